Source: an optimization exercise on an open RTL-to-GDS flow (aim: small area). Production flows keep margins and buffers that such runs may drop.
In this exercise RTL edits were held to simulation tests only and were not proved equivalent to the original.
Runs are listed by start time; runs that overlapped did not see each other's results, and the first one shown may already differ from the original design.
Some runs may be left out. An edit can pass the tests and still lose a function that they never use.
Power and IR drop assume default switching activity.

==> design.v <==
module DivFrec (
	input clk,
	input sys_rst,
	output reg [15:0] cnt);
always @(posedge clk) begin
	if (sys_rst) cnt <= 16'hfff8;
	else cnt <= cnt + 16'd1;
end
endmodule
module Nokia5110 (
	input clk,
	input sys_rst,	 
	input [2:0] stat,
	input [2:0] h,
	input [2:0] e,
	input [2:0] d,
	input calor,
	input frio,
	input cerca,
	input luz,
	input jugar,
	input alimentar,
	input test,
	input reset,
	output reg rst,
	output reg ce,
	output reg dc,
	output reg din,
	output dclk
	);
wire [15:0] cnt;
DivFrec divfrec (.clk(clk), .sys_rst(sys_rst), .cnt(cnt));
assign dclk = cnt[2];
wire tick = (cnt[2:0] == 3'd0);
wire [12:0] t = cnt[15:3];
wire init = (cnt == 16'hfff8);		 
wire pre  = (cnt == 16'hfff0);		 
reg first;			 
reg [2:0] l_stat, l_h, l_e, l_d;
reg [1:0] l_tempe;
reg l_cerca, l_luz, l_jugar, l_alim, l_test, l_reset;
wire win = first ? (t <= 13'd4070) : (t <= 13'd4063);
reg s_bit;
always @* begin
	case (t[4:0])
		5'd9, 5'd14, 5'd15, 5'd16, 5'd25: s_bit = 1'b1;
		default: s_bit = 1'b0;
	endcase
end
wire din1 = (t[12:5] == 8'd0) & s_bit;
reg [7:0] fbyte;
always @* begin
	fbyte = 8'h00;
	case (t[11:3])
		9'd0: fbyte = 8'h0c;
		9'd1: fbyte = 8'h40;
		9'd2: fbyte = 8'h80;
		9'd23: case(l_stat) 3'd0: fbyte = 8'h7e; 3'd1: fbyte = 8'h12; 3'd2: fbyte = 8'h3c; 3'd3: fbyte = 8'h7e; 3'd4: fbyte = 8'h7e; 3'd5: fbyte = 8'h7e; default: fbyte = 8'h7e; endcase
		9'd24: case(l_stat) 3'd0: fbyte = 8'h12; 3'd1: fbyte = 8'h12; 3'd2: fbyte = 8'h42; 3'd3: fbyte = 8'h42; 3'd4: fbyte = 8'h10; 3'd5: fbyte = 8'h52; default: fbyte = 8'h0c; endcase
		9'd25: case(l_stat) 3'd0: fbyte = 8'h12; 3'd1: fbyte = 8'h7e; 3'd2: fbyte = 8'h42; 3'd3: fbyte = 8'h42; 3'd4: fbyte = 8'h10; 3'd5: fbyte = 8'h52; default: fbyte = 8'h18; endcase
		9'd26: case(l_stat) 3'd0: fbyte = 8'h02; 3'd1: fbyte = 8'h00; 3'd2: fbyte = 8'h24; 3'd3: fbyte = 8'h7e; 3'd4: fbyte = 8'h7e; 3'd5: fbyte = 8'h42; default: fbyte = 8'h0c; endcase
		9'd27: case(l_stat) 3'd0: fbyte = 8'h00; 3'd1: fbyte = 8'h7e; 3'd2: fbyte = 8'h00; 3'd3: fbyte = 8'h00; 3'd4: fbyte = 8'h00; 3'd5: fbyte = 8'h00; default: fbyte = 8'h7e; endcase
		9'd28: case(l_stat) 3'd0: fbyte = 8'h38; 3'd1: fbyte = 8'h48; 3'd2: fbyte = 8'h30; 3'd3: fbyte = 8'h38; 3'd4: fbyte = 8'h30; 3'd5: fbyte = 8'h78; default: fbyte = 8'h00; endcase
		9'd29: case(l_stat) 3'd0: fbyte = 8'h54; 3'd1: fbyte = 8'h48; 3'd2: fbyte = 8'h48; 3'd3: fbyte = 8'h54; 3'd4: fbyte = 8'h48; 3'd5: fbyte = 8'h08; default: fbyte = 8'h78; endcase
		9'd30: case(l_stat) 3'd0: fbyte = 8'h54; 3'd1: fbyte = 8'h70; 3'd2: fbyte = 8'h48; 3'd3: fbyte = 8'h54; 3'd4: fbyte = 8'h48; 3'd5: fbyte = 8'h08; default: fbyte = 8'h40; endcase
		9'd31: case(l_stat) 3'd0: fbyte = 8'h18; 3'd1: fbyte = 8'h00; 3'd2: fbyte = 8'h78; 3'd3: fbyte = 8'h18; 3'd4: fbyte = 8'h78; 3'd5: fbyte = 8'h70; default: fbyte = 8'h78; endcase
		9'd32: case(l_stat) 3'd0: fbyte = 8'h00; 3'd1: fbyte = 8'h78; 3'd2: fbyte = 8'h40; 3'd3: fbyte = 8'h00; 3'd4: fbyte = 8'h40; 3'd5: fbyte = 8'h00; default: fbyte = 8'h00; endcase
		9'd33: case(l_stat) 3'd0: fbyte = 8'h7e; 3'd1: fbyte = 8'h40; 3'd2: fbyte = 8'h00; 3'd3: fbyte = 8'h5c; 3'd4: fbyte = 8'h00; 3'd5: fbyte = 8'h78; default: fbyte = 8'h38; endcase
		9'd34: case(l_stat) 3'd0: fbyte = 8'h00; 3'd1: fbyte = 8'h78; 3'd2: fbyte = 8'h78; 3'd3: fbyte = 8'h54; 3'd4: fbyte = 8'h78; 3'd5: fbyte = 8'h14; default: fbyte = 8'h54; endcase
		9'd35: case(l_stat) 3'd0: fbyte = 8'h7a; 3'd1: fbyte = 8'h00; 3'd2: fbyte = 8'h08; 3'd3: fbyte = 8'h74; 3'd4: fbyte = 8'h08; 3'd5: fbyte = 8'h04; default: fbyte = 8'h54; endcase
		9'd36: case(l_stat) 3'd0: fbyte = 8'h00; 3'd1: fbyte = 8'h78; 3'd2: fbyte = 8'h08; 3'd3: fbyte = 8'h00; 3'd4: fbyte = 8'h70; 3'd5: fbyte = 8'h00; default: fbyte = 8'h18; endcase
		9'd37: case(l_stat) 3'd0: fbyte = 8'h64; 3'd1: fbyte = 8'h08; 3'd2: fbyte = 8'h70; 3'd3: fbyte = 8'h30; 3'd4: fbyte = 8'h08; 3'd5: fbyte = 8'h38; default: fbyte = 8'h00; endcase
		9'd38: case(l_stat) 3'd0: fbyte = 8'h54; 3'd1: fbyte = 8'h00; 3'd2: fbyte = 8'h00; 3'd3: fbyte = 8'h48; 3'd4: fbyte = 8'h70; 3'd5: fbyte = 8'h54; default: fbyte = 8'h78; endcase
		9'd39: case(l_stat) 3'd0: fbyte = 8'h4c; 3'd1: fbyte = 8'h78; 3'd2: fbyte = 8'h5c; 3'd3: fbyte = 8'h48; 3'd4: fbyte = 8'h00; 3'd5: fbyte = 8'h54; default: fbyte = 8'h08; endcase
		9'd40: case(l_stat) 3'd0: fbyte = 8'h44; 3'd1: fbyte = 8'h08; 3'd2: fbyte = 8'h54; 3'd3: fbyte = 8'h00; 3'd4: fbyte = 8'h7e; 3'd5: fbyte = 8'h18; default: fbyte = 8'h00; endcase
		9'd41: case(l_stat) 3'd0: fbyte = 8'h00; 3'd1: fbyte = 8'h00; 3'd2: fbyte = 8'h74; 3'd3: fbyte = 8'h30; 3'd4: fbyte = 8'h48; 3'd5: fbyte = 8'h00; default: fbyte = 8'h7e; endcase
		9'd42: case(l_stat) 3'd0: fbyte = 8'h00; 3'd1: fbyte = 8'h7a; 3'd2: fbyte = 8'h00; 3'd3: fbyte = 8'h48; 3'd4: fbyte = 8'h48; 3'd5: fbyte = 8'h78; default: fbyte = 8'h48; endcase
		9'd43: case(l_stat) 3'd0: fbyte = 8'h00; 3'd1: fbyte = 8'h00; 3'd2: fbyte = 8'h30; 3'd3: fbyte = 8'h48; 3'd4: fbyte = 8'h70; 3'd5: fbyte = 8'h08; default: fbyte = 8'h00; endcase
		9'd44: case(l_stat) 3'd0: fbyte = 8'h00; 3'd1: fbyte = 8'h70; 3'd2: fbyte = 8'h48; 3'd3: fbyte = 8'h78; 3'd4: fbyte = 8'h00; 3'd5: fbyte = 8'h00; default: fbyte = 8'h30; endcase
		9'd45: case(l_stat) 3'd0: fbyte = 8'h00; 3'd1: fbyte = 8'h48; 3'd2: fbyte = 8'h48; 3'd3: fbyte = 8'h40; 3'd4: fbyte = 8'h78; 3'd5: fbyte = 8'h78; default: fbyte = 8'h48; endcase
		9'd46: case(l_stat) 3'd0: fbyte = 8'h00; 3'd1: fbyte = 8'h48; 3'd2: fbyte = 8'h78; 3'd3: fbyte = 8'h00; 3'd4: fbyte = 8'h08; 3'd5: fbyte = 8'h08; default: fbyte = 8'h48; endcase
		9'd47: case(l_stat) 3'd0: fbyte = 8'h00; 3'd1: fbyte = 8'h7e; 3'd2: fbyte = 8'h40; 3'd3: fbyte = 8'h78; 3'd4: fbyte = 8'h00; 3'd5: fbyte = 8'h70; default: fbyte = 8'h30; endcase
		9'd48: case(l_stat) 3'd0: fbyte = 8'h00; 3'd1: fbyte = 8'h00; 3'd2: fbyte = 8'h00; 3'd3: fbyte = 8'h08; 3'd4: fbyte = 8'h7a; 3'd5: fbyte = 8'h08; default: fbyte = 8'h00; endcase
		9'd49: case(l_stat) 3'd0: fbyte = 8'h00; 3'd1: fbyte = 8'h30; 3'd2: fbyte = 8'h70; 3'd3: fbyte = 8'h08; 3'd4: fbyte = 8'h00; 3'd5: fbyte = 8'h70; default: fbyte = 8'h00; endcase
		9'd50: case(l_stat) 3'd0: fbyte = 8'h00; 3'd1: fbyte = 8'h48; 3'd2: fbyte = 8'h48; 3'd3: fbyte = 8'h70; 3'd4: fbyte = 8'h38; 3'd5: fbyte = 8'h00; default: fbyte = 8'h00; endcase
		9'd51: case(l_stat) 3'd0: fbyte = 8'h00; 3'd1: fbyte = 8'h48; 3'd2: fbyte = 8'h48; 3'd3: fbyte = 8'h00; 3'd4: fbyte = 8'h54; 3'd5: fbyte = 8'h30; default: fbyte = 8'h00; endcase
		9'd52: case(l_stat) 3'd0: fbyte = 8'h00; 3'd1: fbyte = 8'h30; 3'd2: fbyte = 8'h7e; 3'd3: fbyte = 8'h5c; 3'd4: fbyte = 8'h54; 3'd5: fbyte = 8'h48; default: fbyte = 8'h00; endcase
		9'd53: case(l_stat) 3'd0: fbyte = 8'h00; 3'd1: fbyte = 8'h00; 3'd2: fbyte = 8'h00; 3'd3: fbyte = 8'h54; 3'd4: fbyte = 8'h18; 3'd5: fbyte = 8'h48; default: fbyte = 8'h00; endcase
		9'd54: case(l_stat) 3'd0: fbyte = 8'h00; 3'd1: fbyte = 8'h00; 3'd2: fbyte = 8'h30; 3'd3: fbyte = 8'h74; 3'd4: fbyte = 8'h00; 3'd5: fbyte = 8'h30; default: fbyte = 8'h00; endcase
		9'd55: case(l_stat) 3'd0: fbyte = 8'h00; 3'd1: fbyte = 8'h00; 3'd2: fbyte = 8'h48; 3'd3: fbyte = 8'h00; 3'd4: fbyte = 8'h78; 3'd5: fbyte = 8'h00; default: fbyte = 8'h00; endcase
		9'd56: case(l_stat) 3'd0: fbyte = 8'h00; 3'd1: fbyte = 8'h00; 3'd2: fbyte = 8'h48; 3'd3: fbyte = 8'h30; 3'd4: fbyte = 8'h08; 3'd5: fbyte = 8'h00; default: fbyte = 8'h00; endcase
		9'd57: case(l_stat) 3'd0: fbyte = 8'h00; 3'd1: fbyte = 8'h00; 3'd2: fbyte = 8'h30; 3'd3: fbyte = 8'h48; 3'd4: fbyte = 8'h08; 3'd5: fbyte = 8'h00; default: fbyte = 8'h00; endcase
		9'd58: case(l_stat) 3'd0: fbyte = 8'h00; 3'd1: fbyte = 8'h00; 3'd2: fbyte = 8'h00; 3'd3: fbyte = 8'h48; 3'd4: fbyte = 8'h70; 3'd5: fbyte = 8'h00; default: fbyte = 8'h00; endcase
		9'd59: case(l_stat) 3'd0: fbyte = 8'h00; 3'd1: fbyte = 8'h00; 3'd2: fbyte = 8'h00; 3'd3: fbyte = 8'h30; 3'd4: fbyte = 8'h00; 3'd5: fbyte = 8'h00; default: fbyte = 8'h00; endcase
		9'd60: case(l_stat) 3'd0: fbyte = 8'h00; 3'd1: fbyte = 8'h00; 3'd2: fbyte = 8'h00; 3'd3: fbyte = 8'h00; 3'd4: fbyte = 8'h7e; 3'd5: fbyte = 8'h00; default: fbyte = 8'h00; endcase
		9'd61: case(l_stat) 3'd0: fbyte = 8'h00; 3'd1: fbyte = 8'h00; 3'd2: fbyte = 8'h00; 3'd3: fbyte = 8'h00; 3'd4: fbyte = 8'h48; 3'd5: fbyte = 8'h00; default: fbyte = 8'h00; endcase
		9'd63: case(l_stat) 3'd0: fbyte = 8'h00; 3'd1: fbyte = 8'h00; 3'd2: fbyte = 8'h00; 3'd3: fbyte = 8'h00; 3'd4: fbyte = 8'h30; 3'd5: fbyte = 8'h00; default: fbyte = 8'h00; endcase
		9'd64: case(l_stat) 3'd0: fbyte = 8'h00; 3'd1: fbyte = 8'h00; 3'd2: fbyte = 8'h00; 3'd3: fbyte = 8'h00; 3'd4: fbyte = 8'h48; 3'd5: fbyte = 8'h00; default: fbyte = 8'h00; endcase
		9'd65: case(l_stat) 3'd0: fbyte = 8'h00; 3'd1: fbyte = 8'h00; 3'd2: fbyte = 8'h00; 3'd3: fbyte = 8'h00; 3'd4: fbyte = 8'h48; 3'd5: fbyte = 8'h00; default: fbyte = 8'h00; endcase
		9'd66: case(l_stat) 3'd0: fbyte = 8'h00; 3'd1: fbyte = 8'h00; 3'd2: fbyte = 8'h00; 3'd3: fbyte = 8'h00; 3'd4: fbyte = 8'h30; 3'd5: fbyte = 8'h00; default: fbyte = 8'h00; endcase
		9'd100: fbyte = 8'h7e;
		9'd101: fbyte = 8'h10;
		9'd102: fbyte = 8'h10;
		9'd103: fbyte = 8'h7e;
		9'd105: fbyte = 8'h24;
		9'd107: case(l_h) 3'd0: fbyte = 8'h3c; 3'd1: fbyte = 8'h00; 3'd2: fbyte = 8'h72; 3'd3: fbyte = 8'h42; 3'd4: fbyte = 8'h1e; default: fbyte = 8'h4e; endcase
		9'd108: case(l_h) 3'd0: fbyte = 8'h42; 3'd1: fbyte = 8'h42; 3'd2: fbyte = 8'h52; 3'd3: fbyte = 8'h52; 3'd4: fbyte = 8'h10; default: fbyte = 8'h4a; endcase
		9'd109: case(l_h) 3'd0: fbyte = 8'h42; 3'd1: fbyte = 8'h7e; 3'd2: fbyte = 8'h52; 3'd3: fbyte = 8'h52; 3'd4: fbyte = 8'h10; default: fbyte = 8'h4a; endcase
		9'd110: case(l_h) 3'd0: fbyte = 8'h3c; 3'd1: fbyte = 8'h40; 3'd2: fbyte = 8'h5e; 3'd3: fbyte = 8'h7e; 3'd4: fbyte = 8'h7e; default: fbyte = 8'h7a; endcase
		9'd119: fbyte = 8'hf8;
		9'd120: fbyte = 8'hfc;
		9'd121: fbyte = 8'hfe;
		9'd122: fbyte = 8'hfe;
		9'd123: fbyte = 8'hfe;
		9'd124: fbyte = 8'hfe;
		9'd125: fbyte = 8'hfc;
		9'd126: fbyte = 8'hf8;
		9'd127: fbyte = 8'he0;
		9'd128: fbyte = 8'he0;
		9'd129: fbyte = 8'he0;
		9'd130: fbyte = 8'hf8;
		9'd131: fbyte = 8'hfc;
		9'd132: fbyte = 8'hfe;
		9'd133: fbyte = 8'hfe;
		9'd134: fbyte = 8'hfe;
		9'd135: fbyte = 8'hfe;
		9'd136: fbyte = 8'hfe;
		9'd137: fbyte = 8'hfc;
		9'd138: fbyte = 8'hf8;
		9'd140: case(l_stat) 3'd0: fbyte = 8'h00; 3'd1: fbyte = 8'h00; 3'd2: fbyte = 8'h7f; 3'd3: fbyte = 8'he8; 3'd4: fbyte = 8'h00; 3'd5: fbyte = 8'h00; default: fbyte = 8'h00; endcase
		9'd141: case(l_stat) 3'd0: fbyte = 8'h00; 3'd1: fbyte = 8'h00; 3'd2: fbyte = 8'h41; 3'd3: fbyte = 8'hb8; 3'd4: fbyte = 8'h00; 3'd5: fbyte = 8'h00; default: fbyte = 8'h00; endcase
		9'd142: case(l_stat) 3'd0: fbyte = 8'h00; 3'd1: fbyte = 8'h00; 3'd2: fbyte = 8'h5d; 3'd3: fbyte = 8'h00; 3'd4: fbyte = 8'h00; 3'd5: fbyte = 8'h00; default: fbyte = 8'h00; endcase
		9'd143: case(l_stat) 3'd0: fbyte = 8'h00; 3'd1: fbyte = 8'h00; 3'd2: fbyte = 8'h5d; 3'd3: fbyte = 8'h3a; 3'd4: fbyte = 8'h00; 3'd5: fbyte = 8'h00; default: fbyte = 8'h00; endcase
		9'd144: case(l_stat) 3'd0: fbyte = 8'h00; 3'd1: fbyte = 8'h00; 3'd2: fbyte = 8'h41; 3'd3: fbyte = 8'h2e; 3'd4: fbyte = 8'h00; 3'd5: fbyte = 8'h00; default: fbyte = 8'h00; endcase
		9'd145: case(l_stat) 3'd0: fbyte = 8'h00; 3'd1: fbyte = 8'h00; 3'd2: fbyte = 8'h41; 3'd3: fbyte = 8'h00; 3'd4: fbyte = 8'h00; 3'd5: fbyte = 8'h00; default: fbyte = 8'h00; endcase
		9'd146: case(l_stat) 3'd0: fbyte = 8'h00; 3'd1: fbyte = 8'h00; 3'd2: fbyte = 8'h41; 3'd3: fbyte = 8'h1d; 3'd4: fbyte = 8'h00; 3'd5: fbyte = 8'h00; default: fbyte = 8'h00; endcase
		9'd147: case(l_stat) 3'd0: fbyte = 8'h00; 3'd1: fbyte = 8'h00; 3'd2: fbyte = 8'h41; 3'd3: fbyte = 8'h17; 3'd4: fbyte = 8'h00; 3'd5: fbyte = 8'h00; default: fbyte = 8'h00; endcase
		9'd148: case(l_stat) 3'd0: fbyte = 8'h00; 3'd1: fbyte = 8'h00; 3'd2: fbyte = 8'h41; 3'd3: fbyte = 8'h00; 3'd4: fbyte = 8'h00; 3'd5: fbyte = 8'h00; default: fbyte = 8'h00; endcase
		9'd149: case(l_stat) 3'd0: fbyte = 8'h00; 3'd1: fbyte = 8'h00; 3'd2: fbyte = 8'h41; 3'd3: fbyte = 8'h00; 3'd4: fbyte = 8'h00; 3'd5: fbyte = 8'h00; default: fbyte = 8'h00; endcase
		9'd150: case(l_stat) 3'd0: fbyte = 8'h00; 3'd1: fbyte = 8'h00; 3'd2: fbyte = 8'h41; 3'd3: fbyte = 8'h00; 3'd4: fbyte = 8'h00; 3'd5: fbyte = 8'h00; default: fbyte = 8'h00; endcase
		9'd151: case(l_stat) 3'd0: fbyte = 8'h00; 3'd1: fbyte = 8'h00; 3'd2: fbyte = 8'h7f; 3'd3: fbyte = 8'h00; 3'd4: fbyte = 8'h00; 3'd5: fbyte = 8'h00; default: fbyte = 8'h00; endcase
		9'd152: case(l_stat) 3'd0: fbyte = 8'h00; 3'd1: fbyte = 8'h00; 3'd2: fbyte = 8'h1c; 3'd3: fbyte = 8'h00; 3'd4: fbyte = 8'h00; 3'd5: fbyte = 8'h00; default: fbyte = 8'h00; endcase
		9'd184: fbyte = 8'h7e;
		9'd185: fbyte = 8'h52;
		9'd186: fbyte = 8'h52;
		9'd187: fbyte = 8'h42;
		9'd189: fbyte = 8'h24;
		9'd191: case(l_e) 3'd0: fbyte = 8'h3c; 3'd1: fbyte = 8'h00; 3'd2: fbyte = 8'h72; 3'd3: fbyte = 8'h42; 3'd4: fbyte = 8'h1e; default: fbyte = 8'h4e; endcase
		9'd192: case(l_e) 3'd0: fbyte = 8'h42; 3'd1: fbyte = 8'h42; 3'd2: fbyte = 8'h52; 3'd3: fbyte = 8'h52; 3'd4: fbyte = 8'h10; default: fbyte = 8'h4a; endcase
		9'd193: case(l_e) 3'd0: fbyte = 8'h42; 3'd1: fbyte = 8'h7e; 3'd2: fbyte = 8'h52; 3'd3: fbyte = 8'h52; 3'd4: fbyte = 8'h10; default: fbyte = 8'h4a; endcase
		9'd194: case(l_e) 3'd0: fbyte = 8'h3c; 3'd1: fbyte = 8'h40; 3'd2: fbyte = 8'h5e; 3'd3: fbyte = 8'h7e; 3'd4: fbyte = 8'h7e; default: fbyte = 8'h7a; endcase
		9'd199: fbyte = 8'hc0;
		9'd200: fbyte = 8'h30;
		9'd201: fbyte = 8'h0c;
		9'd202: fbyte = 8'h06;
		9'd203: case(l_stat) 3'd0: fbyte = 8'h87; 3'd1: fbyte = 8'h87; 3'd2: fbyte = 8'h87; 3'd3: fbyte = 8'h07; 3'd4: fbyte = 8'h87; 3'd5: fbyte = 8'h87; default: fbyte = 8'h07; endcase
		9'd204: case(l_stat) 3'd0: fbyte = 8'h47; 3'd1: fbyte = 8'h47; 3'd2: fbyte = 8'h47; 3'd3: fbyte = 8'h87; 3'd4: fbyte = 8'h47; 3'd5: fbyte = 8'h47; default: fbyte = 8'h07; endcase
		9'd205: case(l_stat) 3'd0: fbyte = 8'h27; 3'd1: fbyte = 8'h27; 3'd2: fbyte = 8'h27; 3'd3: fbyte = 8'h87; 3'd4: fbyte = 8'h27; 3'd5: fbyte = 8'h27; default: fbyte = 8'h47; endcase
		9'd206: case(l_stat) 3'd0: fbyte = 8'he7; 3'd1: fbyte = 8'he7; 3'd2: fbyte = 8'he7; 3'd3: fbyte = 8'h87; 3'd4: fbyte = 8'he7; 3'd5: fbyte = 8'he7; default: fbyte = 8'h87; endcase
		9'd207: case(l_stat) 3'd0: fbyte = 8'h27; 3'd1: fbyte = 8'h27; 3'd2: fbyte = 8'h27; 3'd3: fbyte = 8'h87; 3'd4: fbyte = 8'h27; 3'd5: fbyte = 8'h27; default: fbyte = 8'h07; endcase
		9'd208: case(l_stat) 3'd0: fbyte = 8'he7; 3'd1: fbyte = 8'he7; 3'd2: fbyte = 8'he7; 3'd3: fbyte = 8'h87; 3'd4: fbyte = 8'he7; 3'd5: fbyte = 8'he7; default: fbyte = 8'h87; endcase
		9'd209: case(l_stat) 3'd0: fbyte = 8'hc7; 3'd1: fbyte = 8'hc7; 3'd2: fbyte = 8'hc7; 3'd3: fbyte = 8'h87; 3'd4: fbyte = 8'hc7; 3'd5: fbyte = 8'hc7; default: fbyte = 8'h47; endcase
		9'd210: case(l_stat) 3'd0: fbyte = 8'h07; 3'd1: fbyte = 8'h07; 3'd2: fbyte = 8'h07; 3'd3: fbyte = 8'h87; 3'd4: fbyte = 8'h07; 3'd5: fbyte = 8'h07; default: fbyte = 8'h07; endcase
		9'd211: fbyte = 8'h07;
		9'd212: fbyte = 8'h07;
		9'd213: fbyte = 8'h07;
		9'd214: fbyte = 8'h07;
		9'd215: case(l_stat) 3'd0: fbyte = 8'h87; 3'd1: fbyte = 8'h87; 3'd2: fbyte = 8'h87; 3'd3: fbyte = 8'h87; 3'd4: fbyte = 8'h87; 3'd5: fbyte = 8'h87; default: fbyte = 8'h47; endcase
		9'd216: case(l_stat) 3'd0: fbyte = 8'h47; 3'd1: fbyte = 8'h47; 3'd2: fbyte = 8'h47; 3'd3: fbyte = 8'h87; 3'd4: fbyte = 8'h47; 3'd5: fbyte = 8'h47; default: fbyte = 8'h87; endcase
		9'd217: case(l_stat) 3'd0: fbyte = 8'h27; 3'd1: fbyte = 8'h27; 3'd2: fbyte = 8'h27; 3'd3: fbyte = 8'h87; 3'd4: fbyte = 8'h27; 3'd5: fbyte = 8'h27; default: fbyte = 8'h07; endcase
		9'd218: case(l_stat) 3'd0: fbyte = 8'he7; 3'd1: fbyte = 8'he7; 3'd2: fbyte = 8'he7; 3'd3: fbyte = 8'h87; 3'd4: fbyte = 8'he7; 3'd5: fbyte = 8'he7; default: fbyte = 8'h87; endcase
		9'd219: case(l_stat) 3'd0: fbyte = 8'h27; 3'd1: fbyte = 8'h27; 3'd2: fbyte = 8'h27; 3'd3: fbyte = 8'h87; 3'd4: fbyte = 8'h27; 3'd5: fbyte = 8'h27; default: fbyte = 8'h47; endcase
		9'd220: case(l_stat) 3'd0: fbyte = 8'he7; 3'd1: fbyte = 8'he7; 3'd2: fbyte = 8'he7; 3'd3: fbyte = 8'h87; 3'd4: fbyte = 8'he7; 3'd5: fbyte = 8'he7; default: fbyte = 8'h07; endcase
		9'd221: case(l_stat) 3'd0: fbyte = 8'hc7; 3'd1: fbyte = 8'hc7; 3'd2: fbyte = 8'hc7; 3'd3: fbyte = 8'h87; 3'd4: fbyte = 8'hc7; 3'd5: fbyte = 8'hc7; default: fbyte = 8'h07; endcase
		9'd222: fbyte = 8'h07;
		9'd223: fbyte = 8'h06;
		9'd224: fbyte = 8'h0c;
		9'd225: fbyte = 8'h30;
		9'd226: fbyte = 8'hc0;
		9'd237: fbyte = l_test ? 8'h00 : 8'h20;
		9'd238: fbyte = l_test ? 8'h00 : 8'h14;
		9'd239: fbyte = l_test ? 8'h00 : 8'h0c;
		9'd240: fbyte = l_test ? 8'h00 : 8'h1c;
		9'd268: fbyte = 8'h7e;
		9'd269: fbyte = 8'h42;
		9'd270: fbyte = 8'h42;
		9'd271: fbyte = 8'h3c;
		9'd273: fbyte = 8'h24;
		9'd275: case(l_d) 3'd0: fbyte = 8'h3c; 3'd1: fbyte = 8'h00; 3'd2: fbyte = 8'h72; 3'd3: fbyte = 8'h42; 3'd4: fbyte = 8'h1e; default: fbyte = 8'h4e; endcase
		9'd276: case(l_d) 3'd0: fbyte = 8'h42; 3'd1: fbyte = 8'h42; 3'd2: fbyte = 8'h52; 3'd3: fbyte = 8'h52; 3'd4: fbyte = 8'h10; default: fbyte = 8'h4a; endcase
		9'd277: case(l_d) 3'd0: fbyte = 8'h42; 3'd1: fbyte = 8'h7e; 3'd2: fbyte = 8'h52; 3'd3: fbyte = 8'h52; 3'd4: fbyte = 8'h10; default: fbyte = 8'h4a; endcase
		9'd278: case(l_d) 3'd0: fbyte = 8'h3c; 3'd1: fbyte = 8'h40; 3'd2: fbyte = 8'h5e; 3'd3: fbyte = 8'h7e; 3'd4: fbyte = 8'h7e; default: fbyte = 8'h7a; endcase
		9'd283: fbyte = 8'h0f;
		9'd284: case(l_stat) 3'd0: fbyte = 8'h30; 3'd1: fbyte = 8'h30; 3'd2: fbyte = 8'h30; 3'd3: fbyte = 8'h30; 3'd4: fbyte = 8'h30; 3'd5: fbyte = 8'h31; default: fbyte = 8'h30; endcase
		9'd285: case(l_stat) 3'd0: fbyte = 8'h40; 3'd1: fbyte = 8'h40; 3'd2: fbyte = 8'h40; 3'd3: fbyte = 8'h40; 3'd4: fbyte = 8'h40; 3'd5: fbyte = 8'h42; default: fbyte = 8'h40; endcase
		9'd286: case(l_stat) 3'd0: fbyte = 8'h80; 3'd1: fbyte = 8'h80; 3'd2: fbyte = 8'h80; 3'd3: fbyte = 8'h80; 3'd4: fbyte = 8'h80; 3'd5: fbyte = 8'h84; default: fbyte = 8'h80; endcase
		9'd287: case(l_stat) 3'd0: fbyte = 8'h81; 3'd1: fbyte = 8'h81; 3'd2: fbyte = 8'h81; 3'd3: fbyte = 8'h80; 3'd4: fbyte = 8'h81; 3'd5: fbyte = 8'hf9; default: fbyte = 8'h80; endcase
		9'd288: case(l_stat) 3'd0: fbyte = 8'h02; 3'd1: fbyte = 8'h03; 3'd2: fbyte = 8'h02; 3'd3: fbyte = 8'h00; 3'd4: fbyte = 8'h02; 3'd5: fbyte = 8'h7a; default: fbyte = 8'h00; endcase
		9'd289: case(l_stat) 3'd0: fbyte = 8'h04; 3'd1: fbyte = 8'h07; 3'd2: fbyte = 8'h04; 3'd3: fbyte = 8'h00; 3'd4: fbyte = 8'h04; 3'd5: fbyte = 8'h7c; default: fbyte = 8'h04; endcase
		9'd290: case(l_stat) 3'd0: fbyte = 8'h07; 3'd1: fbyte = 8'h07; 3'd2: fbyte = 8'h07; 3'd3: fbyte = 8'h00; 3'd4: fbyte = 8'h07; 3'd5: fbyte = 8'h7f; default: fbyte = 8'h02; endcase
		9'd291: case(l_stat) 3'd0: fbyte = 8'h07; 3'd1: fbyte = 8'h04; 3'd2: fbyte = 8'h07; 3'd3: fbyte = 8'h00; 3'd4: fbyte = 8'h07; 3'd5: fbyte = 8'h7f; default: fbyte = 8'h01; endcase
		9'd292: case(l_stat) 3'd0: fbyte = 8'h07; 3'd1: fbyte = 8'h04; 3'd2: fbyte = 8'h07; 3'd3: fbyte = 8'h00; 3'd4: fbyte = 8'h07; 3'd5: fbyte = 8'h7f; default: fbyte = 8'h02; endcase
		9'd293: case(l_stat) 3'd0: fbyte = 8'h13; 3'd1: fbyte = 8'h43; 3'd2: fbyte = 8'h43; 3'd3: fbyte = 8'h00; 3'd4: fbyte = 8'h13; 3'd5: fbyte = 8'h7b; default: fbyte = 8'h04; endcase
		9'd294: case(l_stat) 3'd0: fbyte = 8'h20; 3'd1: fbyte = 8'h60; 3'd2: fbyte = 8'h60; 3'd3: fbyte = 8'h10; 3'd4: fbyte = 8'h20; 3'd5: fbyte = 8'h78; default: fbyte = 8'h00; endcase
		9'd295: case(l_stat) 3'd0: fbyte = 8'h20; 3'd1: fbyte = 8'h50; 3'd2: fbyte = 8'h50; 3'd3: fbyte = 8'h10; 3'd4: fbyte = 8'h20; 3'd5: fbyte = 8'h78; default: fbyte = 8'h50; endcase
		9'd296: case(l_stat) 3'd0: fbyte = 8'h20; 3'd1: fbyte = 8'h50; 3'd2: fbyte = 8'h50; 3'd3: fbyte = 8'h10; 3'd4: fbyte = 8'h20; 3'd5: fbyte = 8'h78; default: fbyte = 8'h20; endcase
		9'd297: case(l_stat) 3'd0: fbyte = 8'h20; 3'd1: fbyte = 8'h50; 3'd2: fbyte = 8'h50; 3'd3: fbyte = 8'h10; 3'd4: fbyte = 8'he0; 3'd5: fbyte = 8'h78; default: fbyte = 8'h50; endcase
		9'd298: case(l_stat) 3'd0: fbyte = 8'h20; 3'd1: fbyte = 8'h50; 3'd2: fbyte = 8'h50; 3'd3: fbyte = 8'h10; 3'd4: fbyte = 8'he0; 3'd5: fbyte = 8'h78; default: fbyte = 8'h00; endcase
		9'd299: case(l_stat) 3'd0: fbyte = 8'h21; 3'd1: fbyte = 8'h61; 3'd2: fbyte = 8'h61; 3'd3: fbyte = 8'h10; 3'd4: fbyte = 8'he1; 3'd5: fbyte = 8'h79; default: fbyte = 8'h04; endcase
		9'd300: case(l_stat) 3'd0: fbyte = 8'h12; 3'd1: fbyte = 8'h43; 3'd2: fbyte = 8'h42; 3'd3: fbyte = 8'h00; 3'd4: fbyte = 8'h32; 3'd5: fbyte = 8'h7a; default: fbyte = 8'h02; endcase
		9'd301: case(l_stat) 3'd0: fbyte = 8'h04; 3'd1: fbyte = 8'h07; 3'd2: fbyte = 8'h04; 3'd3: fbyte = 8'h00; 3'd4: fbyte = 8'h04; 3'd5: fbyte = 8'h7c; default: fbyte = 8'h01; endcase
		9'd302: case(l_stat) 3'd0: fbyte = 8'h07; 3'd1: fbyte = 8'h07; 3'd2: fbyte = 8'h07; 3'd3: fbyte = 8'h00; 3'd4: fbyte = 8'h07; 3'd5: fbyte = 8'h7f; default: fbyte = 8'h02; endcase
		9'd303: case(l_stat) 3'd0: fbyte = 8'h07; 3'd1: fbyte = 8'h04; 3'd2: fbyte = 8'h07; 3'd3: fbyte = 8'h00; 3'd4: fbyte = 8'h07; 3'd5: fbyte = 8'h7f; default: fbyte = 8'h04; endcase
		9'd304: case(l_stat) 3'd0: fbyte = 8'h07; 3'd1: fbyte = 8'h04; 3'd2: fbyte = 8'h07; 3'd3: fbyte = 8'h00; 3'd4: fbyte = 8'h07; 3'd5: fbyte = 8'h7f; default: fbyte = 8'h00; endcase
		9'd305: case(l_stat) 3'd0: fbyte = 8'h03; 3'd1: fbyte = 8'h03; 3'd2: fbyte = 8'h03; 3'd3: fbyte = 8'h00; 3'd4: fbyte = 8'h03; 3'd5: fbyte = 8'h7b; default: fbyte = 8'h00; endcase
		9'd306: case(l_stat) 3'd0: fbyte = 8'h80; 3'd1: fbyte = 8'h80; 3'd2: fbyte = 8'h80; 3'd3: fbyte = 8'h80; 3'd4: fbyte = 8'h80; 3'd5: fbyte = 8'hf8; default: fbyte = 8'h80; endcase
		9'd307: case(l_stat) 3'd0: fbyte = 8'h80; 3'd1: fbyte = 8'h80; 3'd2: fbyte = 8'h80; 3'd3: fbyte = 8'h80; 3'd4: fbyte = 8'h80; 3'd5: fbyte = 8'h84; default: fbyte = 8'h80; endcase
		9'd308: case(l_stat) 3'd0: fbyte = 8'h40; 3'd1: fbyte = 8'h40; 3'd2: fbyte = 8'h40; 3'd3: fbyte = 8'h40; 3'd4: fbyte = 8'h40; 3'd5: fbyte = 8'h42; default: fbyte = 8'h40; endcase
		9'd309: case(l_stat) 3'd0: fbyte = 8'h30; 3'd1: fbyte = 8'h30; 3'd2: fbyte = 8'h30; 3'd3: fbyte = 8'h30; 3'd4: fbyte = 8'h30; 3'd5: fbyte = 8'h31; default: fbyte = 8'h30; endcase
		9'd310: fbyte = 8'h0f;
		9'd320: fbyte = l_reset ? 8'h00 : 8'h72;
		9'd321: fbyte = l_reset ? 8'h00 : 8'h32;
		9'd322: fbyte = l_reset ? 8'h00 : 8'h52;
		9'd323: fbyte = l_reset ? 8'h00 : 8'h4a;
		9'd324: fbyte = l_reset ? 8'h00 : 8'h4c;
		9'd325: fbyte = l_reset ? 8'h00 : 8'h4e;
		9'd351: fbyte = l_cerca ? 8'h18 : 8'h00;
		9'd352: fbyte = l_cerca ? 8'h18 : 8'h00;
		9'd353: fbyte = l_cerca ? 8'h7e : 8'h00;
		9'd354: fbyte = l_cerca ? 8'h7e : 8'h00;
		9'd355: fbyte = l_cerca ? 8'h18 : 8'h00;
		9'd356: fbyte = l_cerca ? 8'h18 : 8'h00;
		9'd358: fbyte = (l_tempe==2'd2) ? 8'h70 : (l_tempe==2'd1) ? 8'h44 : 8'h00;
		9'd359: fbyte = (l_tempe==2'd2) ? 8'h74 : (l_tempe==2'd1) ? 8'h6e : 8'h00;
		9'd360: fbyte = (l_tempe==2'd2) ? 8'h72 : (l_tempe==2'd1) ? 8'h44 : 8'h00;
		9'd361: fbyte = (l_tempe==2'd2) ? 8'h00 : (l_tempe==2'd1) ? 8'h10 : 8'h00;
		9'd362: fbyte = (l_tempe==2'd2) ? 8'h24 : (l_tempe==2'd1) ? 8'h38 : 8'h00;
		9'd363: fbyte = (l_tempe==2'd2) ? 8'h12 : (l_tempe==2'd1) ? 8'h10 : 8'h00;
		9'd372: fbyte = 8'h19;
		9'd373: fbyte = 8'h25;
		9'd374: fbyte = 8'h23;
		9'd375: case(l_stat) 3'd0: fbyte = 8'h39; 3'd1: fbyte = 8'h39; 3'd2: fbyte = 8'h39; 3'd3: fbyte = 8'h79; 3'd4: fbyte = 8'h39; 3'd5: fbyte = 8'h39; default: fbyte = 8'h79; endcase
		9'd376: case(l_stat) 3'd0: fbyte = 8'h41; 3'd1: fbyte = 8'h41; 3'd2: fbyte = 8'h41; 3'd3: fbyte = 8'h81; 3'd4: fbyte = 8'h41; 3'd5: fbyte = 8'h41; default: fbyte = 8'h81; endcase
		9'd377: case(l_stat) 3'd0: fbyte = 8'h41; 3'd1: fbyte = 8'h41; 3'd2: fbyte = 8'h41; 3'd3: fbyte = 8'h81; 3'd4: fbyte = 8'h41; 3'd5: fbyte = 8'h41; default: fbyte = 8'h81; endcase
		9'd378: case(l_stat) 3'd0: fbyte = 8'h21; 3'd1: fbyte = 8'h21; 3'd2: fbyte = 8'h21; 3'd3: fbyte = 8'h61; 3'd4: fbyte = 8'h21; 3'd5: fbyte = 8'h21; default: fbyte = 8'h61; endcase
		9'd379: fbyte = 8'h21;
		9'd380: fbyte = 8'h21;
		9'd381: fbyte = 8'h21;
		9'd382: fbyte = 8'h61;
		9'd383: fbyte = 8'h61;
		9'd384: fbyte = 8'h81;
		9'd385: fbyte = 8'h81;
		9'd386: fbyte = 8'h79;
		9'd387: fbyte = 8'h23;
		9'd388: fbyte = 8'h25;
		9'd389: fbyte = 8'h19;
		9'd397: fbyte = l_alim ? 8'h00 : 8'h30;
		9'd398: fbyte = l_alim ? 8'h00 : 8'h78;
		9'd399: fbyte = l_alim ? 8'h00 : 8'h78;
		9'd400: fbyte = l_alim ? 8'h00 : 8'h38;
		9'd401: fbyte = l_alim ? 8'h00 : 8'h06;
		9'd402: fbyte = l_alim ? 8'h00 : 8'h04;
		9'd404: fbyte = l_jugar ? 8'h00 : 8'h30;
		9'd405: fbyte = l_jugar ? 8'h00 : 8'h24;
		9'd406: fbyte = l_jugar ? 8'h00 : 8'h20;
		9'd407: fbyte = l_jugar ? 8'h00 : 8'h20;
		9'd408: fbyte = l_jugar ? 8'h00 : 8'h24;
		9'd409: fbyte = l_jugar ? 8'h00 : 8'h30;
		9'd442: fbyte = 8'h02;
		9'd443: fbyte = 8'h02;
		9'd444: fbyte = 8'h02;
		9'd445: fbyte = 8'h7e;
		9'd446: fbyte = 8'h02;
		9'd447: fbyte = 8'h32;
		9'd448: fbyte = 8'h4a;
		9'd449: fbyte = 8'h4a;
		9'd450: fbyte = 8'h7a;
		9'd451: fbyte = 8'h42;
		9'd452: fbyte = 8'h02;
		9'd453: fbyte = 8'h7a;
		9'd454: fbyte = 8'h0a;
		9'd455: fbyte = 8'h72;
		9'd456: fbyte = 8'h0a;
		9'd457: fbyte = 8'h72;
		9'd458: fbyte = 8'h02;
		9'd459: fbyte = 8'h32;
		9'd460: fbyte = 8'h4a;
		9'd461: fbyte = 8'h4a;
		9'd462: fbyte = 8'h7a;
		9'd463: fbyte = 8'h40;
		9'd464: fbyte = 8'h0c;
		9'd465: fbyte = 8'h52;
		9'd466: fbyte = 8'h52;
		9'd467: fbyte = 8'h3e;
		9'd469: fbyte = 8'h30;
		9'd470: fbyte = 8'h48;
		9'd471: fbyte = 8'h48;
		9'd472: fbyte = 8'h30;
		9'd474: fbyte = 8'h7e;
		9'd475: fbyte = 8'h48;
		9'd477: fbyte = 8'h30;
		9'd478: fbyte = 8'h48;
		9'd479: fbyte = 8'h48;
		9'd481: fbyte = 8'h7e;
		9'd482: fbyte = 8'h10;
		9'd483: fbyte = 8'h10;
		9'd484: fbyte = 8'h60;
		9'd486: fbyte = 8'h74;
		9'd507: fbyte = l_luz ? 8'h0d : 8'h00;
		default: fbyte = 8'h00;
	endcase
end
wire din2 = fbyte[~t[2:0]];
always @(posedge clk) begin
	if (sys_rst) begin
		first <= 1'b1;
		rst <= 1'b0; ce <= 1'b0; dc <= 1'b0; din <= 1'b0;
	end else begin
		if (cnt[15:14] == 2'b10) first <= 1'b0;
		if (tick && t == 13'd7) rst <= 1'b1;
		if (tick && !init) ce <= !win;
		if (tick && win) begin
			din <= first ? din1 : din2;
			dc <= !first && (t[11:3] >= 9'd3) && (t[11:3] != 9'd507);
		end
	end
end
always @(posedge clk) begin
	if (pre) l_tempe <= {calor, frio};
	if (init) begin
		l_stat <= stat; l_h <= h; l_e <= e; l_d <= d;
		l_cerca <= cerca; l_luz <= luz; l_jugar <= jugar;
		l_alim <= alimentar; l_test <= test; l_reset <= reset;
	end
end
endmodule
==> run.sh <==
#!/bin/bash
# synth_recipe.tcl (not shown) runs the flow's synth.tcl, then flattens the netlist and writes it again
# the make line also repeats each setting of config.mk as NAME=value (left out here)
make -C /OpenROAD-flow-scripts/flow DESIGN_CONFIG=/design/flow/config.mk WORK_HOME=/design/flow/orfs CLKGATE_MAP_FILE= SYNTH_SCRIPT=/design/flow/synth_recipe.tcl finish
==> config.mk <==
export PLATFORM = sky130hd
export DESIGN_NAME = Nokia5110
export DESIGN_NICKNAME = Nokia5110
export VERILOG_FILES = /design/flow/design.v
export SDC_FILE = /design/flow/constraint.sdc
export NUM_CORES = 4
export LEC_CHECK = 0
export CAP_MARGIN = 20
export CORE_MARGIN = 2
export CORE_UTILIZATION = 40
export SLEW_MARGIN = 20
==> constraint.sdc <==
create_clock -name core_clock -period 10.0 [get_ports {clk}]
set_input_delay 2.0000 -clock core_clock [delete_from_list [all_inputs] [get_ports {clk}]]
set_output_delay 2.0000 -clock core_clock [all_outputs]
set_load 0.01 [all_outputs]
==> results of run 1 <==
worst max-delay path, cell delays in order, from the launching register on:
cell and delay [ps]:
dfxtp_2 330, buf_4 560, and2_1 860, nand2_1 770
o22ai_1 780, nor3_1 130, nand3_1 230, nor4bb_1 160
a211oi_1 260, nand4_1 140, o32ai_1 310
final timing paths:
kind | slack [ps] | to | from
setup / recovery | 5360 | din | divfrec.cnt[6]
hold / removal | 490 | divfrec.cnt[0] | divfrec.cnt[0]
setup reg to reg | 5360 | din | divfrec.cnt[6]
hold reg to reg | 490 | divfrec.cnt[0] | divfrec.cnt[0]
per-stage QoR:
stage / instances / power (µW) / worst slack (ps) / hold WS (ps)
2_1_floorplan: 1209 / 321 / 6920 / 426
3_3_place_gp: 1420 / 404 / 5760 / 439
3_5_place_dp: 1420 / 400 / 5770 / 475
4_1_cts: 1428 / 577 / 5760 / 490
5_1_grt: 1429 / 602 / 5530 / 519
6_report: 1431 / 594 / 5360 / 491
where the power goes:
group          internal (µW)  switching, µW  leakage, µW
Sequential               191           19.9     0.000361
Combinational           53.7            154      0.00221
Clock                   94.3           81.2    0.0000747
Total                    339            255      0.00265
registers in the layout, summed over array words and instances (netlist names), 2 cells and up:
name,flops
l_h,3
l_d,3
l_e,3
l_tempe,2
l_stat,3
divfrec.cnt,16
cell families (layout without fill, tap and decap cells):
logic type / Yosys count / in the layout / synth area share [%]
compound gates: 388 / 388 / 33.1
xor+xnor: 21 / 21 / 2.27
fa+ha+maj: 12 / 12 / 1.80
buf+inv: 149 / 98 / 9.27
flops: 41 / 41 / 12.6
mux: 5 / 5 / 0.634
other cells: 0 / 3 / 0
simple gates: 593 / 593 / 40.3
cells in the final DEF (no fill, tap or decap), drive strengths merged, types with 13 or more instances in the layout:
cell type,count
a2111oi,15
a211oi,15
a21oi,66
a22oi,16
a31oi,14
and3,13
buf,46
clkdlybuf4s50,26
dfxtp,21
edfxtp,20
inv,19
nand2,119
nand2b,31
nand3,59
nand4,32
nor2,119
nor2b,19
nor3,70
nor4,29
o211ai,15
o21ai,75
o22ai,43
o31ai,14
o32ai,18
routing by layer:
metal  share of wire [%]  track usage, %  routed length (µm)
met5               0.068            1.36                  40
met4                  12            39.9                6790
met3                  18            32.2               10900
met2                  36            70.7               21500
met1                  34            61.3               19800
final cells by class:
class                           instances  area, µm²  share of cell area [%]
Clock buffer                            5        125                    1.46
Clock inverter                          3       23.8                   0.278
Inverter                               18       67.6                   0.789
Antenna cell                            3       7.51                  0.0877
Multi-Input combinational cell       1019       6370                    74.4
Timing Repair Buffer                   72        606                    7.07
Sequential cell                        41       1030                    12.0
Tap cell                              270        338                    3.94
==> reports/metrics.csv, run 1 <==
metric;value;unit
final setup fails;0;
Worst Path Required;10210;ps
drt wl/cell;41.3;µm
Worst slew margin;9.06;%
DR vias;12000;
post_cts resized;0;
Die Wd;146;µm
Slew Viols, Final;0;
dpl cell area;0.00840;mm²
Worst-Margin Slew;1350;ps
Post-CTS Setup Bufs;0;
syn_area_per_cell;6.69;µm²
Seq/Total Area, Yosys;12.6;%
crit share post-route;46.4;%
Final ANT Viol Nets;0;
Initial Utilization;40.3;%
GPL Wtd Cong;1.19;
TritonRoute pass-1 iters;13;
core area;0.0200;mm²
flops & latches, synth;41;
initial antenna violation count;7;
port buffer count;26;
Tmin final;4640;ps
CTS Buf Count;5;
Sink Count;41;
Clk pin slew, worst setup/hold paths;80;ps
# IOs;27;
Top FF cell, synth;dfxtp_1;
hold depth;1;
filler cell count in the final layout;2207;
EDFF count, synth;20;
Critical Path Start Type;flip-flop;
worst hold path class;reg -> reg;
LEAKAGE;0.00265;µW
RSZ-0062 raised after global routing;false;
area leader, netlist;edfxtp_1;
Final Hold Viols;0;
cell area after layout;0.00856;mm²
Synth cell types;94;
asr flop ratio synth;0;%
Setup Crit Path Kind;reg -> reg;
most numerous cell in the Yosys netlist;nor2_1;
CP Capture Type;flip-flop;
max-cap violations;0;
Reg2Reg Depth;10;
Clock Tree Buf Depth;2;
clock root buffer master;clkbuf_16;
DRC Markers;0;
Initial DRC Count;3145;
Crit path arrival time;4840;ps
num rows;52;
Max VDD drop;0.0981;mV
final HPWL from detailed placement;42600;µm
post-synth top area share;7.43;%
vias per cell;8.37;
# hold bufs at CTS;0;
worst-path maximum fanout;54;
P&R area growth vs syn;5.93;%
die height;146;µm
Synth Net Count;1241;
number of H-tree levels;2;
layout cells sized above 1;9.24;%
Cell Pwr Density;69.3;mW/mm²
Post-Syn Area;0.00809;mm²
Yosys warnings;2;
vias in the first global route;10900;
Layout Nets;1189;
gr ovfl total;0;
achievable frequency;0.216;GHz
global-route usage over all layers;53.1;%
outcome;timing/DRC/antenna clean;
Post-Route Utilization;42.7;%
DRT Wirelength;59100;µm
post-route setup TNS;0;ps
post-route clock skew;17.5;ps
main area contributors after synthesis;edfxtp_1, nor2_1, nand2_1, dfxtp_1, o21ai_0;
commonest cells in the netlist;nor2_1, nand2_1, o21ai_0;
pin count of the biggest net entering global routing;69;
Die ar.;0.0214;mm²
worst skew pair latency;310;ps
CTS tree;yes;
Cells after Synth;1209;
first-pass GRT wire length;81900;µm
==> run 2: changes to the inputs <==
==> design.v (replaced) <==
module Nokia5110 (
	input clk,
	input sys_rst,	 
	input [2:0] stat,
	input [2:0] h,
	input [2:0] e,
	input [2:0] d,
	input calor,
	input frio,
	input cerca,
	input luz,
	input jugar,
	input alimentar,
	input test,
	input reset,
	output reg rst,
	output reg ce,
	output reg dc,
	output reg din,
	output dclk
	);
reg [15:0] cnt;
always @(posedge clk) cnt <= sys_rst ? 16'hfff8 : cnt + 16'd1;
assign dclk = cnt[2];
wire tick = ~|cnt[2:0];
wire [12:0] t = cnt[15:3];
wire init = &cnt[15:3] & tick;				 
wire pre = &cnt[15:4] & ~cnt[3] & tick;		 
reg first;			 
reg [2:0] l_stat, l_h, l_e, l_d;
reg [1:0] l_tempe;
reg l_cerca, l_luz, l_jugar, l_alim, l_test, l_reset;
wire top7 = &t[11:5];
wire win = ~t[12] & ~top7;					 
wire win_ext = ~t[12] & top7 & ~t[4] & ~t[3] & ~&t[2:0];	 
reg s_bit;
always @* begin
	case (t[4:0])
		5'd9, 5'd14, 5'd15, 5'd16, 5'd25: s_bit = 1'b1;
		default: s_bit = 1'b0;
	endcase
end
wire din1 = ~|t[11:5] & s_bit;
wire din2;
NokiaRom rom (.k(t[11:0]), .stat(l_stat), .h(l_h), .e(l_e), .d(l_d), .tempe(l_tempe),
	.cerca(l_cerca), .luz(l_luz), .jugar(l_jugar), .alim(l_alim), .test(l_test), .reset(l_reset),
	.q(din2));
wire [8:0] b = t[11:3];
wire dc_n = ~first & (|b[8:2] | &b[1:0]) & (b != 9'd507);
always @(posedge clk) begin
	if (sys_rst) begin
		first <= 1'b1;
		rst <= 1'b0; ce <= 1'b0; dc <= 1'b0; din <= 1'b0;
	end else begin
		if (cnt[15] & ~cnt[14]) first <= 1'b0;
		if (cnt[5:0] == 6'b111000 && !cnt[15]) rst <= 1'b1;	 
		if (tick && !init) ce <= ~(win | (first & win_ext));
		if (tick && win) begin
			din <= first ? din1 : din2;
			dc <= dc_n;
		end
	end
end
always @(posedge clk) begin
	if (pre) l_tempe <= {calor, frio};
	if (init) begin
		l_stat <= stat; l_h <= h; l_e <= e; l_d <= d;
		l_cerca <= cerca; l_luz <= luz; l_jugar <= jugar;
		l_alim <= alimentar; l_test <= test; l_reset <= reset;
	end
end
endmodule
module NokiaRom (
	input [11:0] k,
	input [2:0] stat, h, e, d,
	input [1:0] tempe,
	input cerca, luz, jugar, alim, test, reset,
	output q
);
wire n_new_n100;
wire n_new_n101;
wire n_new_n102;
wire n_new_n103;
wire n_new_n104;
wire n_new_n105;
wire n_new_n106;
wire n_new_n107;
wire n_new_n108;
wire n_new_n109;
wire n_new_n110;
wire n_new_n111;
wire n_new_n112;
wire n_new_n113;
wire n_new_n114;
wire n_new_n115;
wire n_new_n116;
wire n_new_n117;
wire n_new_n118;
wire n_new_n119;
wire n_new_n120;
wire n_new_n121;
wire n_new_n122;
wire n_new_n123;
wire n_new_n124;
wire n_new_n125;
wire n_new_n126;
wire n_new_n127;
wire n_new_n128;
wire n_new_n129;
wire n_new_n130;
wire n_new_n131;
wire n_new_n132;
wire n_new_n133;
wire n_new_n134;
wire n_new_n135;
wire n_new_n136;
wire n_new_n137;
wire n_new_n138;
wire n_new_n139;
wire n_new_n140;
wire n_new_n141;
wire n_new_n142;
wire n_new_n143;
wire n_new_n144;
wire n_new_n145;
wire n_new_n146;
wire n_new_n147;
wire n_new_n148;
wire n_new_n149;
wire n_new_n150;
wire n_new_n151;
wire n_new_n152;
wire n_new_n153;
wire n_new_n154;
wire n_new_n155;
wire n_new_n156;
wire n_new_n157;
wire n_new_n158;
wire n_new_n159;
wire n_new_n160;
wire n_new_n161;
wire n_new_n162;
wire n_new_n163;
wire n_new_n164;
wire n_new_n165;
wire n_new_n166;
wire n_new_n167;
wire n_new_n168;
wire n_new_n169;
wire n_new_n170;
wire n_new_n171;
wire n_new_n172;
wire n_new_n173;
wire n_new_n174;
wire n_new_n175;
wire n_new_n176;
wire n_new_n177;
wire n_new_n178;
wire n_new_n179;
wire n_new_n180;
wire n_new_n181;
wire n_new_n182;
wire n_new_n183;
wire n_new_n184;
wire n_new_n185;
wire n_new_n186;
wire n_new_n187;
wire n_new_n188;
wire n_new_n189;
wire n_new_n190;
wire n_new_n191;
wire n_new_n192;
wire n_new_n193;
wire n_new_n194;
wire n_new_n195;
wire n_new_n196;
wire n_new_n197;
wire n_new_n198;
wire n_new_n199;
wire n_new_n200;
wire n_new_n201;
wire n_new_n202;
wire n_new_n203;
wire n_new_n204;
wire n_new_n205;
wire n_new_n206;
wire n_new_n207;
wire n_new_n208;
wire n_new_n209;
wire n_new_n210;
wire n_new_n211;
wire n_new_n212;
wire n_new_n213;
wire n_new_n214;
wire n_new_n215;
wire n_new_n216;
wire n_new_n217;
wire n_new_n218;
wire n_new_n219;
wire n_new_n220;
wire n_new_n221;
wire n_new_n222;
wire n_new_n223;
wire n_new_n224;
wire n_new_n225;
wire n_new_n226;
wire n_new_n227;
wire n_new_n228;
wire n_new_n229;
wire n_new_n230;
wire n_new_n231;
wire n_new_n232;
wire n_new_n233;
wire n_new_n234;
wire n_new_n235;
wire n_new_n236;
wire n_new_n237;
wire n_new_n238;
wire n_new_n239;
wire n_new_n240;
wire n_new_n241;
wire n_new_n242;
wire n_new_n243;
wire n_new_n244;
wire n_new_n245;
wire n_new_n246;
wire n_new_n247;
wire n_new_n248;
wire n_new_n249;
wire n_new_n250;
wire n_new_n251;
wire n_new_n252;
wire n_new_n253;
wire n_new_n254;
wire n_new_n255;
wire n_new_n256;
wire n_new_n257;
wire n_new_n258;
wire n_new_n259;
wire n_new_n260;
wire n_new_n261;
wire n_new_n262;
wire n_new_n263;
wire n_new_n264;
wire n_new_n265;
wire n_new_n266;
wire n_new_n267;
wire n_new_n268;
wire n_new_n269;
wire n_new_n270;
wire n_new_n271;
wire n_new_n272;
wire n_new_n273;
wire n_new_n274;
wire n_new_n275;
wire n_new_n276;
wire n_new_n277;
wire n_new_n278;
wire n_new_n279;
wire n_new_n280;
wire n_new_n281;
wire n_new_n282;
wire n_new_n283;
wire n_new_n284;
wire n_new_n285;
wire n_new_n286;
wire n_new_n287;
wire n_new_n288;
wire n_new_n289;
wire n_new_n290;
wire n_new_n291;
wire n_new_n292;
wire n_new_n293;
wire n_new_n294;
wire n_new_n295;
wire n_new_n296;
wire n_new_n297;
wire n_new_n298;
wire n_new_n299;
wire n_new_n300;
wire n_new_n301;
wire n_new_n302;
wire n_new_n303;
wire n_new_n304;
wire n_new_n305;
wire n_new_n306;
wire n_new_n307;
wire n_new_n308;
wire n_new_n309;
wire n_new_n310;
wire n_new_n311;
wire n_new_n312;
wire n_new_n313;
wire n_new_n314;
wire n_new_n315;
wire n_new_n316;
wire n_new_n317;
wire n_new_n318;
wire n_new_n319;
wire n_new_n320;
wire n_new_n321;
wire n_new_n322;
wire n_new_n323;
wire n_new_n324;
wire n_new_n325;
wire n_new_n326;
wire n_new_n327;
wire n_new_n328;
wire n_new_n329;
wire n_new_n330;
wire n_new_n331;
wire n_new_n332;
wire n_new_n333;
wire n_new_n334;
wire n_new_n335;
wire n_new_n336;
wire n_new_n337;
wire n_new_n338;
wire n_new_n339;
wire n_new_n34;
wire n_new_n340;
wire n_new_n341;
wire n_new_n342;
wire n_new_n343;
wire n_new_n344;
wire n_new_n345;
wire n_new_n346;
wire n_new_n347;
wire n_new_n348;
wire n_new_n349;
wire n_new_n35;
wire n_new_n350;
wire n_new_n351;
wire n_new_n352;
wire n_new_n353;
wire n_new_n354;
wire n_new_n355;
wire n_new_n356;
wire n_new_n357;
wire n_new_n358;
wire n_new_n359;
wire n_new_n36;
wire n_new_n360;
wire n_new_n361;
wire n_new_n362;
wire n_new_n363;
wire n_new_n364;
wire n_new_n365;
wire n_new_n366;
wire n_new_n367;
wire n_new_n368;
wire n_new_n369;
wire n_new_n37;
wire n_new_n370;
wire n_new_n371;
wire n_new_n372;
wire n_new_n373;
wire n_new_n374;
wire n_new_n375;
wire n_new_n376;
wire n_new_n377;
wire n_new_n378;
wire n_new_n379;
wire n_new_n38;
wire n_new_n380;
wire n_new_n381;
wire n_new_n382;
wire n_new_n383;
wire n_new_n384;
wire n_new_n385;
wire n_new_n386;
wire n_new_n387;
wire n_new_n388;
wire n_new_n389;
wire n_new_n39;
wire n_new_n390;
wire n_new_n391;
wire n_new_n392;
wire n_new_n393;
wire n_new_n394;
wire n_new_n395;
wire n_new_n396;
wire n_new_n397;
wire n_new_n398;
wire n_new_n399;
wire n_new_n40;
wire n_new_n400;
wire n_new_n401;
wire n_new_n402;
wire n_new_n403;
wire n_new_n404;
wire n_new_n405;
wire n_new_n406;
wire n_new_n407;
wire n_new_n408;
wire n_new_n409;
wire n_new_n41;
wire n_new_n410;
wire n_new_n411;
wire n_new_n412;
wire n_new_n413;
wire n_new_n414;
wire n_new_n415;
wire n_new_n416;
wire n_new_n417;
wire n_new_n418;
wire n_new_n419;
wire n_new_n42;
wire n_new_n420;
wire n_new_n421;
wire n_new_n422;
wire n_new_n423;
wire n_new_n424;
wire n_new_n425;
wire n_new_n426;
wire n_new_n427;
wire n_new_n428;
wire n_new_n429;
wire n_new_n43;
wire n_new_n430;
wire n_new_n431;
wire n_new_n432;
wire n_new_n433;
wire n_new_n434;
wire n_new_n435;
wire n_new_n436;
wire n_new_n437;
wire n_new_n438;
wire n_new_n439;
wire n_new_n44;
wire n_new_n440;
wire n_new_n441;
wire n_new_n442;
wire n_new_n443;
wire n_new_n444;
wire n_new_n445;
wire n_new_n446;
wire n_new_n447;
wire n_new_n448;
wire n_new_n449;
wire n_new_n45;
wire n_new_n450;
wire n_new_n451;
wire n_new_n452;
wire n_new_n453;
wire n_new_n454;
wire n_new_n455;
wire n_new_n456;
wire n_new_n457;
wire n_new_n458;
wire n_new_n459;
wire n_new_n46;
wire n_new_n460;
wire n_new_n461;
wire n_new_n462;
wire n_new_n463;
wire n_new_n464;
wire n_new_n465;
wire n_new_n466;
wire n_new_n467;
wire n_new_n468;
wire n_new_n469;
wire n_new_n47;
wire n_new_n470;
wire n_new_n471;
wire n_new_n472;
wire n_new_n473;
wire n_new_n474;
wire n_new_n475;
wire n_new_n476;
wire n_new_n477;
wire n_new_n478;
wire n_new_n479;
wire n_new_n48;
wire n_new_n480;
wire n_new_n481;
wire n_new_n482;
wire n_new_n483;
wire n_new_n484;
wire n_new_n485;
wire n_new_n486;
wire n_new_n487;
wire n_new_n488;
wire n_new_n489;
wire n_new_n49;
wire n_new_n490;
wire n_new_n491;
wire n_new_n492;
wire n_new_n493;
wire n_new_n494;
wire n_new_n495;
wire n_new_n496;
wire n_new_n497;
wire n_new_n498;
wire n_new_n499;
wire n_new_n50;
wire n_new_n500;
wire n_new_n501;
wire n_new_n502;
wire n_new_n503;
wire n_new_n504;
wire n_new_n505;
wire n_new_n506;
wire n_new_n507;
wire n_new_n508;
wire n_new_n509;
wire n_new_n51;
wire n_new_n510;
wire n_new_n511;
wire n_new_n512;
wire n_new_n513;
wire n_new_n514;
wire n_new_n515;
wire n_new_n516;
wire n_new_n517;
wire n_new_n518;
wire n_new_n519;
wire n_new_n52;
wire n_new_n520;
wire n_new_n521;
wire n_new_n522;
wire n_new_n523;
wire n_new_n524;
wire n_new_n525;
wire n_new_n526;
wire n_new_n527;
wire n_new_n528;
wire n_new_n529;
wire n_new_n53;
wire n_new_n530;
wire n_new_n531;
wire n_new_n532;
wire n_new_n533;
wire n_new_n534;
wire n_new_n535;
wire n_new_n536;
wire n_new_n537;
wire n_new_n538;
wire n_new_n539;
wire n_new_n54;
wire n_new_n540;
wire n_new_n541;
wire n_new_n542;
wire n_new_n543;
wire n_new_n544;
wire n_new_n545;
wire n_new_n546;
wire n_new_n547;
wire n_new_n548;
wire n_new_n549;
wire n_new_n55;
wire n_new_n550;
wire n_new_n551;
wire n_new_n552;
wire n_new_n553;
wire n_new_n554;
wire n_new_n555;
wire n_new_n556;
wire n_new_n557;
wire n_new_n558;
wire n_new_n559;
wire n_new_n56;
wire n_new_n560;
wire n_new_n561;
wire n_new_n562;
wire n_new_n563;
wire n_new_n564;
wire n_new_n565;
wire n_new_n566;
wire n_new_n567;
wire n_new_n568;
wire n_new_n569;
wire n_new_n57;
wire n_new_n570;
wire n_new_n571;
wire n_new_n572;
wire n_new_n573;
wire n_new_n574;
wire n_new_n575;
wire n_new_n576;
wire n_new_n577;
wire n_new_n578;
wire n_new_n579;
wire n_new_n58;
wire n_new_n580;
wire n_new_n581;
wire n_new_n582;
wire n_new_n583;
wire n_new_n584;
wire n_new_n585;
wire n_new_n586;
wire n_new_n587;
wire n_new_n588;
wire n_new_n589;
wire n_new_n59;
wire n_new_n590;
wire n_new_n591;
wire n_new_n592;
wire n_new_n593;
wire n_new_n594;
wire n_new_n595;
wire n_new_n596;
wire n_new_n597;
wire n_new_n598;
wire n_new_n599;
wire n_new_n60;
wire n_new_n600;
wire n_new_n601;
wire n_new_n602;
wire n_new_n603;
wire n_new_n604;
wire n_new_n605;
wire n_new_n606;
wire n_new_n607;
wire n_new_n608;
wire n_new_n609;
wire n_new_n61;
wire n_new_n610;
wire n_new_n611;
wire n_new_n612;
wire n_new_n613;
wire n_new_n614;
wire n_new_n615;
wire n_new_n616;
wire n_new_n617;
wire n_new_n618;
wire n_new_n619;
wire n_new_n62;
wire n_new_n620;
wire n_new_n621;
wire n_new_n622;
wire n_new_n623;
wire n_new_n624;
wire n_new_n625;
wire n_new_n626;
wire n_new_n627;
wire n_new_n628;
wire n_new_n629;
wire n_new_n63;
wire n_new_n630;
wire n_new_n631;
wire n_new_n632;
wire n_new_n633;
wire n_new_n634;
wire n_new_n635;
wire n_new_n636;
wire n_new_n637;
wire n_new_n638;
wire n_new_n639;
wire n_new_n64;
wire n_new_n640;
wire n_new_n641;
wire n_new_n642;
wire n_new_n643;
wire n_new_n644;
wire n_new_n645;
wire n_new_n646;
wire n_new_n647;
wire n_new_n648;
wire n_new_n649;
wire n_new_n65;
wire n_new_n650;
wire n_new_n651;
wire n_new_n652;
wire n_new_n653;
wire n_new_n654;
wire n_new_n655;
wire n_new_n656;
wire n_new_n657;
wire n_new_n658;
wire n_new_n659;
wire n_new_n66;
wire n_new_n660;
wire n_new_n661;
wire n_new_n662;
wire n_new_n663;
wire n_new_n664;
wire n_new_n665;
wire n_new_n666;
wire n_new_n667;
wire n_new_n668;
wire n_new_n669;
wire n_new_n67;
wire n_new_n670;
wire n_new_n671;
wire n_new_n672;
wire n_new_n673;
wire n_new_n674;
wire n_new_n675;
wire n_new_n676;
wire n_new_n677;
wire n_new_n678;
wire n_new_n679;
wire n_new_n68;
wire n_new_n680;
wire n_new_n681;
wire n_new_n682;
wire n_new_n683;
wire n_new_n684;
wire n_new_n685;
wire n_new_n686;
wire n_new_n687;
wire n_new_n688;
wire n_new_n689;
wire n_new_n69;
wire n_new_n690;
wire n_new_n691;
wire n_new_n692;
wire n_new_n693;
wire n_new_n694;
wire n_new_n695;
wire n_new_n696;
wire n_new_n697;
wire n_new_n698;
wire n_new_n699;
wire n_new_n70;
wire n_new_n700;
wire n_new_n701;
wire n_new_n702;
wire n_new_n703;
wire n_new_n704;
wire n_new_n705;
wire n_new_n706;
wire n_new_n707;
wire n_new_n708;
wire n_new_n709;
wire n_new_n71;
wire n_new_n710;
wire n_new_n711;
wire n_new_n712;
wire n_new_n713;
wire n_new_n714;
wire n_new_n715;
wire n_new_n716;
wire n_new_n717;
wire n_new_n718;
wire n_new_n719;
wire n_new_n72;
wire n_new_n720;
wire n_new_n721;
wire n_new_n722;
wire n_new_n723;
wire n_new_n724;
wire n_new_n725;
wire n_new_n726;
wire n_new_n727;
wire n_new_n728;
wire n_new_n729;
wire n_new_n73;
wire n_new_n730;
wire n_new_n731;
wire n_new_n732;
wire n_new_n733;
wire n_new_n734;
wire n_new_n735;
wire n_new_n736;
wire n_new_n737;
wire n_new_n738;
wire n_new_n739;
wire n_new_n74;
wire n_new_n740;
wire n_new_n741;
wire n_new_n742;
wire n_new_n743;
wire n_new_n744;
wire n_new_n745;
wire n_new_n746;
wire n_new_n747;
wire n_new_n748;
wire n_new_n749;
wire n_new_n75;
wire n_new_n750;
wire n_new_n751;
wire n_new_n752;
wire n_new_n753;
wire n_new_n754;
wire n_new_n755;
wire n_new_n756;
wire n_new_n757;
wire n_new_n758;
wire n_new_n759;
wire n_new_n76;
wire n_new_n760;
wire n_new_n761;
wire n_new_n762;
wire n_new_n763;
wire n_new_n764;
wire n_new_n765;
wire n_new_n766;
wire n_new_n767;
wire n_new_n768;
wire n_new_n769;
wire n_new_n77;
wire n_new_n770;
wire n_new_n771;
wire n_new_n772;
wire n_new_n773;
wire n_new_n774;
wire n_new_n775;
wire n_new_n776;
wire n_new_n777;
wire n_new_n778;
wire n_new_n779;
wire n_new_n78;
wire n_new_n780;
wire n_new_n781;
wire n_new_n782;
wire n_new_n783;
wire n_new_n784;
wire n_new_n785;
wire n_new_n786;
wire n_new_n787;
wire n_new_n788;
wire n_new_n789;
wire n_new_n79;
wire n_new_n790;
wire n_new_n791;
wire n_new_n792;
wire n_new_n793;
wire n_new_n794;
wire n_new_n795;
wire n_new_n796;
wire n_new_n797;
wire n_new_n798;
wire n_new_n799;
wire n_new_n80;
wire n_new_n800;
wire n_new_n801;
wire n_new_n802;
wire n_new_n803;
wire n_new_n804;
wire n_new_n805;
wire n_new_n806;
wire n_new_n807;
wire n_new_n808;
wire n_new_n809;
wire n_new_n81;
wire n_new_n810;
wire n_new_n811;
wire n_new_n812;
wire n_new_n813;
wire n_new_n814;
wire n_new_n815;
wire n_new_n816;
wire n_new_n817;
wire n_new_n818;
wire n_new_n819;
wire n_new_n82;
wire n_new_n820;
wire n_new_n821;
wire n_new_n822;
wire n_new_n823;
wire n_new_n824;
wire n_new_n825;
wire n_new_n826;
wire n_new_n827;
wire n_new_n828;
wire n_new_n829;
wire n_new_n83;
wire n_new_n830;
wire n_new_n831;
wire n_new_n832;
wire n_new_n833;
wire n_new_n834;
wire n_new_n835;
wire n_new_n836;
wire n_new_n837;
wire n_new_n838;
wire n_new_n839;
wire n_new_n84;
wire n_new_n840;
wire n_new_n841;
wire n_new_n842;
wire n_new_n843;
wire n_new_n844;
wire n_new_n845;
wire n_new_n846;
wire n_new_n847;
wire n_new_n848;
wire n_new_n849;
wire n_new_n85;
wire n_new_n850;
wire n_new_n851;
wire n_new_n852;
wire n_new_n853;
wire n_new_n854;
wire n_new_n855;
wire n_new_n856;
wire n_new_n857;
wire n_new_n858;
wire n_new_n859;
wire n_new_n86;
wire n_new_n860;
wire n_new_n861;
wire n_new_n862;
wire n_new_n863;
wire n_new_n864;
wire n_new_n865;
wire n_new_n866;
wire n_new_n867;
wire n_new_n868;
wire n_new_n869;
wire n_new_n87;
wire n_new_n870;
wire n_new_n871;
wire n_new_n872;
wire n_new_n873;
wire n_new_n874;
wire n_new_n875;
wire n_new_n876;
wire n_new_n877;
wire n_new_n878;
wire n_new_n879;
wire n_new_n88;
wire n_new_n880;
wire n_new_n881;
wire n_new_n882;
wire n_new_n883;
wire n_new_n884;
wire n_new_n885;
wire n_new_n886;
wire n_new_n887;
wire n_new_n888;
wire n_new_n889;
wire n_new_n89;
wire n_new_n890;
wire n_new_n891;
wire n_new_n892;
wire n_new_n893;
wire n_new_n894;
wire n_new_n895;
wire n_new_n896;
wire n_new_n897;
wire n_new_n898;
wire n_new_n899;
wire n_new_n90;
wire n_new_n900;
wire n_new_n901;
wire n_new_n902;
wire n_new_n903;
wire n_new_n904;
wire n_new_n905;
wire n_new_n906;
wire n_new_n907;
wire n_new_n908;
wire n_new_n909;
wire n_new_n91;
wire n_new_n910;
wire n_new_n911;
wire n_new_n912;
wire n_new_n913;
wire n_new_n914;
wire n_new_n915;
wire n_new_n916;
wire n_new_n917;
wire n_new_n918;
wire n_new_n919;
wire n_new_n92;
wire n_new_n920;
wire n_new_n921;
wire n_new_n922;
wire n_new_n923;
wire n_new_n924;
wire n_new_n925;
wire n_new_n926;
wire n_new_n927;
wire n_new_n928;
wire n_new_n929;
wire n_new_n93;
wire n_new_n930;
wire n_new_n931;
wire n_new_n932;
wire n_new_n933;
wire n_new_n934;
wire n_new_n935;
wire n_new_n936;
wire n_new_n937;
wire n_new_n938;
wire n_new_n939;
wire n_new_n94;
wire n_new_n940;
wire n_new_n941;
wire n_new_n942;
wire n_new_n943;
wire n_new_n944;
wire n_new_n945;
wire n_new_n946;
wire n_new_n947;
wire n_new_n948;
wire n_new_n949;
wire n_new_n95;
wire n_new_n950;
wire n_new_n951;
wire n_new_n952;
wire n_new_n953;
wire n_new_n954;
wire n_new_n955;
wire n_new_n956;
wire n_new_n957;
wire n_new_n958;
wire n_new_n959;
wire n_new_n96;
wire n_new_n960;
wire n_new_n961;
wire n_new_n962;
wire n_new_n963;
wire n_new_n964;
wire n_new_n97;
wire n_new_n98;
wire n_new_n99;
assign n_new_n34 = ~k[7] & ~k[8];
assign n_new_n35 = ~k[9] & k[10];
assign n_new_n36 = k[11] & n_new_n35;
assign n_new_n37 = n_new_n34 & n_new_n36;
assign n_new_n38 = ~k[5] & ~k[6];
assign n_new_n39 = ~k[3] & n_new_n38;
assign n_new_n40 = n_new_n37 & n_new_n39;
assign n_new_n41 = stat[0] & stat[2];
assign n_new_n42 = ~k[10] & k[11];
assign n_new_n43 = ~k[9] & n_new_n42;
assign n_new_n44 = k[8] & n_new_n43;
assign n_new_n45 = n_new_n41 & n_new_n44;
assign n_new_n46 = n_new_n39 & n_new_n45;
assign n_new_n47 = ~k[3] & ~k[4];
assign n_new_n48 = k[5] & k[6];
assign n_new_n49 = ~alim & n_new_n48;
assign n_new_n50 = ~n_new_n47 & n_new_n49;
assign n_new_n51 = n_new_n37 & n_new_n50;
assign n_new_n52 = ~n_new_n46 & ~n_new_n51;
assign n_new_n53 = ~n_new_n40 & n_new_n52;
assign n_new_n54 = k[4] & ~n_new_n53;
assign n_new_n55 = k[3] & k[4];
assign n_new_n56 = ~k[7] & k[8];
assign n_new_n57 = ~k[6] & n_new_n56;
assign n_new_n58 = ~k[10] & ~k[11];
assign n_new_n59 = k[5] & n_new_n58;
assign n_new_n60 = n_new_n57 & n_new_n59;
assign n_new_n61 = n_new_n55 & n_new_n60;
assign n_new_n62 = stat[0] & stat[1];
assign n_new_n63 = ~k[9] & n_new_n58;
assign n_new_n64 = k[7] & k[8];
assign n_new_n65 = n_new_n63 & n_new_n64;
assign n_new_n66 = n_new_n62 & n_new_n65;
assign n_new_n67 = n_new_n56 & n_new_n63;
assign n_new_n68 = ~stat[0] & stat[2];
assign n_new_n69 = k[4] & stat[0];
assign n_new_n70 = ~n_new_n68 & ~n_new_n69;
assign n_new_n71 = n_new_n67 & ~n_new_n70;
assign n_new_n72 = ~n_new_n66 & ~n_new_n71;
assign n_new_n73 = n_new_n61 & n_new_n72;
assign n_new_n74 = ~k[5] & k[6];
assign n_new_n75 = k[3] & ~k[4];
assign n_new_n76 = ~k[3] & k[4];
assign n_new_n77 = ~n_new_n75 & ~n_new_n76;
assign n_new_n78 = n_new_n74 & ~n_new_n77;
assign n_new_n79 = ~n_new_n72 & n_new_n78;
assign n_new_n80 = ~n_new_n73 & ~n_new_n79;
assign n_new_n81 = ~n_new_n54 & n_new_n80;
assign n_new_n82 = n_new_n48 & n_new_n64;
assign n_new_n83 = n_new_n36 & n_new_n82;
assign n_new_n84 = k[3] & k[5];
assign n_new_n85 = k[9] & k[10];
assign n_new_n86 = k[11] & n_new_n85;
assign n_new_n87 = ~n_new_n84 & n_new_n86;
assign n_new_n88 = n_new_n57 & n_new_n87;
assign n_new_n89 = ~n_new_n83 & ~n_new_n88;
assign n_new_n90 = n_new_n75 & ~n_new_n89;
assign n_new_n91 = ~k[11] & n_new_n35;
assign n_new_n92 = n_new_n64 & n_new_n91;
assign n_new_n93 = n_new_n47 & n_new_n74;
assign n_new_n94 = n_new_n92 & n_new_n93;
assign n_new_n95 = k[9] & n_new_n58;
assign n_new_n96 = n_new_n56 & n_new_n95;
assign n_new_n97 = k[5] & ~k[6];
assign n_new_n98 = n_new_n77 & n_new_n97;
assign n_new_n99 = n_new_n96 & n_new_n98;
assign n_new_n100 = k[7] & ~k[8];
assign n_new_n101 = n_new_n86 & n_new_n100;
assign n_new_n102 = ~k[3] & ~k[5];
assign n_new_n103 = k[4] & k[6];
assign n_new_n104 = n_new_n102 & n_new_n103;
assign n_new_n105 = n_new_n101 & n_new_n104;
assign n_new_n106 = ~n_new_n99 & ~n_new_n105;
assign n_new_n107 = ~n_new_n94 & n_new_n106;
assign n_new_n108 = ~n_new_n90 & n_new_n107;
assign n_new_n109 = ~stat[1] & n_new_n68;
assign n_new_n110 = n_new_n65 & n_new_n109;
assign n_new_n111 = n_new_n34 & n_new_n95;
assign n_new_n112 = n_new_n109 & n_new_n111;
assign n_new_n113 = ~n_new_n110 & ~n_new_n112;
assign n_new_n114 = ~n_new_n74 & ~n_new_n97;
assign n_new_n115 = ~k[4] & n_new_n114;
assign n_new_n116 = ~k[6] & k[7];
assign n_new_n117 = ~k[7] & n_new_n48;
assign n_new_n118 = ~n_new_n116 & ~n_new_n117;
assign n_new_n119 = n_new_n115 & n_new_n118;
assign n_new_n120 = ~n_new_n113 & n_new_n119;
assign n_new_n121 = k[4] & ~n_new_n38;
assign n_new_n122 = n_new_n101 & n_new_n121;
assign n_new_n123 = ~n_new_n120 & ~n_new_n122;
assign n_new_n124 = ~k[4] & ~k[5];
assign n_new_n125 = k[7] & ~n_new_n124;
assign n_new_n126 = n_new_n47 & n_new_n48;
assign n_new_n127 = n_new_n75 & n_new_n97;
assign n_new_n128 = ~n_new_n126 & ~n_new_n127;
assign n_new_n129 = ~k[4] & ~k[6];
assign n_new_n130 = ~n_new_n38 & ~n_new_n129;
assign n_new_n131 = ~n_new_n48 & n_new_n130;
assign n_new_n132 = n_new_n128 & ~n_new_n131;
assign n_new_n133 = ~n_new_n125 & n_new_n132;
assign n_new_n134 = n_new_n45 & n_new_n133;
assign n_new_n135 = ~stat[0] & ~n_new_n103;
assign n_new_n136 = n_new_n77 & n_new_n135;
assign n_new_n137 = ~n_new_n38 & ~n_new_n136;
assign n_new_n138 = ~n_new_n41 & ~n_new_n62;
assign n_new_n139 = stat[1] & ~stat[2];
assign n_new_n140 = ~stat[0] & ~n_new_n139;
assign n_new_n141 = n_new_n138 & ~n_new_n140;
assign n_new_n142 = n_new_n65 & n_new_n141;
assign n_new_n143 = ~n_new_n115 & n_new_n142;
assign n_new_n144 = ~n_new_n137 & n_new_n143;
assign n_new_n145 = ~n_new_n134 & ~n_new_n144;
assign n_new_n146 = n_new_n123 & n_new_n145;
assign n_new_n147 = n_new_n108 & n_new_n146;
assign n_new_n148 = n_new_n63 & n_new_n100;
assign n_new_n149 = n_new_n48 & n_new_n148;
assign n_new_n150 = ~k[4] & n_new_n149;
assign n_new_n151 = ~n_new_n67 & ~n_new_n150;
assign n_new_n152 = ~n_new_n84 & ~n_new_n102;
assign n_new_n153 = ~k[4] & ~n_new_n152;
assign n_new_n154 = ~n_new_n38 & n_new_n153;
assign n_new_n155 = n_new_n48 & n_new_n76;
assign n_new_n156 = ~n_new_n154 & ~n_new_n155;
assign n_new_n157 = ~stat[1] & ~stat[2];
assign n_new_n158 = ~stat[0] & ~n_new_n157;
assign n_new_n159 = stat[0] & ~stat[1];
assign n_new_n160 = ~n_new_n158 & ~n_new_n159;
assign n_new_n161 = stat[1] & ~n_new_n48;
assign n_new_n162 = ~n_new_n160 & ~n_new_n161;
assign n_new_n163 = ~n_new_n156 & n_new_n162;
assign n_new_n164 = ~n_new_n151 & n_new_n163;
assign n_new_n165 = n_new_n47 & ~n_new_n158;
assign n_new_n166 = n_new_n149 & n_new_n165;
assign n_new_n167 = k[4] & n_new_n84;
assign n_new_n168 = ~k[6] & n_new_n167;
assign n_new_n169 = ~n_new_n104 & ~n_new_n168;
assign n_new_n170 = k[9] & n_new_n42;
assign n_new_n171 = n_new_n56 & n_new_n170;
assign n_new_n172 = tempe[0] & ~tempe[1];
assign n_new_n173 = n_new_n171 & n_new_n172;
assign n_new_n174 = ~n_new_n169 & n_new_n173;
assign n_new_n175 = k[4] & n_new_n38;
assign n_new_n176 = k[3] & n_new_n175;
assign n_new_n177 = ~reset & n_new_n34;
assign n_new_n178 = n_new_n170 & n_new_n177;
assign n_new_n179 = n_new_n176 & n_new_n178;
assign n_new_n180 = ~k[0] & ~n_new_n179;
assign n_new_n181 = ~n_new_n174 & n_new_n180;
assign n_new_n182 = ~n_new_n166 & n_new_n181;
assign n_new_n183 = ~stat[0] & ~stat[2];
assign n_new_n184 = stat[1] & ~n_new_n183;
assign n_new_n185 = ~n_new_n157 & ~n_new_n184;
assign n_new_n186 = ~n_new_n77 & n_new_n149;
assign n_new_n187 = n_new_n185 & n_new_n186;
assign n_new_n188 = n_new_n55 & n_new_n74;
assign n_new_n189 = n_new_n35 & n_new_n103;
assign n_new_n190 = ~k[10] & n_new_n97;
assign n_new_n191 = n_new_n76 & n_new_n190;
assign n_new_n192 = ~n_new_n189 & ~n_new_n191;
assign n_new_n193 = ~n_new_n188 & n_new_n192;
assign n_new_n194 = ~k[6] & ~n_new_n64;
assign n_new_n195 = k[6] & ~n_new_n100;
assign n_new_n196 = n_new_n43 & ~n_new_n195;
assign n_new_n197 = ~n_new_n194 & n_new_n196;
assign n_new_n198 = k[11] & n_new_n64;
assign n_new_n199 = luz & n_new_n85;
assign n_new_n200 = n_new_n198 & n_new_n199;
assign n_new_n201 = ~n_new_n197 & ~n_new_n200;
assign n_new_n202 = ~n_new_n193 & ~n_new_n201;
assign n_new_n203 = ~n_new_n187 & ~n_new_n202;
assign n_new_n204 = n_new_n182 & n_new_n203;
assign n_new_n205 = ~n_new_n164 & n_new_n204;
assign n_new_n206 = n_new_n147 & n_new_n205;
assign n_new_n207 = n_new_n81 & n_new_n206;
assign n_new_n208 = ~stat[1] & n_new_n65;
assign n_new_n209 = k[3] & n_new_n124;
assign n_new_n210 = ~n_new_n208 & n_new_n209;
assign n_new_n211 = ~k[4] & n_new_n97;
assign n_new_n212 = ~k[3] & n_new_n211;
assign n_new_n213 = ~n_new_n210 & ~n_new_n212;
assign n_new_n214 = n_new_n38 & n_new_n47;
assign n_new_n215 = n_new_n213 & ~n_new_n214;
assign n_new_n216 = n_new_n65 & ~n_new_n215;
assign n_new_n217 = n_new_n43 & n_new_n56;
assign n_new_n218 = stat[2] & n_new_n217;
assign n_new_n219 = n_new_n67 & n_new_n188;
assign n_new_n220 = ~n_new_n218 & ~n_new_n219;
assign n_new_n221 = ~n_new_n216 & n_new_n220;
assign n_new_n222 = ~n_new_n138 & ~n_new_n221;
assign n_new_n223 = k[6] & n_new_n75;
assign n_new_n224 = ~k[8] & n_new_n91;
assign n_new_n225 = ~k[7] & n_new_n224;
assign n_new_n226 = ~n_new_n67 & ~n_new_n225;
assign n_new_n227 = ~n_new_n70 & n_new_n97;
assign n_new_n228 = ~k[4] & k[5];
assign n_new_n229 = ~k[6] & stat[0];
assign n_new_n230 = ~stat[2] & ~n_new_n229;
assign n_new_n231 = n_new_n228 & n_new_n230;
assign n_new_n232 = ~n_new_n227 & ~n_new_n231;
assign n_new_n233 = stat[1] & ~n_new_n232;
assign n_new_n234 = ~n_new_n226 & n_new_n233;
assign n_new_n235 = ~n_new_n223 & ~n_new_n234;
assign n_new_n236 = n_new_n74 & n_new_n148;
assign n_new_n237 = stat[1] & stat[2];
assign n_new_n238 = ~n_new_n157 & ~n_new_n237;
assign n_new_n239 = ~n_new_n183 & ~n_new_n238;
assign n_new_n240 = n_new_n236 & n_new_n239;
assign n_new_n241 = n_new_n75 & ~n_new_n110;
assign n_new_n242 = ~n_new_n240 & n_new_n241;
assign n_new_n243 = ~n_new_n235 & ~n_new_n242;
assign n_new_n244 = n_new_n65 & n_new_n127;
assign n_new_n245 = n_new_n76 & n_new_n236;
assign n_new_n246 = ~n_new_n244 & ~n_new_n245;
assign n_new_n247 = ~n_new_n167 & n_new_n246;
assign n_new_n248 = ~n_new_n55 & n_new_n183;
assign n_new_n249 = stat[0] & ~stat[2];
assign n_new_n250 = n_new_n67 & n_new_n249;
assign n_new_n251 = n_new_n148 & ~n_new_n159;
assign n_new_n252 = ~n_new_n250 & ~n_new_n251;
assign n_new_n253 = ~n_new_n248 & ~n_new_n252;
assign n_new_n254 = ~n_new_n247 & n_new_n253;
assign n_new_n255 = ~n_new_n243 & ~n_new_n254;
assign n_new_n256 = n_new_n62 & n_new_n225;
assign n_new_n257 = n_new_n223 & n_new_n256;
assign n_new_n258 = ~stat[2] & n_new_n159;
assign n_new_n259 = n_new_n67 & n_new_n258;
assign n_new_n260 = n_new_n36 & n_new_n100;
assign n_new_n261 = ~alim & n_new_n260;
assign n_new_n262 = ~n_new_n259 & ~n_new_n261;
assign n_new_n263 = n_new_n214 & ~n_new_n262;
assign n_new_n264 = n_new_n101 & n_new_n176;
assign n_new_n265 = n_new_n34 & n_new_n86;
assign n_new_n266 = n_new_n76 & n_new_n114;
assign n_new_n267 = n_new_n265 & n_new_n266;
assign n_new_n268 = ~n_new_n264 & ~n_new_n267;
assign n_new_n269 = ~n_new_n263 & n_new_n268;
assign n_new_n270 = ~n_new_n257 & n_new_n269;
assign n_new_n271 = n_new_n110 & n_new_n167;
assign n_new_n272 = ~n_new_n47 & n_new_n74;
assign n_new_n273 = ~n_new_n55 & ~n_new_n272;
assign n_new_n274 = ~n_new_n271 & ~n_new_n273;
assign n_new_n275 = n_new_n110 & ~n_new_n152;
assign n_new_n276 = ~n_new_n265 & ~n_new_n275;
assign n_new_n277 = ~n_new_n103 & ~n_new_n212;
assign n_new_n278 = ~n_new_n276 & n_new_n277;
assign n_new_n279 = ~n_new_n274 & n_new_n278;
assign n_new_n280 = n_new_n270 & ~n_new_n279;
assign n_new_n281 = n_new_n255 & n_new_n280;
assign n_new_n282 = ~n_new_n222 & n_new_n281;
assign n_new_n283 = n_new_n64 & n_new_n170;
assign n_new_n284 = ~n_new_n259 & ~n_new_n283;
assign n_new_n285 = n_new_n98 & ~n_new_n284;
assign n_new_n286 = n_new_n64 & n_new_n95;
assign n_new_n287 = ~k[6] & ~n_new_n167;
assign n_new_n288 = n_new_n286 & ~n_new_n287;
assign n_new_n289 = ~k[7] & ~n_new_n48;
assign n_new_n290 = ~n_new_n188 & n_new_n289;
assign n_new_n291 = n_new_n224 & n_new_n290;
assign n_new_n292 = ~n_new_n288 & ~n_new_n291;
assign n_new_n293 = ~n_new_n285 & n_new_n292;
assign n_new_n294 = n_new_n48 & n_new_n55;
assign n_new_n295 = ~k[5] & n_new_n129;
assign n_new_n296 = ~n_new_n294 & ~n_new_n295;
assign n_new_n297 = ~n_new_n293 & n_new_n296;
assign n_new_n298 = ~stat[0] & stat[1];
assign n_new_n299 = n_new_n76 & ~n_new_n298;
assign n_new_n300 = ~k[4] & ~n_new_n68;
assign n_new_n301 = ~n_new_n299 & ~n_new_n300;
assign n_new_n302 = n_new_n139 & n_new_n225;
assign n_new_n303 = k[5] & n_new_n302;
assign n_new_n304 = n_new_n301 & n_new_n303;
assign n_new_n305 = n_new_n41 & n_new_n197;
assign n_new_n306 = n_new_n294 & n_new_n305;
assign n_new_n307 = n_new_n158 & ~n_new_n237;
assign n_new_n308 = ~n_new_n258 & ~n_new_n307;
assign n_new_n309 = n_new_n38 & n_new_n67;
assign n_new_n310 = n_new_n75 & n_new_n309;
assign n_new_n311 = n_new_n308 & n_new_n310;
assign n_new_n312 = k[5] & ~n_new_n47;
assign n_new_n313 = n_new_n56 & ~n_new_n312;
assign n_new_n314 = ~n_new_n294 & ~n_new_n313;
assign n_new_n315 = cerca & ~n_new_n195;
assign n_new_n316 = n_new_n170 & n_new_n315;
assign n_new_n317 = ~n_new_n314 & n_new_n316;
assign n_new_n318 = ~k[8] & n_new_n43;
assign n_new_n319 = n_new_n77 & n_new_n117;
assign n_new_n320 = n_new_n318 & n_new_n319;
assign n_new_n321 = n_new_n37 & n_new_n127;
assign n_new_n322 = ~n_new_n320 & ~n_new_n321;
assign n_new_n323 = ~n_new_n317 & n_new_n322;
assign n_new_n324 = ~n_new_n311 & n_new_n323;
assign n_new_n325 = ~n_new_n306 & n_new_n324;
assign n_new_n326 = ~n_new_n304 & n_new_n325;
assign n_new_n327 = ~n_new_n297 & n_new_n326;
assign n_new_n328 = n_new_n148 & n_new_n168;
assign n_new_n329 = n_new_n67 & ~n_new_n192;
assign n_new_n330 = ~n_new_n328 & ~n_new_n329;
assign n_new_n331 = n_new_n236 & ~n_new_n301;
assign n_new_n332 = n_new_n330 & ~n_new_n331;
assign n_new_n333 = stat[2] & ~n_new_n332;
assign n_new_n334 = n_new_n48 & n_new_n67;
assign n_new_n335 = k[3] & n_new_n334;
assign n_new_n336 = stat[2] & n_new_n75;
assign n_new_n337 = ~stat[2] & n_new_n175;
assign n_new_n338 = ~n_new_n336 & ~n_new_n337;
assign n_new_n339 = ~n_new_n103 & ~n_new_n129;
assign n_new_n340 = ~n_new_n76 & n_new_n339;
assign n_new_n341 = n_new_n65 & ~n_new_n340;
assign n_new_n342 = ~n_new_n338 & n_new_n341;
assign n_new_n343 = ~n_new_n335 & ~n_new_n342;
assign n_new_n344 = ~n_new_n140 & ~n_new_n343;
assign n_new_n345 = ~n_new_n333 & ~n_new_n344;
assign n_new_n346 = k[5] & n_new_n208;
assign n_new_n347 = ~n_new_n345 & n_new_n346;
assign n_new_n348 = n_new_n327 & ~n_new_n347;
assign n_new_n349 = n_new_n282 & n_new_n348;
assign n_new_n350 = n_new_n207 & n_new_n349;
assign n_new_n351 = ~k[11] & n_new_n85;
assign n_new_n352 = n_new_n34 & n_new_n38;
assign n_new_n353 = n_new_n351 & n_new_n352;
assign n_new_n354 = k[6] & n_new_n96;
assign n_new_n355 = n_new_n116 & n_new_n318;
assign n_new_n356 = ~n_new_n354 & ~n_new_n355;
assign n_new_n357 = ~k[5] & ~n_new_n356;
assign n_new_n358 = n_new_n48 & n_new_n92;
assign n_new_n359 = ~n_new_n357 & ~n_new_n358;
assign n_new_n360 = ~n_new_n356 & n_new_n359;
assign n_new_n361 = ~n_new_n353 & ~n_new_n360;
assign n_new_n362 = ~n_new_n55 & ~n_new_n361;
assign n_new_n363 = n_new_n55 & ~n_new_n359;
assign n_new_n364 = ~n_new_n362 & ~n_new_n363;
assign n_new_n365 = ~h[1] & n_new_n58;
assign n_new_n366 = k[11] & ~d[1];
assign n_new_n367 = k[10] & ~e[1];
assign n_new_n368 = ~n_new_n366 & ~n_new_n367;
assign n_new_n369 = ~n_new_n365 & n_new_n368;
assign n_new_n370 = k[3] & n_new_n369;
assign n_new_n371 = ~h[0] & n_new_n58;
assign n_new_n372 = k[11] & ~d[0];
assign n_new_n373 = k[10] & ~e[0];
assign n_new_n374 = ~n_new_n372 & ~n_new_n373;
assign n_new_n375 = ~n_new_n371 & n_new_n374;
assign n_new_n376 = ~h[2] & n_new_n58;
assign n_new_n377 = k[11] & ~d[2];
assign n_new_n378 = k[10] & ~e[2];
assign n_new_n379 = ~n_new_n377 & ~n_new_n378;
assign n_new_n380 = ~n_new_n376 & n_new_n379;
assign n_new_n381 = n_new_n375 & n_new_n380;
assign n_new_n382 = ~n_new_n370 & n_new_n381;
assign n_new_n383 = ~n_new_n364 & n_new_n382;
assign n_new_n384 = n_new_n67 & n_new_n175;
assign n_new_n385 = n_new_n100 & n_new_n351;
assign n_new_n386 = n_new_n168 & ~n_new_n237;
assign n_new_n387 = k[4] & ~n_new_n62;
assign n_new_n388 = n_new_n102 & n_new_n184;
assign n_new_n389 = ~n_new_n387 & n_new_n388;
assign n_new_n390 = n_new_n115 & ~n_new_n237;
assign n_new_n391 = ~n_new_n389 & ~n_new_n390;
assign n_new_n392 = ~n_new_n386 & n_new_n391;
assign n_new_n393 = n_new_n385 & ~n_new_n392;
assign n_new_n394 = n_new_n47 & n_new_n393;
assign n_new_n395 = ~k[5] & ~k[7];
assign n_new_n396 = k[5] & k[7];
assign n_new_n397 = ~n_new_n395 & ~n_new_n396;
assign n_new_n398 = ~k[8] & n_new_n351;
assign n_new_n399 = k[6] & n_new_n398;
assign n_new_n400 = n_new_n397 & n_new_n399;
assign n_new_n401 = ~n_new_n47 & n_new_n400;
assign n_new_n402 = ~k[3] & n_new_n308;
assign n_new_n403 = k[3] & ~n_new_n160;
assign n_new_n404 = n_new_n384 & ~n_new_n403;
assign n_new_n405 = ~n_new_n402 & n_new_n404;
assign n_new_n406 = ~n_new_n401 & ~n_new_n405;
assign n_new_n407 = ~n_new_n394 & n_new_n406;
assign n_new_n408 = ~n_new_n184 & ~n_new_n407;
assign n_new_n409 = ~n_new_n307 & ~n_new_n408;
assign n_new_n410 = n_new_n384 & ~n_new_n409;
assign n_new_n411 = ~n_new_n383 & ~n_new_n410;
assign n_new_n412 = n_new_n350 & n_new_n411;
assign n_new_n413 = ~stat[1] & n_new_n217;
assign n_new_n414 = ~n_new_n128 & n_new_n413;
assign n_new_n415 = ~n_new_n149 & ~n_new_n185;
assign n_new_n416 = n_new_n67 & n_new_n93;
assign n_new_n417 = n_new_n65 & n_new_n176;
assign n_new_n418 = stat[2] & ~n_new_n417;
assign n_new_n419 = ~n_new_n416 & n_new_n418;
assign n_new_n420 = ~n_new_n415 & ~n_new_n419;
assign n_new_n421 = ~n_new_n414 & ~n_new_n420;
assign n_new_n422 = n_new_n141 & ~n_new_n416;
assign n_new_n423 = ~n_new_n421 & ~n_new_n422;
assign n_new_n424 = ~k[3] & ~stat[1];
assign n_new_n425 = k[3] & stat[1];
assign n_new_n426 = ~n_new_n424 & ~n_new_n425;
assign n_new_n427 = n_new_n74 & ~n_new_n426;
assign n_new_n428 = ~k[4] & n_new_n427;
assign n_new_n429 = ~n_new_n423 & ~n_new_n428;
assign n_new_n430 = ~stat[0] & n_new_n67;
assign n_new_n431 = ~n_new_n429 & n_new_n430;
assign n_new_n432 = ~stat[0] & n_new_n139;
assign n_new_n433 = n_new_n224 & n_new_n432;
assign n_new_n434 = ~n_new_n118 & n_new_n433;
assign n_new_n435 = k[5] & stat[1];
assign n_new_n436 = k[6] & ~n_new_n435;
assign n_new_n437 = n_new_n218 & n_new_n436;
assign n_new_n438 = ~n_new_n302 & ~n_new_n437;
assign n_new_n439 = n_new_n47 & ~n_new_n438;
assign n_new_n440 = ~n_new_n168 & ~n_new_n439;
assign n_new_n441 = n_new_n434 & ~n_new_n440;
assign n_new_n442 = ~n_new_n77 & n_new_n317;
assign n_new_n443 = ~n_new_n441 & ~n_new_n442;
assign n_new_n444 = n_new_n74 & n_new_n173;
assign n_new_n445 = ~n_new_n88 & ~n_new_n444;
assign n_new_n446 = ~n_new_n47 & ~n_new_n445;
assign n_new_n447 = ~tempe[0] & tempe[1];
assign n_new_n448 = n_new_n171 & n_new_n447;
assign n_new_n449 = n_new_n55 & n_new_n448;
assign n_new_n450 = ~n_new_n225 & ~n_new_n449;
assign n_new_n451 = ~n_new_n446 & n_new_n450;
assign n_new_n452 = n_new_n97 & ~n_new_n451;
assign n_new_n453 = n_new_n443 & ~n_new_n452;
assign n_new_n454 = n_new_n228 & n_new_n237;
assign n_new_n455 = ~n_new_n407 & n_new_n454;
assign n_new_n456 = n_new_n303 & n_new_n387;
assign n_new_n457 = ~n_new_n41 & ~n_new_n183;
assign n_new_n458 = ~k[3] & ~n_new_n457;
assign n_new_n459 = ~n_new_n183 & ~n_new_n424;
assign n_new_n460 = n_new_n129 & ~n_new_n459;
assign n_new_n461 = n_new_n67 & n_new_n460;
assign n_new_n462 = ~n_new_n458 & n_new_n461;
assign n_new_n463 = n_new_n426 & n_new_n462;
assign n_new_n464 = n_new_n109 & n_new_n417;
assign n_new_n465 = k[0] & ~n_new_n464;
assign n_new_n466 = ~n_new_n77 & n_new_n97;
assign n_new_n467 = n_new_n66 & n_new_n466;
assign n_new_n468 = ~n_new_n93 & ~n_new_n97;
assign n_new_n469 = ~n_new_n228 & ~n_new_n468;
assign n_new_n470 = n_new_n173 & n_new_n469;
assign n_new_n471 = ~n_new_n467 & ~n_new_n470;
assign n_new_n472 = n_new_n465 & n_new_n471;
assign n_new_n473 = ~n_new_n463 & n_new_n472;
assign n_new_n474 = ~n_new_n456 & n_new_n473;
assign n_new_n475 = ~n_new_n455 & n_new_n474;
assign n_new_n476 = n_new_n453 & n_new_n475;
assign n_new_n477 = ~n_new_n431 & n_new_n476;
assign n_new_n478 = n_new_n236 & n_new_n258;
assign n_new_n479 = n_new_n359 & ~n_new_n478;
assign n_new_n480 = n_new_n75 & ~n_new_n479;
assign n_new_n481 = n_new_n238 & n_new_n251;
assign n_new_n482 = ~n_new_n448 & ~n_new_n481;
assign n_new_n483 = n_new_n104 & ~n_new_n482;
assign n_new_n484 = ~n_new_n320 & ~n_new_n483;
assign n_new_n485 = ~n_new_n480 & n_new_n484;
assign n_new_n486 = n_new_n47 & n_new_n110;
assign n_new_n487 = n_new_n167 & n_new_n259;
assign n_new_n488 = ~n_new_n486 & ~n_new_n487;
assign n_new_n489 = n_new_n48 & ~n_new_n488;
assign n_new_n490 = n_new_n108 & ~n_new_n489;
assign n_new_n491 = k[11] & ~n_new_n176;
assign n_new_n492 = ~n_new_n103 & n_new_n289;
assign n_new_n493 = ~k[8] & n_new_n85;
assign n_new_n494 = ~n_new_n492 & n_new_n493;
assign n_new_n495 = ~n_new_n491 & n_new_n494;
assign n_new_n496 = n_new_n38 & n_new_n75;
assign n_new_n497 = n_new_n261 & n_new_n496;
assign n_new_n498 = ~n_new_n126 & ~n_new_n272;
assign n_new_n499 = n_new_n286 & ~n_new_n498;
assign n_new_n500 = ~n_new_n497 & ~n_new_n499;
assign n_new_n501 = ~n_new_n495 & n_new_n500;
assign n_new_n502 = n_new_n490 & n_new_n501;
assign n_new_n503 = n_new_n61 & ~n_new_n457;
assign n_new_n504 = n_new_n43 & ~n_new_n184;
assign n_new_n505 = k[8] & n_new_n129;
assign n_new_n506 = n_new_n397 & n_new_n505;
assign n_new_n507 = n_new_n504 & n_new_n506;
assign n_new_n508 = n_new_n47 & n_new_n507;
assign n_new_n509 = ~n_new_n503 & ~n_new_n508;
assign n_new_n510 = ~jugar & ~n_new_n114;
assign n_new_n511 = n_new_n260 & n_new_n510;
assign n_new_n512 = n_new_n153 & n_new_n511;
assign n_new_n513 = n_new_n56 & n_new_n114;
assign n_new_n514 = n_new_n504 & n_new_n513;
assign n_new_n515 = ~n_new_n47 & n_new_n514;
assign n_new_n516 = ~n_new_n512 & ~n_new_n515;
assign n_new_n517 = n_new_n509 & n_new_n516;
assign n_new_n518 = ~k[6] & ~n_new_n312;
assign n_new_n519 = ~n_new_n283 & ~n_new_n518;
assign n_new_n520 = ~n_new_n37 & n_new_n518;
assign n_new_n521 = ~n_new_n519 & ~n_new_n520;
assign n_new_n522 = n_new_n211 & n_new_n521;
assign n_new_n523 = ~n_new_n202 & ~n_new_n522;
assign n_new_n524 = n_new_n517 & n_new_n523;
assign n_new_n525 = n_new_n152 & n_new_n197;
assign n_new_n526 = ~n_new_n309 & ~n_new_n525;
assign n_new_n527 = k[4] & n_new_n41;
assign n_new_n528 = ~n_new_n526 & n_new_n527;
assign n_new_n529 = ~n_new_n186 & ~n_new_n310;
assign n_new_n530 = n_new_n160 & ~n_new_n529;
assign n_new_n531 = ~n_new_n528 & ~n_new_n530;
assign n_new_n532 = n_new_n524 & n_new_n531;
assign n_new_n533 = n_new_n502 & n_new_n532;
assign n_new_n534 = ~n_new_n97 & n_new_n339;
assign n_new_n535 = stat[2] & n_new_n425;
assign n_new_n536 = n_new_n217 & n_new_n535;
assign n_new_n537 = ~n_new_n134 & n_new_n536;
assign n_new_n538 = ~n_new_n534 & ~n_new_n537;
assign n_new_n539 = n_new_n76 & ~n_new_n261;
assign n_new_n540 = n_new_n292 & n_new_n340;
assign n_new_n541 = ~n_new_n539 & ~n_new_n540;
assign n_new_n542 = ~n_new_n538 & n_new_n541;
assign n_new_n543 = ~n_new_n298 & ~n_new_n330;
assign n_new_n544 = ~n_new_n457 & n_new_n543;
assign n_new_n545 = n_new_n65 & n_new_n238;
assign n_new_n546 = n_new_n212 & n_new_n545;
assign n_new_n547 = ~n_new_n41 & n_new_n546;
assign n_new_n548 = n_new_n62 & n_new_n224;
assign n_new_n549 = n_new_n176 & n_new_n548;
assign n_new_n550 = n_new_n56 & n_new_n351;
assign n_new_n551 = ~test & n_new_n48;
assign n_new_n552 = n_new_n550 & n_new_n551;
assign n_new_n553 = n_new_n76 & n_new_n552;
assign n_new_n554 = n_new_n184 & n_new_n384;
assign n_new_n555 = ~n_new_n553 & ~n_new_n554;
assign n_new_n556 = ~n_new_n549 & n_new_n555;
assign n_new_n557 = ~n_new_n547 & n_new_n556;
assign n_new_n558 = ~n_new_n544 & n_new_n557;
assign n_new_n559 = ~n_new_n542 & n_new_n558;
assign n_new_n560 = n_new_n533 & n_new_n559;
assign n_new_n561 = n_new_n485 & n_new_n560;
assign n_new_n562 = n_new_n477 & n_new_n561;
assign n_new_n563 = ~n_new_n412 & ~n_new_n562;
assign n_new_n564 = n_new_n236 & n_new_n237;
assign n_new_n565 = k[4] & n_new_n369;
assign n_new_n566 = ~n_new_n361 & n_new_n565;
assign n_new_n567 = ~n_new_n564 & ~n_new_n566;
assign n_new_n568 = ~k[3] & ~n_new_n567;
assign n_new_n569 = n_new_n55 & n_new_n240;
assign n_new_n570 = n_new_n75 & ~n_new_n380;
assign n_new_n571 = n_new_n375 & ~n_new_n570;
assign n_new_n572 = ~n_new_n76 & ~n_new_n375;
assign n_new_n573 = ~n_new_n369 & ~n_new_n572;
assign n_new_n574 = ~n_new_n571 & n_new_n573;
assign n_new_n575 = ~n_new_n361 & n_new_n574;
assign n_new_n576 = ~n_new_n569 & ~n_new_n575;
assign n_new_n577 = n_new_n363 & n_new_n380;
assign n_new_n578 = n_new_n363 & ~n_new_n375;
assign n_new_n579 = ~n_new_n577 & ~n_new_n578;
assign n_new_n580 = ~n_new_n369 & ~n_new_n579;
assign n_new_n581 = k[7] & n_new_n548;
assign n_new_n582 = n_new_n34 & n_new_n63;
assign n_new_n583 = ~n_new_n101 & ~n_new_n550;
assign n_new_n584 = ~n_new_n582 & n_new_n583;
assign n_new_n585 = ~k[4] & ~n_new_n584;
assign n_new_n586 = ~n_new_n581 & ~n_new_n585;
assign n_new_n587 = n_new_n39 & ~n_new_n586;
assign n_new_n588 = ~n_new_n258 & n_new_n328;
assign n_new_n589 = n_new_n55 & n_new_n552;
assign n_new_n590 = n_new_n178 & n_new_n211;
assign n_new_n591 = ~k[1] & ~n_new_n590;
assign n_new_n592 = ~n_new_n589 & n_new_n591;
assign n_new_n593 = ~n_new_n588 & n_new_n592;
assign n_new_n594 = ~k[7] & n_new_n399;
assign n_new_n595 = n_new_n209 & n_new_n594;
assign n_new_n596 = ~n_new_n93 & ~n_new_n168;
assign n_new_n597 = n_new_n433 & ~n_new_n596;
assign n_new_n598 = ~test & n_new_n64;
assign n_new_n599 = n_new_n351 & n_new_n598;
assign n_new_n600 = n_new_n214 & n_new_n599;
assign n_new_n601 = ~n_new_n597 & ~n_new_n600;
assign n_new_n602 = ~n_new_n595 & n_new_n601;
assign n_new_n603 = n_new_n593 & n_new_n602;
assign n_new_n604 = ~n_new_n587 & n_new_n603;
assign n_new_n605 = ~n_new_n580 & n_new_n604;
assign n_new_n606 = n_new_n576 & n_new_n605;
assign n_new_n607 = ~n_new_n568 & n_new_n606;
assign n_new_n608 = ~n_new_n563 & n_new_n607;
assign n_new_n609 = n_new_n380 & ~n_new_n572;
assign n_new_n610 = ~k[4] & ~n_new_n380;
assign n_new_n611 = ~n_new_n565 & ~n_new_n610;
assign n_new_n612 = ~n_new_n609 & n_new_n611;
assign n_new_n613 = ~n_new_n364 & ~n_new_n612;
assign n_new_n614 = n_new_n74 & n_new_n92;
assign n_new_n615 = ~n_new_n77 & n_new_n101;
assign n_new_n616 = ~n_new_n486 & ~n_new_n615;
assign n_new_n617 = n_new_n38 & ~n_new_n616;
assign n_new_n618 = ~n_new_n614 & ~n_new_n617;
assign n_new_n619 = n_new_n48 & ~n_new_n55;
assign n_new_n620 = k[10] & n_new_n38;
assign n_new_n621 = ~n_new_n619 & ~n_new_n620;
assign n_new_n622 = ~n_new_n43 & ~n_new_n86;
assign n_new_n623 = n_new_n34 & ~n_new_n622;
assign n_new_n624 = ~n_new_n621 & n_new_n623;
assign n_new_n625 = ~n_new_n569 & ~n_new_n624;
assign n_new_n626 = n_new_n618 & n_new_n625;
assign n_new_n627 = ~n_new_n613 & n_new_n626;
assign n_new_n628 = ~n_new_n62 & n_new_n217;
assign n_new_n629 = ~n_new_n243 & ~n_new_n628;
assign n_new_n630 = ~n_new_n132 & ~n_new_n140;
assign n_new_n631 = ~n_new_n629 & n_new_n630;
assign n_new_n632 = n_new_n147 & n_new_n345;
assign n_new_n633 = ~n_new_n631 & n_new_n632;
assign n_new_n634 = n_new_n212 & ~n_new_n633;
assign n_new_n635 = ~k[3] & n_new_n249;
assign n_new_n636 = ~n_new_n69 & ~n_new_n237;
assign n_new_n637 = ~n_new_n635 & n_new_n636;
assign n_new_n638 = n_new_n77 & ~n_new_n637;
assign n_new_n639 = ~n_new_n77 & n_new_n426;
assign n_new_n640 = n_new_n185 & n_new_n639;
assign n_new_n641 = ~n_new_n638 & ~n_new_n640;
assign n_new_n642 = ~k[3] & ~n_new_n69;
assign n_new_n643 = n_new_n67 & ~n_new_n642;
assign n_new_n644 = n_new_n427 & n_new_n643;
assign n_new_n645 = n_new_n641 & n_new_n644;
assign n_new_n646 = ~n_new_n238 & n_new_n645;
assign n_new_n647 = ~n_new_n37 & ~n_new_n581;
assign n_new_n648 = n_new_n176 & ~n_new_n647;
assign n_new_n649 = ~stat[1] & n_new_n183;
assign n_new_n650 = n_new_n309 & n_new_n649;
assign n_new_n651 = ~n_new_n174 & ~n_new_n650;
assign n_new_n652 = k[3] & ~n_new_n651;
assign n_new_n653 = ~n_new_n648 & ~n_new_n652;
assign n_new_n654 = ~n_new_n646 & n_new_n653;
assign n_new_n655 = n_new_n502 & n_new_n654;
assign n_new_n656 = ~n_new_n577 & n_new_n655;
assign n_new_n657 = n_new_n167 & n_new_n256;
assign n_new_n658 = n_new_n214 & n_new_n581;
assign n_new_n659 = n_new_n109 & n_new_n416;
assign n_new_n660 = ~k[0] & ~n_new_n659;
assign n_new_n661 = ~n_new_n658 & n_new_n660;
assign n_new_n662 = ~n_new_n657 & n_new_n661;
assign n_new_n663 = k[4] & n_new_n114;
assign n_new_n664 = ~n_new_n454 & ~n_new_n663;
assign n_new_n665 = ~n_new_n390 & n_new_n664;
assign n_new_n666 = ~k[3] & n_new_n628;
assign n_new_n667 = ~n_new_n665 & n_new_n666;
assign n_new_n668 = n_new_n76 & n_new_n258;
assign n_new_n669 = n_new_n331 & ~n_new_n668;
assign n_new_n670 = n_new_n225 & ~n_new_n468;
assign n_new_n671 = n_new_n74 & n_new_n77;
assign n_new_n672 = n_new_n448 & n_new_n671;
assign n_new_n673 = ~n_new_n670 & ~n_new_n672;
assign n_new_n674 = ~n_new_n669 & n_new_n673;
assign n_new_n675 = ~n_new_n667 & n_new_n674;
assign n_new_n676 = n_new_n188 & n_new_n197;
assign n_new_n677 = ~n_new_n114 & n_new_n265;
assign n_new_n678 = ~n_new_n83 & ~n_new_n677;
assign n_new_n679 = ~n_new_n192 & n_new_n198;
assign n_new_n680 = n_new_n678 & ~n_new_n679;
assign n_new_n681 = ~n_new_n676 & n_new_n680;
assign n_new_n682 = n_new_n128 & n_new_n228;
assign n_new_n683 = n_new_n305 & n_new_n682;
assign n_new_n684 = ~n_new_n130 & n_new_n178;
assign n_new_n685 = ~n_new_n212 & n_new_n684;
assign n_new_n686 = n_new_n328 & ~n_new_n432;
assign n_new_n687 = ~n_new_n685 & ~n_new_n686;
assign n_new_n688 = ~n_new_n683 & n_new_n687;
assign n_new_n689 = n_new_n681 & n_new_n688;
assign n_new_n690 = n_new_n675 & n_new_n689;
assign n_new_n691 = n_new_n662 & n_new_n690;
assign n_new_n692 = n_new_n443 & n_new_n691;
assign n_new_n693 = n_new_n656 & n_new_n692;
assign n_new_n694 = ~n_new_n634 & n_new_n693;
assign n_new_n695 = n_new_n627 & n_new_n694;
assign n_new_n696 = ~n_new_n128 & n_new_n197;
assign n_new_n697 = n_new_n41 & n_new_n696;
assign n_new_n698 = ~n_new_n38 & n_new_n283;
assign n_new_n699 = n_new_n37 & ~n_new_n130;
assign n_new_n700 = k[0] & ~n_new_n699;
assign n_new_n701 = ~n_new_n698 & n_new_n700;
assign n_new_n702 = ~n_new_n202 & n_new_n701;
assign n_new_n703 = ~n_new_n697 & n_new_n702;
assign n_new_n704 = n_new_n337 & ~n_new_n647;
assign n_new_n705 = n_new_n223 & n_new_n435;
assign n_new_n706 = ~n_new_n176 & ~n_new_n705;
assign n_new_n707 = n_new_n218 & ~n_new_n706;
assign n_new_n708 = ~n_new_n100 & ~n_new_n188;
assign n_new_n709 = n_new_n504 & ~n_new_n708;
assign n_new_n710 = ~n_new_n314 & n_new_n709;
assign n_new_n711 = ~n_new_n434 & ~n_new_n710;
assign n_new_n712 = ~n_new_n707 & n_new_n711;
assign n_new_n713 = ~n_new_n704 & n_new_n712;
assign n_new_n714 = n_new_n703 & n_new_n713;
assign n_new_n715 = ~n_new_n695 & ~n_new_n714;
assign n_new_n716 = n_new_n55 & n_new_n594;
assign n_new_n717 = n_new_n398 & n_new_n619;
assign n_new_n718 = ~n_new_n48 & n_new_n385;
assign n_new_n719 = k[1] & ~n_new_n718;
assign n_new_n720 = ~n_new_n717 & n_new_n719;
assign n_new_n721 = n_new_n507 & ~n_new_n635;
assign n_new_n722 = ~k[4] & ~n_new_n249;
assign n_new_n723 = n_new_n55 & n_new_n249;
assign n_new_n724 = ~n_new_n722 & ~n_new_n723;
assign n_new_n725 = n_new_n514 & n_new_n724;
assign n_new_n726 = ~n_new_n721 & ~n_new_n725;
assign n_new_n727 = n_new_n720 & n_new_n726;
assign n_new_n728 = ~n_new_n716 & n_new_n727;
assign n_new_n729 = ~n_new_n715 & n_new_n728;
assign n_new_n730 = ~n_new_n608 & ~n_new_n729;
assign n_new_n731 = k[2] & ~n_new_n730;
assign n_new_n732 = n_new_n39 & ~n_new_n308;
assign n_new_n733 = ~n_new_n62 & ~n_new_n109;
assign n_new_n734 = n_new_n188 & ~n_new_n733;
assign n_new_n735 = ~n_new_n258 & ~n_new_n336;
assign n_new_n736 = n_new_n48 & ~n_new_n735;
assign n_new_n737 = ~n_new_n734 & ~n_new_n736;
assign n_new_n738 = ~n_new_n732 & n_new_n737;
assign n_new_n739 = n_new_n67 & ~n_new_n738;
assign n_new_n740 = ~n_new_n186 & ~n_new_n554;
assign n_new_n741 = ~n_new_n41 & ~n_new_n740;
assign n_new_n742 = n_new_n55 & ~n_new_n157;
assign n_new_n743 = ~n_new_n249 & n_new_n742;
assign n_new_n744 = n_new_n149 & n_new_n743;
assign n_new_n745 = ~n_new_n405 & ~n_new_n744;
assign n_new_n746 = ~n_new_n741 & n_new_n745;
assign n_new_n747 = ~n_new_n739 & n_new_n746;
assign n_new_n748 = n_new_n81 & n_new_n747;
assign n_new_n749 = ~n_new_n164 & ~n_new_n331;
assign n_new_n750 = stat[1] & ~n_new_n749;
assign n_new_n751 = n_new_n663 & n_new_n698;
assign n_new_n752 = n_new_n169 & ~n_new_n751;
assign n_new_n753 = ~n_new_n48 & ~n_new_n184;
assign n_new_n754 = ~n_new_n110 & n_new_n753;
assign n_new_n755 = ~n_new_n752 & ~n_new_n754;
assign n_new_n756 = ~k[3] & n_new_n400;
assign n_new_n757 = ~k[4] & n_new_n74;
assign n_new_n758 = n_new_n283 & n_new_n757;
assign n_new_n759 = ~n_new_n756 & ~n_new_n758;
assign n_new_n760 = ~n_new_n755 & n_new_n759;
assign n_new_n761 = ~n_new_n184 & ~n_new_n760;
assign n_new_n762 = ~n_new_n750 & ~n_new_n761;
assign n_new_n763 = n_new_n748 & n_new_n762;
assign n_new_n764 = n_new_n150 & n_new_n424;
assign n_new_n765 = ~n_new_n61 & ~n_new_n310;
assign n_new_n766 = ~n_new_n764 & n_new_n765;
assign n_new_n767 = stat[0] & ~n_new_n766;
assign n_new_n768 = ~n_new_n390 & ~n_new_n496;
assign n_new_n769 = n_new_n385 & ~n_new_n768;
assign n_new_n770 = k[4] & n_new_n138;
assign n_new_n771 = n_new_n131 & ~n_new_n770;
assign n_new_n772 = n_new_n169 & ~n_new_n771;
assign n_new_n773 = n_new_n140 & ~n_new_n535;
assign n_new_n774 = n_new_n217 & ~n_new_n773;
assign n_new_n775 = ~n_new_n772 & n_new_n774;
assign n_new_n776 = ~n_new_n769 & ~n_new_n775;
assign n_new_n777 = ~n_new_n62 & ~n_new_n776;
assign n_new_n778 = ~n_new_n159 & n_new_n543;
assign n_new_n779 = ~n_new_n777 & ~n_new_n778;
assign n_new_n780 = ~n_new_n767 & n_new_n779;
assign n_new_n781 = n_new_n65 & n_new_n496;
assign n_new_n782 = n_new_n420 & n_new_n781;
assign n_new_n783 = ~k[9] & ~k[11];
assign n_new_n784 = n_new_n352 & n_new_n783;
assign n_new_n785 = ~n_new_n265 & ~n_new_n784;
assign n_new_n786 = ~n_new_n75 & ~n_new_n84;
assign n_new_n787 = ~n_new_n785 & ~n_new_n786;
assign n_new_n788 = n_new_n121 & n_new_n535;
assign n_new_n789 = n_new_n718 & n_new_n788;
assign n_new_n790 = ~n_new_n209 & n_new_n684;
assign n_new_n791 = ~n_new_n789 & ~n_new_n790;
assign n_new_n792 = ~n_new_n787 & n_new_n791;
assign n_new_n793 = ~n_new_n434 & ~n_new_n546;
assign n_new_n794 = n_new_n197 & n_new_n682;
assign n_new_n795 = n_new_n448 & n_new_n469;
assign n_new_n796 = ~n_new_n794 & ~n_new_n795;
assign n_new_n797 = n_new_n793 & n_new_n796;
assign n_new_n798 = n_new_n792 & n_new_n797;
assign n_new_n799 = ~n_new_n782 & n_new_n798;
assign n_new_n800 = n_new_n283 & n_new_n755;
assign n_new_n801 = ~n_new_n88 & ~n_new_n462;
assign n_new_n802 = ~n_new_n306 & n_new_n801;
assign n_new_n803 = k[5] & ~n_new_n802;
assign n_new_n804 = ~n_new_n800 & ~n_new_n803;
assign n_new_n805 = n_new_n799 & n_new_n804;
assign n_new_n806 = n_new_n780 & n_new_n805;
assign n_new_n807 = n_new_n763 & n_new_n806;
assign n_new_n808 = n_new_n362 & n_new_n375;
assign n_new_n809 = n_new_n633 & ~n_new_n808;
assign n_new_n810 = n_new_n807 & n_new_n809;
assign n_new_n811 = n_new_n477 & n_new_n810;
assign n_new_n812 = n_new_n627 & n_new_n811;
assign n_new_n813 = n_new_n184 & n_new_n758;
assign n_new_n814 = n_new_n197 & n_new_n663;
assign n_new_n815 = n_new_n37 & n_new_n295;
assign n_new_n816 = ~k[0] & ~n_new_n815;
assign n_new_n817 = ~n_new_n814 & n_new_n816;
assign n_new_n818 = ~n_new_n813 & n_new_n817;
assign n_new_n819 = ~k[4] & n_new_n256;
assign n_new_n820 = n_new_n62 & n_new_n400;
assign n_new_n821 = ~n_new_n819 & ~n_new_n820;
assign n_new_n822 = n_new_n818 & n_new_n821;
assign n_new_n823 = ~n_new_n400 & ~n_new_n784;
assign n_new_n824 = n_new_n76 & ~n_new_n823;
assign n_new_n825 = n_new_n716 & n_new_n753;
assign n_new_n826 = ~n_new_n393 & ~n_new_n825;
assign n_new_n827 = ~n_new_n824 & n_new_n826;
assign n_new_n828 = n_new_n822 & n_new_n827;
assign n_new_n829 = ~n_new_n812 & ~n_new_n828;
assign n_new_n830 = n_new_n168 & n_new_n398;
assign n_new_n831 = n_new_n109 & n_new_n272;
assign n_new_n832 = n_new_n44 & n_new_n831;
assign n_new_n833 = ~n_new_n830 & ~n_new_n832;
assign n_new_n834 = ~k[7] & ~n_new_n833;
assign n_new_n835 = n_new_n38 & n_new_n76;
assign n_new_n836 = n_new_n550 & n_new_n835;
assign n_new_n837 = ~k[1] & ~n_new_n836;
assign n_new_n838 = n_new_n292 & n_new_n837;
assign n_new_n839 = ~n_new_n834 & n_new_n838;
assign n_new_n840 = ~n_new_n829 & n_new_n839;
assign n_new_n841 = ~n_new_n369 & ~n_new_n380;
assign n_new_n842 = ~n_new_n364 & ~n_new_n841;
assign n_new_n843 = ~k[4] & ~n_new_n369;
assign n_new_n844 = k[3] & ~n_new_n610;
assign n_new_n845 = ~n_new_n843 & ~n_new_n844;
assign n_new_n846 = n_new_n375 & ~n_new_n845;
assign n_new_n847 = n_new_n842 & ~n_new_n846;
assign n_new_n848 = ~n_new_n423 & ~n_new_n441;
assign n_new_n849 = ~n_new_n77 & ~n_new_n618;
assign n_new_n850 = n_new_n558 & ~n_new_n849;
assign n_new_n851 = n_new_n848 & n_new_n850;
assign n_new_n852 = ~n_new_n41 & ~n_new_n139;
assign n_new_n853 = n_new_n403 & ~n_new_n852;
assign n_new_n854 = ~k[3] & n_new_n68;
assign n_new_n855 = ~k[9] & ~n_new_n854;
assign n_new_n856 = ~n_new_n853 & n_new_n855;
assign n_new_n857 = n_new_n60 & ~n_new_n856;
assign n_new_n858 = ~n_new_n246 & ~n_new_n733;
assign n_new_n859 = ~n_new_n446 & ~n_new_n858;
assign n_new_n860 = ~n_new_n857 & n_new_n859;
assign n_new_n861 = n_new_n72 & ~n_new_n178;
assign n_new_n862 = n_new_n647 & n_new_n861;
assign n_new_n863 = n_new_n835 & ~n_new_n862;
assign n_new_n864 = ~k[4] & ~stat[1];
assign n_new_n865 = ~n_new_n336 & ~n_new_n864;
assign n_new_n866 = n_new_n236 & ~n_new_n865;
assign n_new_n867 = k[0] & ~n_new_n328;
assign n_new_n868 = ~n_new_n866 & n_new_n867;
assign n_new_n869 = n_new_n601 & n_new_n868;
assign n_new_n870 = n_new_n673 & ~n_new_n775;
assign n_new_n871 = n_new_n869 & n_new_n870;
assign n_new_n872 = ~n_new_n863 & n_new_n871;
assign n_new_n873 = n_new_n860 & n_new_n872;
assign n_new_n874 = n_new_n327 & n_new_n873;
assign n_new_n875 = n_new_n851 & n_new_n874;
assign n_new_n876 = ~n_new_n847 & n_new_n875;
assign n_new_n877 = n_new_n76 & n_new_n375;
assign n_new_n878 = n_new_n842 & n_new_n877;
assign n_new_n879 = stat[2] & n_new_n311;
assign n_new_n880 = ~k[6] & n_new_n45;
assign n_new_n881 = ~n_new_n552 & ~n_new_n880;
assign n_new_n882 = n_new_n75 & ~n_new_n881;
assign n_new_n883 = n_new_n68 & ~n_new_n330;
assign n_new_n884 = ~n_new_n882 & ~n_new_n883;
assign n_new_n885 = ~n_new_n879 & n_new_n884;
assign n_new_n886 = ~n_new_n174 & n_new_n292;
assign n_new_n887 = ~n_new_n487 & ~n_new_n588;
assign n_new_n888 = n_new_n886 & n_new_n887;
assign n_new_n889 = ~n_new_n124 & n_new_n521;
assign n_new_n890 = ~n_new_n463 & ~n_new_n889;
assign n_new_n891 = n_new_n888 & n_new_n890;
assign n_new_n892 = n_new_n41 & n_new_n417;
assign n_new_n893 = ~n_new_n103 & n_new_n511;
assign n_new_n894 = n_new_n131 & ~n_new_n249;
assign n_new_n895 = n_new_n413 & n_new_n894;
assign n_new_n896 = ~n_new_n893 & ~n_new_n895;
assign n_new_n897 = ~n_new_n892 & n_new_n896;
assign n_new_n898 = ~n_new_n439 & n_new_n897;
assign n_new_n899 = n_new_n891 & n_new_n898;
assign n_new_n900 = n_new_n662 & ~n_new_n803;
assign n_new_n901 = n_new_n899 & n_new_n900;
assign n_new_n902 = n_new_n885 & n_new_n901;
assign n_new_n903 = ~n_new_n408 & n_new_n485;
assign n_new_n904 = n_new_n902 & n_new_n903;
assign n_new_n905 = n_new_n152 & n_new_n387;
assign n_new_n906 = n_new_n631 & n_new_n905;
assign n_new_n907 = n_new_n453 & ~n_new_n906;
assign n_new_n908 = n_new_n904 & n_new_n907;
assign n_new_n909 = ~n_new_n878 & n_new_n908;
assign n_new_n910 = ~n_new_n876 & ~n_new_n909;
assign n_new_n911 = n_new_n65 & n_new_n159;
assign n_new_n912 = ~n_new_n550 & ~n_new_n911;
assign n_new_n913 = n_new_n496 & ~n_new_n912;
assign n_new_n914 = n_new_n76 & n_new_n275;
assign n_new_n915 = n_new_n334 & ~n_new_n641;
assign n_new_n916 = ~n_new_n914 & ~n_new_n915;
assign n_new_n917 = ~n_new_n913 & n_new_n916;
assign n_new_n918 = n_new_n270 & n_new_n917;
assign n_new_n919 = n_new_n490 & n_new_n918;
assign n_new_n920 = ~n_new_n142 & ~n_new_n511;
assign n_new_n921 = ~n_new_n213 & ~n_new_n920;
assign n_new_n922 = n_new_n101 & n_new_n154;
assign n_new_n923 = n_new_n66 & n_new_n188;
assign n_new_n924 = n_new_n109 & n_new_n219;
assign n_new_n925 = ~n_new_n923 & ~n_new_n924;
assign n_new_n926 = ~n_new_n922 & n_new_n925;
assign n_new_n927 = n_new_n745 & n_new_n926;
assign n_new_n928 = ~n_new_n921 & n_new_n927;
assign n_new_n929 = k[3] & ~n_new_n678;
assign n_new_n930 = ~n_new_n645 & ~n_new_n929;
assign n_new_n931 = n_new_n47 & ~n_new_n239;
assign n_new_n932 = ~n_new_n535 & ~n_new_n668;
assign n_new_n933 = ~n_new_n931 & n_new_n932;
assign n_new_n934 = n_new_n149 & ~n_new_n933;
assign n_new_n935 = n_new_n67 & n_new_n75;
assign n_new_n936 = n_new_n65 & n_new_n76;
assign n_new_n937 = ~n_new_n935 & ~n_new_n936;
assign n_new_n938 = n_new_n97 & ~n_new_n852;
assign n_new_n939 = ~n_new_n937 & n_new_n938;
assign n_new_n940 = ~n_new_n934 & ~n_new_n939;
assign n_new_n941 = n_new_n930 & n_new_n940;
assign n_new_n942 = n_new_n178 & n_new_n295;
assign n_new_n943 = k[1] & ~n_new_n942;
assign n_new_n944 = ~n_new_n271 & n_new_n943;
assign n_new_n945 = ~n_new_n696 & ~n_new_n795;
assign n_new_n946 = n_new_n944 & n_new_n945;
assign n_new_n947 = n_new_n52 & ~n_new_n134;
assign n_new_n948 = n_new_n946 & n_new_n947;
assign n_new_n949 = n_new_n941 & n_new_n948;
assign n_new_n950 = n_new_n928 & n_new_n949;
assign n_new_n951 = n_new_n919 & n_new_n950;
assign n_new_n952 = ~n_new_n93 & ~n_new_n835;
assign n_new_n953 = n_new_n618 & n_new_n952;
assign n_new_n954 = ~k[6] & ~n_new_n113;
assign n_new_n955 = ~n_new_n66 & ~n_new_n594;
assign n_new_n956 = ~n_new_n954 & n_new_n955;
assign n_new_n957 = ~n_new_n953 & ~n_new_n956;
assign n_new_n958 = ~n_new_n380 & n_new_n578;
assign n_new_n959 = ~n_new_n957 & ~n_new_n958;
assign n_new_n960 = n_new_n951 & n_new_n959;
assign n_new_n961 = n_new_n576 & n_new_n960;
assign n_new_n962 = ~n_new_n910 & n_new_n961;
assign n_new_n963 = ~n_new_n840 & ~n_new_n962;
assign n_new_n964 = ~k[2] & ~n_new_n963;
assign q = ~n_new_n731 & ~n_new_n964;
endmodule
==> flow/run.sh (new file) <==
#!/bin/bash
# Layout: the standard flow (standard.sh) with these changes:
# - synthesis: the ABC run maps the logic for area (abc_area.script beside this file:
#   &nf area mapping, then mfs3 don't-care resynthesis)
#   instead of delay, and Yosys does not pre-extract half/full adders (ADDER_MAP_FILE empty);
# - port buffers are buf_1 cells;
# - clock tree built from clkbuf_8 cells, without dummy loads.
# Each step's full output goes to the ORFS logs under orfs/logs, and each make run's to a log here.
set -euo pipefail
W=$(pwd)
rm -rf "$W/scripts_area"
cp -r "$FLOW_HOME/scripts" "$W/scripts_area"
cp "$W/flow/abc_area.script" "$W/scripts_area/abc_area.script"
bash "$W/standard.sh" ABC_AREA=1 ADDER_MAP_FILE= SCRIPTS_DIR="$W/scripts_area" synth > "$W/synth.log" 2>&1
bash "$W/standard.sh" "BUFFER_PORTS_ARGS=-buffer_cell sky130_fd_sc_hd__buf_1" \
	"CTS_ARGS=-sink_clustering_enable -repair_clock_nets -dont_use_dummy_load -buf_list sky130_fd_sc_hd__clkbuf_8" \
	finish > "$W/layout.log" 2>&1
==> flow/abc_area.script (new file) <==
strash
&get -n
&nf -R 1000 -p -E 10 -F 10 -A 4
&put
mfs3 -ae
mfs3 -ae
topo
==> standard.sh (new file) <==
#!/bin/bash
# synth_recipe.tcl (not shown) runs the flow's synth.tcl, then flattens the netlist and writes it again
# the make line also repeats each setting of config.mk as NAME=value (left out here)
make -C /OpenROAD-flow-scripts/flow DESIGN_CONFIG=/design/flow/config.mk WORK_HOME=/design/flow/orfs CLKGATE_MAP_FILE= SYNTH_SCRIPT=/design/flow/synth_recipe.tcl "${@:-finish}"
--- a/config.mk
+++ b/config.mk
@@ -5,7 +5,10 @@
 export SDC_FILE = /design/flow/constraint.sdc
 export NUM_CORES = 4
 export LEC_CHECK = 0
-export CAP_MARGIN = 20
+export CAP_MARGIN = 30
+export CELL_PAD_IN_SITES_DETAIL_PLACEMENT = 1
+export CELL_PAD_IN_SITES_GLOBAL_PLACEMENT = 1
 export CORE_MARGIN = 2
 export CORE_UTILIZATION = 40
-export SLEW_MARGIN = 20
+export GPL_TIMING_DRIVEN = 0
+export SLEW_MARGIN = 30
removed: run.sh
==> reports/metrics.csv, run 2 <==
metric;value;unit;change
outcome;timing/DRC/antenna clean;;unchanged
leading cell type in the layout, fill and taps excluded;nand2_1;;unchanged
Critical Path Start Type;flip-flop;;unchanged
Int Power;262;µW;was 339 µW
Worst Path Required;10160;ps;was 10,210 ps
num rows;38;;was 52
syn_area_per_cell;6.79;µm²;was 6.69 µm²
Hold Startpoint;rst;;was divfrec.cnt[0]
commonest cells in the netlist;nand2_1, nor2_1, o21ai_0;;was nor2_1, nand2_1, o21ai_0
P&R area growth vs syn;9.86;%;was 5.93%
clock root buffer master;clkbuf_8;;was clkbuf_16
max-cap violations;0;;unchanged
crit path launch;cnt[6];;was divfrec.cnt[6]
main area contributors after synthesis;edfxtp_1, dfxtp_1, nand2_1, nor2_1, o21ai_0;;was edfxtp_1, nor2_1, nand2_1, dfxtp_1, o21ai_0
most frequent cells in the layout;nand2_1, nor2_1, o21ai_0, nor3_1, nand2b_1;;was nand2_1, nor2_1, o21ai_0, nor3_1, a21oi_1
final setup fails;0;;unchanged
Final Hold Viols;0;;unchanged
Cell Pwr Density;82.3;mW/mm²;was 69.3 mW/mm²
post_cts resized;0;;unchanged
met1 WL;10100;µm;was 19,800 µm
flops & latches, synth;41;;unchanged
EDFF count, synth;20;;unchanged
drt wl/cell;35.5;µm;was 41.3 µm
Layout Nets;723;;was 1,189
Clk pin slew, worst setup/hold paths;80;ps;about the same
Hold EP;rst;;was divfrec.cnt[0]
post-synth top area share;13.3;%;was 7.43%
Seq pwr share;52.0;%;was 35.5%
crit-path cells;clkinv_1, nand2_1, clkinv_1, nand2_1, o21ai_0, nand2_1, clkinv_1, o21ai_0, o21ai_0, nor3_1, o21ai_0, a2111o_1, or4_1, o32ai_1, o2111ai_1, a31oi_1, o21ai_0, mux2i_1, nor2_1;;was buf_4, and2_1, nand2_1, o22ai_1, nor3_1, nand3_1, nor4bb_1, a211oi_1, nand4_1, o32ai_1
RSZ-0062 raised after global routing;false;;unchanged
# IOs;27;;unchanged
Cells after Synth;663;;was 1,209
CTS tree;yes;;unchanged
FF-to-FF Start;cnt[6];;was divfrec.cnt[6]
Tmin final;6580;ps;was 4640 ps
Initial Utilization;41.2;%;was 40.3%
Top cell by count, worst path;o21ai_0;;
Reg2Reg Depth;19;;was 10
slowest CP cell;dfxtp_2;;was and2_1
DR top layer;met4;;was met5
GPL Wtd Cong;1.20;;was 1.19
achievable frequency;0.152;GHz;was 0.216 GHz
Yosys warnings;1;;was 2
Slew Viols, Final;0;;unchanged
slowest stage delay, CP;820;ps;was 860 ps
Die Wd;110;µm;was 146 µm
Post-Syn Area;0.00450;mm²;was 0.00809 mm²
final cell count without fillers;841;;was 1,431
first-pass GRT wire length;43700;µm;was 81,900 µm
placed cell count;834;;was 1,420
crit share post-route;65.8;%;was 46.4%
die height;110;µm;was 146 µm
CP Capture Type;flip-flop;;unchanged
worst hold path class;reg -> reg;;unchanged
Clock Tree Buf Depth;2;;unchanged
post-route clock skew;19.9;ps;was 17.5 ps
TritonRoute pass-1 iters;9;;was 13
vias in the first global route;6690;;was 10.9k
Die ar.;0.0121;mm²;was 0.0214 mm²
vias per cell;8.09;;was 8.37
area leader, netlist;edfxtp_1;;unchanged
core area;0.0109;mm²;was 0.0200 mm²
Largest delay share family, worst path;compound AO/OA/AOI/OAI gates;;was simple AND/OR/NAND/NOR gates
Post-Route Utilization;45.3;%;was 42.7%
gr ovfl total;0;;unchanged
DRC Markers;0;;unchanged
Top FF cell, synth;dfxtp_1;;unchanged
flop-to-flop setup slack;3420;ps;was 5360 ps
DRT Wirelength;29800;µm;was 59,100 µm
Worst slew margin;29.3;%;was 9.06%
Max VDD drop;0.176;mV;was 0.0981 mV
Final ANT Viol Nets;0;;unchanged
routed wl met2;12000;µm;was 21,500 µm
global-route usage over all layers;50.4;%;was 53.1%
DR vias;6802;;was 12.0k
# hold bufs at CTS;0;;unchanged
worst skew pair latency;300;ps;was 310 ps
initial antenna violation count;2;;was 7
Post-CTS Setup Bufs;0;;unchanged
Comb power frac;24.0;%;was 34.9%
Switching Fraction;35.6;%;was 42.9%
met3 WL;4730;µm;was 10,900 µm
layout cells sized above 1;3.00;%;was 9.24%
number of H-tree levels;2;;unchanged
pin count of the biggest net entering global routing;31;;was 69
Seq/Total Area, Yosys;22.7;%;was 12.6%
worst-path maximum fanout;29;;was 54
Synth Net Count;685;;was 1,241
post-route setup TNS;0;ps;unchanged
final HPWL from detailed placement;21300;µm;was 42,600 µm
LEAKAGE;0.00162;µW;was 0.00265 µW
critical register-to-register path endpoint;din;;unchanged
Worst-Margin Slew;1050;ps;was 1350 ps
Sink Count;41;;unchanged
Buf/Inv on CP;3;;was 1
asr flop ratio synth;0;%;unchanged
Reg with most FFs;cnt;;was divfrec.cnt
Crit path arrival time;6740;ps;was 4840 ps
max reg flops;16;;unchanged
Synth cell types;58;;was 94
Clk pwr share;24.0;%;was 29.6%
Setup Crit Path Kind;reg -> reg;;unchanged
port buffer count;26;;unchanged
Initial DRC Count;1303;;was 3,145
Sw Pwr;145;µW;was 255 µW
CTS Buf Count;5;;unchanged
hold depth;2;;was 1
## run 2: cell count changes after synthesis, moves of 14 or more
cell	before	now
a21oi_1	66	27
buf_2	49	0
clkbuf_1	51	0
clkinv_1	1	25
inv_1	17	0
nand2_1	117	96
nand3_1	59	31
nand4_1	32	14
nor2_1	118	96
nor3_1	70	42
nor4_1	28	13
o21ai_0	74	53
o22ai_1	43	12
o32ai_1	17	3
## run 2: per-stage QoR
| stage | worst slack (ps) | power [µW] | hold slack, ps | cell area [µm²] |
|---|---|---|---|---|
| 2_1_floorplan | 5690 | 257 | 470 | 4500 |
| 3_3_place_gp | 3200 | 295 | 442 | 4780 |
| 3_5_place_dp | 3950 | 302 | 474 | 4860 |
| 4_1_cts | 3940 | 398 | 503 | 4930 |
| 5_1_grt | 3340 | 413 | 520 | 4950 |
| 6_report | 3420 | 407 | 517 | 4950 |
## run 2: routing by layer
| metal | vias to the layer above | track usage, % |
|---|---|---|
| met2 | 738 | 71.5 |
| met3 | 261 | 22.2 |
| met5 | - | 0 |
| li1 | 2652 | - |
| met1 | 3151 | 58.9 |
| met4 | 0 | 39.5 |
## run 2: worst reg2reg max path, cell delays in order, from the launching register on
cell and delay [ps]:
dfxtp_2 820, clkinv_1 750, nand2_1 660, clkinv_1 460, nand2_1 140, o21ai_0 120
nand2_1 160, clkinv_1 110, o21ai_0 160, o21ai_0 170, nor3_1 400, o21ai_0 290
a2111o_1 510, or4_1 430, o32ai_1 340, o2111ai_1 250, a31oi_1 310, o21ai_0 120
mux2i_1 180, nor2_1 70
## run 2: kinds of logic (layout without fill, tap and decap cells)
logic type | after synthesis | after routing | share of synthesized area, %
other | 0 | 2 | 0
DFF | 41 | 41 | 22.7
muxes | 5 | 5 | 1.14
buffers and inverters | 25 | 61 | 2.08
and+or+nand+nor | 377 | 377 | 40.6
xor gates and xnor gates | 15 | 15 | 2.92
AOI/OAI and AO/OA | 200 | 200 | 30.6
## run 2: worst max-delay path by stage
stage | cells after the start | to | slack [ps]
finish | 19 | din | 3420
global route | 20 | din | 3340
CTS | 19 | din | 3940
detailed placement | 19 | din | 3950
global placement | 17 | din | 3200
floorplan | 18 | din | 5690
## run 2: layout make-up
class                           count  area [µm²]
Fill cell                        1456        5990
Multi-Input combinational cell    597        3430
Sequential cell                    41        1020
Tap cell                          140         175
Timing Repair Buffer               31         150
Inverter                           25        93.8
Clock buffer                        5        68.8
Antenna cell                        2        5.00
## run 2: power groups by stage
stage	Sequential, µW	Combinational (µW)	Clock (µW)
detailed placement	213	88.9	0
global route	211	99.5	103
CTS	209	90.1	98.6
global placement	215	79.2	0
floorplan	206	50.4	0
finish	212	97.9	97.6
==> run 3: too many edits to list; what changed since run 2 <==
design.v: 1943 -> 2214 lines; modules unchanged: 0
  Nokia5110: edited, 72 -> 53 lines
  NokiaNext: new, 2161 lines, shown in part
  removed: NokiaRom
==> module Nokia5110 as of run 3 <==
module Nokia5110 (
	input clk,
	input sys_rst,	 
	input [2:0] stat,
	input [2:0] h,
	input [2:0] e,
	input [2:0] d,
	input calor,
	input frio,
	input cerca,
	input luz,
	input jugar,
	input alimentar,
	input test,
	input reset,
	output reg rst,
	output reg ce,
	output reg dc,
	output reg din,
	output dclk
	);
reg [15:0] cnt;
reg first;
reg [2:0] l_stat, l_h, l_e, l_d;	 
reg [1:0] l_tempe;			 
reg l_cerca, l_luz, l_jugar, l_alim, l_test, l_reset;
wire [15:0] cnt_n;
wire first_n, rst_n, ce_n, dc_n, din_n;
wire [2:0] l_stat_n, l_h_n, l_e_n, l_d_n;
wire [1:0] l_tempe_n;
wire l_cerca_n, l_luz_n, l_jugar_n, l_alim_n, l_test_n, l_reset_n;
NokiaNext nx (.sys_rst(sys_rst), .stat(stat), .h(h), .e(e), .d(d),
	.calor(calor), .frio(frio), .cerca(cerca), .luz(luz), .jugar(jugar),
	.alimentar(alimentar), .test(test), .reset(reset),
	.cnt(cnt), .first(first), .rst(rst), .ce(ce), .dc(dc), .din(din),
	.l_stat(l_stat), .l_h(l_h), .l_e(l_e), .l_d(l_d), .l_tempe(l_tempe),
	.l_cerca(l_cerca), .l_luz(l_luz), .l_jugar(l_jugar), .l_alim(l_alim),
	.l_test(l_test), .l_reset(l_reset),
	.cnt_n(cnt_n), .first_n(first_n), .rst_n(rst_n), .ce_n(ce_n), .dc_n(dc_n), .din_n(din_n),
	.l_stat_n(l_stat_n), .l_h_n(l_h_n), .l_e_n(l_e_n), .l_d_n(l_d_n), .l_tempe_n(l_tempe_n),
	.l_cerca_n(l_cerca_n), .l_luz_n(l_luz_n), .l_jugar_n(l_jugar_n), .l_alim_n(l_alim_n),
	.l_test_n(l_test_n), .l_reset_n(l_reset_n));
assign dclk = cnt[2];
always @(posedge clk) begin
	cnt <= cnt_n;
	first <= first_n;
	rst <= rst_n; ce <= ce_n; dc <= dc_n; din <= din_n;
	l_stat <= l_stat_n; l_h <= l_h_n; l_e <= l_e_n; l_d <= l_d_n;
	l_tempe <= l_tempe_n;
	l_cerca <= l_cerca_n; l_luz <= l_luz_n; l_jugar <= l_jugar_n;
	l_alim <= l_alim_n; l_test <= l_test_n; l_reset <= l_reset_n;
end
endmodule
==> module NokiaNext as of run 3, first 87 of 2161 lines <==
module NokiaNext (
	input sys_rst,
	input [2:0] stat, h, e, d,
	input calor, frio, cerca, luz, jugar, alimentar, test, reset,
	input [15:0] cnt,
	input first, rst, ce, dc, din,
	input [2:0] l_stat, l_h, l_e, l_d,
	input [1:0] l_tempe,
	input l_cerca, l_luz, l_jugar, l_alim, l_test, l_reset,
	output [15:0] cnt_n,
	output first_n, rst_n, ce_n, dc_n, din_n,
	output [2:0] l_stat_n, l_h_n, l_e_n, l_d_n,
	output [1:0] l_tempe_n,
	output l_cerca_n, l_luz_n, l_jugar_n, l_alim_n, l_test_n, l_reset_n
);
wire n_new_n1000;
wire n_new_n1001;
wire n_new_n1002;
wire n_new_n1003;
wire n_new_n1004;
wire n_new_n1005;
wire n_new_n1006;
wire n_new_n1007;
wire n_new_n1008;
wire n_new_n1009;
wire n_new_n1010;
wire n_new_n1011;
wire n_new_n1012;
wire n_new_n1013;
wire n_new_n1014;
wire n_new_n1015;
wire n_new_n1016;
wire n_new_n1017;
wire n_new_n1018;
wire n_new_n1019;
wire n_new_n1020;
wire n_new_n1021;
wire n_new_n1022;
wire n_new_n1023;
wire n_new_n1024;
wire n_new_n1025;
wire n_new_n1026;
wire n_new_n1027;
wire n_new_n1028;
wire n_new_n1029;
wire n_new_n1030;
wire n_new_n1031;
wire n_new_n1032;
wire n_new_n1033;
wire n_new_n1034;
wire n_new_n1035;
wire n_new_n1036;
wire n_new_n1037;
wire n_new_n1038;
wire n_new_n1039;
wire n_new_n1040;
wire n_new_n1041;
wire n_new_n1042;
wire n_new_n1043;
wire n_new_n1044;
wire n_new_n1045;
wire n_new_n1046;
wire n_new_n1047;
wire n_new_n1048;
wire n_new_n1049;
wire n_new_n105;
wire n_new_n1050;
wire n_new_n1051;
wire n_new_n1052;
wire n_new_n1053;
wire n_new_n1054;
wire n_new_n1055;
wire n_new_n1056;
wire n_new_n1057;
wire n_new_n1058;
wire n_new_n1059;
wire n_new_n106;
wire n_new_n1060;
wire n_new_n1061;
wire n_new_n1062;
wire n_new_n1063;
wire n_new_n1064;
wire n_new_n1065;
wire n_new_n1066;
wire n_new_n1067;
wire n_new_n1068;
wire n_new_n1069;
--- a/config.mk
+++ b/config.mk
@@ -12,3 +12,4 @@
 export CORE_UTILIZATION = 40
 export GPL_TIMING_DRIVEN = 0
 export SLEW_MARGIN = 30
+export SYNTH_HIERARCHICAL = 1
==> reports/metrics.csv, run 3 <==
metric;value;unit;change
Die ar.;0.0116;mm²;was 0.0121 mm²
Final Hold Viols;0;;unchanged
worst hold path class;reg -> reg;;unchanged
Post-CTS Setup Bufs;0;;unchanged
initial antenna violation count;1;;was 2
Setup Crit Path Kind;reg -> reg;;unchanged
Slew Viols, Final;0;;unchanged
Initial Utilization;41.5;%;was 41.2%
dpl cell area;0.00465;mm²;was 0.00486 mm²
final setup fails;0;;unchanged
commonest cells in the netlist;nor2_1, nand2_1, a21oi_1, o21ai_0, dfxtp_1;;was nand2_1, nor2_1, o21ai_0
met3 WL;4310;µm;was 4730 µm
most frequent cells in the layout;nor2_1, nand2_1, a21oi_1, o21ai_0, dfxtp_1;;was nand2_1, nor2_1, o21ai_0, nor3_1, nand2b_1
Cells after Synth;657;;was 663
pin count of the biggest net entering global routing;34;;was 31
GPL Wtd Cong;1.22;;was 1.20
asr flop ratio synth;0;%;unchanged
Die Wd;108;µm;was 110 µm
achievable frequency;0.141;GHz;was 0.152 GHz
max reg flops;16;;unchanged
gr ovfl total;0;;unchanged
area leader, netlist;dfxtp_1;;was edfxtp_1
final hold slack;464;ps;was 517 ps
DRC Markers;0;;unchanged
Layout Nets;715;;was 723
Clock Tree Buf Depth;2;;unchanged
Crit path arrival time;7310;ps;was 6740 ps
most numerous cell in the Yosys netlist;nor2_1;;
crit share post-route;70.8;%;was 65.8%
Top FF cell, synth;dfxtp_1;;unchanged
Tmin final;7080;ps;was 6580 ps
Final ANT Viol Nets;0;;unchanged
global-route usage over all layers;47.8;%;was 50.4%
final cell count without fillers;827;;was 841
filler cell count in the final layout;1437;;was 1,456
syn_area_per_cell;6.57;µm²;was 6.79 µm²
TritonRoute pass-1 iters;10;;was 9
Synth cell types;56;;was 58
worst-path maximum fanout;32;;was 29
# IOs;27;;unchanged
Worst Path Required;10230;ps;was 10,160 ps
Clk pin slew, worst setup/hold paths;110;ps;was 80 ps
final HPWL from detailed placement;20200;µm;was 21,300 µm
Critical Path Start Type;flip-flop;;unchanged
Max VDD drop;0.0821;mV;was 0.176 mV
Sink Count;41;;unchanged
register area;825;µm²;was 0.00102 mm²
Seq/Total Area, Yosys;19.0;%;was 22.7%
Synth Net Count;679;;was 685
first-pass GRT wire length;40600;µm;was 43,700 µm
post-route clock skew;30.4;ps;was 19.9 ps
Post-Route Utilization;45.5;%;was 45.3%
met1 WL;10100;µm;about the same
post-synth top area share;19.0;%;was 13.3%
port buffer count;26;;unchanged
placed cell count;821;;was 834
outcome;timing/DRC/antenna clean;;unchanged
post-route setup TNS;0;ps;unchanged
routed wl met2;10700;µm;was 12,000 µm
num rows;37;;was 38
die height;108;µm;was 110 µm
vias per cell;7.90;;was 8.09
worst skew pair latency;330;ps;was 300 ps
Worst-Margin Slew;1090;ps;was 1050 ps
core area;0.0104;mm²;was 0.0109 mm²
Worst slew margin;25.5;%;was 29.3%
Yosys warnings;7;;was 1
RSZ-0062 raised after global routing;false;;unchanged
clock root buffer master;clkbuf_8;;unchanged
EDFF count, synth;0;;was 20
number of H-tree levels;2;;unchanged
max-cap violations;0;;unchanged
LEAKAGE;0.00152;µW;was 0.00162 µW
CTS tree;yes;;unchanged
P&R area growth vs syn;9.70;%;was 9.86%
CTS Buf Count;5;;unchanged
Reg with most FFs;cnt;;unchanged
drt wl/cell;33.4;µm;was 35.5 µm
leading cell type in the layout, fill and taps excluded;nor2_1;;was nand2_1
CP Capture Type;flip-flop;;unchanged
cell area after layout;0.00474;mm²;was 0.00495 mm²
# hold bufs at CTS;0;;unchanged
post_cts resized;0;;unchanged
flops & latches, synth;41;;unchanged
layout cells sized above 1;2.60;%;was 3.00%
DR top layer;met5;;was met4
Post-Syn Area;0.00432;mm²;was 0.00450 mm²
main area contributors after synthesis;dfxtp_1, nor2_1, nand2_1, a21oi_1, o21ai_0;;was edfxtp_1, dfxtp_1, nand2_1, nor2_1, o21ai_0
multi-input combinational cell area;0.00341;mm²;was 0.00343 mm²
Initial DRC Count;1336;;was 1,303
DR vias;6536;;was 6,802
ant diodes;0;;was 2
vias in the first global route;6313;;was 6,690
DRT Wirelength;27600;µm;was 29,800 µm
Cell Pwr Density;107;mW/mm²;was 82.3 mW/mm²
## run 3: path summary, 6_finish.rpt
kind	cells past startpoint	to	start	slack [ps]
worst max register to register	17	din	cnt[6]	2920
worst min-delay path	1	l_h[1]	l_h[1]	460
worst min register to register	1	l_h[1]	l_h[1]	460
worst max-delay path	17	din	cnt[6]	2920
## run 3: cells by family (layout without fill, tap and decap cells)
family	Yosys count	after routing	share of synthesized area, %
buf+inv	35	69	3.04
xor+xnor	7	7	1.42
compound gates	234	234	36.2
flops	41	41	19.0
mux	20	20	5.21
simple gates	320	320	35.1
## run 3: worst max-delay path, stage by stage (launching register included)
cell       delay (ps)
dfxtp_2           900
clkinv_1          710
nor2_2            870
clkinv_1          550
nand2_1           410
clkinv_1          460
nand2_1           200
o32ai_1            90
a21oi_1           170
nand2_1           120
a2111oi_0         960
o2111ai_1         310
nor4_1            370
nor2_1            110
o22ai_1           170
and3_1            240
a2111oi_0         100
o32a_1            190
## run 3: area by class of cell
cell class | instances | share of cell area [%]
multi-input cells | 581 | 71.9
clock buffers | 5 | 1.45
flip-flops and latches | 41 | 17.4
inverters | 35 | 2.77
well taps | 136 | 3.59
repair buffers | 29 | 2.88
## run 3: layer usage
| layer | vias to the layer above | GRT usage (%) |
|---|---|---|
| li1 | 2623 | - |
| met1 | 3013 | 59.9 |
| met2 | 674 | 67.6 |
| met3 | 224 | 19.2 |
| met4 | 2 | 30.2 |
| met5 | - | 0.893 |
## run 3: power by group
part / internal, µW / leakage, µW / switching, µW
Clock: 45.3 / 0.0000359 / 66.8
Combinational: 48.8 / 0.00115 / 120
Sequential: 185 / 0.000338 / 39.5
## run 3: modules after synthesis, one instance, submodules excluded
module     flip-flops and latches  cells inside  copies in the design  cell area [µm²]
Nokia5110                      41            41                     1              821
NokiaNext                       0           616                     1             3500
## run 3: through the flow
step,setup WS [ps],power (µW)
detailed placement,3600,379
finish,2920,506
CTS,3590,486
global route,3100,518
floorplan,5880,309
global placement,2630,370
==> run 4: changes to the inputs <==
==> design.v (replaced) <==
module Nokia5110 (
	input clk,
	input sys_rst,	 
	input [2:0] stat,
	input [2:0] h,
	input [2:0] e,
	input [2:0] d,
	input calor,
	input frio,
	input cerca,
	input luz,
	input jugar,
	input alimentar,
	input test,
	input reset,
	output reg rst,
	output reg ce,
	output reg dc,
	output reg din,
	output dclk
	);
reg [15:0] cnt;
reg first;
reg [2:0] l_stat, l_h, l_e, l_d;	 
reg [1:0] l_tempe;			 
reg l_cerca, l_luz, l_jugar, l_alim, l_test, l_reset;
wire [15:0] cnt_n;
wire first_n, rst_n, ce_n, dc_n, din_n;
wire [2:0] l_stat_n, l_h_n, l_e_n, l_d_n;
wire [1:0] l_tempe_n;
wire l_cerca_n, l_luz_n, l_jugar_n, l_alim_n, l_test_n, l_reset_n;
NokiaNext nx (.sys_rst(sys_rst), .stat(stat), .h(h), .e(e), .d(d),
	.calor(calor), .frio(frio), .cerca(cerca), .luz(luz), .jugar(jugar),
	.alimentar(alimentar), .test(test), .reset(reset),
	.cnt(cnt), .first(first), .rst(rst), .ce(ce), .dc(dc), .din(din),
	.l_stat(l_stat), .l_h(l_h), .l_e(l_e), .l_d(l_d), .l_tempe(l_tempe),
	.l_cerca(l_cerca), .l_luz(l_luz), .l_jugar(l_jugar), .l_alim(l_alim),
	.l_test(l_test), .l_reset(l_reset),
	.cnt_n(cnt_n), .first_n(first_n), .rst_n(rst_n), .ce_n(ce_n), .dc_n(dc_n), .din_n(din_n),
	.l_stat_n(l_stat_n), .l_h_n(l_h_n), .l_e_n(l_e_n), .l_d_n(l_d_n), .l_tempe_n(l_tempe_n),
	.l_cerca_n(l_cerca_n), .l_luz_n(l_luz_n), .l_jugar_n(l_jugar_n), .l_alim_n(l_alim_n),
	.l_test_n(l_test_n), .l_reset_n(l_reset_n));
assign dclk = cnt[2];
always @(posedge clk) begin
	cnt <= cnt_n;
	first <= first_n;
	rst <= rst_n; ce <= ce_n; dc <= dc_n; din <= din_n;
	l_stat <= l_stat_n; l_h <= l_h_n; l_e <= l_e_n; l_d <= l_d_n;
	l_tempe <= l_tempe_n;
	l_cerca <= l_cerca_n; l_luz <= l_luz_n; l_jugar <= l_jugar_n;
	l_alim <= l_alim_n; l_test <= l_test_n; l_reset <= l_reset_n;
end
endmodule
module NokiaNext (
	input sys_rst,
	input [2:0] stat, h, e, d,
	input calor, frio, cerca, luz, jugar, alimentar, test, reset,
	input [15:0] cnt,
	input first, rst, ce, dc, din,
	input [2:0] l_stat, l_h, l_e, l_d,
	input [1:0] l_tempe,
	input l_cerca, l_luz, l_jugar, l_alim, l_test, l_reset,
	output [15:0] cnt_n,
	output first_n, rst_n, ce_n, dc_n, din_n,
	output [2:0] l_stat_n, l_h_n, l_e_n, l_d_n,
	output [1:0] l_tempe_n,
	output l_cerca_n, l_luz_n, l_jugar_n, l_alim_n, l_test_n, l_reset_n
);
wire n_new_n1000;
wire n_new_n1001;
wire n_new_n1002;
wire n_new_n1003;
wire n_new_n1004;
wire n_new_n1005;
wire n_new_n1006;
wire n_new_n1007;
wire n_new_n1008;
wire n_new_n1009;
wire n_new_n1010;
wire n_new_n1011;
wire n_new_n1012;
wire n_new_n1013;
wire n_new_n1014;
wire n_new_n1015;
wire n_new_n1016;
wire n_new_n1017;
wire n_new_n1018;
wire n_new_n1019;
wire n_new_n1020;
wire n_new_n1021;
wire n_new_n1022;
wire n_new_n1023;
wire n_new_n1024;
wire n_new_n1025;
wire n_new_n1026;
wire n_new_n1027;
wire n_new_n1028;
wire n_new_n1029;
wire n_new_n1030;
wire n_new_n1031;
wire n_new_n1032;
wire n_new_n1033;
wire n_new_n1034;
wire n_new_n1035;
wire n_new_n1036;
wire n_new_n1037;
wire n_new_n1038;
wire n_new_n1039;
wire n_new_n1040;
wire n_new_n1041;
wire n_new_n1042;
wire n_new_n1043;
wire n_new_n1044;
wire n_new_n1045;
wire n_new_n1046;
wire n_new_n1047;
wire n_new_n1048;
wire n_new_n1049;
wire n_new_n105;
wire n_new_n1050;
wire n_new_n1051;
wire n_new_n1052;
wire n_new_n1053;
wire n_new_n1054;
wire n_new_n1055;
wire n_new_n1056;
wire n_new_n1057;
wire n_new_n1058;
wire n_new_n1059;
wire n_new_n106;
wire n_new_n1060;
wire n_new_n1061;
wire n_new_n1062;
wire n_new_n1063;
wire n_new_n1064;
wire n_new_n1065;
wire n_new_n1066;
wire n_new_n1067;
wire n_new_n1068;
wire n_new_n1069;
wire n_new_n107;
wire n_new_n1070;
wire n_new_n1071;
wire n_new_n1072;
wire n_new_n1073;
wire n_new_n1074;
wire n_new_n1075;
wire n_new_n1076;
wire n_new_n1077;
wire n_new_n1078;
wire n_new_n1079;
wire n_new_n1080;
wire n_new_n1081;
wire n_new_n1082;
wire n_new_n1083;
wire n_new_n1084;
wire n_new_n1085;
wire n_new_n1086;
wire n_new_n1087;
wire n_new_n1088;
wire n_new_n1089;
wire n_new_n109;
wire n_new_n1090;
wire n_new_n1091;
wire n_new_n1092;
wire n_new_n1093;
wire n_new_n1094;
wire n_new_n1095;
wire n_new_n1096;
wire n_new_n1097;
wire n_new_n1098;
wire n_new_n1099;
wire n_new_n110;
wire n_new_n1100;
wire n_new_n1101;
wire n_new_n1102;
wire n_new_n1103;
wire n_new_n1104;
wire n_new_n1105;
wire n_new_n1106;
wire n_new_n1107;
wire n_new_n1108;
wire n_new_n1109;
wire n_new_n111;
wire n_new_n1110;
wire n_new_n1111;
wire n_new_n1112;
wire n_new_n1113;
wire n_new_n1114;
wire n_new_n1115;
wire n_new_n1116;
wire n_new_n1118;
wire n_new_n1119;
wire n_new_n1121;
wire n_new_n1122;
wire n_new_n1124;
wire n_new_n1125;
wire n_new_n1127;
wire n_new_n1128;
wire n_new_n113;
wire n_new_n1130;
wire n_new_n1131;
wire n_new_n1133;
wire n_new_n1134;
wire n_new_n1136;
wire n_new_n1137;
wire n_new_n1139;
wire n_new_n114;
wire n_new_n1140;
wire n_new_n1142;
wire n_new_n1143;
wire n_new_n1145;
wire n_new_n1146;
wire n_new_n1148;
wire n_new_n1149;
wire n_new_n115;
wire n_new_n1151;
wire n_new_n1152;
wire n_new_n1154;
wire n_new_n1155;
wire n_new_n1156;
wire n_new_n1158;
wire n_new_n1159;
wire n_new_n1161;
wire n_new_n1162;
wire n_new_n1164;
wire n_new_n1165;
wire n_new_n1167;
wire n_new_n1168;
wire n_new_n117;
wire n_new_n1170;
wire n_new_n1171;
wire n_new_n1173;
wire n_new_n1174;
wire n_new_n1176;
wire n_new_n1177;
wire n_new_n118;
wire n_new_n119;
wire n_new_n121;
wire n_new_n122;
wire n_new_n123;
wire n_new_n124;
wire n_new_n126;
wire n_new_n127;
wire n_new_n128;
wire n_new_n130;
wire n_new_n131;
wire n_new_n132;
wire n_new_n133;
wire n_new_n134;
wire n_new_n135;
wire n_new_n137;
wire n_new_n138;
wire n_new_n139;
wire n_new_n140;
wire n_new_n141;
wire n_new_n143;
wire n_new_n144;
wire n_new_n145;
wire n_new_n146;
wire n_new_n148;
wire n_new_n149;
wire n_new_n150;
wire n_new_n152;
wire n_new_n153;
wire n_new_n154;
wire n_new_n155;
wire n_new_n157;
wire n_new_n158;
wire n_new_n159;
wire n_new_n160;
wire n_new_n162;
wire n_new_n163;
wire n_new_n164;
wire n_new_n166;
wire n_new_n167;
wire n_new_n168;
wire n_new_n169;
wire n_new_n171;
wire n_new_n172;
wire n_new_n173;
wire n_new_n175;
wire n_new_n176;
wire n_new_n178;
wire n_new_n179;
wire n_new_n180;
wire n_new_n181;
wire n_new_n182;
wire n_new_n184;
wire n_new_n185;
wire n_new_n186;
wire n_new_n187;
wire n_new_n188;
wire n_new_n189;
wire n_new_n190;
wire n_new_n191;
wire n_new_n192;
wire n_new_n193;
wire n_new_n194;
wire n_new_n195;
wire n_new_n196;
wire n_new_n197;
wire n_new_n198;
wire n_new_n199;
wire n_new_n200;
wire n_new_n201;
wire n_new_n202;
wire n_new_n204;
wire n_new_n205;
wire n_new_n206;
wire n_new_n207;
wire n_new_n208;
wire n_new_n209;
wire n_new_n210;
wire n_new_n211;
wire n_new_n212;
wire n_new_n213;
wire n_new_n214;
wire n_new_n216;
wire n_new_n217;
wire n_new_n218;
wire n_new_n219;
wire n_new_n220;
wire n_new_n221;
wire n_new_n222;
wire n_new_n223;
wire n_new_n224;
wire n_new_n225;
wire n_new_n226;
wire n_new_n227;
wire n_new_n228;
wire n_new_n229;
wire n_new_n230;
wire n_new_n231;
wire n_new_n232;
wire n_new_n233;
wire n_new_n234;
wire n_new_n235;
wire n_new_n236;
wire n_new_n237;
wire n_new_n238;
wire n_new_n239;
wire n_new_n240;
wire n_new_n241;
wire n_new_n242;
wire n_new_n243;
wire n_new_n244;
wire n_new_n245;
wire n_new_n246;
wire n_new_n247;
wire n_new_n248;
wire n_new_n249;
wire n_new_n250;
wire n_new_n251;
wire n_new_n252;
wire n_new_n253;
wire n_new_n254;
wire n_new_n255;
wire n_new_n256;
wire n_new_n257;
wire n_new_n258;
wire n_new_n259;
wire n_new_n260;
wire n_new_n261;
wire n_new_n262;
wire n_new_n263;
wire n_new_n264;
wire n_new_n265;
wire n_new_n266;
wire n_new_n267;
wire n_new_n268;
wire n_new_n269;
wire n_new_n270;
wire n_new_n271;
wire n_new_n272;
wire n_new_n273;
wire n_new_n274;
wire n_new_n275;
wire n_new_n276;
wire n_new_n277;
wire n_new_n278;
wire n_new_n279;
wire n_new_n280;
wire n_new_n281;
wire n_new_n282;
wire n_new_n283;
wire n_new_n284;
wire n_new_n285;
wire n_new_n286;
wire n_new_n287;
wire n_new_n288;
wire n_new_n289;
wire n_new_n290;
wire n_new_n291;
wire n_new_n292;
wire n_new_n293;
wire n_new_n294;
wire n_new_n295;
wire n_new_n296;
wire n_new_n297;
wire n_new_n298;
wire n_new_n299;
wire n_new_n300;
wire n_new_n301;
wire n_new_n302;
wire n_new_n303;
wire n_new_n304;
wire n_new_n305;
wire n_new_n306;
wire n_new_n307;
wire n_new_n308;
wire n_new_n309;
wire n_new_n310;
wire n_new_n311;
wire n_new_n312;
wire n_new_n313;
wire n_new_n314;
wire n_new_n315;
wire n_new_n316;
wire n_new_n317;
wire n_new_n318;
wire n_new_n319;
wire n_new_n320;
wire n_new_n321;
wire n_new_n322;
wire n_new_n323;
wire n_new_n324;
wire n_new_n325;
wire n_new_n326;
wire n_new_n327;
wire n_new_n328;
wire n_new_n329;
wire n_new_n330;
wire n_new_n331;
wire n_new_n332;
wire n_new_n333;
wire n_new_n334;
wire n_new_n335;
wire n_new_n336;
wire n_new_n337;
wire n_new_n338;
wire n_new_n339;
wire n_new_n340;
wire n_new_n341;
wire n_new_n342;
wire n_new_n343;
wire n_new_n344;
wire n_new_n345;
wire n_new_n346;
wire n_new_n347;
wire n_new_n348;
wire n_new_n349;
wire n_new_n350;
wire n_new_n351;
wire n_new_n352;
wire n_new_n353;
wire n_new_n354;
wire n_new_n355;
wire n_new_n356;
wire n_new_n357;
wire n_new_n358;
wire n_new_n359;
wire n_new_n360;
wire n_new_n361;
wire n_new_n362;
wire n_new_n363;
wire n_new_n364;
wire n_new_n365;
wire n_new_n366;
wire n_new_n367;
wire n_new_n368;
wire n_new_n369;
wire n_new_n370;
wire n_new_n371;
wire n_new_n372;
wire n_new_n373;
wire n_new_n374;
wire n_new_n375;
wire n_new_n376;
wire n_new_n377;
wire n_new_n378;
wire n_new_n379;
wire n_new_n380;
wire n_new_n381;
wire n_new_n382;
wire n_new_n383;
wire n_new_n384;
wire n_new_n385;
wire n_new_n386;
wire n_new_n387;
wire n_new_n388;
wire n_new_n389;
wire n_new_n390;
wire n_new_n391;
wire n_new_n392;
wire n_new_n393;
wire n_new_n394;
wire n_new_n395;
wire n_new_n396;
wire n_new_n397;
wire n_new_n398;
wire n_new_n399;
wire n_new_n400;
wire n_new_n401;
wire n_new_n402;
wire n_new_n403;
wire n_new_n404;
wire n_new_n405;
wire n_new_n406;
wire n_new_n407;
wire n_new_n408;
wire n_new_n409;
wire n_new_n410;
wire n_new_n411;
wire n_new_n412;
wire n_new_n413;
wire n_new_n414;
wire n_new_n415;
wire n_new_n416;
wire n_new_n417;
wire n_new_n418;
wire n_new_n419;
wire n_new_n420;
wire n_new_n421;
wire n_new_n422;
wire n_new_n423;
wire n_new_n424;
wire n_new_n425;
wire n_new_n426;
wire n_new_n427;
wire n_new_n428;
wire n_new_n429;
wire n_new_n430;
wire n_new_n431;
wire n_new_n432;
wire n_new_n433;
wire n_new_n434;
wire n_new_n435;
wire n_new_n436;
wire n_new_n437;
wire n_new_n438;
wire n_new_n439;
wire n_new_n440;
wire n_new_n441;
wire n_new_n442;
wire n_new_n443;
wire n_new_n444;
wire n_new_n445;
wire n_new_n446;
wire n_new_n447;
wire n_new_n448;
wire n_new_n449;
wire n_new_n450;
wire n_new_n451;
wire n_new_n452;
wire n_new_n453;
wire n_new_n454;
wire n_new_n455;
wire n_new_n456;
wire n_new_n457;
wire n_new_n458;
wire n_new_n459;
wire n_new_n460;
wire n_new_n461;
wire n_new_n462;
wire n_new_n463;
wire n_new_n464;
wire n_new_n465;
wire n_new_n466;
wire n_new_n467;
wire n_new_n468;
wire n_new_n469;
wire n_new_n470;
wire n_new_n471;
wire n_new_n472;
wire n_new_n473;
wire n_new_n474;
wire n_new_n475;
wire n_new_n476;
wire n_new_n477;
wire n_new_n478;
wire n_new_n479;
wire n_new_n480;
wire n_new_n481;
wire n_new_n482;
wire n_new_n483;
wire n_new_n484;
wire n_new_n485;
wire n_new_n486;
wire n_new_n487;
wire n_new_n488;
wire n_new_n489;
wire n_new_n490;
wire n_new_n491;
wire n_new_n492;
wire n_new_n493;
wire n_new_n494;
wire n_new_n495;
wire n_new_n496;
wire n_new_n497;
wire n_new_n498;
wire n_new_n499;
wire n_new_n500;
wire n_new_n501;
wire n_new_n502;
wire n_new_n503;
wire n_new_n504;
wire n_new_n505;
wire n_new_n506;
wire n_new_n507;
wire n_new_n508;
wire n_new_n509;
wire n_new_n510;
wire n_new_n511;
wire n_new_n512;
wire n_new_n513;
wire n_new_n514;
wire n_new_n515;
wire n_new_n516;
wire n_new_n517;
wire n_new_n518;
wire n_new_n519;
wire n_new_n520;
wire n_new_n521;
wire n_new_n522;
wire n_new_n523;
wire n_new_n524;
wire n_new_n525;
wire n_new_n526;
wire n_new_n527;
wire n_new_n528;
wire n_new_n529;
wire n_new_n530;
wire n_new_n531;
wire n_new_n532;
wire n_new_n533;
wire n_new_n534;
wire n_new_n535;
wire n_new_n536;
wire n_new_n537;
wire n_new_n538;
wire n_new_n539;
wire n_new_n540;
wire n_new_n541;
wire n_new_n542;
wire n_new_n543;
wire n_new_n544;
wire n_new_n545;
wire n_new_n546;
wire n_new_n547;
wire n_new_n548;
wire n_new_n549;
wire n_new_n550;
wire n_new_n551;
wire n_new_n552;
wire n_new_n553;
wire n_new_n554;
wire n_new_n555;
wire n_new_n556;
wire n_new_n557;
wire n_new_n558;
wire n_new_n559;
wire n_new_n560;
wire n_new_n561;
wire n_new_n562;
wire n_new_n563;
wire n_new_n564;
wire n_new_n565;
wire n_new_n566;
wire n_new_n567;
wire n_new_n568;
wire n_new_n569;
wire n_new_n570;
wire n_new_n571;
wire n_new_n572;
wire n_new_n573;
wire n_new_n574;
wire n_new_n575;
wire n_new_n576;
wire n_new_n577;
wire n_new_n578;
wire n_new_n579;
wire n_new_n580;
wire n_new_n581;
wire n_new_n582;
wire n_new_n583;
wire n_new_n584;
wire n_new_n585;
wire n_new_n586;
wire n_new_n587;
wire n_new_n588;
wire n_new_n589;
wire n_new_n590;
wire n_new_n591;
wire n_new_n592;
wire n_new_n593;
wire n_new_n594;
wire n_new_n595;
wire n_new_n596;
wire n_new_n597;
wire n_new_n598;
wire n_new_n599;
wire n_new_n600;
wire n_new_n601;
wire n_new_n602;
wire n_new_n603;
wire n_new_n604;
wire n_new_n605;
wire n_new_n606;
wire n_new_n607;
wire n_new_n608;
wire n_new_n609;
wire n_new_n610;
wire n_new_n611;
wire n_new_n612;
wire n_new_n613;
wire n_new_n614;
wire n_new_n615;
wire n_new_n616;
wire n_new_n617;
wire n_new_n618;
wire n_new_n619;
wire n_new_n620;
wire n_new_n621;
wire n_new_n622;
wire n_new_n623;
wire n_new_n624;
wire n_new_n625;
wire n_new_n626;
wire n_new_n627;
wire n_new_n628;
wire n_new_n629;
wire n_new_n630;
wire n_new_n631;
wire n_new_n632;
wire n_new_n633;
wire n_new_n634;
wire n_new_n635;
wire n_new_n636;
wire n_new_n637;
wire n_new_n638;
wire n_new_n639;
wire n_new_n640;
wire n_new_n641;
wire n_new_n642;
wire n_new_n643;
wire n_new_n644;
wire n_new_n645;
wire n_new_n646;
wire n_new_n647;
wire n_new_n648;
wire n_new_n649;
wire n_new_n650;
wire n_new_n651;
wire n_new_n652;
wire n_new_n653;
wire n_new_n654;
wire n_new_n655;
wire n_new_n656;
wire n_new_n657;
wire n_new_n658;
wire n_new_n659;
wire n_new_n660;
wire n_new_n661;
wire n_new_n662;
wire n_new_n663;
wire n_new_n664;
wire n_new_n665;
wire n_new_n666;
wire n_new_n667;
wire n_new_n668;
wire n_new_n669;
wire n_new_n670;
wire n_new_n671;
wire n_new_n672;
wire n_new_n673;
wire n_new_n674;
wire n_new_n675;
wire n_new_n676;
wire n_new_n677;
wire n_new_n678;
wire n_new_n679;
wire n_new_n680;
wire n_new_n681;
wire n_new_n682;
wire n_new_n683;
wire n_new_n684;
wire n_new_n685;
wire n_new_n686;
wire n_new_n687;
wire n_new_n688;
wire n_new_n689;
wire n_new_n690;
wire n_new_n691;
wire n_new_n692;
wire n_new_n693;
wire n_new_n694;
wire n_new_n695;
wire n_new_n696;
wire n_new_n697;
wire n_new_n698;
wire n_new_n699;
wire n_new_n700;
wire n_new_n701;
wire n_new_n702;
wire n_new_n703;
wire n_new_n704;
wire n_new_n705;
wire n_new_n706;
wire n_new_n707;
wire n_new_n708;
wire n_new_n709;
wire n_new_n710;
wire n_new_n711;
wire n_new_n712;
wire n_new_n713;
wire n_new_n714;
wire n_new_n715;
wire n_new_n716;
wire n_new_n717;
wire n_new_n718;
wire n_new_n719;
wire n_new_n720;
wire n_new_n721;
wire n_new_n722;
wire n_new_n723;
wire n_new_n724;
wire n_new_n725;
wire n_new_n726;
wire n_new_n727;
wire n_new_n728;
wire n_new_n729;
wire n_new_n730;
wire n_new_n731;
wire n_new_n732;
wire n_new_n733;
wire n_new_n734;
wire n_new_n735;
wire n_new_n736;
wire n_new_n737;
wire n_new_n738;
wire n_new_n739;
wire n_new_n740;
wire n_new_n741;
wire n_new_n742;
wire n_new_n743;
wire n_new_n744;
wire n_new_n745;
wire n_new_n746;
wire n_new_n747;
wire n_new_n748;
wire n_new_n749;
wire n_new_n750;
wire n_new_n751;
wire n_new_n752;
wire n_new_n753;
wire n_new_n754;
wire n_new_n755;
wire n_new_n756;
wire n_new_n757;
wire n_new_n758;
wire n_new_n759;
wire n_new_n760;
wire n_new_n761;
wire n_new_n762;
wire n_new_n763;
wire n_new_n764;
wire n_new_n765;
wire n_new_n766;
wire n_new_n767;
wire n_new_n768;
wire n_new_n769;
wire n_new_n770;
wire n_new_n771;
wire n_new_n772;
wire n_new_n773;
wire n_new_n774;
wire n_new_n775;
wire n_new_n776;
wire n_new_n777;
wire n_new_n778;
wire n_new_n779;
wire n_new_n780;
wire n_new_n781;
wire n_new_n782;
wire n_new_n783;
wire n_new_n784;
wire n_new_n785;
wire n_new_n786;
wire n_new_n787;
wire n_new_n788;
wire n_new_n789;
wire n_new_n790;
wire n_new_n791;
wire n_new_n792;
wire n_new_n793;
wire n_new_n794;
wire n_new_n795;
wire n_new_n796;
wire n_new_n797;
wire n_new_n798;
wire n_new_n799;
wire n_new_n800;
wire n_new_n801;
wire n_new_n802;
wire n_new_n803;
wire n_new_n804;
wire n_new_n805;
wire n_new_n806;
wire n_new_n807;
wire n_new_n808;
wire n_new_n809;
wire n_new_n810;
wire n_new_n811;
wire n_new_n812;
wire n_new_n813;
wire n_new_n814;
wire n_new_n815;
wire n_new_n816;
wire n_new_n817;
wire n_new_n818;
wire n_new_n819;
wire n_new_n820;
wire n_new_n821;
wire n_new_n822;
wire n_new_n823;
wire n_new_n824;
wire n_new_n825;
wire n_new_n826;
wire n_new_n827;
wire n_new_n828;
wire n_new_n829;
wire n_new_n830;
wire n_new_n831;
wire n_new_n832;
wire n_new_n833;
wire n_new_n834;
wire n_new_n835;
wire n_new_n836;
wire n_new_n837;
wire n_new_n838;
wire n_new_n839;
wire n_new_n840;
wire n_new_n841;
wire n_new_n842;
wire n_new_n843;
wire n_new_n844;
wire n_new_n845;
wire n_new_n846;
wire n_new_n847;
wire n_new_n848;
wire n_new_n849;
wire n_new_n850;
wire n_new_n851;
wire n_new_n852;
wire n_new_n853;
wire n_new_n854;
wire n_new_n855;
wire n_new_n856;
wire n_new_n857;
wire n_new_n858;
wire n_new_n859;
wire n_new_n860;
wire n_new_n861;
wire n_new_n862;
wire n_new_n863;
wire n_new_n864;
wire n_new_n865;
wire n_new_n866;
wire n_new_n867;
wire n_new_n868;
wire n_new_n869;
wire n_new_n870;
wire n_new_n871;
wire n_new_n872;
wire n_new_n873;
wire n_new_n874;
wire n_new_n875;
wire n_new_n876;
wire n_new_n877;
wire n_new_n878;
wire n_new_n879;
wire n_new_n880;
wire n_new_n881;
wire n_new_n882;
wire n_new_n883;
wire n_new_n884;
wire n_new_n885;
wire n_new_n886;
wire n_new_n887;
wire n_new_n888;
wire n_new_n889;
wire n_new_n890;
wire n_new_n891;
wire n_new_n892;
wire n_new_n893;
wire n_new_n894;
wire n_new_n895;
wire n_new_n896;
wire n_new_n897;
wire n_new_n898;
wire n_new_n899;
wire n_new_n900;
wire n_new_n901;
wire n_new_n902;
wire n_new_n903;
wire n_new_n904;
wire n_new_n905;
wire n_new_n906;
wire n_new_n907;
wire n_new_n908;
wire n_new_n909;
wire n_new_n910;
wire n_new_n911;
wire n_new_n912;
wire n_new_n913;
wire n_new_n914;
wire n_new_n915;
wire n_new_n916;
wire n_new_n917;
wire n_new_n918;
wire n_new_n919;
wire n_new_n920;
wire n_new_n921;
wire n_new_n922;
wire n_new_n923;
wire n_new_n924;
wire n_new_n925;
wire n_new_n926;
wire n_new_n927;
wire n_new_n928;
wire n_new_n929;
wire n_new_n930;
wire n_new_n931;
wire n_new_n932;
wire n_new_n933;
wire n_new_n934;
wire n_new_n935;
wire n_new_n936;
wire n_new_n937;
wire n_new_n938;
wire n_new_n939;
wire n_new_n940;
wire n_new_n941;
wire n_new_n942;
wire n_new_n943;
wire n_new_n944;
wire n_new_n945;
wire n_new_n946;
wire n_new_n947;
wire n_new_n948;
wire n_new_n949;
wire n_new_n950;
wire n_new_n951;
wire n_new_n952;
wire n_new_n953;
wire n_new_n954;
wire n_new_n955;
wire n_new_n956;
wire n_new_n957;
wire n_new_n958;
wire n_new_n959;
wire n_new_n960;
wire n_new_n961;
wire n_new_n962;
wire n_new_n963;
wire n_new_n964;
wire n_new_n965;
wire n_new_n966;
wire n_new_n967;
wire n_new_n968;
wire n_new_n969;
wire n_new_n970;
wire n_new_n971;
wire n_new_n972;
wire n_new_n973;
wire n_new_n974;
wire n_new_n975;
wire n_new_n976;
wire n_new_n977;
wire n_new_n978;
wire n_new_n979;
wire n_new_n980;
wire n_new_n981;
wire n_new_n982;
wire n_new_n983;
wire n_new_n984;
wire n_new_n985;
wire n_new_n986;
wire n_new_n987;
wire n_new_n988;
wire n_new_n989;
wire n_new_n990;
wire n_new_n991;
wire n_new_n992;
wire n_new_n993;
wire n_new_n994;
wire n_new_n995;
wire n_new_n996;
wire n_new_n997;
wire n_new_n998;
wire n_new_n999;
assign cnt_n[0] = ~sys_rst & ~cnt[0];
assign n_new_n105 = ~cnt[0] & ~cnt[1];
assign n_new_n106 = cnt[0] & cnt[1];
assign n_new_n107 = ~sys_rst & ~n_new_n106;
assign cnt_n[1] = ~n_new_n105 & n_new_n107;
assign n_new_n109 = cnt[2] & n_new_n106;
assign n_new_n110 = ~cnt[2] & ~n_new_n106;
assign n_new_n111 = ~sys_rst & ~n_new_n110;
assign cnt_n[2] = ~n_new_n109 & n_new_n111;
assign n_new_n113 = cnt[3] & n_new_n109;
assign n_new_n114 = ~cnt[3] & ~n_new_n109;
assign n_new_n115 = ~n_new_n113 & ~n_new_n114;
assign cnt_n[3] = ~(~sys_rst & ~n_new_n115);
assign n_new_n117 = cnt[4] & n_new_n113;
assign n_new_n118 = ~cnt[4] & ~n_new_n113;
assign n_new_n119 = ~n_new_n117 & ~n_new_n118;
assign cnt_n[4] = ~(~sys_rst & ~n_new_n119);
assign n_new_n121 = ~cnt[5] & ~n_new_n117;
assign n_new_n122 = cnt[4] & cnt[5];
assign n_new_n123 = n_new_n113 & n_new_n122;
assign n_new_n124 = ~n_new_n121 & ~n_new_n123;
assign cnt_n[5] = ~(~sys_rst & ~n_new_n124);
assign n_new_n126 = cnt[6] & ~n_new_n123;
assign n_new_n127 = ~cnt[6] & n_new_n123;
assign n_new_n128 = ~sys_rst & ~n_new_n127;
assign cnt_n[6] = ~(~n_new_n126 & n_new_n128);
assign n_new_n130 = cnt[6] & cnt[7];
assign n_new_n131 = ~cnt[6] & ~cnt[7];
assign n_new_n132 = ~n_new_n130 & ~n_new_n131;
assign n_new_n133 = ~n_new_n126 & n_new_n132;
assign n_new_n134 = ~n_new_n123 & n_new_n130;
assign n_new_n135 = ~sys_rst & ~n_new_n134;
assign cnt_n[7] = ~(~n_new_n133 & n_new_n135);
assign n_new_n137 = n_new_n123 & n_new_n130;
assign n_new_n138 = ~cnt[8] & ~n_new_n137;
assign n_new_n139 = cnt[8] & n_new_n130;
assign n_new_n140 = n_new_n123 & n_new_n139;
assign n_new_n141 = ~n_new_n138 & ~n_new_n140;
assign cnt_n[8] = ~(~sys_rst & ~n_new_n141);
assign n_new_n143 = ~cnt[9] & ~n_new_n140;
assign n_new_n144 = cnt[8] & cnt[9];
assign n_new_n145 = n_new_n137 & n_new_n144;
assign n_new_n146 = ~n_new_n143 & ~n_new_n145;
assign cnt_n[9] = ~(~sys_rst & ~n_new_n146);
assign n_new_n148 = cnt[10] & n_new_n145;
assign n_new_n149 = ~cnt[10] & ~n_new_n145;
assign n_new_n150 = ~n_new_n148 & ~n_new_n149;
assign cnt_n[10] = ~(~sys_rst & ~n_new_n150);
assign n_new_n152 = ~cnt[11] & ~n_new_n148;
assign n_new_n153 = cnt[10] & cnt[11];
assign n_new_n154 = n_new_n145 & n_new_n153;
assign n_new_n155 = ~n_new_n152 & ~n_new_n154;
assign cnt_n[11] = ~(~sys_rst & ~n_new_n155);
assign n_new_n157 = ~cnt[12] & ~n_new_n154;
assign n_new_n158 = cnt[12] & n_new_n153;
assign n_new_n159 = n_new_n145 & n_new_n158;
assign n_new_n160 = ~n_new_n157 & ~n_new_n159;
assign cnt_n[12] = ~(~sys_rst & ~n_new_n160);
assign n_new_n162 = cnt[13] & n_new_n159;
assign n_new_n163 = ~cnt[13] & ~n_new_n159;
assign n_new_n164 = ~n_new_n162 & ~n_new_n163;
assign cnt_n[13] = ~(~sys_rst & ~n_new_n164);
assign n_new_n166 = ~cnt[14] & ~n_new_n162;
assign n_new_n167 = cnt[13] & cnt[14];
assign n_new_n168 = n_new_n159 & n_new_n167;
assign n_new_n169 = ~n_new_n166 & ~n_new_n168;
assign cnt_n[14] = ~(~sys_rst & ~n_new_n169);
assign n_new_n171 = ~cnt[15] & n_new_n168;
assign n_new_n172 = cnt[15] & ~n_new_n168;
assign n_new_n173 = ~sys_rst & ~n_new_n172;
assign cnt_n[15] = ~(~n_new_n171 & n_new_n173);
assign n_new_n175 = ~cnt[14] & cnt[15];
assign n_new_n176 = first & ~n_new_n175;
assign first_n = ~(~sys_rst & ~n_new_n176);
assign n_new_n178 = cnt[3] & n_new_n122;
assign n_new_n179 = ~cnt[2] & n_new_n105;
assign n_new_n180 = ~cnt[15] & n_new_n179;
assign n_new_n181 = n_new_n178 & n_new_n180;
assign n_new_n182 = ~rst & ~n_new_n181;
assign rst_n = ~sys_rst & ~n_new_n182;
assign n_new_n184 = cnt[9] & n_new_n130;
assign n_new_n185 = n_new_n158 & n_new_n167;
assign n_new_n186 = n_new_n184 & n_new_n185;
assign n_new_n187 = cnt[8] & cnt[15];
assign n_new_n188 = n_new_n122 & n_new_n187;
assign n_new_n189 = n_new_n179 & n_new_n188;
assign n_new_n190 = n_new_n186 & n_new_n189;
assign n_new_n191 = cnt[3] & n_new_n190;
assign n_new_n192 = n_new_n179 & ~n_new_n191;
assign n_new_n193 = ~ce & ~n_new_n192;
assign n_new_n194 = n_new_n153 & n_new_n167;
assign n_new_n195 = n_new_n144 & n_new_n194;
assign n_new_n196 = cnt[12] & n_new_n195;
assign n_new_n197 = n_new_n180 & ~n_new_n196;
assign n_new_n198 = ~sys_rst & ~n_new_n197;
assign n_new_n199 = first & n_new_n131;
assign n_new_n200 = ~n_new_n178 & n_new_n199;
assign n_new_n201 = n_new_n180 & n_new_n200;
assign n_new_n202 = n_new_n198 & ~n_new_n201;
assign ce_n = ~n_new_n193 & n_new_n202;
assign n_new_n204 = dc & n_new_n198;
assign n_new_n205 = ~first_n & n_new_n197;
assign n_new_n206 = ~cnt[11] & ~cnt[12];
assign n_new_n207 = ~cnt[13] & ~cnt[14];
assign n_new_n208 = n_new_n206 & n_new_n207;
assign n_new_n209 = ~cnt[9] & ~cnt[10];
assign n_new_n210 = ~cnt[8] & n_new_n209;
assign n_new_n211 = n_new_n208 & n_new_n210;
assign n_new_n212 = ~n_new_n130 & n_new_n211;
assign n_new_n213 = ~n_new_n186 & ~n_new_n212;
assign n_new_n214 = n_new_n205 & n_new_n213;
assign dc_n = ~(~n_new_n204 & ~n_new_n214);
assign n_new_n216 = din & ~n_new_n197;
assign n_new_n217 = cnt[6] & ~cnt[7];
assign n_new_n218 = n_new_n122 & n_new_n217;
assign n_new_n219 = ~cnt[6] & cnt[7];
assign n_new_n220 = ~cnt[3] & ~n_new_n219;
assign n_new_n221 = cnt[3] & ~cnt[6];
assign n_new_n222 = ~cnt[4] & ~cnt[5];
assign n_new_n223 = ~n_new_n221 & n_new_n222;
assign n_new_n224 = ~n_new_n220 & n_new_n223;
assign n_new_n225 = ~n_new_n218 & ~n_new_n224;
assign n_new_n226 = first & n_new_n211;
assign n_new_n227 = ~n_new_n225 & n_new_n226;
assign n_new_n228 = n_new_n197 & n_new_n227;
assign n_new_n229 = ~n_new_n216 & ~n_new_n228;
assign n_new_n230 = ~sys_rst & ~n_new_n229;
assign n_new_n231 = cnt[13] & ~cnt[14];
assign n_new_n232 = n_new_n206 & n_new_n231;
assign n_new_n233 = ~l_stat[0] & ~l_stat[2];
assign n_new_n234 = l_stat[1] & n_new_n233;
assign n_new_n235 = n_new_n232 & n_new_n234;
assign n_new_n236 = l_stat[1] & ~l_stat[2];
assign n_new_n237 = ~cnt[8] & cnt[9];
assign n_new_n238 = cnt[10] & n_new_n208;
assign n_new_n239 = n_new_n237 & n_new_n238;
assign n_new_n240 = ~n_new_n236 & n_new_n239;
assign n_new_n241 = l_stat[0] & ~l_stat[2];
assign n_new_n242 = l_stat[1] & l_stat[2];
assign n_new_n243 = ~n_new_n241 & ~n_new_n242;
assign n_new_n244 = cnt[6] & ~n_new_n243;
assign n_new_n245 = n_new_n240 & n_new_n244;
assign n_new_n246 = ~cnt[10] & cnt[11];
assign n_new_n247 = n_new_n207 & n_new_n246;
assign n_new_n248 = ~cnt[12] & n_new_n247;
assign n_new_n249 = ~cnt[10] & n_new_n206;
assign n_new_n250 = n_new_n231 & n_new_n249;
assign n_new_n251 = ~n_new_n248 & ~n_new_n250;
assign n_new_n252 = cnt[7] & ~cnt[9];
assign n_new_n253 = ~n_new_n233 & n_new_n252;
assign n_new_n254 = ~n_new_n131 & ~n_new_n253;
assign n_new_n255 = ~cnt[7] & ~cnt[9];
assign n_new_n256 = l_stat[0] & n_new_n255;
assign n_new_n257 = cnt[8] & l_stat[1];
assign n_new_n258 = cnt[9] & l_stat[2];
assign n_new_n259 = n_new_n257 & ~n_new_n258;
assign n_new_n260 = ~n_new_n256 & n_new_n259;
assign n_new_n261 = ~n_new_n254 & n_new_n260;
assign n_new_n262 = ~n_new_n251 & n_new_n261;
assign n_new_n263 = ~n_new_n245 & ~n_new_n262;
assign n_new_n264 = cnt[8] & ~cnt[9];
assign n_new_n265 = n_new_n130 & n_new_n264;
assign n_new_n266 = n_new_n263 & ~n_new_n265;
assign n_new_n267 = n_new_n235 & ~n_new_n266;
assign n_new_n268 = ~cnt[8] & ~cnt[9];
assign n_new_n269 = ~cnt[7] & n_new_n268;
assign n_new_n270 = cnt[6] & cnt[8];
assign n_new_n271 = cnt[7] & cnt[8];
assign n_new_n272 = n_new_n209 & ~n_new_n271;
assign n_new_n273 = ~n_new_n270 & n_new_n272;
assign n_new_n274 = ~n_new_n269 & ~n_new_n273;
assign n_new_n275 = cnt[11] & ~n_new_n274;
assign n_new_n276 = cnt[8] & cnt[10];
assign n_new_n277 = n_new_n184 & n_new_n276;
assign n_new_n278 = ~n_new_n275 & ~n_new_n277;
assign n_new_n279 = ~cnt[13] & cnt[14];
assign n_new_n280 = cnt[12] & l_cerca;
assign n_new_n281 = ~n_new_n153 & n_new_n280;
assign n_new_n282 = n_new_n279 & n_new_n281;
assign n_new_n283 = ~n_new_n278 & n_new_n282;
assign n_new_n284 = n_new_n132 & n_new_n283;
assign n_new_n285 = ~n_new_n267 & ~n_new_n284;
assign n_new_n286 = ~cnt[8] & ~n_new_n131;
assign n_new_n287 = ~n_new_n144 & ~n_new_n268;
assign n_new_n288 = ~n_new_n286 & n_new_n287;
assign n_new_n289 = n_new_n250 & n_new_n288;
assign n_new_n290 = cnt[12] & n_new_n246;
assign n_new_n291 = n_new_n279 & n_new_n290;
assign n_new_n292 = ~l_tempe[0] & l_tempe[1];
assign n_new_n293 = n_new_n291 & n_new_n292;
assign n_new_n294 = ~n_new_n132 & n_new_n237;
assign n_new_n295 = n_new_n293 & n_new_n294;
assign n_new_n296 = ~n_new_n289 & ~n_new_n295;
assign n_new_n297 = n_new_n167 & n_new_n290;
assign n_new_n298 = n_new_n252 & ~n_new_n270;
assign n_new_n299 = n_new_n297 & n_new_n298;
assign n_new_n300 = n_new_n296 & ~n_new_n299;
assign n_new_n301 = cnt[8] & ~n_new_n300;
assign n_new_n302 = n_new_n285 & ~n_new_n301;
assign n_new_n303 = l_stat[0] & l_stat[1];
assign n_new_n304 = ~cnt[12] & n_new_n153;
assign n_new_n305 = n_new_n207 & n_new_n304;
assign n_new_n306 = n_new_n303 & n_new_n305;
assign n_new_n307 = n_new_n264 & n_new_n306;
assign n_new_n308 = ~cnt[9] & n_new_n248;
assign n_new_n309 = ~l_stat[1] & ~l_stat[2];
assign n_new_n310 = ~l_stat[0] & ~n_new_n309;
assign n_new_n311 = l_stat[0] & ~l_stat[1];
assign n_new_n312 = ~n_new_n310 & ~n_new_n311;
assign n_new_n313 = cnt[6] & ~n_new_n303;
assign n_new_n314 = n_new_n312 & n_new_n313;
assign n_new_n315 = n_new_n308 & n_new_n314;
assign n_new_n316 = ~n_new_n307 & ~n_new_n315;
assign n_new_n317 = n_new_n132 & ~n_new_n316;
assign n_new_n318 = n_new_n131 & ~n_new_n242;
assign n_new_n319 = l_stat[1] & n_new_n217;
assign n_new_n320 = ~n_new_n318 & ~n_new_n319;
assign n_new_n321 = n_new_n237 & n_new_n248;
assign n_new_n322 = ~l_stat[0] & n_new_n321;
assign n_new_n323 = ~cnt[10] & n_new_n144;
assign n_new_n324 = ~cnt[11] & cnt[12];
assign n_new_n325 = n_new_n231 & n_new_n324;
assign n_new_n326 = l_stat[2] & n_new_n325;
assign n_new_n327 = n_new_n323 & n_new_n326;
assign n_new_n328 = ~n_new_n322 & ~n_new_n327;
assign n_new_n329 = ~n_new_n320 & ~n_new_n328;
assign n_new_n330 = ~cnt[10] & n_new_n235;
assign n_new_n331 = n_new_n271 & n_new_n330;
assign n_new_n332 = cnt[3] & ~n_new_n331;
assign n_new_n333 = ~n_new_n255 & n_new_n287;
assign n_new_n334 = ~n_new_n286 & n_new_n333;
assign n_new_n335 = l_tempe[0] & ~l_tempe[1];
assign n_new_n336 = n_new_n291 & n_new_n335;
assign n_new_n337 = n_new_n334 & n_new_n336;
assign n_new_n338 = n_new_n130 & n_new_n268;
assign n_new_n339 = ~l_stat[0] & l_stat[2];
assign n_new_n340 = ~l_stat[1] & n_new_n339;
assign n_new_n341 = n_new_n305 & n_new_n340;
assign n_new_n342 = n_new_n338 & n_new_n341;
assign n_new_n343 = ~n_new_n337 & ~n_new_n342;
assign n_new_n344 = n_new_n332 & n_new_n343;
assign n_new_n345 = ~n_new_n329 & n_new_n344;
assign n_new_n346 = ~n_new_n317 & n_new_n345;
assign n_new_n347 = n_new_n302 & n_new_n346;
assign n_new_n348 = cnt[10] & n_new_n167;
assign n_new_n349 = n_new_n206 & n_new_n348;
assign n_new_n350 = ~l_alim & n_new_n349;
assign n_new_n351 = ~cnt[7] & ~n_new_n350;
assign n_new_n352 = n_new_n324 & n_new_n348;
assign n_new_n353 = cnt[7] & ~n_new_n352;
assign n_new_n354 = cnt[6] & n_new_n268;
assign n_new_n355 = ~n_new_n353 & n_new_n354;
assign n_new_n356 = ~n_new_n351 & n_new_n355;
assign n_new_n357 = n_new_n130 & n_new_n144;
assign n_new_n358 = ~l_stat[1] & n_new_n248;
assign n_new_n359 = n_new_n241 & n_new_n358;
assign n_new_n360 = n_new_n357 & n_new_n359;
assign n_new_n361 = cnt[7] & cnt[9];
assign n_new_n362 = ~n_new_n144 & ~n_new_n361;
assign n_new_n363 = ~cnt[10] & n_new_n362;
assign n_new_n364 = n_new_n325 & ~n_new_n363;
assign n_new_n365 = ~n_new_n360 & ~n_new_n364;
assign n_new_n366 = ~n_new_n356 & n_new_n365;
assign n_new_n367 = cnt[9] & n_new_n231;
assign n_new_n368 = n_new_n304 & n_new_n367;
assign n_new_n369 = ~cnt[8] & n_new_n368;
assign n_new_n370 = n_new_n217 & n_new_n268;
assign n_new_n371 = ~cnt[8] & n_new_n219;
assign n_new_n372 = ~n_new_n370 & ~n_new_n371;
assign n_new_n373 = n_new_n352 & ~n_new_n372;
assign n_new_n374 = ~n_new_n369 & ~n_new_n373;
assign n_new_n375 = cnt[7] & ~n_new_n268;
assign n_new_n376 = n_new_n352 & n_new_n375;
assign n_new_n377 = ~n_new_n131 & ~n_new_n376;
assign n_new_n378 = ~n_new_n374 & ~n_new_n377;
assign n_new_n379 = cnt[12] & n_new_n247;
assign n_new_n380 = ~n_new_n132 & n_new_n264;
assign n_new_n381 = n_new_n379 & n_new_n380;
assign n_new_n382 = n_new_n144 & n_new_n217;
assign n_new_n383 = n_new_n194 & n_new_n382;
assign n_new_n384 = n_new_n297 & n_new_n370;
assign n_new_n385 = ~n_new_n383 & ~n_new_n384;
assign n_new_n386 = ~n_new_n381 & n_new_n385;
assign n_new_n387 = ~n_new_n378 & n_new_n386;
assign n_new_n388 = n_new_n131 & n_new_n144;
assign n_new_n389 = n_new_n158 & n_new_n207;
assign n_new_n390 = ~n_new_n341 & ~n_new_n389;
assign n_new_n391 = n_new_n388 & ~n_new_n390;
assign n_new_n392 = ~n_new_n131 & n_new_n237;
assign n_new_n393 = n_new_n389 & n_new_n392;
assign n_new_n394 = ~n_new_n391 & ~n_new_n393;
assign n_new_n395 = n_new_n387 & n_new_n394;
assign n_new_n396 = n_new_n366 & n_new_n395;
assign n_new_n397 = ~cnt[6] & ~cnt[8];
assign n_new_n398 = ~n_new_n270 & ~n_new_n397;
assign n_new_n399 = cnt[7] & n_new_n398;
assign n_new_n400 = l_stat[0] & l_stat[2];
assign n_new_n401 = ~n_new_n399 & n_new_n400;
assign n_new_n402 = cnt[11] & cnt[12];
assign n_new_n403 = n_new_n231 & n_new_n402;
assign n_new_n404 = ~l_test & n_new_n403;
assign n_new_n405 = n_new_n323 & n_new_n404;
assign n_new_n406 = cnt[10] & n_new_n268;
assign n_new_n407 = n_new_n232 & n_new_n303;
assign n_new_n408 = n_new_n406 & n_new_n407;
assign n_new_n409 = ~n_new_n405 & ~n_new_n408;
assign n_new_n410 = n_new_n399 & ~n_new_n409;
assign n_new_n411 = ~n_new_n233 & ~n_new_n400;
assign n_new_n412 = cnt[7] & ~cnt[8];
assign n_new_n413 = l_stat[1] & n_new_n412;
assign n_new_n414 = n_new_n411 & n_new_n413;
assign n_new_n415 = cnt[8] & n_new_n219;
assign n_new_n416 = ~n_new_n241 & ~n_new_n310;
assign n_new_n417 = n_new_n415 & n_new_n416;
assign n_new_n418 = ~n_new_n414 & ~n_new_n417;
assign n_new_n419 = n_new_n308 & ~n_new_n418;
assign n_new_n420 = n_new_n131 & n_new_n264;
assign n_new_n421 = ~l_stat[1] & l_stat[2];
assign n_new_n422 = ~n_new_n236 & ~n_new_n421;
assign n_new_n423 = n_new_n420 & ~n_new_n422;
assign n_new_n424 = n_new_n305 & n_new_n423;
assign n_new_n425 = ~n_new_n419 & ~n_new_n424;
assign n_new_n426 = ~n_new_n410 & n_new_n425;
assign n_new_n427 = ~n_new_n401 & ~n_new_n426;
assign n_new_n428 = ~cnt[9] & cnt[10];
assign n_new_n429 = cnt[11] & ~cnt[12];
assign n_new_n430 = n_new_n279 & n_new_n429;
assign n_new_n431 = n_new_n428 & n_new_n430;
assign n_new_n432 = n_new_n206 & n_new_n279;
assign n_new_n433 = cnt[9] & cnt[10];
assign n_new_n434 = n_new_n432 & n_new_n433;
assign n_new_n435 = ~n_new_n431 & ~n_new_n434;
assign n_new_n436 = n_new_n399 & ~n_new_n435;
assign n_new_n437 = n_new_n287 & n_new_n436;
assign n_new_n438 = l_luz & n_new_n186;
assign n_new_n439 = ~n_new_n437 & ~n_new_n438;
assign n_new_n440 = n_new_n308 & n_new_n412;
assign n_new_n441 = ~n_new_n436 & ~n_new_n440;
assign n_new_n442 = n_new_n400 & ~n_new_n441;
assign n_new_n443 = ~n_new_n242 & ~n_new_n303;
assign n_new_n444 = ~cnt[8] & ~cnt[10];
assign n_new_n445 = ~n_new_n276 & ~n_new_n444;
assign n_new_n446 = n_new_n443 & n_new_n445;
assign n_new_n447 = n_new_n255 & n_new_n430;
assign n_new_n448 = n_new_n446 & n_new_n447;
assign n_new_n449 = ~cnt[6] & n_new_n448;
assign n_new_n450 = n_new_n247 & n_new_n264;
assign n_new_n451 = n_new_n130 & n_new_n450;
assign n_new_n452 = ~n_new_n411 & n_new_n451;
assign n_new_n453 = ~n_new_n449 & ~n_new_n452;
assign n_new_n454 = ~n_new_n442 & n_new_n453;
assign n_new_n455 = n_new_n439 & n_new_n454;
assign n_new_n456 = ~n_new_n427 & n_new_n455;
assign n_new_n457 = n_new_n396 & n_new_n456;
assign n_new_n458 = cnt[8] & ~n_new_n368;
assign n_new_n459 = cnt[9] & n_new_n379;
assign n_new_n460 = n_new_n428 & n_new_n432;
assign n_new_n461 = ~n_new_n459 & ~n_new_n460;
assign n_new_n462 = ~cnt[8] & n_new_n461;
assign n_new_n463 = ~n_new_n458 & ~n_new_n462;
assign n_new_n464 = ~l_stat[1] & n_new_n241;
assign n_new_n465 = n_new_n239 & n_new_n464;
assign n_new_n466 = ~n_new_n463 & ~n_new_n465;
assign n_new_n467 = n_new_n217 & ~n_new_n466;
assign n_new_n468 = n_new_n238 & ~n_new_n311;
assign n_new_n469 = ~n_new_n422 & n_new_n468;
assign n_new_n470 = ~n_new_n293 & ~n_new_n469;
assign n_new_n471 = cnt[9] & n_new_n371;
assign n_new_n472 = ~n_new_n265 & ~n_new_n471;
assign n_new_n473 = ~n_new_n470 & ~n_new_n472;
assign n_new_n474 = n_new_n323 & n_new_n432;
assign n_new_n475 = ~n_new_n132 & n_new_n474;
assign n_new_n476 = ~n_new_n473 & ~n_new_n475;
assign n_new_n477 = ~n_new_n467 & n_new_n476;
assign n_new_n478 = ~cnt[9] & ~n_new_n139;
assign n_new_n479 = n_new_n389 & ~n_new_n478;
assign n_new_n480 = ~cnt[10] & ~n_new_n144;
assign n_new_n481 = ~n_new_n184 & n_new_n480;
assign n_new_n482 = n_new_n232 & n_new_n481;
assign n_new_n483 = ~n_new_n479 & ~n_new_n482;
assign n_new_n484 = ~n_new_n255 & ~n_new_n361;
assign n_new_n485 = ~n_new_n219 & n_new_n484;
assign n_new_n486 = n_new_n483 & n_new_n485;
assign n_new_n487 = cnt[7] & n_new_n264;
assign n_new_n488 = ~cnt[10] & n_new_n430;
assign n_new_n489 = cnt[6] & n_new_n242;
assign n_new_n490 = n_new_n488 & n_new_n489;
assign n_new_n491 = ~n_new_n484 & ~n_new_n490;
assign n_new_n492 = ~n_new_n487 & ~n_new_n491;
assign n_new_n493 = ~n_new_n486 & n_new_n492;
assign n_new_n494 = n_new_n400 & n_new_n430;
assign n_new_n495 = cnt[6] & ~n_new_n494;
assign n_new_n496 = ~n_new_n287 & ~n_new_n350;
assign n_new_n497 = ~n_new_n495 & n_new_n496;
assign n_new_n498 = n_new_n493 & ~n_new_n497;
assign n_new_n499 = ~n_new_n303 & n_new_n488;
assign n_new_n500 = ~n_new_n242 & n_new_n499;
assign n_new_n501 = ~n_new_n287 & n_new_n500;
assign n_new_n502 = n_new_n144 & n_new_n238;
assign n_new_n503 = n_new_n248 & n_new_n370;
assign n_new_n504 = ~n_new_n502 & ~n_new_n503;
assign n_new_n505 = ~n_new_n130 & n_new_n312;
assign n_new_n506 = ~n_new_n504 & n_new_n505;
assign n_new_n507 = ~n_new_n501 & ~n_new_n506;
assign n_new_n508 = ~n_new_n131 & ~n_new_n507;
assign n_new_n509 = n_new_n167 & n_new_n249;
assign n_new_n510 = n_new_n131 & ~n_new_n509;
assign n_new_n511 = n_new_n264 & ~n_new_n510;
assign n_new_n512 = n_new_n131 & n_new_n237;
assign n_new_n513 = ~l_jugar & n_new_n349;
assign n_new_n514 = n_new_n512 & n_new_n513;
assign n_new_n515 = ~n_new_n511 & ~n_new_n514;
assign n_new_n516 = n_new_n158 & n_new_n279;
assign n_new_n517 = ~n_new_n131 & ~n_new_n516;
assign n_new_n518 = ~n_new_n513 & n_new_n517;
assign n_new_n519 = ~n_new_n515 & ~n_new_n518;
assign n_new_n520 = ~cnt[7] & n_new_n519;
assign n_new_n521 = ~n_new_n508 & ~n_new_n520;
assign n_new_n522 = ~n_new_n498 & n_new_n521;
assign n_new_n523 = n_new_n477 & n_new_n522;
assign n_new_n524 = n_new_n457 & n_new_n523;
assign n_new_n525 = n_new_n347 & n_new_n524;
assign n_new_n526 = ~n_new_n359 & ~n_new_n516;
assign n_new_n527 = n_new_n380 & ~n_new_n526;
assign n_new_n528 = ~n_new_n331 & ~n_new_n357;
assign n_new_n529 = n_new_n483 & n_new_n528;
assign n_new_n530 = ~n_new_n527 & n_new_n529;
assign n_new_n531 = n_new_n400 & ~n_new_n435;
assign n_new_n532 = n_new_n236 & n_new_n250;
assign n_new_n533 = n_new_n357 & ~n_new_n532;
assign n_new_n534 = ~n_new_n531 & n_new_n533;
assign n_new_n535 = ~n_new_n269 & ~n_new_n534;
assign n_new_n536 = ~n_new_n530 & n_new_n535;
assign n_new_n537 = ~n_new_n234 & ~n_new_n464;
assign n_new_n538 = ~n_new_n340 & n_new_n537;
assign n_new_n539 = n_new_n503 & n_new_n538;
assign n_new_n540 = n_new_n217 & n_new_n264;
assign n_new_n541 = n_new_n509 & n_new_n540;
assign n_new_n542 = ~n_new_n475 & ~n_new_n541;
assign n_new_n543 = ~n_new_n539 & n_new_n542;
assign n_new_n544 = ~n_new_n283 & n_new_n543;
assign n_new_n545 = ~n_new_n536 & n_new_n544;
assign n_new_n546 = ~n_new_n131 & n_new_n323;
assign n_new_n547 = n_new_n274 & ~n_new_n546;
assign n_new_n548 = n_new_n494 & ~n_new_n547;
assign n_new_n549 = n_new_n387 & ~n_new_n548;
assign n_new_n550 = ~cnt[7] & ~n_new_n287;
assign n_new_n551 = ~cnt[10] & n_new_n324;
assign n_new_n552 = ~n_new_n153 & ~n_new_n551;
assign n_new_n553 = n_new_n207 & ~n_new_n445;
assign n_new_n554 = n_new_n340 & n_new_n553;
assign n_new_n555 = ~n_new_n552 & n_new_n554;
assign n_new_n556 = n_new_n550 & n_new_n555;
assign n_new_n557 = ~cnt[6] & n_new_n268;
assign n_new_n558 = l_stat[1] & ~n_new_n132;
assign n_new_n559 = ~n_new_n557 & n_new_n558;
assign n_new_n560 = ~n_new_n412 & ~n_new_n559;
assign n_new_n561 = n_new_n305 & ~n_new_n537;
assign n_new_n562 = n_new_n362 & n_new_n561;
assign n_new_n563 = ~n_new_n560 & n_new_n562;
assign n_new_n564 = ~n_new_n376 & ~n_new_n563;
assign n_new_n565 = ~n_new_n556 & n_new_n564;
assign n_new_n566 = n_new_n549 & n_new_n565;
assign n_new_n567 = ~l_alim & n_new_n323;
assign n_new_n568 = ~n_new_n557 & ~n_new_n567;
assign n_new_n569 = ~n_new_n494 & ~n_new_n509;
assign n_new_n570 = cnt[7] & ~n_new_n569;
assign n_new_n571 = ~n_new_n568 & n_new_n570;
assign n_new_n572 = ~cnt[7] & l_stat[0];
assign n_new_n573 = ~n_new_n233 & ~n_new_n572;
assign n_new_n574 = n_new_n248 & n_new_n573;
assign n_new_n575 = ~n_new_n306 & ~n_new_n574;
assign n_new_n576 = n_new_n132 & n_new_n237;
assign n_new_n577 = ~n_new_n575 & n_new_n576;
assign n_new_n578 = n_new_n451 & n_new_n575;
assign n_new_n579 = ~n_new_n577 & ~n_new_n578;
assign n_new_n580 = ~n_new_n571 & n_new_n579;
assign n_new_n581 = n_new_n566 & n_new_n580;
assign n_new_n582 = n_new_n130 & n_new_n463;
assign n_new_n583 = cnt[8] & ~n_new_n461;
assign n_new_n584 = n_new_n210 & n_new_n325;
assign n_new_n585 = ~n_new_n583 & ~n_new_n584;
assign n_new_n586 = ~n_new_n130 & ~n_new_n585;
assign n_new_n587 = ~n_new_n582 & ~n_new_n586;
assign n_new_n588 = ~l_h[0] & n_new_n207;
assign n_new_n589 = cnt[14] & ~l_d[0];
assign n_new_n590 = cnt[13] & ~l_e[0];
assign n_new_n591 = ~n_new_n589 & ~n_new_n590;
assign n_new_n592 = ~n_new_n588 & n_new_n591;
assign n_new_n593 = ~l_h[2] & n_new_n207;
assign n_new_n594 = cnt[14] & ~l_d[2];
assign n_new_n595 = cnt[13] & ~l_e[2];
assign n_new_n596 = ~n_new_n594 & ~n_new_n595;
assign n_new_n597 = ~n_new_n593 & n_new_n596;
assign n_new_n598 = n_new_n592 & n_new_n597;
assign n_new_n599 = ~l_h[1] & n_new_n207;
assign n_new_n600 = cnt[14] & ~l_d[1];
assign n_new_n601 = cnt[13] & ~l_e[1];
assign n_new_n602 = ~n_new_n600 & ~n_new_n601;
assign n_new_n603 = ~n_new_n599 & n_new_n602;
assign n_new_n604 = cnt[6] & n_new_n603;
assign n_new_n605 = n_new_n598 & ~n_new_n604;
assign n_new_n606 = ~n_new_n587 & n_new_n605;
assign n_new_n607 = n_new_n581 & ~n_new_n606;
assign n_new_n608 = n_new_n545 & n_new_n607;
assign n_new_n609 = cnt[6] & l_stat[0];
assign n_new_n610 = ~l_stat[0] & ~l_stat[1];
assign n_new_n611 = l_stat[2] & ~n_new_n610;
assign n_new_n612 = ~n_new_n609 & ~n_new_n611;
assign n_new_n613 = n_new_n440 & n_new_n612;
assign n_new_n614 = n_new_n144 & n_new_n248;
assign n_new_n615 = n_new_n132 & n_new_n614;
assign n_new_n616 = ~cnt[7] & ~n_new_n268;
assign n_new_n617 = ~n_new_n398 & n_new_n616;
assign n_new_n618 = ~n_new_n358 & ~n_new_n502;
assign n_new_n619 = n_new_n617 & ~n_new_n618;
assign n_new_n620 = ~n_new_n615 & ~n_new_n619;
assign n_new_n621 = ~n_new_n613 & n_new_n620;
assign n_new_n622 = ~n_new_n312 & ~n_new_n621;
assign n_new_n623 = cnt[7] & n_new_n321;
assign n_new_n624 = cnt[13] & n_new_n290;
assign n_new_n625 = n_new_n305 & n_new_n311;
assign n_new_n626 = ~n_new_n624 & ~n_new_n625;
assign n_new_n627 = n_new_n370 & ~n_new_n626;
assign n_new_n628 = n_new_n255 & n_new_n305;
assign n_new_n629 = ~n_new_n627 & n_new_n628;
assign n_new_n630 = ~n_new_n623 & ~n_new_n629;
assign n_new_n631 = l_stat[0] & ~n_new_n309;
assign n_new_n632 = ~n_new_n617 & n_new_n631;
assign n_new_n633 = ~n_new_n630 & n_new_n632;
assign n_new_n634 = n_new_n167 & n_new_n551;
assign n_new_n635 = n_new_n341 & ~n_new_n361;
assign n_new_n636 = ~n_new_n634 & ~n_new_n635;
assign n_new_n637 = ~n_new_n130 & ~n_new_n392;
assign n_new_n638 = ~cnt[11] & ~n_new_n637;
assign n_new_n639 = cnt[11] & ~n_new_n397;
assign n_new_n640 = ~cnt[9] & ~n_new_n270;
assign n_new_n641 = n_new_n639 & n_new_n640;
assign n_new_n642 = ~n_new_n420 & ~n_new_n641;
assign n_new_n643 = ~n_new_n638 & n_new_n642;
assign n_new_n644 = ~n_new_n636 & n_new_n643;
assign n_new_n645 = n_new_n263 & n_new_n439;
assign n_new_n646 = ~n_new_n644 & n_new_n645;
assign n_new_n647 = ~n_new_n633 & n_new_n646;
assign n_new_n648 = ~n_new_n622 & n_new_n647;
assign n_new_n649 = n_new_n241 & n_new_n248;
assign n_new_n650 = ~n_new_n468 & ~n_new_n649;
assign n_new_n651 = n_new_n305 & n_new_n540;
assign n_new_n652 = n_new_n219 & n_new_n464;
assign n_new_n653 = ~n_new_n234 & n_new_n238;
assign n_new_n654 = ~n_new_n652 & n_new_n653;
assign n_new_n655 = ~n_new_n472 & n_new_n654;
assign n_new_n656 = ~n_new_n651 & ~n_new_n655;
assign n_new_n657 = ~n_new_n303 & ~n_new_n340;
assign n_new_n658 = ~n_new_n656 & ~n_new_n657;
assign n_new_n659 = ~n_new_n139 & ~n_new_n658;
assign n_new_n660 = ~n_new_n650 & ~n_new_n659;
assign n_new_n661 = n_new_n312 & n_new_n440;
assign n_new_n662 = cnt[7] & ~n_new_n241;
assign n_new_n663 = ~n_new_n309 & n_new_n662;
assign n_new_n664 = n_new_n502 & n_new_n663;
assign n_new_n665 = ~n_new_n661 & ~n_new_n664;
assign n_new_n666 = n_new_n398 & n_new_n443;
assign n_new_n667 = ~n_new_n665 & n_new_n666;
assign n_new_n668 = ~n_new_n219 & n_new_n268;
assign n_new_n669 = ~n_new_n287 & n_new_n634;
assign n_new_n670 = ~n_new_n668 & ~n_new_n669;
assign n_new_n671 = cnt[6] & ~n_new_n352;
assign n_new_n672 = ~n_new_n670 & ~n_new_n671;
assign n_new_n673 = n_new_n351 & ~n_new_n359;
assign n_new_n674 = n_new_n672 & ~n_new_n673;
assign n_new_n675 = ~cnt[10] & n_new_n407;
assign n_new_n676 = n_new_n617 & n_new_n675;
assign n_new_n677 = ~n_new_n674 & ~n_new_n676;
assign n_new_n678 = n_new_n400 & n_new_n488;
assign n_new_n679 = ~l_reset & n_new_n279;
assign n_new_n680 = n_new_n551 & n_new_n679;
assign n_new_n681 = n_new_n338 & n_new_n680;
assign n_new_n682 = ~cnt[3] & ~n_new_n681;
assign n_new_n683 = ~n_new_n678 & n_new_n682;
assign n_new_n684 = n_new_n131 & ~n_new_n310;
assign n_new_n685 = n_new_n502 & n_new_n684;
assign n_new_n686 = n_new_n336 & ~n_new_n472;
assign n_new_n687 = n_new_n421 & n_new_n651;
assign n_new_n688 = ~n_new_n686 & ~n_new_n687;
assign n_new_n689 = ~n_new_n685 & n_new_n688;
assign n_new_n690 = n_new_n683 & n_new_n689;
assign n_new_n691 = n_new_n677 & n_new_n690;
assign n_new_n692 = ~n_new_n667 & n_new_n691;
assign n_new_n693 = ~n_new_n660 & n_new_n692;
assign n_new_n694 = n_new_n648 & n_new_n693;
assign n_new_n695 = n_new_n608 & n_new_n694;
assign n_new_n696 = ~n_new_n525 & ~n_new_n695;
assign n_new_n697 = n_new_n582 & n_new_n597;
assign n_new_n698 = ~n_new_n592 & ~n_new_n597;
assign n_new_n699 = n_new_n582 & n_new_n698;
assign n_new_n700 = ~n_new_n697 & ~n_new_n699;
assign n_new_n701 = ~n_new_n603 & ~n_new_n700;
assign n_new_n702 = cnt[6] & ~n_new_n405;
assign n_new_n703 = cnt[7] & n_new_n603;
assign n_new_n704 = ~n_new_n585 & n_new_n703;
assign n_new_n705 = ~n_new_n208 & ~n_new_n403;
assign n_new_n706 = ~cnt[10] & ~n_new_n705;
assign n_new_n707 = ~n_new_n352 & ~n_new_n706;
assign n_new_n708 = n_new_n269 & ~n_new_n707;
assign n_new_n709 = n_new_n239 & n_new_n242;
assign n_new_n710 = n_new_n235 & n_new_n512;
assign n_new_n711 = n_new_n131 & n_new_n406;
assign n_new_n712 = n_new_n404 & n_new_n711;
assign n_new_n713 = ~n_new_n710 & ~n_new_n712;
assign n_new_n714 = ~n_new_n130 & ~n_new_n408;
assign n_new_n715 = n_new_n713 & n_new_n714;
assign n_new_n716 = ~n_new_n709 & n_new_n715;
assign n_new_n717 = ~n_new_n708 & n_new_n716;
assign n_new_n718 = ~n_new_n704 & n_new_n717;
assign n_new_n719 = ~n_new_n702 & ~n_new_n718;
assign n_new_n720 = n_new_n325 & n_new_n444;
assign n_new_n721 = cnt[6] & n_new_n237;
assign n_new_n722 = n_new_n720 & n_new_n721;
assign n_new_n723 = n_new_n264 & n_new_n680;
assign n_new_n724 = ~n_new_n722 & ~n_new_n723;
assign n_new_n725 = ~cnt[7] & ~n_new_n724;
assign n_new_n726 = n_new_n238 & n_new_n265;
assign n_new_n727 = ~n_new_n241 & n_new_n726;
assign n_new_n728 = ~cnt[4] & cnt[5];
assign n_new_n729 = ~n_new_n727 & n_new_n728;
assign n_new_n730 = ~n_new_n725 & n_new_n729;
assign n_new_n731 = ~n_new_n267 & n_new_n730;
assign n_new_n732 = ~n_new_n719 & n_new_n731;
assign n_new_n733 = ~n_new_n701 & n_new_n732;
assign n_new_n734 = ~n_new_n696 & n_new_n733;
assign n_new_n735 = n_new_n131 & n_new_n321;
assign n_new_n736 = ~n_new_n537 & ~n_new_n735;
assign n_new_n737 = ~n_new_n388 & ~n_new_n540;
assign n_new_n738 = n_new_n500 & ~n_new_n737;
assign n_new_n739 = ~n_new_n234 & ~n_new_n421;
assign n_new_n740 = ~n_new_n502 & n_new_n739;
assign n_new_n741 = n_new_n305 & n_new_n338;
assign n_new_n742 = l_stat[2] & ~n_new_n741;
assign n_new_n743 = ~n_new_n735 & n_new_n742;
assign n_new_n744 = ~n_new_n740 & ~n_new_n743;
assign n_new_n745 = ~n_new_n738 & ~n_new_n744;
assign n_new_n746 = ~n_new_n736 & ~n_new_n745;
assign n_new_n747 = n_new_n341 & n_new_n672;
assign n_new_n748 = n_new_n374 & ~n_new_n747;
assign n_new_n749 = n_new_n132 & ~n_new_n748;
assign n_new_n750 = ~n_new_n427 & ~n_new_n749;
assign n_new_n751 = ~n_new_n746 & n_new_n750;
assign n_new_n752 = ~n_new_n592 & n_new_n597;
assign n_new_n753 = ~cnt[7] & ~n_new_n597;
assign n_new_n754 = cnt[6] & ~n_new_n753;
assign n_new_n755 = n_new_n603 & ~n_new_n754;
assign n_new_n756 = ~n_new_n752 & ~n_new_n755;
assign n_new_n757 = ~n_new_n587 & ~n_new_n756;
assign n_new_n758 = n_new_n713 & ~n_new_n726;
assign n_new_n759 = n_new_n336 & n_new_n392;
assign n_new_n760 = ~n_new_n236 & ~n_new_n400;
assign n_new_n761 = n_new_n313 & ~n_new_n760;
assign n_new_n762 = ~cnt[6] & n_new_n339;
assign n_new_n763 = ~cnt[12] & ~n_new_n762;
assign n_new_n764 = ~n_new_n761 & n_new_n763;
assign n_new_n765 = n_new_n450 & ~n_new_n764;
assign n_new_n766 = ~n_new_n759 & ~n_new_n765;
assign n_new_n767 = n_new_n758 & n_new_n766;
assign n_new_n768 = n_new_n399 & ~n_new_n631;
assign n_new_n769 = n_new_n333 & n_new_n488;
assign n_new_n770 = ~n_new_n610 & ~n_new_n762;
assign n_new_n771 = n_new_n769 & n_new_n770;
assign n_new_n772 = ~n_new_n768 & n_new_n771;
assign n_new_n773 = n_new_n240 & n_new_n560;
assign n_new_n774 = ~n_new_n772 & ~n_new_n773;
assign n_new_n775 = n_new_n767 & n_new_n774;
assign n_new_n776 = n_new_n300 & n_new_n775;
assign n_new_n777 = ~n_new_n407 & ~n_new_n680;
assign n_new_n778 = n_new_n575 & n_new_n777;
assign n_new_n779 = n_new_n493 & ~n_new_n778;
assign n_new_n780 = ~n_new_n658 & ~n_new_n779;
assign n_new_n781 = n_new_n776 & n_new_n780;
assign n_new_n782 = n_new_n545 & n_new_n781;
assign n_new_n783 = ~n_new_n757 & n_new_n782;
assign n_new_n784 = n_new_n751 & n_new_n783;
assign n_new_n785 = cnt[3] & n_new_n784;
assign n_new_n786 = ~l_stat[2] & n_new_n769;
assign n_new_n787 = n_new_n784 & n_new_n786;
assign n_new_n788 = ~cnt[7] & ~n_new_n702;
assign n_new_n789 = cnt[9] & n_new_n325;
assign n_new_n790 = n_new_n446 & n_new_n789;
assign n_new_n791 = n_new_n255 & n_new_n494;
assign n_new_n792 = ~n_new_n790 & ~n_new_n791;
assign n_new_n793 = ~n_new_n788 & n_new_n792;
assign n_new_n794 = ~n_new_n451 & ~n_new_n503;
assign n_new_n795 = n_new_n263 & n_new_n794;
assign n_new_n796 = l_stat[0] & ~n_new_n795;
assign n_new_n797 = cnt[10] & n_new_n325;
assign n_new_n798 = ~n_new_n265 & ~n_new_n550;
assign n_new_n799 = ~n_new_n242 & ~n_new_n798;
assign n_new_n800 = n_new_n219 & ~n_new_n303;
assign n_new_n801 = n_new_n397 & ~n_new_n443;
assign n_new_n802 = ~n_new_n800 & n_new_n801;
assign n_new_n803 = ~n_new_n799 & ~n_new_n802;
assign n_new_n804 = n_new_n797 & ~n_new_n803;
assign n_new_n805 = n_new_n443 & n_new_n804;
assign n_new_n806 = ~n_new_n257 & n_new_n258;
assign n_new_n807 = n_new_n488 & n_new_n806;
assign n_new_n808 = n_new_n131 & ~n_new_n807;
assign n_new_n809 = ~n_new_n805 & n_new_n808;
assign n_new_n810 = ~n_new_n796 & n_new_n809;
assign n_new_n811 = ~n_new_n793 & ~n_new_n810;
assign n_new_n812 = ~n_new_n362 & n_new_n516;
assign n_new_n813 = n_new_n483 & ~n_new_n812;
assign n_new_n814 = n_new_n268 & n_new_n509;
assign n_new_n815 = cnt[7] & n_new_n814;
assign n_new_n816 = n_new_n400 & n_new_n741;
assign n_new_n817 = ~n_new_n686 & ~n_new_n816;
assign n_new_n818 = ~n_new_n815 & n_new_n817;
assign n_new_n819 = n_new_n813 & n_new_n818;
assign n_new_n820 = ~n_new_n519 & n_new_n819;
assign n_new_n821 = ~n_new_n315 & ~n_new_n726;
assign n_new_n822 = ~l_stat[1] & n_new_n769;
assign n_new_n823 = ~n_new_n539 & ~n_new_n822;
assign n_new_n824 = n_new_n821 & n_new_n823;
assign n_new_n825 = ~n_new_n241 & ~n_new_n451;
assign n_new_n826 = ~n_new_n824 & n_new_n825;
assign n_new_n827 = ~n_new_n132 & n_new_n241;
assign n_new_n828 = ~n_new_n762 & ~n_new_n827;
assign n_new_n829 = n_new_n248 & n_new_n264;
assign n_new_n830 = ~n_new_n828 & n_new_n829;
assign n_new_n831 = n_new_n560 & n_new_n830;
assign n_new_n832 = n_new_n297 & n_new_n420;
assign n_new_n833 = n_new_n357 & n_new_n531;
assign n_new_n834 = ~n_new_n832 & ~n_new_n833;
assign n_new_n835 = ~n_new_n831 & n_new_n834;
assign n_new_n836 = n_new_n321 & n_new_n340;
assign n_new_n837 = ~n_new_n408 & ~n_new_n836;
assign n_new_n838 = n_new_n131 & ~n_new_n837;
assign n_new_n839 = n_new_n139 & n_new_n675;
assign n_new_n840 = ~cnt[3] & ~n_new_n839;
assign n_new_n841 = ~n_new_n838 & n_new_n840;
assign n_new_n842 = n_new_n835 & n_new_n841;
assign n_new_n843 = ~n_new_n826 & n_new_n842;
assign n_new_n844 = n_new_n820 & n_new_n843;
assign n_new_n845 = n_new_n477 & n_new_n844;
assign n_new_n846 = ~n_new_n811 & n_new_n845;
assign n_new_n847 = ~n_new_n787 & n_new_n846;
assign n_new_n848 = ~n_new_n785 & ~n_new_n847;
assign n_new_n849 = n_new_n248 & ~n_new_n538;
assign n_new_n850 = ~n_new_n555 & ~n_new_n849;
assign n_new_n851 = n_new_n493 & ~n_new_n850;
assign n_new_n852 = n_new_n549 & n_new_n677;
assign n_new_n853 = ~n_new_n851 & n_new_n852;
assign n_new_n854 = n_new_n341 & n_new_n557;
assign n_new_n855 = ~n_new_n435 & ~n_new_n737;
assign n_new_n856 = ~n_new_n352 & ~n_new_n720;
assign n_new_n857 = n_new_n617 & ~n_new_n856;
assign n_new_n858 = ~n_new_n855 & ~n_new_n857;
assign n_new_n859 = ~n_new_n854 & n_new_n858;
assign n_new_n860 = n_new_n394 & n_new_n859;
assign n_new_n861 = n_new_n236 & ~n_new_n609;
assign n_new_n862 = n_new_n286 & n_new_n861;
assign n_new_n863 = n_new_n217 & n_new_n400;
assign n_new_n864 = ~n_new_n862 & ~n_new_n863;
assign n_new_n865 = n_new_n305 & ~n_new_n864;
assign n_new_n866 = n_new_n643 & ~n_new_n865;
assign n_new_n867 = ~n_new_n513 & ~n_new_n561;
assign n_new_n868 = ~cnt[7] & ~n_new_n867;
assign n_new_n869 = ~n_new_n866 & n_new_n868;
assign n_new_n870 = n_new_n287 & n_new_n634;
assign n_new_n871 = ~n_new_n195 & ~n_new_n870;
assign n_new_n872 = n_new_n509 & n_new_n567;
assign n_new_n873 = n_new_n871 & ~n_new_n872;
assign n_new_n874 = cnt[6] & ~n_new_n873;
assign n_new_n875 = ~n_new_n869 & ~n_new_n874;
assign n_new_n876 = n_new_n860 & n_new_n875;
assign n_new_n877 = n_new_n318 & ~n_new_n464;
assign n_new_n878 = ~n_new_n489 & ~n_new_n652;
assign n_new_n879 = ~n_new_n877 & n_new_n878;
assign n_new_n880 = n_new_n502 & ~n_new_n879;
assign n_new_n881 = l_stat[1] & n_new_n800;
assign n_new_n882 = l_stat[2] & n_new_n217;
assign n_new_n883 = ~n_new_n609 & ~n_new_n882;
assign n_new_n884 = ~n_new_n881 & n_new_n883;
assign n_new_n885 = n_new_n243 & n_new_n884;
assign n_new_n886 = n_new_n132 & ~n_new_n243;
assign n_new_n887 = n_new_n614 & ~n_new_n886;
assign n_new_n888 = ~n_new_n885 & n_new_n887;
assign n_new_n889 = n_new_n130 & n_new_n340;
assign n_new_n890 = cnt[6] & n_new_n234;
assign n_new_n891 = n_new_n219 & n_new_n311;
assign n_new_n892 = ~n_new_n319 & ~n_new_n891;
assign n_new_n893 = ~n_new_n890 & n_new_n892;
assign n_new_n894 = ~n_new_n889 & n_new_n893;
assign n_new_n895 = n_new_n321 & ~n_new_n894;
assign n_new_n896 = ~n_new_n888 & ~n_new_n895;
assign n_new_n897 = ~n_new_n880 & n_new_n896;
assign n_new_n898 = n_new_n306 & n_new_n512;
assign n_new_n899 = n_new_n269 & n_new_n680;
assign n_new_n900 = cnt[4] & ~cnt[5];
assign n_new_n901 = ~n_new_n899 & n_new_n900;
assign n_new_n902 = ~n_new_n898 & n_new_n901;
assign n_new_n903 = ~n_new_n627 & n_new_n902;
assign n_new_n904 = n_new_n217 & n_new_n248;
assign n_new_n905 = n_new_n219 & n_new_n305;
assign n_new_n906 = ~n_new_n904 & ~n_new_n905;
assign n_new_n907 = n_new_n264 & ~n_new_n760;
assign n_new_n908 = ~n_new_n906 & n_new_n907;
assign n_new_n909 = ~n_new_n571 & ~n_new_n908;
assign n_new_n910 = n_new_n903 & n_new_n909;
assign n_new_n911 = n_new_n897 & n_new_n910;
assign n_new_n912 = n_new_n876 & n_new_n911;
assign n_new_n913 = n_new_n293 & n_new_n334;
assign n_new_n914 = cnt[6] & ~n_new_n665;
assign n_new_n915 = ~n_new_n913 & ~n_new_n914;
assign n_new_n916 = ~n_new_n699 & n_new_n915;
assign n_new_n917 = n_new_n912 & n_new_n916;
assign n_new_n918 = n_new_n853 & n_new_n917;
assign n_new_n919 = ~n_new_n598 & ~n_new_n603;
assign n_new_n920 = ~cnt[6] & n_new_n592;
assign n_new_n921 = ~n_new_n585 & n_new_n920;
assign n_new_n922 = ~n_new_n919 & n_new_n921;
assign n_new_n923 = n_new_n341 & ~n_new_n398;
assign n_new_n924 = ~n_new_n557 & ~n_new_n721;
assign n_new_n925 = n_new_n306 & ~n_new_n924;
assign n_new_n926 = ~n_new_n923 & ~n_new_n925;
assign n_new_n927 = ~n_new_n922 & n_new_n926;
assign n_new_n928 = cnt[7] & ~n_new_n927;
assign n_new_n929 = n_new_n302 & ~n_new_n928;
assign n_new_n930 = n_new_n918 & n_new_n929;
assign n_new_n931 = ~n_new_n848 & n_new_n930;
assign n_new_n932 = ~n_new_n734 & ~n_new_n931;
assign n_new_n933 = ~n_new_n219 & ~n_new_n592;
assign n_new_n934 = ~n_new_n217 & n_new_n592;
assign n_new_n935 = ~n_new_n933 & ~n_new_n934;
assign n_new_n936 = n_new_n919 & n_new_n935;
assign n_new_n937 = ~n_new_n585 & n_new_n936;
assign n_new_n938 = cnt[7] & n_new_n245;
assign n_new_n939 = ~n_new_n937 & ~n_new_n938;
assign n_new_n940 = ~n_new_n932 & n_new_n939;
assign n_new_n941 = ~cnt[7] & n_new_n239;
assign n_new_n942 = ~n_new_n655 & ~n_new_n941;
assign n_new_n943 = n_new_n339 & ~n_new_n660;
assign n_new_n944 = ~n_new_n942 & ~n_new_n943;
assign n_new_n945 = n_new_n309 & ~n_new_n727;
assign n_new_n946 = n_new_n944 & ~n_new_n945;
assign n_new_n947 = n_new_n321 & ~n_new_n657;
assign n_new_n948 = n_new_n489 & n_new_n797;
assign n_new_n949 = n_new_n287 & ~n_new_n948;
assign n_new_n950 = n_new_n144 & ~n_new_n516;
assign n_new_n951 = ~n_new_n949 & ~n_new_n950;
assign n_new_n952 = cnt[7] & ~n_new_n951;
assign n_new_n953 = ~n_new_n370 & ~n_new_n952;
assign n_new_n954 = ~n_new_n947 & ~n_new_n953;
assign n_new_n955 = ~cnt[9] & n_new_n680;
assign n_new_n956 = ~n_new_n330 & ~n_new_n375;
assign n_new_n957 = ~n_new_n955 & n_new_n956;
assign n_new_n958 = ~n_new_n954 & ~n_new_n957;
assign n_new_n959 = n_new_n370 & n_new_n797;
assign n_new_n960 = ~n_new_n772 & ~n_new_n959;
assign n_new_n961 = ~l_stat[0] & ~n_new_n960;
assign n_new_n962 = n_new_n835 & ~n_new_n921;
assign n_new_n963 = ~n_new_n961 & n_new_n962;
assign n_new_n964 = n_new_n581 & n_new_n963;
assign n_new_n965 = ~n_new_n958 & n_new_n964;
assign n_new_n966 = n_new_n597 & ~n_new_n933;
assign n_new_n967 = ~n_new_n703 & ~n_new_n753;
assign n_new_n968 = ~n_new_n966 & n_new_n967;
assign n_new_n969 = ~n_new_n587 & ~n_new_n968;
assign n_new_n970 = ~n_new_n474 & ~n_new_n669;
assign n_new_n971 = ~n_new_n139 & ~n_new_n970;
assign n_new_n972 = ~n_new_n938 & ~n_new_n971;
assign n_new_n973 = n_new_n748 & n_new_n972;
assign n_new_n974 = ~n_new_n969 & n_new_n973;
assign n_new_n975 = ~n_new_n557 & ~n_new_n765;
assign n_new_n976 = n_new_n849 & ~n_new_n975;
assign n_new_n977 = n_new_n500 & ~n_new_n610;
assign n_new_n978 = n_new_n547 & n_new_n977;
assign n_new_n979 = ~n_new_n235 & ~n_new_n865;
assign n_new_n980 = ~cnt[9] & ~n_new_n979;
assign n_new_n981 = ~n_new_n978 & ~n_new_n980;
assign n_new_n982 = ~n_new_n976 & n_new_n981;
assign n_new_n983 = n_new_n237 & n_new_n516;
assign n_new_n984 = ~n_new_n287 & n_new_n797;
assign n_new_n985 = ~n_new_n983 & ~n_new_n984;
assign n_new_n986 = ~cnt[7] & n_new_n443;
assign n_new_n987 = ~n_new_n985 & n_new_n986;
assign n_new_n988 = ~n_new_n443 & n_new_n516;
assign n_new_n989 = ~n_new_n341 & ~n_new_n988;
assign n_new_n990 = ~n_new_n472 & ~n_new_n989;
assign n_new_n991 = n_new_n537 & n_new_n884;
assign n_new_n992 = n_new_n614 & ~n_new_n991;
assign n_new_n993 = ~n_new_n990 & ~n_new_n992;
assign n_new_n994 = ~n_new_n987 & n_new_n993;
assign n_new_n995 = ~n_new_n211 & ~n_new_n634;
assign n_new_n996 = cnt[6] & ~n_new_n412;
assign n_new_n997 = ~n_new_n995 & n_new_n996;
assign n_new_n998 = ~cnt[6] & n_new_n790;
assign n_new_n999 = ~n_new_n997 & ~n_new_n998;
assign n_new_n1000 = ~n_new_n382 & ~n_new_n420;
assign n_new_n1001 = ~n_new_n435 & ~n_new_n1000;
assign n_new_n1002 = n_new_n131 & n_new_n311;
assign n_new_n1003 = n_new_n132 & ~n_new_n400;
assign n_new_n1004 = ~n_new_n1002 & ~n_new_n1003;
assign n_new_n1005 = n_new_n502 & ~n_new_n1004;
assign n_new_n1006 = ~n_new_n1001 & ~n_new_n1005;
assign n_new_n1007 = n_new_n999 & n_new_n1006;
assign n_new_n1008 = n_new_n425 & n_new_n1007;
assign n_new_n1009 = n_new_n994 & n_new_n1008;
assign n_new_n1010 = n_new_n982 & n_new_n1009;
assign n_new_n1011 = ~n_new_n796 & n_new_n915;
assign n_new_n1012 = n_new_n1010 & n_new_n1011;
assign n_new_n1013 = n_new_n974 & n_new_n1012;
assign n_new_n1014 = n_new_n965 & n_new_n1013;
assign n_new_n1015 = n_new_n347 & n_new_n1014;
assign n_new_n1016 = ~n_new_n946 & n_new_n1015;
assign n_new_n1017 = n_new_n237 & n_new_n988;
assign n_new_n1018 = ~cnt[7] & ~n_new_n675;
assign n_new_n1019 = ~n_new_n814 & n_new_n1018;
assign n_new_n1020 = ~n_new_n1017 & n_new_n1019;
assign n_new_n1021 = ~n_new_n287 & ~n_new_n435;
assign n_new_n1022 = cnt[7] & ~n_new_n212;
assign n_new_n1023 = ~n_new_n1021 & n_new_n1022;
assign n_new_n1024 = ~n_new_n1020 & ~n_new_n1023;
assign n_new_n1025 = ~n_new_n219 & ~n_new_n303;
assign n_new_n1026 = n_new_n445 & ~n_new_n1025;
assign n_new_n1027 = n_new_n130 & n_new_n444;
assign n_new_n1028 = n_new_n443 & n_new_n1027;
assign n_new_n1029 = ~n_new_n1026 & ~n_new_n1028;
assign n_new_n1030 = n_new_n789 & ~n_new_n1029;
assign n_new_n1031 = ~cnt[3] & ~n_new_n1030;
assign n_new_n1032 = ~n_new_n804 & n_new_n1031;
assign n_new_n1033 = ~n_new_n1024 & n_new_n1032;
assign n_new_n1034 = ~n_new_n1016 & ~n_new_n1033;
assign n_new_n1035 = n_new_n340 & n_new_n392;
assign n_new_n1036 = n_new_n488 & n_new_n1035;
assign n_new_n1037 = ~cnt[10] & n_new_n231;
assign n_new_n1038 = n_new_n252 & n_new_n1037;
assign n_new_n1039 = ~n_new_n270 & ~n_new_n402;
assign n_new_n1040 = ~n_new_n639 & ~n_new_n1039;
assign n_new_n1041 = n_new_n1038 & n_new_n1040;
assign n_new_n1042 = n_new_n222 & ~n_new_n1041;
assign n_new_n1043 = ~n_new_n1036 & n_new_n1042;
assign n_new_n1044 = n_new_n483 & n_new_n1043;
assign n_new_n1045 = ~n_new_n1034 & n_new_n1044;
assign n_new_n1046 = n_new_n435 & ~n_new_n769;
assign n_new_n1047 = n_new_n184 & n_new_n443;
assign n_new_n1048 = ~n_new_n1046 & n_new_n1047;
assign n_new_n1049 = n_new_n400 & n_new_n855;
assign n_new_n1050 = ~n_new_n268 & n_new_n516;
assign n_new_n1051 = cnt[3] & ~n_new_n1050;
assign n_new_n1052 = ~n_new_n323 & ~n_new_n428;
assign n_new_n1053 = n_new_n235 & ~n_new_n1052;
assign n_new_n1054 = n_new_n272 & n_new_n509;
assign n_new_n1055 = ~n_new_n1053 & ~n_new_n1054;
assign n_new_n1056 = n_new_n1051 & n_new_n1055;
assign n_new_n1057 = ~n_new_n1049 & n_new_n1056;
assign n_new_n1058 = ~n_new_n1048 & n_new_n1057;
assign n_new_n1059 = ~l_stat[2] & n_new_n408;
assign n_new_n1060 = ~n_new_n490 & ~n_new_n1059;
assign n_new_n1061 = ~n_new_n287 & n_new_n484;
assign n_new_n1062 = ~n_new_n1060 & n_new_n1061;
assign n_new_n1063 = n_new_n439 & ~n_new_n1062;
assign n_new_n1064 = n_new_n1058 & n_new_n1063;
assign n_new_n1065 = ~n_new_n408 & ~n_new_n814;
assign n_new_n1066 = ~n_new_n686 & n_new_n1065;
assign n_new_n1067 = n_new_n130 & ~n_new_n1066;
assign n_new_n1068 = n_new_n422 & n_new_n895;
assign n_new_n1069 = ~cnt[6] & ~n_new_n237;
assign n_new_n1070 = n_new_n499 & n_new_n1069;
assign n_new_n1071 = ~n_new_n315 & ~n_new_n1070;
assign n_new_n1072 = ~cnt[7] & n_new_n242;
assign n_new_n1073 = ~cnt[8] & n_new_n1072;
assign n_new_n1074 = n_new_n264 & ~n_new_n1072;
assign n_new_n1075 = ~n_new_n1073 & ~n_new_n1074;
assign n_new_n1076 = ~n_new_n1071 & n_new_n1075;
assign n_new_n1077 = ~n_new_n1068 & ~n_new_n1076;
assign n_new_n1078 = ~n_new_n1067 & n_new_n1077;
assign n_new_n1079 = cnt[8] & ~n_new_n217;
assign n_new_n1080 = n_new_n955 & ~n_new_n1079;
assign n_new_n1081 = ~cnt[9] & n_new_n415;
assign n_new_n1082 = ~cnt[13] & ~n_new_n1081;
assign n_new_n1083 = ~cnt[12] & n_new_n361;
assign n_new_n1084 = cnt[13] & ~n_new_n1083;
assign n_new_n1085 = cnt[14] & n_new_n153;
assign n_new_n1086 = ~n_new_n1084 & n_new_n1085;
assign n_new_n1087 = ~n_new_n1082 & n_new_n1086;
assign n_new_n1088 = n_new_n871 & ~n_new_n1087;
assign n_new_n1089 = ~n_new_n1080 & n_new_n1088;
assign n_new_n1090 = n_new_n400 & n_new_n1001;
assign n_new_n1091 = n_new_n296 & ~n_new_n1090;
assign n_new_n1092 = n_new_n1089 & n_new_n1091;
assign n_new_n1093 = n_new_n841 & n_new_n1092;
assign n_new_n1094 = n_new_n1078 & n_new_n1093;
assign n_new_n1095 = n_new_n396 & ~n_new_n697;
assign n_new_n1096 = n_new_n1094 & n_new_n1095;
assign n_new_n1097 = n_new_n420 & ~n_new_n566;
assign n_new_n1098 = n_new_n285 & ~n_new_n1097;
assign n_new_n1099 = n_new_n1096 & n_new_n1098;
assign n_new_n1100 = n_new_n974 & n_new_n1099;
assign n_new_n1101 = ~n_new_n944 & n_new_n1100;
assign n_new_n1102 = ~n_new_n1064 & ~n_new_n1101;
assign n_new_n1103 = ~n_new_n130 & n_new_n241;
assign n_new_n1104 = ~n_new_n662 & ~n_new_n1103;
assign n_new_n1105 = n_new_n501 & ~n_new_n1104;
assign n_new_n1106 = ~n_new_n277 & n_new_n325;
assign n_new_n1107 = ~n_new_n481 & n_new_n1106;
assign n_new_n1108 = n_new_n448 & ~n_new_n827;
assign n_new_n1109 = n_new_n122 & ~n_new_n1108;
assign n_new_n1110 = ~n_new_n1107 & n_new_n1109;
assign n_new_n1111 = ~n_new_n437 & n_new_n1110;
assign n_new_n1112 = ~n_new_n1105 & n_new_n1111;
assign n_new_n1113 = ~n_new_n1102 & n_new_n1112;
assign n_new_n1114 = n_new_n205 & ~n_new_n1113;
assign n_new_n1115 = ~n_new_n1045 & n_new_n1114;
assign n_new_n1116 = ~n_new_n940 & n_new_n1115;
assign din_n = ~(~n_new_n230 & ~n_new_n1116);
assign n_new_n1118 = l_stat[0] & ~n_new_n191;
assign n_new_n1119 = stat[0] & n_new_n191;
assign l_stat_n[0] = ~(~n_new_n1118 & ~n_new_n1119);
assign n_new_n1121 = l_stat[1] & ~n_new_n191;
assign n_new_n1122 = stat[1] & n_new_n191;
assign l_stat_n[1] = ~(~n_new_n1121 & ~n_new_n1122);
assign n_new_n1124 = l_stat[2] & ~n_new_n191;
assign n_new_n1125 = stat[2] & n_new_n191;
assign l_stat_n[2] = ~(~n_new_n1124 & ~n_new_n1125);
assign n_new_n1127 = l_h[0] & ~n_new_n191;
assign n_new_n1128 = h[0] & n_new_n191;
assign l_h_n[0] = ~(~n_new_n1127 & ~n_new_n1128);
assign n_new_n1130 = l_h[1] & ~n_new_n191;
assign n_new_n1131 = h[1] & n_new_n191;
assign l_h_n[1] = ~(~n_new_n1130 & ~n_new_n1131);
assign n_new_n1133 = l_h[2] & ~n_new_n191;
assign n_new_n1134 = h[2] & n_new_n191;
assign l_h_n[2] = ~(~n_new_n1133 & ~n_new_n1134);
assign n_new_n1136 = l_e[0] & ~n_new_n191;
assign n_new_n1137 = e[0] & n_new_n191;
assign l_e_n[0] = ~(~n_new_n1136 & ~n_new_n1137);
assign n_new_n1139 = l_e[1] & ~n_new_n191;
assign n_new_n1140 = e[1] & n_new_n191;
assign l_e_n[1] = ~(~n_new_n1139 & ~n_new_n1140);
assign n_new_n1142 = l_e[2] & ~n_new_n191;
assign n_new_n1143 = e[2] & n_new_n191;
assign l_e_n[2] = ~(~n_new_n1142 & ~n_new_n1143);
assign n_new_n1145 = l_d[0] & ~n_new_n191;
assign n_new_n1146 = d[0] & n_new_n191;
assign l_d_n[0] = ~(~n_new_n1145 & ~n_new_n1146);
assign n_new_n1148 = l_d[1] & ~n_new_n191;
assign n_new_n1149 = d[1] & n_new_n191;
assign l_d_n[1] = ~(~n_new_n1148 & ~n_new_n1149);
assign n_new_n1151 = l_d[2] & ~n_new_n191;
assign n_new_n1152 = d[2] & n_new_n191;
assign l_d_n[2] = ~(~n_new_n1151 & ~n_new_n1152);
assign n_new_n1154 = ~cnt[3] & n_new_n190;
assign n_new_n1155 = l_tempe[0] & ~n_new_n1154;
assign n_new_n1156 = frio & n_new_n1154;
assign l_tempe_n[0] = ~(~n_new_n1155 & ~n_new_n1156);
assign n_new_n1158 = l_tempe[1] & ~n_new_n1154;
assign n_new_n1159 = calor & n_new_n1154;
assign l_tempe_n[1] = ~(~n_new_n1158 & ~n_new_n1159);
assign n_new_n1161 = l_cerca & ~n_new_n191;
assign n_new_n1162 = cerca & n_new_n191;
assign l_cerca_n = ~(~n_new_n1161 & ~n_new_n1162);
assign n_new_n1164 = l_luz & ~n_new_n191;
assign n_new_n1165 = luz & n_new_n191;
assign l_luz_n = ~(~n_new_n1164 & ~n_new_n1165);
assign n_new_n1167 = l_jugar & ~n_new_n191;
assign n_new_n1168 = jugar & n_new_n191;
assign l_jugar_n = ~(~n_new_n1167 & ~n_new_n1168);
assign n_new_n1170 = l_alim & ~n_new_n191;
assign n_new_n1171 = alimentar & n_new_n191;
assign l_alim_n = ~(~n_new_n1170 & ~n_new_n1171);
assign n_new_n1173 = l_test & ~n_new_n191;
assign n_new_n1174 = test & n_new_n191;
assign l_test_n = ~(~n_new_n1173 & ~n_new_n1174);
assign n_new_n1176 = l_reset & ~n_new_n191;
assign n_new_n1177 = reset & n_new_n191;
assign l_reset_n = ~(~n_new_n1176 & ~n_new_n1177);
endmodule
==> reports/metrics.csv, run 4 <==
metric;value;unit;change
outcome;timing/DRC/antenna clean;;unchanged
final HPWL from detailed placement;19900;µm;was 20,200 µm
commonest cells in the netlist;nand2_1, nor2_1, o21ai_0;;was nor2_1, nand2_1, a21oi_1, o21ai_0, dfxtp_1
flop-to-flop setup slack;4040;ps;was 2920 ps
DRC Markers;0;;unchanged
Slew Viols, Final;0;;unchanged
Sink Count;41;;unchanged
xor/xnor share of the synthesized area;1.01;%;was 1.42%
post-route setup slack;4040;ps;was 2920 ps
achievable frequency;0.168;GHz;was 0.141 GHz
Top FF cell, synth;dfxtp_1;;unchanged
main area contributors after synthesis;dfxtp_1, nand2_1, nor2_1, o21ai_0, a21oi_1;;was dfxtp_1, nor2_1, nand2_1, a21oi_1, o21ai_0
register area;827;µm²;was 825 µm²
layout cells sized above 1;3.18;%;was 2.60%
final hold slack;470;ps;was 464 ps
multi-input combinational cell area;0.00340;mm²;was 0.00341 mm²
RSZ-0062 raised after global routing;false;;unchanged
TritonRoute pass-1 iters;8;;was 10
Final ANT Viol Nets;0;;unchanged
Clk pin slew, worst setup/hold paths;90;ps;was 110 ps
cell area after layout;0.00472;mm²;was 0.00474 mm²
Post-Place Setup Slack;4530;ps;was 3600 ps
core area;0.0104;mm²;unchanged
Clock Tree Buf Depth;2;;unchanged
Worst Path Required;10170;ps;was 10,230 ps
Initial DRC Count;1407;;was 1,336
Final Hold Viols;0;;unchanged
critical register-to-register path endpoint;din;;unchanged
worst hold path class;reg -> reg;;unchanged
max reg flops;16;;unchanged
Hold Startpoint;l_test;;was l_h[1]
Reg2Reg Depth;14;;was 17
worst skew pair latency;330;ps;about the same
Compound-Gate Fraction of Synth Area;35.4;%;was 36.2%
die height;108;µm;unchanged
FF-to-FF Start;cnt[7];;was cnt[6]
Worst slew margin;22.2;%;was 25.5%
GPL Wtd Cong;1.24;;was 1.22
post-synthesis simple-gate area fraction;36.2;%;was 35.1%
Crit path arrival time;6120;ps;was 7310 ps
Worst-Margin Slew;1160;ps;was 1090 ps
Post-CTS Setup Bufs;0;;unchanged
mux share of post-synthesis cell area;5.48;%;was 5.21%
crit share post-route;59.6;%;was 70.8%
asr flop ratio synth;0;%;unchanged
hold depth;1;;unchanged
pin count of the biggest net entering global routing;36;;was 34
Cells after Synth;657;;unchanged
final setup fails;0;;unchanged
flops & latches, synth;41;;unchanged
placed cell count;822;;was 821
LEAKAGE;0.00155;µW;was 0.00152 µW
Reg with most FFs;cnt;;unchanged
Setup Crit Path Kind;reg -> reg;;unchanged
Tmin final;5960;ps;was 7080 ps
Synth Net Count;679;;unchanged
number of H-tree levels;2;;unchanged
Max VDD drop;0.0780;mV;was 0.0821 mV
ant diodes;0;;unchanged
Hold EP;l_test;;was l_h[1]
gr ovfl total;0;;unchanged
dpl cell area;0.00465;mm²;about the same
Critical Path Start Type;flip-flop;;unchanged
Seq/Total Area, Yosys;19.0;%;unchanged
leading cell type in the layout, fill and taps excluded;nand2_1;;was nor2_1
# IOs;27;;unchanged
area leader, netlist;dfxtp_1;;unchanged
global-route usage over all layers;47.3;%;was 47.8%
CP Capture Type;flip-flop;;unchanged
Layout Nets;716;;was 715
CTS tree;yes;;unchanged
vias per cell;7.87;;was 7.90
EDFF count, synth;0;;unchanged
CTS Buf Count;5;;unchanged
post_cts resized;0;;unchanged
post-synth top area share;19.0;%;unchanged
largest family of logic cells by synthesized area;simple AND/OR/NAND/NOR gates;;was compound AO/OA/AOI/OAI gates
port buffer count;26;;unchanged
worst-path maximum fanout;32;;unchanged
Post-Syn Area;0.00432;mm²;unchanged
# hold bufs at CTS;0;;unchanged
syn_area_per_cell;6.57;µm²;unchanged
num rows;37;;unchanged
most frequent cells in the layout;nand2_1, nor2_1, o21ai_0, a21oi_1, dfxtp_1;;was nor2_1, nand2_1, a21oi_1, o21ai_0, dfxtp_1
Die ar.;0.0116;mm²;unchanged
DRT Wirelength;27300;µm;was 27,600 µm
post-route setup TNS;0;ps;unchanged
first-pass GRT wire length;39800;µm;was 40,600 µm
filler cell count in the final layout;1411;;was 1,437
Synth Area in Adders;0;%;unchanged
Cell Pwr Density;103;mW/mm²;was 107 mW/mm²
drt wl/cell;33.0;µm;was 33.4 µm
Synth cell types;55;;was 56
max-cap violations;0;;unchanged
Die Wd;108;µm;unchanged
vias in the first global route;6207;;was 6,313
DR vias;6518;;was 6,536
Initial Utilization;41.5;%;unchanged
initial antenna violation count;1;;unchanged
final cell count without fillers;828;;was 827
post-route clock skew;15.8;ps;was 30.4 ps
P&R area growth vs syn;9.36;%;was 9.70%
clock root buffer master;clkbuf_8;;unchanged
Yosys warnings;7;;unchanged
## run 4: cell count changes after synthesis, moves of 5 or more
cell      change
nand2b_1      -5
nor2b_1       +8
a32oi_1       +5
nor4_1        +6
o22ai_1       -5
o21bai_1      +5
nor3_1        -6
## run 4: routing by layer
layer  track usage [%]  routed length, µm  part of all wire (%)  up-vias
li1                  -                  -                     -     2608
met1              59.4               9860                    36     3004
met2              67.5              10900                    40      666
met3              17.7               4170                    15      238
met4              30.1               2380                   8.7        2
met5                 0                 11                 0.040        -
## run 4: logic make-up (layout without fill, tap and decap cells)
kind of cell	Yosys count	in the layout
AO/OA/AOI/OAI	229	229
XOR/XNOR	5	5
buffers and inverters	34	69
flip-flops	41	41
multiplexers	21	21
AND/OR/NAND/NOR	327	327
## run 4: area by class of cell
class | count | area share [%]
Multi-Input combinational cell | 582 | 72.1
Sequential cell | 41 | 17.5
Tap cell | 136 | 3.60
Inverter | 34 | 2.70
Timing Repair Buffer | 30 | 2.65
Clock buffer | 5 | 1.46
## run 4: worst max-delay path, stage by stage, from the launching register on
cell       delay (ps)
dfxtp_2           870
clkinv_1          690
nand2_1           680
nand2_1           430
clkinv_1          450
a2111oi_0         180
a2111oi_1         890
o2111ai_1         290
a311oi_1          320
nand4_1           160
o32ai_1           260
o311ai_1          150
buf_2             180
o2111ai_1         100
o21ai_0           140
## run 4: how the worst max path moves through the flow
stage | start | to | depth (start not counted)
floorplan | cnt[7] | din | 17
global placement | cnt[7] | din | 14
detailed placement | cnt[7] | din | 14
CTS | cnt[9] | din | 16
global route | cnt[7] | din | 15
finish | cnt[7] | din | 14
## run 4: power breakdown
| group | switching [µW] | total (µW) | internal, µW | leakage, µW |
|---|---|---|---|---|
| logic | 107 | 156 | 49.0 | 0.00118 |
| clock network | 64.2 | 109 | 45.2 | 0.0000359 |
| registers | 34.5 | 219 | 184 | 0.000336 |
## run 4: per-module statistics from Yosys, one instance, submodules excluded
| module | cells | times used | cell area, µm² |
|---|---|---|---|
| NokiaNext | 616 | 1 | 3500 |
| Nokia5110 | 41 | 1 | 821 |
## run 4: per-stage QoR
stage | total power, µW | utilization [%]
after floorplan | 302 | -
after global placement | 359 | 44.0
after detailed placement | 368 | 44.6
after CTS | 472 | 45.3
after global routing | 496 | 45.3
final | 485 | 45.3
--- run 5: outline of the changes from run 4 ---
design.v: 2178 -> 2174 lines; modules unchanged: 1
  NokiaNext: edited, 2125 -> 2121 lines, shown in part
==> module NokiaNext, changes in run 5, first 97 of 2253 lines <==
@@ -133,7 +133,6 @@
 wire n_new_n1111;
 wire n_new_n1112;
 wire n_new_n1113;
-wire n_new_n1114;
 wire n_new_n1115;
 wire n_new_n1116;
 wire n_new_n1118;
@@ -163,76 +162,75 @@
 wire n_new_n115;
 wire n_new_n1151;
 wire n_new_n1152;
+wire n_new_n1153;
 wire n_new_n1154;
-wire n_new_n1155;
 wire n_new_n1156;
-wire n_new_n1158;
+wire n_new_n1157;
 wire n_new_n1159;
-wire n_new_n1161;
+wire n_new_n1160;
 wire n_new_n1162;
-wire n_new_n1164;
+wire n_new_n1163;
 wire n_new_n1165;
-wire n_new_n1167;
+wire n_new_n1166;
 wire n_new_n1168;
+wire n_new_n1169;
 wire n_new_n117;
-wire n_new_n1170;
 wire n_new_n1171;
-wire n_new_n1173;
+wire n_new_n1172;
 wire n_new_n1174;
-wire n_new_n1176;
-wire n_new_n1177;
+wire n_new_n1175;
 wire n_new_n118;
 wire n_new_n119;
 wire n_new_n121;
 wire n_new_n122;
 wire n_new_n123;
 wire n_new_n124;
-wire n_new_n126;
+wire n_new_n125;
 wire n_new_n127;
 wire n_new_n128;
-wire n_new_n130;
+wire n_new_n129;
 wire n_new_n131;
 wire n_new_n132;
 wire n_new_n133;
-wire n_new_n134;
 wire n_new_n135;
+wire n_new_n136;
 wire n_new_n137;
 wire n_new_n138;
 wire n_new_n139;
-wire n_new_n140;
 wire n_new_n141;
+wire n_new_n142;
 wire n_new_n143;
-wire n_new_n144;
 wire n_new_n145;
 wire n_new_n146;
-wire n_new_n148;
+wire n_new_n147;
 wire n_new_n149;
 wire n_new_n150;
-wire n_new_n152;
+wire n_new_n151;
 wire n_new_n153;
 wire n_new_n154;
 wire n_new_n155;
 wire n_new_n157;
 wire n_new_n158;
 wire n_new_n159;
-wire n_new_n160;
+wire n_new_n161;
 wire n_new_n162;
 wire n_new_n163;
 wire n_new_n164;
-wire n_new_n166;
+wire n_new_n165;
 wire n_new_n167;
 wire n_new_n168;
 wire n_new_n169;
 wire n_new_n171;
 wire n_new_n172;
-wire n_new_n173;
+wire n_new_n174;
 wire n_new_n175;
 wire n_new_n176;
-wire n_new_n178;
+wire n_new_n177;
 wire n_new_n179;
--- a/config.mk
+++ b/config.mk
@@ -5,11 +5,11 @@
 export SDC_FILE = /design/flow/constraint.sdc
 export NUM_CORES = 4
 export LEC_CHECK = 0
-export CAP_MARGIN = 30
+export CAP_MARGIN = 20
 export CELL_PAD_IN_SITES_DETAIL_PLACEMENT = 1
 export CELL_PAD_IN_SITES_GLOBAL_PLACEMENT = 1
 export CORE_MARGIN = 2
 export CORE_UTILIZATION = 40
 export GPL_TIMING_DRIVEN = 0
-export SLEW_MARGIN = 30
+export SLEW_MARGIN = 20
 export SYNTH_HIERARCHICAL = 1
==> reports/metrics.csv, run 5 <==
metric;value;unit;change
area leader, netlist;dfxtp_1;;unchanged
final cell count without fillers;835;;was 828
Slew Viols, Final;0;;unchanged
Reg2Reg Depth;15;;was 14
Final ANT Viol Nets;0;;unchanged
leading cell type in the layout, fill and taps excluded;nand2_1;;unchanged
FF-to-FF Start;cnt[7];;unchanged
asr flop ratio synth;0;%;unchanged
worst-path maximum fanout;37;;was 32
number of H-tree levels;2;;unchanged
main area contributors after synthesis;dfxtp_1, nand2_1, nor2_1, a21oi_1, o21ai_0;;was dfxtp_1, nand2_1, nor2_1, o21ai_0, a21oi_1
Synth cell types;51;;was 55
syn_area_per_cell;6.57;µm²;about the same
Cell Pwr Density;102;mW/mm²;was 103 mW/mm²
max reg flops;16;;unchanged
worst hold path class;reg -> reg;;unchanged
Die ar.;0.0117;mm²;was 0.0116 mm²
flops & latches, synth;41;;unchanged
Post-Syn Area;0.00434;mm²;was 0.00432 mm²
Yosys warnings;7;;unchanged
most frequent cells in the layout;nand2_1, nor2_1, a21oi_1, o21ai_0, dfxtp_1;;was nand2_1, nor2_1, o21ai_0, a21oi_1, dfxtp_1
LEAKAGE;0.00154;µW;was 0.00155 µW
P&R area growth vs syn;9.17;%;was 9.36%
Initial DRC Count;1159;;was 1,407
clock root buffer master;clkbuf_8;;unchanged
post-route setup TNS;0;ps;unchanged
Tmin final;7300;ps;was 5960 ps
CTS Buf Count;5;;unchanged
first-pass GRT wire length;40500;µm;was 39,800 µm
outcome;timing/DRC/antenna clean;;unchanged
num rows;38;;was 37
Setup Crit Path Kind;reg -> reg;;unchanged
RSZ-0062 raised after global routing;false;;unchanged
EDFF count, synth;0;;unchanged
post_cts resized;0;;unchanged
post-synth top area share;18.9;%;was 19.0%
Worst-Margin Slew;1130;ps;was 1160 ps
DRC Markers;0;;unchanged
achievable frequency;0.137;GHz;was 0.168 GHz
post-route clock skew;27.8;ps;was 15.8 ps
placed cell count;829;;was 822
vias per cell;7.78;;was 7.87
gr ovfl total;0;;unchanged
# IOs;27;;unchanged
TritonRoute pass-1 iters;9;;was 8
Clk pin slew, worst setup/hold paths;100;ps;was 90 ps
final setup fails;0;;unchanged
Crit path arrival time;7480;ps;was 6120 ps
DRT Wirelength;27600;µm;was 27,300 µm
layout cells sized above 1;2.45;%;was 3.18%
Cells after Synth;660;;was 657
drt wl/cell;33.0;µm;about the same
commonest cells in the netlist;nand2_1, nor2_1, a21oi_1;;was nand2_1, nor2_1, o21ai_0
die height;108;µm;about the same
Sink Count;41;;unchanged
crit share post-route;73.0;%;was 59.6%
register area;826;µm²;was 827 µm²
Clock Tree Buf Depth;2;;unchanged
Layout Nets;718;;was 716
Critical Path Start Type;flip-flop;;unchanged
DR vias;6499;;was 6,518
multi-input combinational cell area;0.00341;mm²;was 0.00340 mm²
# hold bufs at CTS;0;;unchanged
core area;0.0107;mm²;was 0.0104 mm²
Initial Utilization;40.5;%;was 41.5%
port buffer count;26;;unchanged
crit path launch;cnt[7];;unchanged
CTS tree;yes;;unchanged
most numerous cell in the Yosys netlist;nand2_1;;
filler cell count in the final layout;1474;;was 1,411
vias in the first global route;6300;;was 6,207
hold depth;1;;unchanged
Worst Path Required;10180;ps;was 10,170 ps
initial antenna violation count;2;;was 1
Worst slew margin;24.6;%;was 22.2%
Synth Net Count;682;;was 679
Final Hold Viols;0;;unchanged
max-cap violations;0;;unchanged
Die Wd;108;µm;about the same
GPL Wtd Cong;1.20;;was 1.24
Post-CTS Setup Bufs;0;;unchanged
Hold Startpoint;l_e[1];;was l_test
Reg with most FFs;cnt;;unchanged
global-route usage over all layers;47.8;%;was 47.3%
Max VDD drop;0.0719;mV;was 0.0780 mV
pin count of the biggest net entering global routing;38;;was 36
CP Capture Type;flip-flop;;unchanged
final HPWL from detailed placement;20000;µm;was 19,900 µm
worst skew pair latency;320;ps;was 330 ps
Top FF cell, synth;dfxtp_1;;unchanged
Seq/Total Area, Yosys;18.9;%;was 19.0%
## run 5: cell types whose count changed after synthesis, moves of 4 or more
cell	delta
a21oi_1	+6
o32ai_1	+5
nand2b_1	+8
nor2b_1	-5
o22ai_1	+4
mux2i_1	+4
a32oi_1	-5
nand4_1	-4
nor2_1	-9
nor4_1	-4
xor2_1	+4
nand3_1	+7
o221ai_1	+7
## run 5: area by class of cell
type / instances / area share, %
diodes: 1 / 0.0528
multi-input cells: 585 / 72.0
inverters: 34 / 2.69
well taps: 140 / 3.70
clock buffers: 5 / 1.45
repair buffers: 29 / 2.69
flip-flops and latches: 41 / 17.4
## run 5: path summary, 6_finish.rpt
check,to,slack (ps)
worst max-delay path,din,2700
worst min-delay path,l_e[1],460
worst max register to register,din,2700
worst min register to register,l_e[1],460
## run 5: modules after synthesis (local to each module, per instance)
module / cell area (µm²) / times used / flops+latches / cells inside
Nokia5110: 821 / 1 / 41 / 41
NokiaNext: 3520 / 1 / 0 / 619
## run 5: layer usage
metal  global-route usage (%)  part of all wire [%]
met5                     3.57                     0
met1                     56.4                    35
met2                     68.0                    39
met4                     33.6                   9.6
met3                     21.9                    16
## run 5: through the flow
stage | util, % | hold slack, ps | cell area (µm²) | setup slack (ps) | power [µW]
2_1_floorplan | - | 425 | 4340 | 5240 | 299
3_3_place_gp | 43.1 | 432 | 4610 | 2070 | 359
3_5_place_dp | 43.6 | 442 | 4660 | 3440 | 363
4_1_cts | 44.2 | 461 | 4730 | 3350 | 469
5_1_grt | 44.3 | 480 | 4740 | 2550 | 493
6_report | 44.3 | 458 | 4740 | 2700 | 483
## run 5: worst max-delay path, cell delays in order, from the launching register on
cell       delay (ps)
dfxtp_2           920
clkinv_1          920
nor2_2            980
clkinv_1          670
o21ai_0           500
o22ai_1           230
a221o_1           330
a311o_1           450
nor4_1            580
o2111ai_1         290
nor3_1            240
nand3_1            90
a2111oi_0         420
a21oi_1           190
o221ai_1          240
o21ai_0           110
## run 5: kinds of logic (layout without fill, tap and decap cells)
| family | Yosys count | in the layout | synth area share, % |
|---|---|---|---|
| compound gates | 232 | 232 | 35.0 |
| simple gates | 319 | 319 | 35.1 |
| buf+inv | 34 | 68 | 2.94 |
| mux | 23 | 23 | 5.86 |
| other cells | 0 | 1 | 0 |
| xor+xnor | 11 | 11 | 2.22 |
| flops | 41 | 41 | 18.9 |
## run 5: where the power goes
group	internal [µW]	switching (µW)	total [µW]
Sequential	184	30.0	214
Combinational	46.3	111	157
Clock	45.4	66.8	112
Total	276	207	483
==> run 6: changes to the inputs <==
--- a/config.mk
+++ b/config.mk
@@ -5,11 +5,11 @@
 export SDC_FILE = /design/flow/constraint.sdc
 export NUM_CORES = 4
 export LEC_CHECK = 0
-export CAP_MARGIN = 20
+export CAP_MARGIN = 30
 export CELL_PAD_IN_SITES_DETAIL_PLACEMENT = 1
 export CELL_PAD_IN_SITES_GLOBAL_PLACEMENT = 1
 export CORE_MARGIN = 2
 export CORE_UTILIZATION = 40
 export GPL_TIMING_DRIVEN = 0
-export SLEW_MARGIN = 20
+export SLEW_MARGIN = 30
 export SYNTH_HIERARCHICAL = 1
==> reports/metrics.csv, run 6 <==
metric;value;unit;change
outcome;timing/DRC/antenna clean;;unchanged
worst-path maximum fanout;37;;unchanged
Buf/Inv on CP;2;;unchanged
CTS tree;yes;;unchanged
register area;826;µm²;unchanged
final hold slack;457;ps;was 458 ps
number of H-tree levels;2;;unchanged
clock root buffer master;clkbuf_8;;unchanged
Reg2Reg Depth;15;;unchanged
initial antenna violation count;1;;was 2
post-route setup slack;2670;ps;was 2700 ps
crit-path cells;clkinv_1, nor2_2, clkinv_1, o21ai_0, o22ai_1, a221o_1, a311o_1, nor4_1, o2111ai_1, nor3_1, nand3_1, a2111oi_0, a21oi_1, o221ai_1, o21ai_0;;unchanged
RSZ-0062 raised after global routing;false;;unchanged
asr flop ratio synth;0;%;unchanged
Final ANT Viol Nets;0;;unchanged
drt wl/cell;32.9;µm;was 33.0 µm
leading cell type in the layout, fill and taps excluded;nand2_1;;unchanged
post-route setup TNS;0;ps;unchanged
DRC Markers;0;;unchanged
Initial DRC Count;1255;;was 1,159
Synth cell types;51;;unchanged
filler cell count in the final layout;1450;;was 1,474
grt met1 use;59.3;%;was 56.4%
Crit path arrival time;7520;ps;was 7480 ps
vias per cell;7.88;;was 7.78
Stages on worst setup path;15;;unchanged
main area contributors after synthesis;dfxtp_1, nand2_1, nor2_1, a21oi_1, o21ai_0;;unchanged
hold depth;1;;unchanged
EDFF count, synth;0;;unchanged
syn_area_per_cell;6.57;µm²;unchanged
Final Hold Viols;0;;unchanged
global-route usage over all layers;48.3;%;was 47.8%
Max VDD drop;0.0738;mV;was 0.0719 mV
pin count of the biggest net entering global routing;38;;unchanged
port buffer count;26;;unchanged
cell area after layout;0.00473;mm²;was 0.00474 mm²
multi-input combinational cell area;0.00342;mm²;was 0.00341 mm²
post-synth top area share;18.9;%;unchanged
Post-CTS Setup Bufs;0;;unchanged
gr ovfl total;0;;unchanged
slowest CP cell;nor2_2;;unchanged
P&R area growth vs syn;9.11;%;was 9.17%
CP Capture Type;flip-flop;;unchanged
Worst-Margin Slew;1100;ps;was 1130 ps
Slew Viols, Final;0;;unchanged
# IOs;27;;unchanged
most frequent cells in the layout;nand2_1, nor2_1, a21oi_1, o21ai_0, dfxtp_1;;unchanged
Critical Path Start Type;flip-flop;;unchanged
crit share post-route;73.3;%;was 73.0%
final HPWL from detailed placement;20000;µm;about the same
Sink Count;41;;unchanged
Post-Place Setup Slack;3400;ps;was 3440 ps
LEAKAGE;0.00153;µW;was 0.00154 µW
Clk pin slew, worst setup/hold paths;110;ps;was 100 ps
Clock Tree Buf Depth;2;;unchanged
Die ar.;0.0117;mm²;unchanged
commonest cells in the netlist;nand2_1, nor2_1, a21oi_1;;unchanged
worst hold path class;reg -> reg;;unchanged
Worst slew margin;26.0;%;was 24.6%
Largest delay share family, worst path;compound AO/OA/AOI/OAI gates;;unchanged
met2 Usage GRT;69.1;%;was 68.0%
GPL Wtd Cong;1.20;;unchanged
Cells after Synth;660;;unchanged
Setup Crit Path Kind;reg -> reg;;unchanged
Initial Utilization;40.5;%;unchanged
Cell Pwr Density;104;mW/mm²;was 102 mW/mm²
Reg with most FFs;cnt;;unchanged
worst skew pair latency;320;ps;about the same
layer with the highest usage;met2;;unchanged
vias in the first global route;6277;;was 6,300
flops & latches, synth;41;;unchanged
Post-Syn Area;0.00434;mm²;unchanged
dpl cell area;0.00465;mm²;was 0.00466 mm²
post-route clock skew;26.4;ps;was 27.8 ps
DR vias;6580;;was 6,499
# hold bufs at CTS;0;;unchanged
Tmin final;7330;ps;was 7300 ps
first-pass GRT wire length;40700;µm;was 40,500 µm
DRT Wirelength;27500;µm;was 27,600 µm
final setup fails;0;;unchanged
max-cap violations;0;;unchanged
area leader, netlist;dfxtp_1;;unchanged
achievable frequency;0.136;GHz;was 0.137 GHz
die height;108;µm;unchanged
CTS Buf Count;5;;unchanged
Layout Nets;716;;was 718
overall power;490;µW;was 483 µW
Die Wd;108;µm;unchanged
TritonRoute pass-1 iters;8;;was 9
Worst Path Required;10190;ps;was 10,180 ps
most numerous cell in the Yosys netlist;nand2_1;;unchanged
GRT met3 Usage;20.0;%;was 21.9%
Yosys warnings;7;;unchanged
num rows;38;;unchanged
post_cts resized;0;;unchanged
core area;0.0107;mm²;unchanged
Top FF cell, synth;dfxtp_1;;unchanged
Synth Net Count;682;;unchanged
Seq/Total Area, Yosys;18.9;%;unchanged
slowest stage delay, CP;990;ps;was 980 ps
layout cells sized above 1;2.46;%;was 2.45%
max reg flops;16;;unchanged
## run 6: layout make-up
| type | count | area share (%) |
|---|---|---|
| diodes | 3 | 0.159 |
| clock buffers | 5 | 1.45 |
| inverters | 34 | 2.70 |
| multi-input cells | 585 | 72.3 |
| flip-flops and latches | 41 | 17.4 |
| well taps | 140 | 3.70 |
| repair buffers | 27 | 2.22 |
## run 6: routing by layer
metal  up-vias  routed length (µm)
li1       2602                   -
met1      3020                9870
met2       703               10800
met3       255                4180
met4         0                2640
met5         -                   0
## run 6: cells by family after synthesis
group / Yosys count / share of synthesized area [%]
AO/OA/AOI/OAI: 232 / 35.0
XOR/XNOR: 11 / 2.22
buffers and inverters: 34 / 2.94
flip-flops: 41 / 18.9
multiplexers: 23 / 5.86
AND/OR/NAND/NOR: 319 / 35.1
## run 6: per-module statistics from Yosys (local to each module, per instance)
module	area, µm²	cells	copies in the design
Nokia5110	821	41	1
NokiaNext	3520	619	1
## run 6: worst register-to-register path, stage by stage (launching register included)
cell,delay [ps]
dfxtp_2,890
clkinv_1,910
nor2_2,990
clkinv_1,680
o21ai_0,490
o22ai_1,240
a221o_1,360
a311o_1,420
nor4_1,570
o2111ai_1,300
nor3_1,240
nand3_1,100
a2111oi_0,450
a21oi_1,180
o221ai_1,260
o21ai_0,120
## run 6: path summary, 6_finish.rpt
kind                            slack (ps)    from     end
worst max-delay path                  2670  cnt[7]     din
worst min-delay path                   460  l_e[1]  l_e[1]
worst max register to register        2670  cnt[7]     din
worst min register to register         460  l_e[1]  l_e[1]
## run 6: through the flow
step,util (%),cells
2_1_floorplan,-,660
3_3_place_gp,43.1,826
3_5_place_dp,43.5,827
4_1_cts,44.1,832
5_1_grt,44.2,832
6_report,44.2,835
## run 6: report_power, final
| group | switching [µW] | total [µW] | internal [µW] |
|---|---|---|---|
| Sequential | 30.3 | 214 | 184 |
| Clock | 73.9 | 119 | 45.6 |
| Combinational | 111 | 157 | 45.2 |

port drivers added, routing unchanged:
How much do the figures lean on ideal ports? The routed layouts below were timed once more, with nothing changed but the port constraints.
Step 1: set_driving_cell puts a clkbuf_16 on clk and a buf_2 on each other input, an assumption about the parent block.
Step 2 also shifts input and output timing later by t, the mid clock arrival at the registers, as if the neighbouring blocks saw the same clock.
a / b / c = ideal / step 1 / step 2; a / b = the first two.
run | shift t [ns] | slack for setup (ns) | worst data-port slew with drivers (ns)
run 1 | 0.356 | 5.364 / 5.364 / 5.364 | 0.06
run 2 | 0.322 | 3.424 / 3.424 / 3.424 | 0.05
run 3 | 0.354 | 2.925 / 2.925 / 2.925 | 0.03
run 4 | 0.359 | 4.041 / 4.041 / 4.041 | 0.03
run 5 | 0.337 | 2.698 / 2.698 / 2.698 | 0.03
run 6 | 0.346 | 2.671 / 2.671 / 2.671 | 0.03
After both steps setup and hold are still met in every run listed.
